Source: an optimization exercise on an open RTL-to-GDS flow (aim: small area and a short achievable clock period). Production flows keep margins and buffers that such runs may drop.
At most, simulation tests tie the RTL to the original design; equivalence was not proved.
The runs stand in the order in which they began. Some may have run side by side, so a run need not build on the results above it, and the first need not be the original design.
Not every run is shown, and edits may drop behaviour that the tests do not exercise.
For runs 2 to 5, 9 and 11, only the layout was checked, not whether the RTL still works.
Power and IR drop assume default switching activity.

--- design/flow/config.mk ---
export PLATFORM = sky130hd
export DESIGN_NAME = decode
export DESIGN_NICKNAME = decode
export VERILOG_FILES = /design/flow/design.v
export SDC_FILE = /design/flow/constraint.sdc
export NUM_CORES = 4
export LEC_CHECK = 0
export CAP_MARGIN = 20
export CORE_MARGIN = 2
export CORE_UTILIZATION = 40
export PLACE_DENSITY = 0.6
export SLEW_MARGIN = 20
--- design/flow/constraint.sdc ---
create_clock -name core_clock -period 6.0 [get_ports {clk}]
set_input_delay 1.2000 -clock core_clock [delete_from_list [all_inputs] [get_ports {clk}]]
set_output_delay 1.2000 -clock core_clock [all_outputs]
set_load 0.01 [all_outputs]
--- design/flow/design.v ---
module decode(
	clk		,
	rst_n		,
	data_in	,
	data_out	
	);
	input clk;
	input rst_n;
	input [1:0] data_in;	 
	output reg data_out;
	wire [1:0] dis_00,dis_01,dis_10,dis_11;
	wire [31:0] add_1,add_2,add_3,add_4,add_5,add_6,add_7,add_8;
	reg [9:0]	path_s0,path_s1,path_s2,path_s3;   
	reg [31:0]	dis_s0,dis_s1,dis_s2,dis_s3;
	reg [19:0]count_clear;
	assign dis_00=data_in[1]+data_in[0];
	assign dis_01=data_in[1]+(data_in[0]^1'b1);
	assign dis_10=(data_in[1]^1'b1)+data_in[0];
	assign dis_11=(data_in[1]^1'b1)+(data_in[0]^1'b1);
	always @(posedge clk or negedge rst_n)
		if (rst_n==1'b0)
			count_clear<=20'b0;
		else if (count_clear>=20'd50000)
			count_clear<=20'b0;
		else
			count_clear<=count_clear+1'b1;
	assign add_1=dis_00+dis_s0;  
	assign add_2=dis_11+dis_s2;
	always @(posedge clk or negedge rst_n)
	begin
		if (rst_n==1'b0) 
			begin
				path_s0=10'b0;
				dis_s0=32'b0;
			end
		else if (count_clear==20'd50000)
			begin
				path_s0=10'b0;
				dis_s0=32'b0;
			end
		else if (add_1<=add_2)
			begin
				path_s0<={path_s0[8:0],1'b0};
				dis_s0<=add_1;
			end
		else 
			begin
				path_s0<={path_s2[8:0],1'b0};
				dis_s0<=add_2;
			end
	end
	assign add_3=dis_11+dis_s0;
	assign add_4=dis_00+dis_s2;
	always @(posedge clk or negedge rst_n)
	begin
		if (rst_n==1'b0) 
			begin
				path_s1=10'b0;
				dis_s1=32'b0;
			end
		else if (count_clear==20'd50000)
			begin
				path_s1=10'b0;
				dis_s1=32'b0;
			end
		else if (add_3<=add_4)
			begin
				path_s1<={path_s0[8:0],1'b1};
				dis_s1<=add_3;
			end
		else 
			begin
				path_s1<={path_s2[8:0],1'b1};
				dis_s1<=add_4;
			end
	end
	assign add_5=dis_01+dis_s1;
	assign add_6=dis_10+dis_s3;
	always @(posedge clk or negedge rst_n)
	begin
		if (rst_n==1'b0)
			begin
				path_s2=10'b0;
				dis_s2=32'b0;
			end
		else if (count_clear==20'd50000)
			begin
				path_s2=10'b0;
				dis_s2=32'b0;
			end
		else if (add_5<=add_6)
			begin
				path_s2<={path_s1[8:0],1'b0};
				dis_s2<=add_5;
			end
		else 
			begin
				path_s2<={path_s3[8:0],1'b0};
				dis_s2<=add_6;
			end
	end
	assign add_7=dis_10+dis_s1;
	assign add_8=dis_01+dis_s3;
	always @(posedge clk or negedge rst_n)
	begin
		if (rst_n==1'b0)
			begin
				path_s3=10'b0;
				dis_s3=32'b0;
			end
		else if (count_clear==20'd50000)
			begin
				path_s3=10'b0;
				dis_s3=32'b0;
			end
		else if (add_7<add_8)
			begin
				path_s3<={path_s1[8:0],1'b1};
				dis_s3<=add_7;
			end
		else 
			begin
				path_s3<={path_s3[8:0],1'b1};
				dis_s3<=add_8;
			end
	end
	always @(*)
	begin
		if ((dis_s0<=dis_s1)&&(dis_s0<=dis_s2)&&(dis_s0<=dis_s3))
			data_out<=path_s0[9];
		else if ((dis_s1<=dis_s0)&&(dis_s1<=dis_s2)&&(dis_s1<=dis_s3))
			data_out<=path_s1[9];
		else if ((dis_s2<=dis_s0)&&(dis_s2<=dis_s1)&&(dis_s2<=dis_s3))
			data_out<=path_s2[9];
		else  data_out<=path_s3[9];
	end
endmodule
--- design/flow/run.sh ---
#!/bin/bash
# synth_recipe.tcl (not shown) runs the flow's synth.tcl, then flattens the netlist and writes it again
# the make line also repeats each setting of config.mk as NAME=value (left out here)
make -C /OpenROAD-flow-scripts/flow DESIGN_CONFIG=/design/flow/config.mk WORK_HOME=/design/flow/orfs CLKGATE_MAP_FILE= SYNTH_SCRIPT=/design/flow/synth_recipe.tcl finish
==> results by group, run 1 <==
Status
  • Status: complete, no violations

Timing
  • Hold_ws: 0.464 ns
  • Fin crit period: 5.75 ns
  • Max Slew Vio Count: 0
  • # setup viols final: 0
  • Max Freq: 174 MHz
  • Fin crit share: 0.958
  • Final setup skew: 0.0203 ns
  • Worst Max-Slew Pin Slew: 1.08 ns
  • Final Hold Viols: 0
  • Slew HR: 0.275

GRT
  • Remaining global-route overflow: 0
  • Initial antenna violation count: 0
  • First-pass GRT wire length: 105 mm
  • Total track usage: 0.272
  • Largest net degree at the start of global routing: 97
  • Vias in the first global route: 18.0k

Cells and area
  • Layout cells sized above 1: 0.109
  • Final #Nets: 2770
  • Non-Filler Instances: 3056
  • Diode count: 0
  • Area delta synth->final: 14.7%

Place
  • Placed Instances: 3023
  • Port bufs: 4
  • Routability cong.: 0.960
  • DPL Wire Length: 54.0 mm

Yosys
  • Area leader, netlist: dfrtp_1
  • Yosys Warn Count: 1
  • Avg Cell Area, Syn: 8.46 sq um
  • Number of flops mapped to enable cells by yosys: 0
  • Mapped Area: 19400 sq um
  • Ys async rst share: 1.00
  • Netlist cell types: 73
  • Most numerous cell in the Yosys netlist: ha_1
  • Post-synth top cells: ha_1, xnor2_1, nand2_1
  • Ys flop type: dfrtp_1
  • Post-synth top area share: 0.235
  • Yosys reg bits: 182
  • Sequential-to-total area share from yosys stat: 0.235
  • Area contributors post-synth: dfrtp_1, ha_1, xnor2_1, a211oi_1, nand2_1
  • Syn Inst Count: 2293

CTS
  • Clk root buf: clkbuf_16
  • Clk latency of the worst-skew pair: 0.52 ns
  • TritonCTS clock tree: built
  • Cts bufs inserted: 17
  • H-tree Lvls: 4
  • CTS clk-pin slew, worst paths: 0.08 ns
  • Hold Buf Count CTS: 0
  • Clock sinks: 182
  • Clk buf depth: 2

Route
  • Vias: 18.1k
  • Initial DRC Count: 1648
  • Post-route ant nets: 0
  • Final Routed Wirelength: 66.3 mm
  • WL/cell: 21.7 um
  • Drt drc: 0
  • TritonRoute pass-1 iters: 7
  • Vias per cell: 5.92

Floorplanning
  • Core Area: 47800 sq um
  • DIE HEIGHT: 224 um
  • I/O Pins: 5
  • Cell Rows: 80
  • Die Width: 224 um
  • Starting Density: 0.405
  • Full die area: 50300 sq um

Job
  • Max Cap Viol: 0

Critical path
  • Critical path type: input port to flip-flop
  • Worst Path Required: 6.41 ns
  • Worst Path Max Fanout: 27
  • Startpoint type of the worst setup path: input port
  • Worst Path Arrival: 6.16 ns
  • CP Capture Type: flip-flop

Hold path
  • Hold WC Path Type: flip-flop to flip-flop
==> per-layer routing <==
layer	routed length, um	global-route usage	up-vias	share of wire
li1	-	-	8710	-
met1	29800	0.364	8705	0.45
met2	30400	0.442	560	0.46
met3	4150	0.0492	103	0.062
met4	1980	0.0927	0	0.030
met5	0	0	-	0
==> through the flow <==
stage | TNS (ns) | cell area [sq um] | setup slack (ns) | utilization
after detailed placement | -9.92 | 21600 | -0.379 | 0.450
after global placement | -5.06 | 21600 | -0.266 | 0.450
after floorplan | 0 | 19400 | 0.472 | -
final | 0 | 22300 | 0.253 | 0.465
after CTS | 0 | 22200 | 0.145 | 0.464
after global routing | -0.103 | 22300 | -0.0475 | 0.465
==> what timing repair did <==
action,in CTS,in global routing
resized for setup,0,9
buffers inserted,0,1
endpoints found under the setup margin,0,38
==> registers in the layout (all words and copies together) (netlist names) <==
signal / count
dis_s0: 32
dis_s2: 32
count_clear: 20
path_s0: 8
dis_s3: 32
path_s1: 8
path_s3: 10
path_s2: 8
dis_s1: 32
==> logic make-up after synthesis <==
group,count (synthesis),share of synthesized area
simple gates,836,0.219
compound gates,431,0.150
fa+ha+maj,338,0.218
xor+xnor,259,0.118
buf+inv,211,0.0426
flops,182,0.235
mux,35,0.0181
other cells,1,0.000193
==> worst max-delay path: stages <==
cell	delay, ns
clkdlybuf4s50_1	0.48
inv_1	0.06
ha_1	0.34
inv_1	0.11
ha_1	0.20
buf_4	0.14
ha_1	0.13
a21oi_1	0.12
nor3_1	0.66
nand3_1	0.24
xnor2_2	0.20
ha_1	0.31
nand4_1	0.22
nor4_2	0.36
buf_4	0.20
nand3_2	0.14
nand2_1	0.13
o21a_1	0.20
nand2_1	0.11
buf_12	0.19
buf_12	0.15
a211oi_1	0.25
==> worst paths after layout <==
| path | start | endpoint | slack, ns | cells past startpoint |
|---|---|---|---|---|
| max in group asynchronous | rst_n | dis_s2[13] | 3.90 | 2 |
| setup reg to reg | dis_s1[20] | dis_s2[6] | 0.89 | 17 |
| min in group asynchronous | rst_n | path_s0[3] | 0.74 | 1 |
| hold / removal | path_s3[0] | path_s3[1] | 0.46 | 1 |
| setup / recovery | data_in[0] | dis_s2[6] | 0.25 | 22 |
| hold reg to reg | path_s3[0] | path_s3[1] | 0.46 | 1 |
==> cell type report <==
class | count | area (sq um)
Tap cell | 615 | 769
Sequential cell | 182 | 4550
Multi-Input combinational cell | 1903 | 14100
Fill cell | 4735 | 25600
Inverter | 124 | 465
Timing Repair Buffer | 200 | 1720
Clock inverter | 15 | 228
Clock buffer | 17 | 425
==> cell usage in the layout (no fill, tap or decap), types with 4 or more instances in the layout <==
cell type / count
ha_1: 338
xnor2_1: 212
nand2_1: 203
dfrtp_1: 182
buf_4: 179
nor2_1: 137
nor3_1: 135
a21oi_1: 124
inv_1: 121
a211oi_1: 118
nand4_1: 102
nand3_1: 86
a21o_1: 58
nor4_1: 55
o21ai_0: 47
xor2_1: 45
mux2i_1: 35
nor2b_1: 19
and4_1: 18
clkbuf_16: 17
buf_12: 16
or3_1: 14
and3_1: 14
o211ai_1: 13
a221oi_1: 10
and2_1: 9
a31oi_1: 9
o21a_1: 8
nand2b_1: 8
clkinv_8: 7
or4_1: 5
nor3b_1: 5
a211oi_2: 5
a221o_1: 5
inv_12: 4
conb_1: 4
Power of run 1 is not shown: the default activity estimate is doubtful for this run.
==> run 2, diff against run 1 <==
==> design/flow/design.v (replaced) <==
module decode(
	clk,
	rst_n,
	data_in,
	data_out
	);
	input clk;
	input rst_n;
	input [1:0] data_in;	 
	output reg data_out;
	reg [4:0] m;
	reg [6:0] p0, p1, p2, p3;
	reg [15:0] lf;
	reg old;	 
	wire clr = (lf == 16'h1a00);
	wire [15:0] lf_nx = {lf[14:0], lf[15]^lf[13]^lf[12]^lf[10]^clr};
	reg [4:0] mn;
	reg [3:0] dec;
	reg [1:0] sel;
	always @(*) begin
		case ({m, data_in})
			7'b00000_00: begin mn = 5'd1; dec = 4'b1010; sel = 2'd0; end
			7'b00000_01: begin mn = 5'd2; dec = 4'b1000; sel = 2'd1; end
			7'b00000_10: begin mn = 5'd2; dec = 4'b0100; sel = 2'd3; end
			7'b00000_11: begin mn = 5'd1; dec = 4'b1001; sel = 2'd2; end
			7'b00001_00: begin mn = 5'd3; dec = 4'b0010; sel = 2'd0; end
			7'b00001_01: begin mn = 5'd4; dec = 4'b1000; sel = 2'd1; end
			7'b00001_10: begin mn = 5'd5; dec = 4'b0100; sel = 2'd1; end
			7'b00001_11: begin mn = 5'd6; dec = 4'b0001; sel = 2'd0; end
			7'b00010_00: begin mn = 5'd6; dec = 4'b1110; sel = 2'd2; end
			7'b00010_01: begin mn = 5'd5; dec = 4'b1011; sel = 2'd3; end
			7'b00010_10: begin mn = 5'd4; dec = 4'b0111; sel = 2'd3; end
			7'b00010_11: begin mn = 5'd3; dec = 4'b1101; sel = 2'd2; end
			7'b00011_00: begin mn = 5'd7; dec = 4'b1010; sel = 2'd0; end
			7'b00011_01: begin mn = 5'd0; dec = 4'b1000; sel = 2'd0; end
			7'b00011_10: begin mn = 5'd0; dec = 4'b0100; sel = 2'd0; end
			7'b00011_11: begin mn = 5'd8; dec = 4'b1001; sel = 2'd0; end
			7'b00100_00: begin mn = 5'd8; dec = 4'b1010; sel = 2'd2; end
			7'b00100_01: begin mn = 5'd0; dec = 4'b1011; sel = 2'd2; end
			7'b00100_10: begin mn = 5'd0; dec = 4'b0111; sel = 2'd2; end
			7'b00100_11: begin mn = 5'd7; dec = 4'b1001; sel = 2'd2; end
			7'b00101_00: begin mn = 5'd0; dec = 4'b1110; sel = 2'd0; end
			7'b00101_01: begin mn = 5'd9; dec = 4'b1000; sel = 2'd3; end
			7'b00101_10: begin mn = 5'd10; dec = 4'b0100; sel = 2'd3; end
			7'b00101_11: begin mn = 5'd0; dec = 4'b1101; sel = 2'd2; end
			7'b00110_00: begin mn = 5'd0; dec = 4'b0010; sel = 2'd0; end
			7'b00110_01: begin mn = 5'd10; dec = 4'b1000; sel = 2'd1; end
			7'b00110_10: begin mn = 5'd9; dec = 4'b0100; sel = 2'd1; end
			7'b00110_11: begin mn = 5'd0; dec = 4'b0001; sel = 2'd2; end
			7'b00111_00: begin mn = 5'd11; dec = 4'b0000; sel = 2'd0; end
			7'b00111_01: begin mn = 5'd12; dec = 4'b1000; sel = 2'd0; end
			7'b00111_10: begin mn = 5'd13; dec = 4'b0100; sel = 2'd0; end
			7'b00111_11: begin mn = 5'd14; dec = 4'b0000; sel = 2'd0; end
			7'b01000_00: begin mn = 5'd15; dec = 4'b0010; sel = 2'd0; end
			7'b01000_01: begin mn = 5'd16; dec = 4'b1000; sel = 2'd1; end
			7'b01000_10: begin mn = 5'd17; dec = 4'b0000; sel = 2'd1; end
			7'b01000_11: begin mn = 5'd18; dec = 4'b0001; sel = 2'd0; end
			7'b01001_00: begin mn = 5'd18; dec = 4'b1110; sel = 2'd2; end
			7'b01001_01: begin mn = 5'd17; dec = 4'b1011; sel = 2'd3; end
			7'b01001_10: begin mn = 5'd16; dec = 4'b1111; sel = 2'd3; end
			7'b01001_11: begin mn = 5'd15; dec = 4'b1101; sel = 2'd2; end
			7'b01010_00: begin mn = 5'd14; dec = 4'b1110; sel = 2'd2; end
			7'b01010_01: begin mn = 5'd13; dec = 4'b1011; sel = 2'd2; end
			7'b01010_10: begin mn = 5'd12; dec = 4'b0111; sel = 2'd2; end
			7'b01010_11: begin mn = 5'd11; dec = 4'b1101; sel = 2'd2; end
			7'b01011_00: begin mn = 5'd19; dec = 4'b1000; sel = 2'd0; end
			7'b01011_01: begin mn = 5'd1; dec = 4'b1000; sel = 2'd0; end
			7'b01011_10: begin mn = 5'd1; dec = 4'b0100; sel = 2'd0; end
			7'b01011_11: begin mn = 5'd20; dec = 4'b1000; sel = 2'd0; end
			7'b01100_00: begin mn = 5'd1; dec = 4'b0010; sel = 2'd0; end
			7'b01100_01: begin mn = 5'd4; dec = 4'b1000; sel = 2'd1; end
			7'b01100_10: begin mn = 5'd5; dec = 4'b0100; sel = 2'd1; end
			7'b01100_11: begin mn = 5'd1; dec = 4'b0001; sel = 2'd2; end
			7'b01101_00: begin mn = 5'd3; dec = 4'b1010; sel = 2'd0; end
			7'b01101_01: begin mn = 5'd2; dec = 4'b1000; sel = 2'd1; end
			7'b01101_10: begin mn = 5'd2; dec = 4'b0100; sel = 2'd3; end
			7'b01101_11: begin mn = 5'd6; dec = 4'b1001; sel = 2'd0; end
			7'b01110_00: begin mn = 5'd2; dec = 4'b0010; sel = 2'd1; end
			7'b01110_01: begin mn = 5'd21; dec = 4'b1000; sel = 2'd1; end
			7'b01110_10: begin mn = 5'd22; dec = 4'b0000; sel = 2'd1; end
			7'b01110_11: begin mn = 5'd2; dec = 4'b0001; sel = 2'd1; end
			7'b01111_00: begin mn = 5'd1; dec = 4'b1110; sel = 2'd0; end
			7'b01111_01: begin mn = 5'd5; dec = 4'b1000; sel = 2'd3; end
			7'b01111_10: begin mn = 5'd4; dec = 4'b0100; sel = 2'd3; end
			7'b01111_11: begin mn = 5'd1; dec = 4'b1101; sel = 2'd2; end
			7'b10000_00: begin mn = 5'd20; dec = 4'b1010; sel = 2'd2; end
			7'b10000_01: begin mn = 5'd1; dec = 4'b1011; sel = 2'd2; end
			7'b10000_10: begin mn = 5'd1; dec = 4'b0111; sel = 2'd2; end
			7'b10000_11: begin mn = 5'd19; dec = 4'b1001; sel = 2'd2; end
			7'b10001_00: begin mn = 5'd2; dec = 4'b1110; sel = 2'd3; end
			7'b10001_01: begin mn = 5'd22; dec = 4'b1000; sel = 2'd3; end
			7'b10001_10: begin mn = 5'd21; dec = 4'b1100; sel = 2'd3; end
			7'b10001_11: begin mn = 5'd2; dec = 4'b1101; sel = 2'd3; end
			7'b10010_00: begin mn = 5'd6; dec = 4'b1010; sel = 2'd2; end
			7'b10010_01: begin mn = 5'd2; dec = 4'b1011; sel = 2'd1; end
			7'b10010_10: begin mn = 5'd2; dec = 4'b0111; sel = 2'd3; end
			7'b10010_11: begin mn = 5'd3; dec = 4'b1001; sel = 2'd2; end
			7'b10011_00: begin mn = 5'd19; dec = 4'b0000; sel = 2'd0; end
			7'b10011_01: begin mn = 5'd23; dec = 4'b1000; sel = 2'd0; end
			7'b10011_10: begin mn = 5'd24; dec = 4'b0100; sel = 2'd0; end
			7'b10011_11: begin mn = 5'd20; dec = 4'b0000; sel = 2'd0; end
			7'b10100_00: begin mn = 5'd25; dec = 4'b0010; sel = 2'd1; end
			7'b10100_01: begin mn = 5'd21; dec = 4'b0000; sel = 2'd1; end
			7'b10100_10: begin mn = 5'd22; dec = 4'b0000; sel = 2'd1; end
			7'b10100_11: begin mn = 5'd26; dec = 4'b0001; sel = 2'd1; end
			7'b10101_00: begin mn = 5'd20; dec = 4'b1111; sel = 2'd2; end
			7'b10101_01: begin mn = 5'd24; dec = 4'b1011; sel = 2'd2; end
			7'b10101_10: begin mn = 5'd23; dec = 4'b0111; sel = 2'd2; end
			7'b10101_11: begin mn = 5'd19; dec = 4'b1111; sel = 2'd2; end
			7'b10110_00: begin mn = 5'd26; dec = 4'b1110; sel = 2'd3; end
			7'b10110_01: begin mn = 5'd22; dec = 4'b1111; sel = 2'd3; end
			7'b10110_10: begin mn = 5'd21; dec = 4'b1111; sel = 2'd3; end
			7'b10110_11: begin mn = 5'd25; dec = 4'b1101; sel = 2'd3; end
			7'b10111_00: begin mn = 5'd3; dec = 4'b0010; sel = 2'd0; end
			7'b10111_01: begin mn = 5'd27; dec = 4'b1000; sel = 2'd1; end
			7'b10111_10: begin mn = 5'd28; dec = 4'b0000; sel = 2'd1; end
			7'b10111_11: begin mn = 5'd6; dec = 4'b0001; sel = 2'd0; end
			7'b11000_00: begin mn = 5'd29; dec = 4'b0000; sel = 2'd0; end
			7'b11000_01: begin mn = 5'd4; dec = 4'b1000; sel = 2'd1; end
			7'b11000_10: begin mn = 5'd5; dec = 4'b0100; sel = 2'd1; end
			7'b11000_11: begin mn = 5'd30; dec = 4'b0000; sel = 2'd0; end
			7'b11001_00: begin mn = 5'd6; dec = 4'b1110; sel = 2'd2; end
			7'b11001_01: begin mn = 5'd28; dec = 4'b1011; sel = 2'd3; end
			7'b11001_10: begin mn = 5'd27; dec = 4'b1111; sel = 2'd3; end
			7'b11001_11: begin mn = 5'd3; dec = 4'b1101; sel = 2'd2; end
			7'b11010_00: begin mn = 5'd30; dec = 4'b1110; sel = 2'd2; end
			7'b11010_01: begin mn = 5'd5; dec = 4'b1011; sel = 2'd3; end
			7'b11010_10: begin mn = 5'd4; dec = 4'b0111; sel = 2'd3; end
			7'b11010_11: begin mn = 5'd29; dec = 4'b1101; sel = 2'd2; end
			7'b11011_00: begin mn = 5'd8; dec = 4'b0010; sel = 2'd2; end
			7'b11011_01: begin mn = 5'd12; dec = 4'b1011; sel = 2'd2; end
			7'b11011_10: begin mn = 5'd13; dec = 4'b0111; sel = 2'd2; end
			7'b11011_11: begin mn = 5'd7; dec = 4'b0001; sel = 2'd2; end
			7'b11100_00: begin mn = 5'd15; dec = 4'b1110; sel = 2'd0; end
			7'b11100_01: begin mn = 5'd9; dec = 4'b1000; sel = 2'd3; end
			7'b11100_10: begin mn = 5'd10; dec = 4'b0100; sel = 2'd3; end
			7'b11100_11: begin mn = 5'd18; dec = 4'b1101; sel = 2'd0; end
			7'b11101_00: begin mn = 5'd7; dec = 4'b1110; sel = 2'd0; end
			7'b11101_01: begin mn = 5'd13; dec = 4'b1000; sel = 2'd0; end
			7'b11101_10: begin mn = 5'd12; dec = 4'b0100; sel = 2'd0; end
			7'b11101_11: begin mn = 5'd8; dec = 4'b1101; sel = 2'd0; end
			7'b11110_00: begin mn = 5'd18; dec = 4'b0010; sel = 2'd2; end
			7'b11110_01: begin mn = 5'd10; dec = 4'b1011; sel = 2'd1; end
			7'b11110_10: begin mn = 5'd9; dec = 4'b0111; sel = 2'd1; end
			7'b11110_11: begin mn = 5'd15; dec = 4'b0001; sel = 2'd2; end
			default: begin mn = 5'd0; dec = 4'b0000; sel = 2'd0; end
		endcase
	end
	reg pick;
	always @(*)
		case (sel)
			2'd0: pick = p0[6];
			2'd1: pick = p1[6];
			2'd2: pick = p2[6];
			default: pick = p3[6];
		endcase
	always @(posedge clk or negedge rst_n)
		if (!rst_n) begin
			lf <= 16'h3400;
			old <= 1'b0;
			m <= 5'd0;
			data_out <= 1'b0;
		end else begin
			lf <= lf_nx;
			old <= ~clr & (old | lf[7]);
			m <= clr ? 5'd0 : mn;
			data_out <= ~clr & old & pick;
		end
	always @(posedge clk) begin
		p0 <= {dec[0] ? p2[5:0] : p0[5:0], dec[0]};
		p1 <= {dec[1] ? p2[5:0] : p0[5:0], dec[1]};
		p2 <= {dec[2] ? p3[5:0] : p1[5:0], dec[2]};
		p3 <= {dec[3] ? p3[5:0] : p1[5:0], dec[3]};
	end
endmodule
==> results by group, run 2 <==
Cells and area
  • Diode count: 0 (unchanged)
  • Max reg flops: 16
  • Layout cells sized above 1: 0.166 (was 0.109)
  • Sequential cell area: 1140 sq um (was 4550 sq um)
  • Final #Nets: 377 (was 2770)
  • Final Cell Area: 3540 sq um (was 22300 sq um)
  • Area delta synth->final: 3.43% (was 14.7%)
  • Non-Filler Instances: 467 (was 3056)
  • Most common cell after layout, fill and taps aside: nor2_1 (was ha_1)
  • Share of the core filled with cells: 0.429 (was 0.465)
  • Largest Register: lf
  • Filler cells: 818 (was 4735)
  • Area of the multi-input gates: 2060 sq um (was 14100 sq um)
  • Commonest cells after routing, fill and taps aside: nor2_1, nand2_1, dfxtp_1, a21oi_1, mux2_2 (was ha_1, xnor2_1, nand2_1, dfrtp_1, buf_4)

GRT
  • Vias in the first global route: 2513 (was 18.0k)
  • Largest net degree at the start of global routing: 60 (was 97)
  • Met2 Track Usage GR: 0.273 (was 0.442)
  • Remaining global-route overflow: 0 (unchanged)
  • Grt peak-use layer: met2 (unchanged)
  • First-pass GRT wire length: 12.9 mm (was 105 mm)
  • Met1 Track Usage GR: 0.256 (was 0.364)
  • Initial antenna violation count: 0 (unchanged)
  • Met3 Use GR: 0.0194 (was 0.0492)
  • Total track usage: 0.176 (was 0.272)

Timing
  • Worst Max-Slew Pin Slew: 0.826 ns (was 1.08 ns)
  • Max Freq: 251 MHz (was 174 MHz)
  • Fin crit share: 0.665 (was 0.958)
  • RSZ-0062 raised after global routing: false
  • Fin crit period: 3.99 ns (was 5.75 ns)
  • Slew HR: 0.449 (was 0.275)
  • Max Slew Vio Count: 0 (unchanged)
  • Final TNS setup: 0 ns (unchanged)
  • Final setup skew: 0.00315 ns (was 0.0203 ns)
  • Final Hold Viols: 0 (unchanged)
  • # setup viols final: 0 (unchanged)

CTS
  • H-tree Lvls: 2 (was 4)
  • Post-CTS setup buffers: 0 (unchanged)
  • Clk latency of the worst-skew pair: 0.29 ns (was 0.52 ns)
  • Clk root buf: clkbuf_8 (was clkbuf_16)
  • CTS clk-pin slew, worst paths: 0.09 ns (was 0.08 ns)
  • Clock sinks: 51 (was 182)
  • Clk buf depth: 2 (unchanged)
  • Post-CTS sizing: 0 (unchanged)
  • Hold Buf Count CTS: 0 (unchanged)
  • Cts bufs inserted: 5 (was 17)
  • TritonCTS clock tree: built (unchanged)

Route
  • Post-route ant nets: 0 (unchanged)
  • TritonRoute pass-1 iters: 5 (was 7)
  • Vias per cell: 5.95 (was 5.92)
  • Final Routed Wirelength: 7.79 mm (was 66.3 mm)
  • WL/cell: 16.7 um (was 21.7 um)
  • Vias: 2780 (was 18.1k)
  • Drt drc: 0 (unchanged)
  • Initial DRC Count: 206 (was 1648)

Critical path
  • Startpoint type of the worst setup path: input port (unchanged)
  • R2R Path Start: m[0] (was dis_s1[20])
  • Critical R2R Capture: data_out (was dis_s2[6])
  • CP Capture Type: flip-flop (unchanged)
  • Worst Path Arrival: 4.18 ns (was 6.16 ns)
  • Worst Path Max Fanout: 15 (was 27)
  • Worst Reg2Reg Path Length in Cells: 9 (was 17)
  • R2R Setup Slk: 3.06 ns (was 0.89 ns)
  • Worst Path Required: 6.19 ns (was 6.41 ns)
  • Critical path type: input port to flip-flop (unchanged)

Floorplanning
  • I/O Pins: 5 (unchanged)
  • Die Width: 96.5 um (was 224 um)
  • DIE HEIGHT: 96.5 um (was 224 um)
  • Cell Rows: 33 (was 80)
  • Starting Density: 0.415 (was 0.405)
  • Core Area: 8260 sq um (was 47800 sq um)
  • Full die area: 9320 sq um (was 50300 sq um)

Hold path
  • Hold WC Path Type: flip-flop to flip-flop (unchanged)
  • Hold EP: lf[4] (was path_s3[1])
  • Hold Path Stages: 0 (was 1)
  • Hold Crit Start: lf[3] (was path_s3[0])

Yosys
  • Post-synth top area share: 0.164 (was 0.235)
  • Ys async rst share: 0.451 (was 1.00)
  • Syn Inst Count: 380 (was 2293)
  • Yosys Warn Count: 1 (unchanged)
  • Number of flops mapped to enable cells by yosys: 0 (unchanged)
  • Sequential-to-total area share from yosys stat: 0.333 (was 0.235)
  • Avg Cell Area, Syn: 9.02 sq um (was 8.46 sq um)
  • Most numerous cell in the Yosys netlist: nor2_1 (was ha_1)
  • Mapped Area: 3430 sq um (was 19400 sq um)
  • Post-synth top cells: nor2_1, nand2_1, dfxtp_1 (was ha_1, xnor2_1, nand2_1)
  • Yosys reg bits: 51 (was 182)
  • Netlist cell types: 73 (unchanged)
  • Area contributors post-synth: dfxtp_1, dfrtp_1, mux2_2, ha_1, a21oi_1 (was dfrtp_1, ha_1, xnor2_1, a211oi_1, nand2_1)
  • Area leader, netlist: dfxtp_1 (was dfrtp_1)
  • Ys flop type: dfxtp_1 (was dfrtp_1)

Place
  • Port bufs: 4 (unchanged)
  • Placed Area: 3430 sq um (was 21600 sq um)
  • DPL Wire Length: 5.26 mm (was 54.0 mm)
  • Placed Instances: 459 (was 3023)
  • Routability cong.: 0.902 (was 0.960)

Status
  • Status: complete, no violations (unchanged)

Power
  • P per Cell Area: 569 nW/um^2
  • Leakage Power: 1.40 nW
  • Peak supply drop: 0.000269 V

Job
  • Max Cap Viol: 0 (unchanged)
[run 2: cell types whose count changed after synthesis, moves of 113 or more]
| cell | delta |
|---|---|
| nand2_1 | -174 |
| xnor2_1 | -208 |
| dfrtp_1 | -162 |
| inv_1 | -113 |
| nor3_1 | -126 |
| ha_1 | -326 |
[run 2: metrics by stage]
stage	power, mW	setup WS (ns)	hold slack (ns)
floorplan	1.59	2.85	0.346
finish	2.02	2.01	0.376
detailed placement	1.77	1.72	0.357
global placement	1.76	1.90	0.355
CTS	2.02	2.02	0.379
global route	2.18	1.72	0.387
[run 2: how the worst max path moves through the flow]
stage / startpoint / endpoint / slack [ns] / cells after the start
finish: data_in[1] / p3[2] / 2.01 / 8
global route: data_in[1] / p3[4] / 1.72 / 8
CTS: data_in[1] / p3[2] / 2.02 / 8
detailed placement: data_in[1] / p3[2] / 1.72 / 8
global placement: data_in[1] / p3[4] / 1.90 / 8
floorplan: data_in[1] / data_out / 2.85 / 10
[run 2: power breakdown]
group / switching, mW / internal [mW] / leakage [nW]
clock: 0.104 / 0.135 / 0.0612
sequential: 0.112 / 0.466 / 0.538
combinational: 0.670 / 0.531 / 0.797
total: 0.886 / 1.13 / 1.40
[run 2: critical path: stages]
cell	delay [ns]
clkdlybuf4s50_1	0.67
inv_1	0.32
ha_1	0.57
a21oi_1	0.13
a2111oi_0	0.43
o21ai_1	0.17
a21oi_4	0.30
mux2_2	0.38
[run 2: final cells by class]
| type | instances | share of cell area |
|---|---|---|
| timing repair buffer | 8 | 0.0184 |
| multi-input combinational | 286 | 0.580 |
| inverter | 9 | 0.00953 |
| sequential | 51 | 0.322 |
| clock inverter | 2 | 0.00989 |
| clock buffer | 6 | 0.0233 |
| tap | 105 | 0.0371 |
[run 2: kinds of logic (layout without fill, tap and decap cells)]
group / after synthesis / after routing / share of synthesized area
buffers and inverters: 43 / 25 / 0.0672
and+or+nand+nor: 114 / 114 / 0.168
adders and majority gates: 13 / 13 / 0.0467
DFF: 51 / 51 / 0.333
AOI/OAI and AO/OA: 115 / 115 / 0.247
xor gates and xnor gates: 9 / 9 / 0.0230
muxes: 35 / 35 / 0.115
[run 2: routing by layer]
layer | routed length [um] | vias up
met5 | 0 | -
met4 | 66 | 0
met3 | 362 | 8
met2 | 3560 | 79
met1 | 3800 | 1342
li1 | - | 1351
==> run 3, diff against run 2 <==
--- a/design/flow/config.mk
+++ b/design/flow/config.mk
@@ -5,8 +5,10 @@
 export SDC_FILE = /design/flow/constraint.sdc
 export NUM_CORES = 4
 export LEC_CHECK = 0
+export ABC_CLOCK_PERIOD_IN_PS = 2000
 export CAP_MARGIN = 20
 export CORE_MARGIN = 2
 export CORE_UTILIZATION = 40
 export PLACE_DENSITY = 0.6
+export SETUP_SLACK_MARGIN = 3.5
 export SLEW_MARGIN = 20
==> results by group, run 3 <==
Status
  • Status: complete, no violations (unchanged)

Place
  • DPL Wire Length: 5.25 mm (was 5.26 mm)
  • Placed Instances: 460 (was 459)
  • Routability cong.: 0.818 (was 0.902)
  • Port bufs: 4 (unchanged)

Critical path
  • CP Capture Type: flip-flop (unchanged)
  • Worst stage delay on the critical path: 0.32 ns (was 0.67 ns)
  • Buf/Inv on CP: 3 (was 2)
  • Sequence of cells on the critical path: buf_16, clkinv_8, buf_6, ha_4, or2_4, a221o_1, a32oi_1, o21ai_1, nor2_1, a311oi_2 (was clkdlybuf4s50_1, inv_1, ha_1, a21oi_1, a2111oi_0, o21ai_1, a21oi_4, mux2_2)
  • Worst Path Required: 6.15 ns (was 6.19 ns)
  • Startpoint type of the worst setup path: input port (unchanged)
  • Critical path type: input port to flip-flop (unchanged)
  • Critical path's top delay family: compound AO/OA/AOI/OAI gates (unchanged)
  • Worst Path Max Fanout: 7 (was 15)
  • CP max-delay cell: a221o_1 (was clkdlybuf4s50_1)
  • Worst Path Arrival: 2.83 ns (was 4.18 ns)

Yosys
  • Yosys reg bits: 51 (unchanged)
  • Number of flops mapped to enable cells by yosys: 0 (unchanged)
  • Avg Cell Area, Syn: 9.02 sq um (unchanged)
  • Area leader, netlist: dfxtp_1 (unchanged)
  • Post-synth top area share: 0.164 (unchanged)
  • Netlist cell types: 73 (unchanged)
  • Mapped Area: 3430 sq um (unchanged)
  • Syn Inst Count: 380 (unchanged)
  • Yosys Warn Count: 1 (unchanged)
  • Ys flop type: dfxtp_1 (unchanged)
  • Ys async rst share: 0.451 (unchanged)
  • Area contributors post-synth: dfxtp_1, dfrtp_1, mux2_2, ha_1, a21oi_1 (unchanged)
  • Post-synth top cells: nor2_1, nand2_1, dfxtp_1 (unchanged)
  • Most numerous cell in the Yosys netlist: nor2_1 (unchanged)
  • Sequential-to-total area share from yosys stat: 0.333 (unchanged)

Timing
  • Final setup skew: 0.00776 ns (was 0.00315 ns)
  • Worst Max-Slew Pin Slew: 0.579 ns (was 0.826 ns)
  • Fin crit share: 0.446 (was 0.665)
  • Final TNS setup: 0 ns (unchanged)
  • RSZ-0062 raised after global routing: true (was false)
  • Max Slew Vio Count: 0 (unchanged)
  • Slew HR: 0.611 (was 0.449)
  • Fin crit period: 2.68 ns (was 3.99 ns)
  • # setup viols final: 0 (unchanged)
  • Final Hold Viols: 0 (unchanged)
  • Max Freq: 373 MHz (was 251 MHz)

Floorplanning
  • Core Area: 8260 sq um (unchanged)
  • Cell Rows: 33 (unchanged)
  • I/O Pins: 5 (unchanged)
  • DIE HEIGHT: 96.5 um (unchanged)
  • Die Width: 96.5 um (unchanged)
  • Starting Density: 0.415 (unchanged)
  • Full die area: 9320 sq um (unchanged)

Route
  • Initial DRC Count: 263 (was 206)
  • Final Routed Wirelength: 8.97 mm (was 7.79 mm)
  • Vias: 3041 (was 2780)
  • WL/cell: 18.1 um (was 16.7 um)
  • Drt drc: 0 (unchanged)
  • TritonRoute pass-1 iters: 5 (unchanged)
  • Vias per cell: 6.12 (was 5.95)
  • Post-route ant nets: 0 (unchanged)

CTS
  • TritonCTS clock tree: built (unchanged)
  • Cts bufs inserted: 5 (unchanged)
  • Hold Buf Count CTS: 0 (unchanged)
  • Clk root buf: clkbuf_8 (unchanged)
  • CTS clk-pin slew, worst paths: 0.09 ns (about the same)
  • Clock sinks: 51 (unchanged)
  • Clk buf depth: 2 (unchanged)
  • H-tree Lvls: 2 (unchanged)
  • Clk latency of the worst-skew pair: 0.30 ns (was 0.29 ns)

GRT
  • Largest net degree at the start of global routing: 60 (unchanged)
  • Vias in the first global route: 2722 (was 2513)
  • Met3 Use GR: 0.0349 (was 0.0194)
  • Remaining global-route overflow: 0 (unchanged)
  • Total track usage: 0.198 (was 0.176)
  • Met1 Track Usage GR: 0.278 (was 0.256)
  • First-pass GRT wire length: 14.1 mm (was 12.9 mm)
  • Initial antenna violation count: 0 (unchanged)
  • Met2 Track Usage GR: 0.310 (was 0.273)
  • Grt peak-use layer: met2 (unchanged)

Cells and area
  • Sequential cell area: 1140 sq um (about the same)
  • Max reg flops: 16 (unchanged)
  • Largest Register: lf (unchanged)
  • Final #Nets: 407 (was 377)
  • Most common cell after layout, fill and taps aside: nor2_1 (unchanged)
  • Area of the multi-input gates: 2230 sq um (was 2060 sq um)
  • Commonest cells after routing, fill and taps aside: nor2_1, nand2_1, dfxtp_1, a21oi_1, buf_4 (was nor2_1, nand2_1, dfxtp_1, a21oi_1, mux2_2)
  • Layout cells sized above 1: 0.306 (was 0.166)
  • Area delta synth->final: 17.4% (was 3.43%)
  • Filler cells: 788 (was 818)
  • Diode count: 0 (unchanged)
  • Non-Filler Instances: 497 (was 467)

Hold path
  • Hold WC Path Type: flip-flop to flip-flop (unchanged)

Power
  • P per Cell Area: 548 nW/um^2 (was 569 nW/um^2)
  • Leakage Power: 1.61 nW (was 1.40 nW)
  • Peak supply drop: 0.000293 V (was 0.000269 V)

Job
  • Max Cap Viol: 0 (unchanged)
[run 3: cell counts after synthesis]
Identical to the previous run, type by type.
[run 3: logic make-up after synthesis]
logic type	count (synthesis)	synth area share
compound gates	115	0.247
xor+xnor	9	0.0230
fa+ha+maj	13	0.0467
buf+inv	43	0.0672
flops	51	0.333
mux	35	0.115
simple gates	114	0.168
[run 3: cell type report]
cell class / count / area share
inverters: 9 / 0.0131
well taps: 105 / 0.0327
clock inverters: 1 / 0.00156
repair buffers: 38 / 0.0896
flip-flops and latches: 51 / 0.284
multi-input cells: 286 / 0.555
clock buffers: 7 / 0.0240
[run 3: power breakdown]
group | switching [mW] | internal [mW] | total [mW] | leakage, nW
Sequential | 0.0706 | 0.468 | 0.539 | 0.536
Combinational | 0.790 | 0.661 | 1.45 | 1.01
Clock | 0.109 | 0.105 | 0.215 | 0.0548
Total | 0.969 | 1.24 | 2.20 | 1.61
[run 3: through the flow]
stage | instance area (sq um) | power [mW] | hold slack, ns | utilization | setup slack, ns
2_1_floorplan | 3530 | 1.63 | 0.346 | - | 3.08
3_3_place_gp | 3490 | 1.80 | 0.351 | 0.422 | 1.97
3_5_place_dp | 3490 | 1.82 | 0.352 | 0.422 | 1.90
4_1_cts | 3850 | 2.13 | 0.376 | 0.466 | 3.33
5_1_grt | 4020 | 2.36 | 0.387 | 0.487 | 3.28
6_report | 4020 | 2.20 | 0.375 | 0.487 | 3.32
[run 3: path summary, 6_finish.rpt]
check | start | endpoint | slack, ns | depth (start not counted)
min in group asynchronous | rst_n | lf[3] | 0.85 | 1
worst max register to register | m[1] | p2[3] | 3.52 | 7
worst min register to register | lf[4] | lf[5] | 0.38 | 0
worst min-delay path | lf[4] | lf[5] | 0.38 | 0
max in group asynchronous | rst_n | m[1] | 4.78 | 1
worst max-delay path | data_in[1] | m[3] | 3.32 | 10
[run 3: what timing repair did]
action,CTS,global route
setup endpoints to repair,34,31
pin swaps,16,21
buffers inserted,18,11
gates resized for setup,39,28
[run 3: routing by layer]
metal / routed length [um] / up-vias
met5: 0 / -
met4: 223 / 0
met3: 633 / 20
met2: 4160 / 130
met1: 3950 / 1478
li1: - / 1413
==> run 4, diff against run 3 <==
--- a/design/flow/config.mk
+++ b/design/flow/config.mk
@@ -10,5 +10,5 @@
 export CORE_MARGIN = 2
 export CORE_UTILIZATION = 40
 export PLACE_DENSITY = 0.6
-export SETUP_SLACK_MARGIN = 3.5
+export SETUP_SLACK_MARGIN = 4.0
 export SLEW_MARGIN = 20
==> results by group, run 4 <==
Status
  • Status: complete, no violations (unchanged)

Hold path
  • Hold Crit Start: lf[4] (unchanged)
  • Hold EP: lf[5] (unchanged)
  • Hold Path Stages: 0 (unchanged)
  • Hold WC Path Type: flip-flop to flip-flop (unchanged)

Timing
  • Max Freq: 373 MHz (about the same)
  • Hold_ws: 0.378 ns (was 0.375 ns)
  • Worst Max-Slew Pin Slew: 0.562 ns (was 0.579 ns)
  • # setup viols final: 0 (unchanged)
  • RSZ-0062 raised after global routing: true (unchanged)
  • Max Slew Vio Count: 0 (unchanged)
  • Slew HR: 0.626 (was 0.611)
  • Fin crit period: 2.68 ns (about the same)
  • Final Hold Viols: 0 (unchanged)
  • Fin crit share: 0.447 (was 0.446)
  • Final TNS setup: 0 ns (unchanged)
  • Final setup skew: 0.0112 ns (was 0.00776 ns)

CTS
  • Clock sinks: 51 (unchanged)
  • TritonCTS clock tree: built (unchanged)
  • Cts bufs inserted: 5 (unchanged)
  • Hold Buf Count CTS: 0 (unchanged)
  • CTS clk-pin slew, worst paths: 0.10 ns (was 0.09 ns)
  • Clk buf depth: 2 (unchanged)
  • Clk latency of the worst-skew pair: 0.31 ns (was 0.30 ns)
  • Clk root buf: clkbuf_8 (unchanged)
  • H-tree Lvls: 2 (unchanged)

Critical path
  • CP Capture Type: flip-flop (unchanged)
  • Worst Reg2Reg Path Length in Cells: 10 (was 7)
  • Startpoint type of the worst setup path: input port (unchanged)
  • Critical R2R Capture: data_out (was p2[3])
  • Worst Path Required: 6.20 ns (was 6.15 ns)
  • Worst Path Arrival: 2.88 ns (was 2.83 ns)
  • R2R Setup Slk: 3.41 ns (was 3.52 ns)
  • R2R Path Start: m[0] (was m[1])
  • Worst Path Max Fanout: 6 (was 7)
  • Critical path type: input port to flip-flop (unchanged)

Cells and area
  • Commonest cells after routing, fill and taps aside: buf_4, nor2_1, dfxtp_1, nand2_1, a21oi_1 (was nor2_1, nand2_1, dfxtp_1, a21oi_1, buf_4)
  • Filler cells: 742 (was 788)
  • Max reg flops: 16 (unchanged)
  • Layout cells sized above 1: 0.389 (was 0.306)
  • Most common cell after layout, fill and taps aside: buf_4 (was nor2_1)
  • Final #Nets: 429 (was 407)
  • Area delta synth->final: 29.0% (was 17.4%)
  • Largest Register: lf (unchanged)
  • Diode count: 0 (unchanged)

Yosys
  • Ys flop type: dfxtp_1 (unchanged)
  • Syn Inst Count: 380 (unchanged)
  • Most numerous cell in the Yosys netlist: nor2_1 (unchanged)
  • Ys async rst share: 0.451 (unchanged)
  • Mapped Area: 3430 sq um (unchanged)
  • Avg Cell Area, Syn: 9.02 sq um (unchanged)
  • Netlist cell types: 73 (unchanged)
  • Area contributors post-synth: dfxtp_1, dfrtp_1, mux2_2, ha_1, a21oi_1 (unchanged)
  • Post-synth top area share: 0.164 (unchanged)
  • Area leader, netlist: dfxtp_1 (unchanged)
  • Post-synth top cells: nor2_1, nand2_1, dfxtp_1 (unchanged)
  • Yosys Warn Count: 1 (unchanged)
  • Number of flops mapped to enable cells by yosys: 0 (unchanged)
  • Sequential-to-total area share from yosys stat: 0.333 (unchanged)
  • Yosys reg bits: 51 (unchanged)

Floorplanning
  • I/O Pins: 5 (unchanged)
  • Full die area: 9320 sq um (unchanged)
  • Core Area: 8260 sq um (unchanged)
  • Cell Rows: 33 (unchanged)
  • Starting Density: 0.415 (unchanged)
  • DIE HEIGHT: 96.5 um (unchanged)
  • Die Width: 96.5 um (unchanged)

GRT
  • Largest net degree at the start of global routing: 64 (was 60)
  • Total track usage: 0.206 (was 0.198)
  • Vias in the first global route: 2851 (was 2722)
  • Remaining global-route overflow: 0 (unchanged)
  • First-pass GRT wire length: 14.6 mm (was 14.1 mm)
  • Initial antenna violation count: 0 (unchanged)

Route
  • Vias: 3137 (was 3041)
  • Drt drc: 0 (unchanged)
  • Final Routed Wirelength: 9.59 mm (was 8.97 mm)
  • WL/cell: 18.5 um (was 18.1 um)
  • Post-route ant nets: 0 (unchanged)
  • TritonRoute pass-1 iters: 5 (unchanged)
  • Initial DRC Count: 330 (was 263)
  • Vias per cell: 6.04 (was 6.12)

Job
  • Max Cap Viol: 0 (unchanged)

Place
  • Port bufs: 4 (unchanged)
  • DPL Wire Length: 5.26 mm (was 5.25 mm)
  • Routability cong.: 0.819 (was 0.818)

Power
  • Peak supply drop: 0.000300 V (was 0.000293 V)
  • Leakage Power: 1.78 nW (was 1.61 nW)
  • P per Cell Area: 548 nW/um^2 (about the same)
==> run 4: cell counts after synthesis <==
No cell type changed its count.
==> run 4: final cells by class <==
class / count / area [sq um] / share of cell area
repair buffers: 60 / 601 / 0.136
clock inverters: 2 / 15.0 / 0.00340
multi-input cells: 286 / 2390 / 0.542
clock buffers: 6 / 72.6 / 0.0164
flip-flops and latches: 51 / 1150 / 0.259
inverters: 9 / 58.8 / 0.0133
well taps: 105 / 131 / 0.0297
==> run 4: power by group <==
| part | internal, mW | switching, mW | leakage, nW |
|---|---|---|---|
| clock | 0.0843 | 0.113 | 0.0461 |
| sequential | 0.471 | 0.0564 | 0.535 |
| combinational | 0.806 | 0.891 | 1.20 |
==> run 4: worst max-delay path by stage <==
stage | to | start | depth (start not counted)
final | data_out | data_in[1] | 11
after global routing | data_out | data_in[1] | 11
after CTS | p3[2] | data_in[1] | 9
after detailed placement | p3[5] | data_in[0] | 8
after global placement | p3[6] | data_in[0] | 8
after floorplan | p3[1] | data_in[1] | 9
==> run 4: routing by layer <==
layer,vias up,track usage,part of all wire
met2,153,0.321,0.46
met5,-,0,0
met3,25,0.0295,0.063
met1,1512,0.292,0.45
met4,0,0.0681,0.025
li1,1447,-,-
==> run 4: kinds of logic (layout without fill, tap and decap cells) <==
group | Yosys count | in the layout | share of synthesized area
AOI/OAI and AO/OA | 115 | 115 | 0.247
xor gates and xnor gates | 9 | 9 | 0.0230
adders and majority gates | 13 | 13 | 0.0467
buffers and inverters | 43 | 77 | 0.0672
DFF | 51 | 51 | 0.333
muxes | 35 | 35 | 0.115
and+or+nand+nor | 114 | 114 | 0.168
==> run 4: repair_timing <==
item	CTS	global route
hold endpoints to repair	0	0
setup endpoints to repair	56	37
buffers inserted	35	15
pin swaps	17	33
cloned	1	0
gates resized for setup	71	48
==> run 4: stage by stage <==
stage                     cell area [sq um]  total power, mW  instances  utilization  setup WS (ns)
after floorplan                        3530             1.63        380            -           3.08
after CTS                              4120             2.22        504        0.499           3.32
after global routing                   4420             2.58        519        0.535           3.33
after global placement                 3490             1.81        460        0.423           2.05
final                                  4420             2.42        519        0.535           3.32
after detailed placement               3490             1.82        460        0.423           1.99
==> run 4: critical path: stages <==
cell	delay [ns]
buf_12	0.10
clkinv_8	0.05
buf_6	0.12
ha_4	0.26
buf_6	0.12
xnor2_2	0.13
nor4_2	0.07
nor3_2	0.28
o311ai_2	0.18
o311ai_1	0.30
a21oi_1	0.06
==> run 5, diff against run 4 <==
==> design/flow/design.v (replaced) <==
module decode(
	clk,
	rst_n,
	data_in,
	data_out
	);
	input clk;
	input rst_n;
	input [1:0] data_in;	 
	output reg data_out;
	reg [4:0] m;
	reg [6:0] p0, p1, p2, p3;
	reg [15:0] lf;
	reg old;	 
	wire clr = (lf == 16'h1a00);
	wire [15:0] lf_nx = {lf[14:0], lf[15]^lf[13]^lf[12]^lf[10]^clr};
	wire [10:0] t0, t1, t2, t3;
	decode_step #(2'd0) u0 (.m(m), .t(t0));
	decode_step #(2'd1) u1 (.m(m), .t(t1));
	decode_step #(2'd2) u2 (.m(m), .t(t2));
	decode_step #(2'd3) u3 (.m(m), .t(t3));
	reg [10:0] t;
	always @(*)
		case (data_in)
			2'd0: t = t0;
			2'd1: t = t1;
			2'd2: t = t2;
			default: t = t3;
		endcase
	wire [4:0] mn = t[10:6];
	wire [3:0] dec = t[5:2];
	wire [1:0] sel = t[1:0];
	reg pick;
	always @(*)
		case (sel)
			2'd0: pick = p0[6];
			2'd1: pick = p1[6];
			2'd2: pick = p2[6];
			default: pick = p3[6];
		endcase
	always @(posedge clk or negedge rst_n)
		if (!rst_n) begin
			lf <= 16'h3400;
			old <= 1'b0;
			m <= 5'd0;
			data_out <= 1'b0;
		end else begin
			lf <= lf_nx;
			old <= ~clr & (old | lf[7]);
			m <= clr ? 5'd0 : mn;
			data_out <= ~clr & old & pick;
		end
	always @(posedge clk) begin
		p0 <= {dec[0] ? p2[5:0] : p0[5:0], dec[0]};
		p1 <= {dec[1] ? p2[5:0] : p0[5:0], dec[1]};
		p2 <= {dec[2] ? p3[5:0] : p1[5:0], dec[2]};
		p3 <= {dec[3] ? p3[5:0] : p1[5:0], dec[3]};
	end
endmodule
module decode_step #(parameter [1:0] D = 2'd0) (
	input [4:0] m,
	output reg [10:0] t
	);
	always @(*) begin
		t = {5'd0, 4'b0000, 2'd0};
		case (D)
			2'd0:
				case (m)
					5'd0: t = {5'd6, 4'b1010, 2'd0};
					5'd6: t = {5'd2, 4'b0010, 2'd0};
					5'd16: t = {5'd22, 4'b1110, 2'd2};
					5'd2: t = {5'd18, 4'b1010, 2'd0};
					5'd1: t = {5'd30, 4'b1010, 2'd2};
					5'd17: t = {5'd0, 4'b1110, 2'd0};
					5'd22: t = {5'd0, 4'b0010, 2'd0};
					5'd18: t = {5'd10, 4'b0000, 2'd0};
					5'd30: t = {5'd31, 4'b0010, 2'd0};
					5'd24: t = {5'd15, 4'b1110, 2'd2};
					5'd27: t = {5'd11, 4'b1110, 2'd2};
					5'd10: t = {5'd26, 4'b1000, 2'd0};
					5'd4: t = {5'd6, 4'b0010, 2'd0};
					5'd7: t = {5'd2, 4'b1010, 2'd0};
					5'd11: t = {5'd16, 4'b0010, 2'd1};
					5'd31: t = {5'd6, 4'b1110, 2'd0};
					5'd29: t = {5'd23, 4'b1010, 2'd2};
					5'd19: t = {5'd16, 4'b1110, 2'd3};
					5'd15: t = {5'd22, 4'b1010, 2'd2};
					5'd26: t = {5'd26, 4'b0000, 2'd0};
					5'd23: t = {5'd12, 4'b0010, 2'd1};
					5'd25: t = {5'd23, 4'b1111, 2'd2};
					5'd9: t = {5'd13, 4'b1110, 2'd3};
					5'd20: t = {5'd2, 4'b0010, 2'd0};
					5'd21: t = {5'd8, 4'b0000, 2'd0};
					5'd12: t = {5'd22, 4'b1110, 2'd2};
					5'd13: t = {5'd5, 4'b1110, 2'd2};
					5'd14: t = {5'd30, 4'b0010, 2'd2};
					5'd28: t = {5'd31, 4'b1110, 2'd0};
					5'd8: t = {5'd18, 4'b1110, 2'd0};
					5'd5: t = {5'd15, 4'b0010, 2'd2};
					default: ;
				endcase
			2'd1:
				case (m)
					5'd0: t = {5'd16, 4'b1000, 2'd1};
					5'd6: t = {5'd1, 4'b1000, 2'd1};
					5'd16: t = {5'd17, 4'b1011, 2'd3};
					5'd2: t = {5'd0, 4'b1000, 2'd0};
					5'd1: t = {5'd0, 4'b1011, 2'd2};
					5'd17: t = {5'd24, 4'b1000, 2'd3};
					5'd22: t = {5'd27, 4'b1000, 2'd1};
					5'd18: t = {5'd4, 4'b1000, 2'd0};
					5'd30: t = {5'd29, 4'b1000, 2'd1};
					5'd24: t = {5'd19, 4'b1011, 2'd3};
					5'd27: t = {5'd7, 4'b1011, 2'd2};
					5'd10: t = {5'd6, 4'b1000, 2'd0};
					5'd4: t = {5'd1, 4'b1000, 2'd1};
					5'd7: t = {5'd16, 4'b1000, 2'd1};
					5'd11: t = {5'd25, 4'b1000, 2'd1};
					5'd31: t = {5'd17, 4'b1000, 2'd3};
					5'd29: t = {5'd6, 4'b1011, 2'd2};
					5'd19: t = {5'd9, 4'b1000, 2'd3};
					5'd15: t = {5'd16, 4'b1011, 2'd1};
					5'd26: t = {5'd20, 4'b1000, 2'd0};
					5'd23: t = {5'd25, 4'b0000, 2'd1};
					5'd25: t = {5'd21, 4'b1011, 2'd2};
					5'd9: t = {5'd9, 4'b1111, 2'd3};
					5'd20: t = {5'd14, 4'b1000, 2'd1};
					5'd21: t = {5'd1, 4'b1000, 2'd1};
					5'd12: t = {5'd28, 4'b1011, 2'd3};
					5'd13: t = {5'd17, 4'b1011, 2'd3};
					5'd14: t = {5'd4, 4'b1011, 2'd2};
					5'd28: t = {5'd24, 4'b1000, 2'd3};
					5'd8: t = {5'd7, 4'b1000, 2'd0};
					5'd5: t = {5'd27, 4'b1011, 2'd1};
					default: ;
				endcase
			2'd2:
				case (m)
					5'd0: t = {5'd16, 4'b0100, 2'd3};
					5'd6: t = {5'd17, 4'b0100, 2'd1};
					5'd16: t = {5'd1, 4'b0111, 2'd3};
					5'd2: t = {5'd0, 4'b0100, 2'd0};
					5'd1: t = {5'd0, 4'b0111, 2'd2};
					5'd17: t = {5'd27, 4'b0100, 2'd3};
					5'd22: t = {5'd24, 4'b0100, 2'd1};
					5'd18: t = {5'd7, 4'b0100, 2'd0};
					5'd30: t = {5'd19, 4'b0000, 2'd1};
					5'd24: t = {5'd29, 4'b1111, 2'd3};
					5'd27: t = {5'd4, 4'b0111, 2'd2};
					5'd10: t = {5'd6, 4'b0100, 2'd0};
					5'd4: t = {5'd17, 4'b0100, 2'd1};
					5'd7: t = {5'd16, 4'b0100, 2'd3};
					5'd11: t = {5'd9, 4'b0000, 2'd1};
					5'd31: t = {5'd1, 4'b0100, 2'd3};
					5'd29: t = {5'd6, 4'b0111, 2'd2};
					5'd19: t = {5'd25, 4'b1100, 2'd3};
					5'd15: t = {5'd16, 4'b0111, 2'd3};
					5'd26: t = {5'd21, 4'b0100, 2'd0};
					5'd23: t = {5'd9, 4'b0000, 2'd1};
					5'd25: t = {5'd20, 4'b0111, 2'd2};
					5'd9: t = {5'd25, 4'b1111, 2'd3};
					5'd20: t = {5'd28, 4'b0000, 2'd1};
					5'd21: t = {5'd17, 4'b0100, 2'd1};
					5'd12: t = {5'd14, 4'b1111, 2'd3};
					5'd13: t = {5'd1, 4'b0111, 2'd3};
					5'd14: t = {5'd7, 4'b0111, 2'd2};
					5'd28: t = {5'd27, 4'b0100, 2'd3};
					5'd8: t = {5'd4, 4'b0100, 2'd0};
					5'd5: t = {5'd24, 4'b0111, 2'd1};
					default: ;
				endcase
			2'd3:
				case (m)
					5'd0: t = {5'd6, 4'b1001, 2'd2};
					5'd6: t = {5'd22, 4'b0001, 2'd0};
					5'd16: t = {5'd2, 4'b1101, 2'd2};
					5'd2: t = {5'd30, 4'b1001, 2'd0};
					5'd1: t = {5'd18, 4'b1001, 2'd2};
					5'd17: t = {5'd0, 4'b1101, 2'd2};
					5'd22: t = {5'd0, 4'b0001, 2'd2};
					5'd18: t = {5'd11, 4'b0000, 2'd0};
					5'd30: t = {5'd15, 4'b0001, 2'd0};
					5'd24: t = {5'd31, 4'b1101, 2'd2};
					5'd27: t = {5'd10, 4'b1101, 2'd2};
					5'd10: t = {5'd23, 4'b1000, 2'd0};
					5'd4: t = {5'd6, 4'b0001, 2'd2};
					5'd7: t = {5'd22, 4'b1001, 2'd0};
					5'd11: t = {5'd16, 4'b0001, 2'd1};
					5'd31: t = {5'd6, 4'b1101, 2'd2};
					5'd29: t = {5'd26, 4'b1001, 2'd2};
					5'd19: t = {5'd16, 4'b1101, 2'd3};
					5'd15: t = {5'd2, 4'b1001, 2'd2};
					5'd26: t = {5'd23, 4'b0000, 2'd0};
					5'd23: t = {5'd13, 4'b0001, 2'd1};
					5'd25: t = {5'd26, 4'b1111, 2'd2};
					5'd9: t = {5'd12, 4'b1101, 2'd3};
					5'd20: t = {5'd22, 4'b0001, 2'd0};
					5'd21: t = {5'd5, 4'b0000, 2'd0};
					5'd12: t = {5'd2, 4'b1101, 2'd2};
					5'd13: t = {5'd8, 4'b1101, 2'd2};
					5'd14: t = {5'd18, 4'b0001, 2'd2};
					5'd28: t = {5'd15, 4'b1101, 2'd0};
					5'd8: t = {5'd30, 4'b1101, 2'd0};
					5'd5: t = {5'd31, 4'b0001, 2'd2};
					default: ;
				endcase
		endcase
	end
endmodule
--- a/design/flow/config.mk
+++ b/design/flow/config.mk
@@ -10,5 +10,6 @@
 export CORE_MARGIN = 2
 export CORE_UTILIZATION = 40
 export PLACE_DENSITY = 0.6
-export SETUP_SLACK_MARGIN = 4.0
+export SETUP_SLACK_MARGIN = 3.5
 export SLEW_MARGIN = 20
+export SYNTH_HIERARCHICAL = 1
==> results by group, run 5 <==
Status
  • Status: complete, no violations (unchanged)

Yosys
  • Ys flop type: dfxtp_1 (unchanged)
  • Post-Synth Simple-Gate Area: 0.137 (was 0.168)
  • Mux share of post-synthesis cell area: 0.206 (was 0.115)
  • Yosys reg bits: 51 (unchanged)
  • Yosys Warn Count: 11 (was 1)
  • Post-synthesis xor/xnor area fraction: 0.0192 (was 0.0230)
  • Most numerous cell in the Yosys netlist: ha_1 (was nor2_1)
  • Post-synth top cells: ha_1, dfxtp_1, mux2_4 (was nor2_1, nand2_1, dfxtp_1)
  • Post-synthesis adder-cell area fraction: 0.0969 (was 0.0467)
  • Ys async rst share: 0.451 (unchanged)
  • Avg Cell Area, Syn: 10.2 sq um (was 9.02 sq um)
  • Syn Inst Count: 403 (was 380)
  • Sequential-to-total area share from yosys stat: 0.277 (was 0.333)
  • Area leader, netlist: dfxtp_1 (unchanged)
  • Largest family of logic cells by synthesized area: multiplexers (was compound AO/OA/AOI/OAI gates)
  • Post-synth top area share: 0.136 (was 0.164)
  • Mapped Area: 4110 sq um (was 3430 sq um)
  • Number of flops mapped to enable cells by yosys: 0 (unchanged)
  • Area contributors post-synth: dfxtp_1, dfrtp_1, mux2_4, ha_1, mux4_1 (was dfxtp_1, dfrtp_1, mux2_2, ha_1, a21oi_1)
  • Netlist cell types: 71 (was 73)
  • Complex-gate fraction of the synthesized area: 0.178 (was 0.247)

Timing
  • Final TNS setup: 0 ns (unchanged)
  • Final Hold Viols: 0 (unchanged)
  • Worst Max-Slew Pin Slew: 0.937 ns (was 0.562 ns)
  • RSZ-0062 raised after global routing: true (unchanged)
  • Final setup skew: 0.00982 ns (was 0.0112 ns)
  • Max Freq: 387 MHz (was 373 MHz)
  • Fin crit share: 0.431 (was 0.447)
  • Fin crit period: 2.58 ns (was 2.68 ns)
  • Max Slew Vio Count: 0 (unchanged)
  • # setup viols final: 0 (unchanged)
  • Slew HR: 0.373 (was 0.626)

Critical path
  • CP max-delay cell: mux4_2 (was o311ai_1)
  • Worst Reg2Reg Path Length in Cells: 6 (was 10)
  • Critical path type: flip-flop to flip-flop (was input port to flip-flop)
  • Worst Path Required: 6.18 ns (was 6.20 ns)
  • Buf/Inv on CP: 1 (was 4)
  • Sequence of cells on the critical path: buf_6, ha_4, maj3_2, a221o_1, mux4_2, mux2_4 (was buf_12, clkinv_8, buf_6, ha_4, buf_6, xnor2_2, nor4_2, nor3_2, o311ai_2, o311ai_1, a21oi_1)
  • CP Capture Type: flip-flop (unchanged)
  • Worst Path Arrival: 2.76 ns (was 2.88 ns)
  • Worst Path Max Fanout: 7 (was 6)
  • Critical path's top delay family: multiplexers (was compound AO/OA/AOI/OAI gates)
  • Worst stage delay on the critical path: 0.60 ns (was 0.30 ns)
  • Crit. path cell count: 6 (was 11)
  • Startpoint type of the worst setup path: flip-flop (was input port)

Hold path
  • Hold Path Stages: 0 (unchanged)
  • Hold WC Path Type: flip-flop to flip-flop (unchanged)

Floorplanning
  • DIE HEIGHT: 105 um (was 96.5 um)
  • Cell Rows: 36 (was 33)
  • Die Width: 105 um (was 96.5 um)
  • Full die area: 11100 sq um (was 9320 sq um)
  • Core Area: 9860 sq um (was 8260 sq um)
  • I/O Pins: 5 (unchanged)
  • Starting Density: 0.416 (was 0.415)

Cells and area
  • Final #Nets: 443 (was 429)
  • Most common cell after layout, fill and taps aside: dfxtp_1 (was buf_4)
  • Area delta synth->final: 14.3% (was 29.0%)
  • Commonest cells after routing, fill and taps aside: dfxtp_1, mux2_4, nand2_1, nor2_1 (was buf_4, nor2_1, dfxtp_1, nand2_1, a21oi_1)
  • Sequential cell area: 1160 sq um (was 1150 sq um)
  • Layout cells sized above 1: 0.312 (was 0.389)
  • Largest Register: lf (unchanged)
  • Area of the multi-input gates: 2810 sq um (was 2390 sq um)
  • Diode count: 0 (unchanged)
  • Filler cells: 899 (was 742)
  • Non-Filler Instances: 543 (was 519)
  • Max reg flops: 16 (unchanged)

Route
  • Vias per cell: 5.94 (was 6.04)
  • Final Routed Wirelength: 10.2 mm (was 9.59 mm)
  • Post-route ant nets: 0 (unchanged)
  • Vias: 3223 (was 3137)
  • Initial DRC Count: 366 (was 330)
  • Drt drc: 0 (unchanged)
  • WL/cell: 18.8 um (was 18.5 um)
  • TritonRoute pass-1 iters: 7 (was 5)

GRT
  • Largest net degree at the start of global routing: 55 (was 64)
  • First-pass GRT wire length: 16.5 mm (was 14.6 mm)
  • Remaining global-route overflow: 0 (unchanged)
  • Initial antenna violation count: 0 (unchanged)
  • Total track usage: 0.186 (was 0.206)
  • Vias in the first global route: 3000 (was 2851)

CTS
  • TritonCTS clock tree: built (unchanged)
  • Hold Buf Count CTS: 0 (unchanged)
  • Clk latency of the worst-skew pair: 0.29 ns (was 0.31 ns)
  • Clock sinks: 51 (unchanged)
  • CTS clk-pin slew, worst paths: 0.08 ns (was 0.10 ns)
  • H-tree Lvls: 2 (unchanged)
  • Clk buf depth: 2 (unchanged)
  • Clk root buf: clkbuf_8 (unchanged)
  • Cts bufs inserted: 5 (unchanged)

Place
  • Routability cong.: 0.871 (was 0.819)
  • Placed Instances: 510 (was 460)
  • DPL Wire Length: 5.99 mm (was 5.26 mm)
  • Port bufs: 4 (unchanged)

Job
  • Max Cap Viol: 0 (unchanged)
-- run 5: cell count changes after synthesis, sizes merged, moves of 12 or more --
cell / before / now
nor2: 33 / 21
a21oi: 29 / 15
ha: 12 / 30
inv: 8 / 22
mux4: 1 / 13
-- run 5: layout make-up --
class,count,share of cell area
Multi-Input combinational cell,297,0.598
Sequential cell,51,0.247
Timing Repair Buffer,32,0.0733
Tap cell,133,0.0354
Inverter,22,0.0210
Clock buffer,6,0.0176
Clock inverter,2,0.00746
-- run 5: cells by family after synthesis --
family	after synthesis
AO/OA/AOI/OAI	101
XOR/XNOR	9
adder cells (fa/ha/maj)	32
buffers and inverters	55
flip-flops	51
multiplexers	52
AND/OR/NAND/NOR	103
-- run 5: stage by stage --
stage,utilization,setup slack [ns],hold WS [ns],cell area (sq um)
global placement,0.417,2.72,0.358,4110
floorplan,-,3.46,0.347,4150
CTS,0.465,3.43,0.382,4590
global route,0.476,3.38,0.389,4700
detailed placement,0.417,2.70,0.354,4110
finish,0.476,3.42,0.378,4700
-- run 5: final timing paths --
kind / slack [ns] / start / endpoint
max reg2reg: 3.42 / m[0] / p1[3]
max in group asynchronous: 3.90 / rst_n / m[2]
min in group asynchronous: 1.43 / rst_n / m[3]
min: 0.38 / lf[11] / lf[12]
min reg2reg: 0.38 / lf[11] / lf[12]
max: 3.42 / m[0] / p1[3]
-- run 5: repair_timing --
action                                  CTS  global route
pin swaps                                 2             5
endpoints found under the setup margin   34            29
hold endpoints to repair                  0             0
setup buffers                            24             1
cloned                                    0             0
resized for setup                        43            17
-- run 5: layer usage --
layer,track usage,part of all wire,vias to the layer above,wire (um)
met5,0,0,-,0
li1,-,-,1490,-
met4,0.0667,0.032,0,323
met2,0.287,0.46,119,4740
met1,0.263,0.45,1585,4590
met3,0.0278,0.057,29,582
-- run 5: worst register-to-register path, delay by kind of cell (launching register included) --
| kind | cells | cell delay (ns) |
|---|---|---|
| compound gates | 1 | 0.33 |
| fa+ha+maj | 2 | 0.45 |
| buf+inv | 1 | 0.18 |
| flops | 1 | 0.58 |
| mux | 2 | 0.94 |
Power of run 5 is not shown: the default activity estimate is doubtful for this run.
==> run 6, diff against run 5 <==
==> design/flow/design.v (replaced) <==
module decode(
	clk,
	rst_n,
	data_in,
	data_out
	);
	input clk;
	input rst_n;
	input [1:0] data_in;	 
	output reg data_out;
	reg [4:0] m;
	reg [6:0] p0, p1, p2, p3;
	reg [15:0] lf;
	reg old;	 
	wire clr = (lf == 16'h1a00);
	wire [15:0] lf_nx = {lf[14:0], lf[15]^lf[13]^lf[12]^lf[10]^clr};
	reg [4:0] mn;
	reg [3:0] dec;
	reg [1:0] sel;
	always @(*) begin
		case ({m, data_in})
			7'b00000_00: begin mn = 5'd6; dec = 4'b1010; sel = 2'd0; end
			7'b00000_01: begin mn = 5'd16; dec = 4'b1000; sel = 2'd1; end
			7'b00000_10: begin mn = 5'd16; dec = 4'b0100; sel = 2'd3; end
			7'b00000_11: begin mn = 5'd6; dec = 4'b1001; sel = 2'd2; end
			7'b00110_00: begin mn = 5'd2; dec = 4'b0010; sel = 2'd0; end
			7'b00110_01: begin mn = 5'd1; dec = 4'b1000; sel = 2'd1; end
			7'b00110_10: begin mn = 5'd17; dec = 4'b0100; sel = 2'd1; end
			7'b00110_11: begin mn = 5'd22; dec = 4'b0001; sel = 2'd0; end
			7'b10000_00: begin mn = 5'd22; dec = 4'b1110; sel = 2'd2; end
			7'b10000_01: begin mn = 5'd17; dec = 4'b1011; sel = 2'd3; end
			7'b10000_10: begin mn = 5'd1; dec = 4'b0111; sel = 2'd3; end
			7'b10000_11: begin mn = 5'd2; dec = 4'b1101; sel = 2'd2; end
			7'b00010_00: begin mn = 5'd18; dec = 4'b1010; sel = 2'd0; end
			7'b00010_01: begin mn = 5'd0; dec = 4'b1000; sel = 2'd0; end
			7'b00010_10: begin mn = 5'd0; dec = 4'b0100; sel = 2'd0; end
			7'b00010_11: begin mn = 5'd30; dec = 4'b1001; sel = 2'd0; end
			7'b00001_00: begin mn = 5'd30; dec = 4'b1010; sel = 2'd2; end
			7'b00001_01: begin mn = 5'd0; dec = 4'b1011; sel = 2'd2; end
			7'b00001_10: begin mn = 5'd0; dec = 4'b0111; sel = 2'd2; end
			7'b00001_11: begin mn = 5'd18; dec = 4'b1001; sel = 2'd2; end
			7'b10001_00: begin mn = 5'd0; dec = 4'b1110; sel = 2'd0; end
			7'b10001_01: begin mn = 5'd24; dec = 4'b1000; sel = 2'd3; end
			7'b10001_10: begin mn = 5'd27; dec = 4'b0100; sel = 2'd3; end
			7'b10001_11: begin mn = 5'd0; dec = 4'b1101; sel = 2'd2; end
			7'b10110_00: begin mn = 5'd0; dec = 4'b0010; sel = 2'd0; end
			7'b10110_01: begin mn = 5'd27; dec = 4'b1000; sel = 2'd1; end
			7'b10110_10: begin mn = 5'd24; dec = 4'b0100; sel = 2'd1; end
			7'b10110_11: begin mn = 5'd0; dec = 4'b0001; sel = 2'd2; end
			7'b10010_00: begin mn = 5'd10; dec = 4'b0000; sel = 2'd0; end
			7'b10010_01: begin mn = 5'd4; dec = 4'b1000; sel = 2'd0; end
			7'b10010_10: begin mn = 5'd7; dec = 4'b0100; sel = 2'd0; end
			7'b10010_11: begin mn = 5'd11; dec = 4'b0000; sel = 2'd0; end
			7'b11110_00: begin mn = 5'd31; dec = 4'b0010; sel = 2'd0; end
			7'b11110_01: begin mn = 5'd29; dec = 4'b1000; sel = 2'd1; end
			7'b11110_10: begin mn = 5'd19; dec = 4'b0000; sel = 2'd1; end
			7'b11110_11: begin mn = 5'd15; dec = 4'b0001; sel = 2'd0; end
			7'b11000_00: begin mn = 5'd15; dec = 4'b1110; sel = 2'd2; end
			7'b11000_01: begin mn = 5'd19; dec = 4'b1011; sel = 2'd3; end
			7'b11000_10: begin mn = 5'd29; dec = 4'b1111; sel = 2'd3; end
			7'b11000_11: begin mn = 5'd31; dec = 4'b1101; sel = 2'd2; end
			7'b11011_00: begin mn = 5'd11; dec = 4'b1110; sel = 2'd2; end
			7'b11011_01: begin mn = 5'd7; dec = 4'b1011; sel = 2'd2; end
			7'b11011_10: begin mn = 5'd4; dec = 4'b0111; sel = 2'd2; end
			7'b11011_11: begin mn = 5'd10; dec = 4'b1101; sel = 2'd2; end
			7'b01010_00: begin mn = 5'd26; dec = 4'b1000; sel = 2'd0; end
			7'b01010_01: begin mn = 5'd6; dec = 4'b1000; sel = 2'd0; end
			7'b01010_10: begin mn = 5'd6; dec = 4'b0100; sel = 2'd0; end
			7'b01010_11: begin mn = 5'd23; dec = 4'b1000; sel = 2'd0; end
			7'b00100_00: begin mn = 5'd6; dec = 4'b0010; sel = 2'd0; end
			7'b00100_01: begin mn = 5'd1; dec = 4'b1000; sel = 2'd1; end
			7'b00100_10: begin mn = 5'd17; dec = 4'b0100; sel = 2'd1; end
			7'b00100_11: begin mn = 5'd6; dec = 4'b0001; sel = 2'd2; end
			7'b00111_00: begin mn = 5'd2; dec = 4'b1010; sel = 2'd0; end
			7'b00111_01: begin mn = 5'd16; dec = 4'b1000; sel = 2'd1; end
			7'b00111_10: begin mn = 5'd16; dec = 4'b0100; sel = 2'd3; end
			7'b00111_11: begin mn = 5'd22; dec = 4'b1001; sel = 2'd0; end
			7'b01011_00: begin mn = 5'd16; dec = 4'b0010; sel = 2'd1; end
			7'b01011_01: begin mn = 5'd25; dec = 4'b1000; sel = 2'd1; end
			7'b01011_10: begin mn = 5'd9; dec = 4'b0000; sel = 2'd1; end
			7'b01011_11: begin mn = 5'd16; dec = 4'b0001; sel = 2'd1; end
			7'b11111_00: begin mn = 5'd6; dec = 4'b1110; sel = 2'd0; end
			7'b11111_01: begin mn = 5'd17; dec = 4'b1000; sel = 2'd3; end
			7'b11111_10: begin mn = 5'd1; dec = 4'b0100; sel = 2'd3; end
			7'b11111_11: begin mn = 5'd6; dec = 4'b1101; sel = 2'd2; end
			7'b11101_00: begin mn = 5'd23; dec = 4'b1010; sel = 2'd2; end
			7'b11101_01: begin mn = 5'd6; dec = 4'b1011; sel = 2'd2; end
			7'b11101_10: begin mn = 5'd6; dec = 4'b0111; sel = 2'd2; end
			7'b11101_11: begin mn = 5'd26; dec = 4'b1001; sel = 2'd2; end
			7'b10011_00: begin mn = 5'd16; dec = 4'b1110; sel = 2'd3; end
			7'b10011_01: begin mn = 5'd9; dec = 4'b1000; sel = 2'd3; end
			7'b10011_10: begin mn = 5'd25; dec = 4'b1100; sel = 2'd3; end
			7'b10011_11: begin mn = 5'd16; dec = 4'b1101; sel = 2'd3; end
			7'b01111_00: begin mn = 5'd22; dec = 4'b1010; sel = 2'd2; end
			7'b01111_01: begin mn = 5'd16; dec = 4'b1011; sel = 2'd1; end
			7'b01111_10: begin mn = 5'd16; dec = 4'b0111; sel = 2'd3; end
			7'b01111_11: begin mn = 5'd2; dec = 4'b1001; sel = 2'd2; end
			7'b11010_00: begin mn = 5'd26; dec = 4'b0000; sel = 2'd0; end
			7'b11010_01: begin mn = 5'd20; dec = 4'b1000; sel = 2'd0; end
			7'b11010_10: begin mn = 5'd21; dec = 4'b0100; sel = 2'd0; end
			7'b11010_11: begin mn = 5'd23; dec = 4'b0000; sel = 2'd0; end
			7'b10111_00: begin mn = 5'd12; dec = 4'b0010; sel = 2'd1; end
			7'b10111_01: begin mn = 5'd25; dec = 4'b0000; sel = 2'd1; end
			7'b10111_10: begin mn = 5'd9; dec = 4'b0000; sel = 2'd1; end
			7'b10111_11: begin mn = 5'd13; dec = 4'b0001; sel = 2'd1; end
			7'b11001_00: begin mn = 5'd23; dec = 4'b1111; sel = 2'd2; end
			7'b11001_01: begin mn = 5'd21; dec = 4'b1011; sel = 2'd2; end
			7'b11001_10: begin mn = 5'd20; dec = 4'b0111; sel = 2'd2; end
			7'b11001_11: begin mn = 5'd26; dec = 4'b1111; sel = 2'd2; end
			7'b01001_00: begin mn = 5'd13; dec = 4'b1110; sel = 2'd3; end
			7'b01001_01: begin mn = 5'd9; dec = 4'b1111; sel = 2'd3; end
			7'b01001_10: begin mn = 5'd25; dec = 4'b1111; sel = 2'd3; end
			7'b01001_11: begin mn = 5'd12; dec = 4'b1101; sel = 2'd3; end
			7'b10100_00: begin mn = 5'd2; dec = 4'b0010; sel = 2'd0; end
			7'b10100_01: begin mn = 5'd14; dec = 4'b1000; sel = 2'd1; end
			7'b10100_10: begin mn = 5'd28; dec = 4'b0000; sel = 2'd1; end
			7'b10100_11: begin mn = 5'd22; dec = 4'b0001; sel = 2'd0; end
			7'b10101_00: begin mn = 5'd8; dec = 4'b0000; sel = 2'd0; end
			7'b10101_01: begin mn = 5'd1; dec = 4'b1000; sel = 2'd1; end
			7'b10101_10: begin mn = 5'd17; dec = 4'b0100; sel = 2'd1; end
			7'b10101_11: begin mn = 5'd5; dec = 4'b0000; sel = 2'd0; end
			7'b01100_00: begin mn = 5'd22; dec = 4'b1110; sel = 2'd2; end
			7'b01100_01: begin mn = 5'd28; dec = 4'b1011; sel = 2'd3; end
			7'b01100_10: begin mn = 5'd14; dec = 4'b1111; sel = 2'd3; end
			7'b01100_11: begin mn = 5'd2; dec = 4'b1101; sel = 2'd2; end
			7'b01101_00: begin mn = 5'd5; dec = 4'b1110; sel = 2'd2; end
			7'b01101_01: begin mn = 5'd17; dec = 4'b1011; sel = 2'd3; end
			7'b01101_10: begin mn = 5'd1; dec = 4'b0111; sel = 2'd3; end
			7'b01101_11: begin mn = 5'd8; dec = 4'b1101; sel = 2'd2; end
			7'b01110_00: begin mn = 5'd30; dec = 4'b0010; sel = 2'd2; end
			7'b01110_01: begin mn = 5'd4; dec = 4'b1011; sel = 2'd2; end
			7'b01110_10: begin mn = 5'd7; dec = 4'b0111; sel = 2'd2; end
			7'b01110_11: begin mn = 5'd18; dec = 4'b0001; sel = 2'd2; end
			7'b11100_00: begin mn = 5'd31; dec = 4'b1110; sel = 2'd0; end
			7'b11100_01: begin mn = 5'd24; dec = 4'b1000; sel = 2'd3; end
			7'b11100_10: begin mn = 5'd27; dec = 4'b0100; sel = 2'd3; end
			7'b11100_11: begin mn = 5'd15; dec = 4'b1101; sel = 2'd0; end
			7'b01000_00: begin mn = 5'd18; dec = 4'b1110; sel = 2'd0; end
			7'b01000_01: begin mn = 5'd7; dec = 4'b1000; sel = 2'd0; end
			7'b01000_10: begin mn = 5'd4; dec = 4'b0100; sel = 2'd0; end
			7'b01000_11: begin mn = 5'd30; dec = 4'b1101; sel = 2'd0; end
			7'b00101_00: begin mn = 5'd15; dec = 4'b0010; sel = 2'd2; end
			7'b00101_01: begin mn = 5'd27; dec = 4'b1011; sel = 2'd1; end
			7'b00101_10: begin mn = 5'd24; dec = 4'b0111; sel = 2'd1; end
			7'b00101_11: begin mn = 5'd31; dec = 4'b0001; sel = 2'd2; end
			default: begin mn = 5'd0; dec = 4'b0000; sel = 2'd0; end
		endcase
	end
	reg pick;
	always @(*)
		case (sel)
			2'd0: pick = p0[6];
			2'd1: pick = p1[6];
			2'd2: pick = p2[6];
			default: pick = p3[6];
		endcase
	always @(posedge clk or negedge rst_n)
		if (!rst_n) begin
			lf <= 16'h3400;
			old <= 1'b0;
			m <= 5'd0;
			data_out <= 1'b0;
		end else begin
			lf <= lf_nx;
			old <= ~clr & (old | lf[7]);
			m <= clr ? 5'd0 : mn;
			data_out <= ~clr & old & pick;
		end
	always @(posedge clk) begin
		p0 <= {dec[0] ? p2[5:0] : p0[5:0], dec[0]};
		p1 <= {dec[1] ? p2[5:0] : p0[5:0], dec[1]};
		p2 <= {dec[2] ? p3[5:0] : p1[5:0], dec[2]};
		p3 <= {dec[3] ? p3[5:0] : p1[5:0], dec[3]};
	end
endmodule
--- a/design/flow/config.mk
+++ b/design/flow/config.mk
@@ -12,4 +12,3 @@
 export PLACE_DENSITY = 0.6
 export SETUP_SLACK_MARGIN = 3.5
 export SLEW_MARGIN = 20
-export SYNTH_HIERARCHICAL = 1
==> results by group, run 6 <==
Status
  • Status: complete, no violations (unchanged)

Yosys
  • Sequential-to-total area share from yosys stat: 0.360 (was 0.277)
  • Area leader, netlist: dfxtp_1 (unchanged)
  • Yosys Warn Count: 1 (was 11)
  • Post-synth top area share: 0.177 (was 0.136)
  • Post-synth top cells: nor2_1, dfxtp_1, o21ai_0 (was ha_1, dfxtp_1, mux2_4)
  • Syn Inst Count: 351 (was 403)
  • Mapped Area: 3160 sq um (was 4110 sq um)
  • Number of flops mapped to enable cells by yosys: 0 (unchanged)
  • Area contributors post-synth: dfxtp_1, dfrtp_1, mux2_2, o21ai_0, ha_1 (was dfxtp_1, dfrtp_1, mux2_4, ha_1, mux4_1)
  • Yosys reg bits: 51 (unchanged)
  • Ys async rst share: 0.451 (unchanged)
  • Avg Cell Area, Syn: 9.02 sq um (was 10.2 sq um)
  • Ys flop type: dfxtp_1 (unchanged)
  • Netlist cell types: 65 (was 71)
  • Most numerous cell in the Yosys netlist: nor2_1 (was ha_1)

Place
  • Port bufs: 4 (unchanged)
  • Routability cong.: 0.865 (was 0.871)
  • Pre-CTS setup slack: 1.85 ns (was 2.70 ns)
  • DPL Wire Length: 5.08 mm (was 5.99 mm)

Floorplanning
  • DIE HEIGHT: 92.9 um (was 105 um)
  • I/O Pins: 5 (unchanged)
  • Starting Density: 0.412 (was 0.416)
  • Core Area: 7690 sq um (was 9860 sq um)
  • Cell Rows: 32 (was 36)
  • Die Width: 92.9 um (was 105 um)
  • Full die area: 8640 sq um (was 11100 sq um)

Route
  • Drt drc: 0 (unchanged)
  • Initial DRC Count: 384 (was 366)
  • Final Routed Wirelength: 8.76 mm (was 10.2 mm)
  • Post-route ant nets: 0 (unchanged)
  • Vias per cell: 6.11 (was 5.94)
  • TritonRoute pass-1 iters: 7 (unchanged)
  • WL/cell: 18.3 um (was 18.8 um)
  • Vias: 2921 (was 3223)

Timing
  • # setup viols final: 0 (unchanged)
  • Max Freq: 360 MHz (was 387 MHz)
  • Fin crit share: 0.463 (was 0.431)
  • Final setup skew: 0.0122 ns (was 0.00982 ns)
  • Slew HR: 0.589 (was 0.373)
  • Final TNS setup: 0 ns (unchanged)
  • RSZ-0062 raised after global routing: true (unchanged)
  • Final Hold Viols: 0 (unchanged)
  • Fin crit period: 2.78 ns (was 2.58 ns)
  • Worst Max-Slew Pin Slew: 0.617 ns (was 0.937 ns)
  • Max Slew Vio Count: 0 (unchanged)
  • Setup ws final: 3.22 ns (was 3.42 ns)

GRT
  • Vias in the first global route: 2751 (was 3000)
  • Largest net degree at the start of global routing: 53 (was 55)
  • Remaining global-route overflow: 0 (unchanged)
  • Initial antenna violation count: 0 (unchanged)
  • First-pass GRT wire length: 13.9 mm (was 16.5 mm)
  • Total track usage: 0.203 (was 0.186)

Job
  • Max Cap Viol: 0 (unchanged)

Cells and area
  • Commonest cells after routing, fill and taps aside: buf_4, nor2_1, dfxtp_1, o21ai_0 (was dfxtp_1, mux2_4, nand2_1, nor2_1)
  • Largest Register: lf (unchanged)
  • Final #Nets: 389 (was 443)
  • Max reg flops: 16 (unchanged)
  • Area delta synth->final: 28.2% (was 14.3%)
  • Most common cell after layout, fill and taps aside: buf_4 (was dfxtp_1)
  • Layout cells sized above 1: 0.362 (was 0.312)
  • Diode count: 0 (unchanged)

CTS
  • Cts bufs inserted: 5 (unchanged)
  • CTS clk-pin slew, worst paths: 0.09 ns (was 0.08 ns)
  • Clk root buf: clkbuf_8 (unchanged)
  • Clock sinks: 51 (unchanged)
  • Clk latency of the worst-skew pair: 0.31 ns (was 0.29 ns)
  • H-tree Lvls: 2 (unchanged)
  • TritonCTS clock tree: built (unchanged)
  • Clk buf depth: 2 (unchanged)

Hold path
  • Hold WC Path Type: flip-flop to flip-flop (unchanged)
  • Hold Crit Start: lf[9] (was lf[11])
  • Hold Path Stages: 0 (unchanged)
  • Hold EP: lf[10] (was lf[12])

Critical path
  • CP Capture Type: flip-flop (unchanged)
  • Worst Path Arrival: 2.98 ns (was 2.76 ns)
  • Startpoint type of the worst setup path: input port (was flip-flop)
  • Critical R2R Capture: data_out (was p1[3])
  • Worst Path Required: 6.20 ns (was 6.18 ns)
  • Worst Path Max Fanout: 6 (was 7)
  • Critical path type: input port to flip-flop (was flip-flop to flip-flop)
  • R2R Setup Slk: 3.32 ns (was 3.42 ns)
  • R2R Path Start: m[0] (unchanged)
  • Worst Reg2Reg Path Length in Cells: 8 (was 6)
run 6: cell count changes after synthesis, sizes merged, moves of 5 or more:
cell and delta:
o21ai +10, inv -9, nor2 +12, buf -15, nor2b -12, a21oi +7
mux4 -9, mux2 -5, clkbuf +13, ha -20
run 6: layer usage:
metal  global-route usage  vias up  routed length [um]
met5                    0        -                   0
met1                0.271     1401                3810
met4               0.0711        0                 233
met3               0.0407       34                 628
met2                0.327      146                4090
li1                     -     1340                   -
run 6: kinds of logic after synthesis:
group,synth area share
AOI/OAI and AO/OA,0.247
and+or+nand+nor,0.151
DFF,0.360
buffers and inverters,0.0581
muxes,0.136
adders and majority gates,0.0395
xor gates and xnor gates,0.00831
run 6: layout make-up:
type,count,area (sq um)
inverters,13,60.1
flip-flops and latches,51,1140
clock buffers,6,93.8
multi-input cells,256,2140
clock inverters,2,13.8
repair buffers,48,472
fillers,673,3630
well taps,102,128
run 6: worst max-delay path, cell delays in order:
cell        delay (ns)
buf_12            0.09
clkinvlp_4        0.14
ha_4              0.30
nand2b_4          0.15
a21oi_2           0.15
o21ai_2           0.08
o221ai_2          0.21
mux4_2            0.52
nor2b_4           0.13
run 6: how the worst max path moves through the flow:
stage,startpoint,end,cells past startpoint
after CTS,data_in[0],data_out,9
final,data_in[1],data_out,9
after global placement,data_in[1],data_out,9
after global routing,data_in[1],data_out,9
after floorplan,data_in[1],data_out,8
after detailed placement,data_in[1],data_out,9
run 6: repair_timing:
item | CTS | global route
hold buffers | 0 | 0
gates resized for setup | 48 | 34
pin swaps | 13 | 23
setup buffers | 26 | 14
setup endpoints to repair | 34 | 33
endpoints found under the hold margin | 0 | 0
run 6: per-stage QoR:
stage               cells  cell area [sq um]  hold slack (ns)  utilization
global route          478               4060            0.383        0.528
finish                478               4060            0.377        0.528
CTS                   464               3810            0.378        0.495
global placement      430               3330            0.354        0.433
floorplan             351               3310            0.347            -
detailed placement    430               3330            0.354        0.433
Power of run 6 is not shown: the default activity estimate is doubtful for this run.
==> run 7, diff against run 6 <==
==> design/flow/config.mk (replaced) <==
export PLATFORM = sky130hd
export DESIGN_NAME = decode
export DESIGN_NICKNAME = decode
export VERILOG_FILES = /design/flow/design.v
export SDC_FILE = /design/flow/constraint.sdc
export NUM_CORES = 4
export LEC_CHECK = 0
export ABC_CLOCK_PERIOD_IN_PS = 1500
export CAP_MARGIN = 20
export CORE_MARGIN = 2
export CORE_UTILIZATION = 65
export PLACE_DENSITY = 0.75
export SETUP_SLACK_MARGIN = 3.5
export SLEW_MARGIN = 20
==> results by group, run 7 <==
Status
  • Status: complete, no violations (unchanged)

Cells and area
  • Area delta synth->final: 20.3% (was 28.2%)
  • Filler cells: 292 (was 673)
  • Commonest cells after routing, fill and taps aside: nor2_1, dfxtp_1, buf_4 (was buf_4, nor2_1, dfxtp_1, o21ai_0)
  • Max reg flops: 16 (unchanged)
  • Diode count: 0 (unchanged)
  • Sequential cell area: 1140 sq um (about the same)
  • Largest Register: lf (unchanged)
  • Final #Nets: 379 (was 389)
  • Area of the multi-input gates: 2090 sq um (was 2140 sq um)
  • Most common cell after layout, fill and taps aside: nor2_1 (was buf_4)
  • Layout cells sized above 1: 0.322 (was 0.362)

Place
  • Pre-CTS setup slack: 1.76 ns (was 1.85 ns)
  • Port bufs: 4 (unchanged)
  • Routability cong.: 0.877 (was 0.865)
  • DPL Wire Length: 4.75 mm (was 5.08 mm)

CTS
  • Clk buf depth: 2 (unchanged)
  • Clk root buf: clkbuf_8 (unchanged)
  • CTS clk-pin slew, worst paths: 0.10 ns (was 0.09 ns)
  • Hold Buf Count CTS: 0 (unchanged)
  • Clk latency of the worst-skew pair: 0.31 ns (about the same)
  • Cts bufs inserted: 5 (unchanged)
  • Clock sinks: 51 (unchanged)
  • H-tree Lvls: 2 (unchanged)
  • TritonCTS clock tree: built (unchanged)

Yosys
  • Avg Cell Area, Syn: 9.02 sq um (unchanged)
  • Sequential-to-total area share from yosys stat: 0.360 (unchanged)
  • Number of flops mapped to enable cells by yosys: 0 (unchanged)
  • Post-synth top area share: 0.177 (unchanged)
  • Netlist cell types: 65 (unchanged)
  • Most numerous cell in the Yosys netlist: nor2_1 (unchanged)
  • Ys async rst share: 0.451 (unchanged)
  • Post-synth top cells: nor2_1, dfxtp_1, o21ai_0 (unchanged)
  • Area leader, netlist: dfxtp_1 (unchanged)
  • Mapped Area: 3160 sq um (unchanged)
  • Yosys reg bits: 51 (unchanged)
  • Ys flop type: dfxtp_1 (unchanged)
  • Yosys Warn Count: 1 (unchanged)
  • Area contributors post-synth: dfxtp_1, dfrtp_1, mux2_2, o21ai_0, ha_1 (unchanged)
  • Syn Inst Count: 351 (unchanged)

Route
  • Vias: 2923 (was 2921)
  • Drt drc: 0 (unchanged)
  • Vias per cell: 6.75 (was 6.11)
  • Initial DRC Count: 438 (was 384)
  • WL/cell: 19.5 um (was 18.3 um)
  • Final Routed Wirelength: 8.45 mm (was 8.76 mm)
  • TritonRoute pass-1 iters: 9 (was 7)
  • Post-route ant nets: 0 (unchanged)

Critical path
  • CP Capture Type: flip-flop (unchanged)
  • Worst Reg2Reg Path Length in Cells: 10 (was 8)
  • Critical R2R Capture: data_out (unchanged)
  • Worst stage delay on the critical path: 0.49 ns (was 0.52 ns)
  • CP Capture Point: m[0] (was data_out)
  • Startpoint type of the worst setup path: input port (unchanged)
  • CP max-delay cell: mux4_2 (unchanged)
  • R2R Path Start: m[0] (unchanged)
  • Worst Path Arrival: 2.96 ns (was 2.98 ns)
  • Worst Path Max Fanout: 6 (unchanged)
  • Sequence of cells on the critical path: buf_12, clkinvlp_4, ha_4, buf_6, nor2b_4, or3_1, o31ai_1, mux4_2, o21ai_2, nor2_1 (was buf_12, clkinvlp_4, ha_4, nand2b_4, a21oi_2, o21ai_2, o221ai_2, mux4_2, nor2b_4)
  • CP Launch Point: data_in[1] (unchanged)
  • Worst Path Required: 6.20 ns (about the same)
  • R2R Setup Slk: 3.40 ns (was 3.32 ns)
  • Critical path type: input port to flip-flop (unchanged)

Timing
  • Final Hold Viols: 0 (unchanged)
  • RSZ-0062 raised after global routing: true (unchanged)
  • Fin crit share: 0.460 (was 0.463)
  • Final setup skew: 0.00368 ns (was 0.0122 ns)
  • Worst Max-Slew Pin Slew: 0.603 ns (was 0.617 ns)
  • Fin crit period: 2.76 ns (was 2.78 ns)
  • Final TNS setup: 0 ns (unchanged)
  • Max Freq: 362 MHz (was 360 MHz)
  • Setup ws final: 3.24 ns (was 3.22 ns)
  • # setup viols final: 0 (unchanged)
  • Slew HR: 0.598 (was 0.589)
  • Max Slew Vio Count: 0 (unchanged)

Hold path
  • Hold WC Path Type: flip-flop to flip-flop (unchanged)

GRT
  • First-pass GRT wire length: 13.9 mm (about the same)
  • Total track usage: 0.336 (was 0.203)
  • Largest net degree at the start of global routing: 58 (was 53)
  • Vias in the first global route: 2835 (was 2751)
  • Remaining global-route overflow: 0 (unchanged)
  • Initial antenna violation count: 0 (unchanged)

Floorplanning
  • DIE HEIGHT: 73.8 um (was 92.9 um)
  • Die Width: 73.8 um (was 92.9 um)
  • Full die area: 5440 sq um (was 8640 sq um)
  • Core Area: 4720 sq um (was 7690 sq um)
  • Starting Density: 0.670 (was 0.412)
  • Cell Rows: 25 (was 32)
  • I/O Pins: 5 (unchanged)

Job
  • Max Cap Viol: 0 (unchanged)
[run 7: how the worst min path moves through the flow]
stage	depth (start not counted)	startpoint	end	slack [ns]
after floorplan	0	lf[11]	lf[12]	0.35
after global placement	0	lf[11]	lf[12]	0.36
after detailed placement	0	lf[11]	lf[12]	0.36
after CTS	0	lf[11]	lf[12]	0.38
after global routing	0	lf[9]	lf[10]	0.39
final	0	lf[11]	lf[12]	0.38
[run 7: per-layer routing]
metal  vias up  part of all wire  global-route usage
li1       1315                 -                   -
met1      1346              0.41               0.440
met2       201              0.45               0.518
met3        61             0.089              0.0549
met4         0             0.059               0.204
met5         -                 0                   0
[run 7: area by class of cell]
| class | instances | area share |
|---|---|---|
| clock buffer | 5 | 0.0181 |
| multi-input combinational | 256 | 0.550 |
| inverter | 13 | 0.0158 |
| sequential | 51 | 0.300 |
| tap | 67 | 0.0220 |
| timing repair buffer | 38 | 0.0868 |
| clock inverter | 3 | 0.00723 |
[run 7: per-stage QoR]
step	cells	hold WS, ns	util	cell area [sq um]
floorplan	351	0.347	-	3310
global placement	395	0.357	0.696	3290
detailed placement	395	0.360	0.696	3290
CTS	432	0.383	0.802	3790
global route	433	0.391	0.806	3810
finish	433	0.382	0.806	3810
[run 7: cell families (layout without fill, tap and decap cells)]
logic type	after synthesis	after routing	share of synthesized area
AO/OA/AOI/OAI	112	112	0.247
AND/OR/NAND/NOR	96	96	0.151
flip-flops	51	51	0.360
buffers and inverters	44	59	0.0581
multiplexers	35	35	0.136
adder cells (fa/ha/maj)	10	10	0.0395
XOR/XNOR	3	3	0.00831
[run 7: worst max-delay path: cells and delay by family]
family | cells | cell delay (ns)
muxes | 1 | 0.49
and+or+nand+nor | 3 | 0.36
buffers and inverters | 3 | 0.38
adders and majority gates | 1 | 0.31
AOI/OAI and AO/OA | 2 | 0.23
[run 7: timing repair]
item / CTS / global route
pin swaps: 24 / 9
buffers inserted: 29 / 1
resized for setup: 56 / 4
endpoints found under the setup margin: 34 / 32
Power of run 7 is not shown: the default activity estimate is doubtful for this run.
==> run 8, diff against run 7 <==
==> design/flow/config.mk (replaced) <==
export PLATFORM = sky130hd
export DESIGN_NAME = decode
export DESIGN_NICKNAME = decode
export VERILOG_FILES = /design/flow/design.v
export SDC_FILE = /design/flow/constraint.sdc
export NUM_CORES = 4
export LEC_CHECK = 0
export ABC_CLOCK_PERIOD_IN_PS = 2500
export CAP_MARGIN = 20
export CORE_MARGIN = 2
export CORE_UTILIZATION = 65
export PLACE_DENSITY = 0.75
export SETUP_SLACK_MARGIN = 3.2
export SLEW_MARGIN = 20
==> results by group, run 8 <==
Status
  • Status: complete, no violations (unchanged)

Route
  • TritonRoute pass-1 iters: 6 (was 9)
  • Vias per cell: 6.66 (was 6.75)
  • Vias: 2825 (was 2923)
  • Drt drc: 0 (unchanged)
  • Final Routed Wirelength: 8.21 mm (was 8.45 mm)
  • WL/cell: 19.4 um (was 19.5 um)
  • Initial DRC Count: 376 (was 438)
  • Post-route ant nets: 0 (unchanged)

CTS
  • H-tree Lvls: 2 (unchanged)
  • TritonCTS clock tree: built (unchanged)
  • Clock sinks: 51 (unchanged)
  • Hold Buf Count CTS: 0 (unchanged)
  • Clk buf depth: 2 (unchanged)
  • Cts bufs inserted: 5 (unchanged)
  • Clk latency of the worst-skew pair: 0.30 ns (was 0.31 ns)
  • CTS clk-pin slew, worst paths: 0.10 ns (about the same)
  • Clk root buf: clkbuf_8 (unchanged)

Cells and area
  • Non-Filler Instances: 424 (was 433)
  • Final #Nets: 370 (was 379)
  • Commonest cells after routing, fill and taps aside: nor2_1, dfxtp_1, o21ai_0, buf_4, a21oi_1 (was nor2_1, dfxtp_1, buf_4)
  • Filler cells: 335 (was 292)
  • Largest Register: lf (unchanged)
  • Diode count: 0 (unchanged)
  • Sequential cell area: 1140 sq um (unchanged)
  • Layout cells sized above 1: 0.258 (was 0.322)
  • Area of the multi-input gates: 1990 sq um (was 2090 sq um)
  • Final Cell Area: 3630 sq um (was 3810 sq um)
  • Max reg flops: 16 (unchanged)
  • Area delta synth->final: 14.7% (was 20.3%)
  • Most common cell after layout, fill and taps aside: nor2_1 (unchanged)

Yosys
  • Number of flops mapped to enable cells by yosys: 0 (unchanged)
  • Post-synth top cells: nor2_1, dfxtp_1, o21ai_0 (unchanged)
  • Yosys Warn Count: 1 (unchanged)
  • Syn Inst Count: 351 (unchanged)
  • Area leader, netlist: dfxtp_1 (unchanged)
  • Ys async rst share: 0.451 (unchanged)
  • Mapped Area: 3160 sq um (unchanged)
  • Post-synth top area share: 0.177 (unchanged)
  • Area contributors post-synth: dfxtp_1, dfrtp_1, mux2_2, o21ai_0, ha_1 (unchanged)
  • Avg Cell Area, Syn: 9.02 sq um (unchanged)
  • Sequential-to-total area share from yosys stat: 0.360 (unchanged)
  • Yosys reg bits: 51 (unchanged)
  • Ys flop type: dfxtp_1 (unchanged)
  • Most numerous cell in the Yosys netlist: nor2_1 (unchanged)
  • Netlist cell types: 65 (unchanged)

Timing
  • Final Hold Viols: 0 (unchanged)
  • Fin crit share: 0.473 (was 0.460)
  • # setup viols final: 0 (unchanged)
  • Max Freq: 353 MHz (was 362 MHz)
  • Max Slew Vio Count: 0 (unchanged)
  • Slew HR: 0.601 (was 0.598)
  • Worst Max-Slew Pin Slew: 0.598 ns (was 0.603 ns)
  • Final setup skew: 0.0113 ns (was 0.00368 ns)
  • Hold_ws: 0.379 ns (was 0.382 ns)
  • RSZ-0062 raised after global routing: true (unchanged)
  • Fin crit period: 2.84 ns (was 2.76 ns)
  • Final TNS setup: 0 ns (unchanged)

Critical path
  • Critical path type: input port to flip-flop (unchanged)
  • Startpoint type of the worst setup path: input port (unchanged)
  • CP Capture Type: flip-flop (unchanged)
  • Worst Reg2Reg Path Length in Cells: 10 (unchanged)
  • Worst Path Max Fanout: 6 (unchanged)
  • Worst Path Arrival: 3.03 ns (was 2.96 ns)
  • Worst Path Required: 6.20 ns (about the same)

Place
  • Port bufs: 4 (unchanged)
  • Routability cong.: 0.957 (was 0.877)
  • Placed Area: 3250 sq um (was 3290 sq um)
  • DPL Wire Length: 4.88 mm (was 4.75 mm)
  • Placed Instances: 396 (was 395)

Floorplanning
  • Die Width: 73.8 um (unchanged)
  • I/O Pins: 5 (unchanged)
  • DIE HEIGHT: 73.8 um (unchanged)
  • Cell Rows: 25 (unchanged)
  • Full die area: 5440 sq um (unchanged)
  • Starting Density: 0.670 (unchanged)
  • Core Area: 4720 sq um (unchanged)

Hold path
  • Hold Path Stages: 0 (unchanged)
  • Hold WC Path Type: flip-flop to flip-flop (unchanged)

GRT
  • Total track usage: 0.310 (was 0.336)
  • Largest net degree at the start of global routing: 58 (unchanged)
  • Remaining global-route overflow: 0 (unchanged)
  • Initial antenna violation count: 0 (unchanged)
  • Vias in the first global route: 2594 (was 2835)
  • First-pass GRT wire length: 13.0 mm (was 13.9 mm)

Job
  • Max Cap Viol: 0 (unchanged)
[run 8: cell counts after synthesis]
Identical to the previous run, type by type.
[run 8: final timing paths]
| check | startpoint | end | slack (ns) |
|---|---|---|---|
| min in group asynchronous | rst_n | m[2] | 0.86 |
| max in group asynchronous | rst_n | lf[12] | 4.78 |
| worst max-delay path | data_in[0] | data_out | 3.16 |
| worst min register to register | lf[9] | lf[10] | 0.38 |
| worst min-delay path | lf[9] | lf[10] | 0.38 |
| worst max register to register | m[0] | data_out | 3.33 |
[run 8: routing by layer]
layer / part of all wire / routed length (um) / track usage / vias to the layer above
li1: - / - / - / 1298
met2: 0.47 / 3880 / 0.491 / 165
met3: 0.076 / 625 / 0.0466 / 39
met5: 0 / 0 / 0 / -
met4: 0.041 / 336 / 0.141 / 0
met1: 0.41 / 3370 / 0.418 / 1323
[run 8: cell type report]
class,count,area share
well taps,67,0.0231
flip-flops and latches,51,0.314
inverters,13,0.0165
repair buffers,29,0.0744
clock inverters,2,0.00448
clock buffers,6,0.0200
multi-input cells,256,0.547
[run 8: critical path, stage by stage]
cell	delay [ns]
buf_12	0.09
clkinvlp_4	0.15
ha_4	0.21
and3b_1	0.17
or3_1	0.35
a21oi_2	0.15
o221ai_2	0.12
mux4_2	0.45
nor2b_4	0.14
[run 8: through the flow]
stage | util | worst slack (ns)
2_1_floorplan | - | 3.12
3_3_place_gp | 0.689 | 1.93
3_5_place_dp | 0.689 | 1.82
4_1_cts | 0.735 | 3.18
5_1_grt | 0.769 | 3.14
6_report | 0.769 | 3.16
[run 8: cells by family after synthesis]
kind of cell,Yosys count,share of synthesized area
AO/OA/AOI/OAI,112,0.247
adder cells (fa/ha/maj),10,0.0395
multiplexers,35,0.136
flip-flops,51,0.360
XOR/XNOR,3,0.00831
buffers and inverters,44,0.0581
AND/OR/NAND/NOR,96,0.151
[run 8: timing repair]
action	CTS	global route
pin swaps	4	7
endpoints found under the hold margin	0	0
cloned	0	1
setup endpoints to repair	34	27
buffers inserted	9	10
resized for setup	24	15
Power of run 8 is not shown: the default activity estimate is doubtful for this run.
==> run 9, diff against run 8 <==
==> design/flow/design.v (replaced) <==
module decode(
	clk,
	rst_n,
	data_in,
	data_out
	);
	input clk;
	input rst_n;
	input [1:0] data_in;	 
	output reg data_out;
	reg [4:0] m;
	reg [3:0] dec;
	reg [5:0] p0, p1, p2, p3;
	reg [15:0] lf;
	reg old;	 
	wire clr = (lf == 16'h1a00);
	wire [15:0] lf_nx = {lf[14:0], lf[15]^lf[13]^lf[12]^lf[10]^clr};
	wire [6:0] q0 = {dec[0] ? p2 : p0, dec[0]};
	wire [6:0] q1 = {dec[1] ? p2 : p0, dec[1]};
	wire [6:0] q2 = {dec[2] ? p3 : p1, dec[2]};
	wire [6:0] q3 = {dec[3] ? p3 : p1, dec[3]};
	reg [4:0] mn;
	reg [3:0] dn;
	always @(*) begin
		case ({m, data_in})
			7'b00000_00: begin mn = 5'd6; dn = 4'b1010; end
			7'b00000_01: begin mn = 5'd7; dn = 4'b1000; end
			7'b00000_10: begin mn = 5'd7; dn = 4'b0100; end
			7'b00000_11: begin mn = 5'd6; dn = 4'b1001; end
			7'b00110_00: begin mn = 5'd3; dn = 4'b0010; end
			7'b00110_01: begin mn = 5'd9; dn = 4'b1000; end
			7'b00110_10: begin mn = 5'd11; dn = 4'b0100; end
			7'b00110_11: begin mn = 5'd5; dn = 4'b0001; end
			7'b00111_00: begin mn = 5'd5; dn = 4'b1110; end
			7'b00111_01: begin mn = 5'd11; dn = 4'b1011; end
			7'b00111_10: begin mn = 5'd9; dn = 4'b0111; end
			7'b00111_11: begin mn = 5'd3; dn = 4'b1101; end
			7'b00011_00: begin mn = 5'd24; dn = 4'b1010; end
			7'b00011_01: begin mn = 5'd0; dn = 4'b1000; end
			7'b00011_10: begin mn = 5'd0; dn = 4'b0100; end
			7'b00011_11: begin mn = 5'd16; dn = 4'b1001; end
			7'b01001_00: begin mn = 5'd16; dn = 4'b1010; end
			7'b01001_01: begin mn = 5'd0; dn = 4'b1011; end
			7'b01001_10: begin mn = 5'd0; dn = 4'b0111; end
			7'b01001_11: begin mn = 5'd24; dn = 4'b1001; end
			7'b01011_00: begin mn = 5'd0; dn = 4'b1110; end
			7'b01011_01: begin mn = 5'd17; dn = 4'b1000; end
			7'b01011_10: begin mn = 5'd25; dn = 4'b0100; end
			7'b01011_11: begin mn = 5'd0; dn = 4'b1101; end
			7'b00101_00: begin mn = 5'd0; dn = 4'b0010; end
			7'b00101_01: begin mn = 5'd25; dn = 4'b1000; end
			7'b00101_10: begin mn = 5'd17; dn = 4'b0100; end
			7'b00101_11: begin mn = 5'd0; dn = 4'b0001; end
			7'b11000_00: begin mn = 5'd28; dn = 4'b0000; end
			7'b11000_01: begin mn = 5'd4; dn = 4'b1000; end
			7'b11000_10: begin mn = 5'd8; dn = 4'b0100; end
			7'b11000_11: begin mn = 5'd20; dn = 4'b0000; end
			7'b10000_00: begin mn = 5'd12; dn = 4'b0010; end
			7'b10000_01: begin mn = 5'd27; dn = 4'b1000; end
			7'b10000_10: begin mn = 5'd21; dn = 4'b0000; end
			7'b10000_11: begin mn = 5'd30; dn = 4'b0001; end
			7'b10001_00: begin mn = 5'd30; dn = 4'b1110; end
			7'b10001_01: begin mn = 5'd21; dn = 4'b1011; end
			7'b10001_10: begin mn = 5'd27; dn = 4'b1111; end
			7'b10001_11: begin mn = 5'd12; dn = 4'b1101; end
			7'b11001_00: begin mn = 5'd20; dn = 4'b1110; end
			7'b11001_01: begin mn = 5'd8; dn = 4'b1011; end
			7'b11001_10: begin mn = 5'd4; dn = 4'b0111; end
			7'b11001_11: begin mn = 5'd28; dn = 4'b1101; end
			7'b11100_00: begin mn = 5'd2; dn = 4'b1000; end
			7'b11100_01: begin mn = 5'd6; dn = 4'b1000; end
			7'b11100_10: begin mn = 5'd6; dn = 4'b0100; end
			7'b11100_11: begin mn = 5'd14; dn = 4'b1000; end
			7'b00100_00: begin mn = 5'd6; dn = 4'b0010; end
			7'b00100_01: begin mn = 5'd9; dn = 4'b1000; end
			7'b00100_10: begin mn = 5'd11; dn = 4'b0100; end
			7'b00100_11: begin mn = 5'd6; dn = 4'b0001; end
			7'b01000_00: begin mn = 5'd3; dn = 4'b1010; end
			7'b01000_01: begin mn = 5'd7; dn = 4'b1000; end
			7'b01000_10: begin mn = 5'd7; dn = 4'b0100; end
			7'b01000_11: begin mn = 5'd5; dn = 4'b1001; end
			7'b10100_00: begin mn = 5'd7; dn = 4'b0010; end
			7'b10100_01: begin mn = 5'd31; dn = 4'b1000; end
			7'b10100_10: begin mn = 5'd15; dn = 4'b0000; end
			7'b10100_11: begin mn = 5'd7; dn = 4'b0001; end
			7'b01100_00: begin mn = 5'd6; dn = 4'b1110; end
			7'b01100_01: begin mn = 5'd11; dn = 4'b1000; end
			7'b01100_10: begin mn = 5'd9; dn = 4'b0100; end
			7'b01100_11: begin mn = 5'd6; dn = 4'b1101; end
			7'b11011_00: begin mn = 5'd14; dn = 4'b1010; end
			7'b11011_01: begin mn = 5'd6; dn = 4'b1011; end
			7'b11011_10: begin mn = 5'd6; dn = 4'b0111; end
			7'b11011_11: begin mn = 5'd2; dn = 4'b1001; end
			7'b10101_00: begin mn = 5'd7; dn = 4'b1110; end
			7'b10101_01: begin mn = 5'd15; dn = 4'b1000; end
			7'b10101_10: begin mn = 5'd31; dn = 4'b1100; end
			7'b10101_11: begin mn = 5'd7; dn = 4'b1101; end
			7'b11110_00: begin mn = 5'd5; dn = 4'b1010; end
			7'b11110_01: begin mn = 5'd7; dn = 4'b1011; end
			7'b11110_10: begin mn = 5'd7; dn = 4'b0111; end
			7'b11110_11: begin mn = 5'd3; dn = 4'b1001; end
			7'b00010_00: begin mn = 5'd2; dn = 4'b0000; end
			7'b00010_01: begin mn = 5'd10; dn = 4'b1000; end
			7'b00010_10: begin mn = 5'd26; dn = 4'b0100; end
			7'b00010_11: begin mn = 5'd14; dn = 4'b0000; end
			7'b01110_00: begin mn = 5'd1; dn = 4'b0010; end
			7'b01110_01: begin mn = 5'd31; dn = 4'b0000; end
			7'b01110_10: begin mn = 5'd15; dn = 4'b0000; end
			7'b01110_11: begin mn = 5'd13; dn = 4'b0001; end
			7'b11111_00: begin mn = 5'd14; dn = 4'b1111; end
			7'b11111_01: begin mn = 5'd26; dn = 4'b1011; end
			7'b11111_10: begin mn = 5'd10; dn = 4'b0111; end
			7'b11111_11: begin mn = 5'd2; dn = 4'b1111; end
			7'b01111_00: begin mn = 5'd13; dn = 4'b1110; end
			7'b01111_01: begin mn = 5'd15; dn = 4'b1111; end
			7'b01111_10: begin mn = 5'd31; dn = 4'b1111; end
			7'b01111_11: begin mn = 5'd1; dn = 4'b1101; end
			7'b01010_00: begin mn = 5'd3; dn = 4'b0010; end
			7'b01010_01: begin mn = 5'd19; dn = 4'b1000; end
			7'b01010_10: begin mn = 5'd23; dn = 4'b0000; end
			7'b01010_11: begin mn = 5'd5; dn = 4'b0001; end
			7'b11010_00: begin mn = 5'd29; dn = 4'b0000; end
			7'b11010_01: begin mn = 5'd9; dn = 4'b1000; end
			7'b11010_10: begin mn = 5'd11; dn = 4'b0100; end
			7'b11010_11: begin mn = 5'd22; dn = 4'b0000; end
			7'b00001_00: begin mn = 5'd5; dn = 4'b1110; end
			7'b00001_01: begin mn = 5'd23; dn = 4'b1011; end
			7'b00001_10: begin mn = 5'd19; dn = 4'b1111; end
			7'b00001_11: begin mn = 5'd3; dn = 4'b1101; end
			7'b01101_00: begin mn = 5'd22; dn = 4'b1110; end
			7'b01101_01: begin mn = 5'd11; dn = 4'b1011; end
			7'b01101_10: begin mn = 5'd9; dn = 4'b0111; end
			7'b01101_11: begin mn = 5'd29; dn = 4'b1101; end
			7'b10011_00: begin mn = 5'd16; dn = 4'b0010; end
			7'b10011_01: begin mn = 5'd4; dn = 4'b1011; end
			7'b10011_10: begin mn = 5'd8; dn = 4'b0111; end
			7'b10011_11: begin mn = 5'd24; dn = 4'b0001; end
			7'b10111_00: begin mn = 5'd12; dn = 4'b1110; end
			7'b10111_01: begin mn = 5'd17; dn = 4'b1000; end
			7'b10111_10: begin mn = 5'd25; dn = 4'b0100; end
			7'b10111_11: begin mn = 5'd30; dn = 4'b1101; end
			7'b11101_00: begin mn = 5'd24; dn = 4'b1110; end
			7'b11101_01: begin mn = 5'd8; dn = 4'b1000; end
			7'b11101_10: begin mn = 5'd4; dn = 4'b0100; end
			7'b11101_11: begin mn = 5'd16; dn = 4'b1101; end
			7'b10110_00: begin mn = 5'd30; dn = 4'b0010; end
			7'b10110_01: begin mn = 5'd25; dn = 4'b1011; end
			7'b10110_10: begin mn = 5'd17; dn = 4'b0111; end
			7'b10110_11: begin mn = 5'd12; dn = 4'b0001; end
			default: begin mn = 5'd0; dn = 4'b0000; end
		endcase
	end
	reg [7:0] sl;
	always @(*) begin
		case (m)
			5'd0: sl = {2'd2, 2'd3, 2'd1, 2'd0};
			5'd6: sl = {2'd0, 2'd1, 2'd1, 2'd0};
			5'd7: sl = {2'd2, 2'd3, 2'd3, 2'd2};
			5'd3: sl = {2'd0, 2'd0, 2'd0, 2'd0};
			5'd9: sl = {2'd2, 2'd2, 2'd2, 2'd2};
			5'd11: sl = {2'd2, 2'd3, 2'd3, 2'd0};
			5'd5: sl = {2'd2, 2'd1, 2'd1, 2'd0};
			5'd24: sl = {2'd0, 2'd0, 2'd0, 2'd0};
			5'd16: sl = {2'd0, 2'd1, 2'd1, 2'd0};
			5'd17: sl = {2'd2, 2'd3, 2'd3, 2'd2};
			5'd25: sl = {2'd2, 2'd2, 2'd2, 2'd2};
			5'd28: sl = {2'd0, 2'd0, 2'd0, 2'd0};
			5'd4: sl = {2'd2, 2'd1, 2'd1, 2'd0};
			5'd8: sl = {2'd0, 2'd3, 2'd1, 2'd0};
			5'd20: sl = {2'd1, 2'd1, 2'd1, 2'd1};
			5'd12: sl = {2'd2, 2'd3, 2'd3, 2'd0};
			5'd27: sl = {2'd2, 2'd2, 2'd2, 2'd2};
			5'd21: sl = {2'd3, 2'd3, 2'd3, 2'd3};
			5'd30: sl = {2'd2, 2'd3, 2'd1, 2'd2};
			5'd2: sl = {2'd0, 2'd0, 2'd0, 2'd0};
			5'd14: sl = {2'd1, 2'd1, 2'd1, 2'd1};
			5'd31: sl = {2'd2, 2'd2, 2'd2, 2'd2};
			5'd15: sl = {2'd3, 2'd3, 2'd3, 2'd3};
			5'd10: sl = {2'd0, 2'd1, 2'd1, 2'd0};
			5'd26: sl = {2'd0, 2'd1, 2'd1, 2'd0};
			5'd1: sl = {2'd2, 2'd3, 2'd3, 2'd2};
			5'd13: sl = {2'd2, 2'd3, 2'd3, 2'd2};
			5'd19: sl = {2'd2, 2'd2, 2'd2, 2'd2};
			5'd23: sl = {2'd0, 2'd3, 2'd3, 2'd0};
			5'd29: sl = {2'd0, 2'd0, 2'd0, 2'd0};
			5'd22: sl = {2'd2, 2'd1, 2'd1, 2'd2};
			default: sl = 8'd0;
		endcase
	end
	wire [3:0] b8 = {q3[6], q2[6], q1[6], q0[6]};
	wire [3:0] cand = {b8[sl[7:6]], b8[sl[5:4]], b8[sl[3:2]], b8[sl[1:0]]};
	always @(posedge clk or negedge rst_n)
		if (!rst_n) begin
			lf <= 16'h3400;
			old <= 1'b0;
			m <= 5'd0;
			data_out <= 1'b0;
		end else begin
			lf <= lf_nx;
			old <= ~clr & (old | lf[7]);
			m <= clr ? 5'd0 : mn;
			data_out <= ~clr & old & cand[data_in];
		end
	always @(posedge clk) begin
		dec <= dn;
		p0 <= q0[5:0];
		p1 <= q1[5:0];
		p2 <= q2[5:0];
		p3 <= q3[5:0];
	end
endmodule
--- a/design/flow/config.mk
+++ b/design/flow/config.mk
@@ -10,5 +10,5 @@
 export CORE_MARGIN = 2
 export CORE_UTILIZATION = 65
 export PLACE_DENSITY = 0.75
-export SETUP_SLACK_MARGIN = 3.2
+export SETUP_SLACK_MARGIN = 3.6
 export SLEW_MARGIN = 20
==> results by group, run 9 <==
Timing
  • Final Hold Viols: 0 (unchanged)
  • # setup viols final: 0 (unchanged)
  • Max Slew Vio Count: 0 (unchanged)
  • RSZ-0062 raised after global routing: true (unchanged)
  • Fin crit period: 2.50 ns (was 2.84 ns)
  • Final setup skew: 0.00585 ns (was 0.0113 ns)
  • Worst Max-Slew Pin Slew: 0.619 ns (was 0.598 ns)
  • Max Freq: 400 MHz (was 353 MHz)
  • Final TNS setup: 0 ns (unchanged)
  • Hold_ws: 0.375 ns (was 0.379 ns)
  • Slew HR: 0.587 (was 0.601)
  • Fin crit share: 0.417 (was 0.473)

GRT
  • Remaining global-route overflow: 0 (unchanged)
  • First-pass GRT wire length: 12.7 mm (was 13.0 mm)
  • Total track usage: 0.293 (was 0.310)
  • Largest net degree at the start of global routing: 56 (was 58)
  • Vias in the first global route: 2571 (was 2594)
  • Initial antenna violation count: 0 (unchanged)

CTS
  • Clk root buf: clkbuf_8 (unchanged)
  • TritonCTS clock tree: built (unchanged)
  • CTS clk-pin slew, worst paths: 0.09 ns (was 0.10 ns)
  • Clk buf depth: 2 (unchanged)
  • Clk latency of the worst-skew pair: 0.30 ns (about the same)
  • Cts bufs inserted: 5 (unchanged)
  • H-tree Lvls: 2 (unchanged)
  • Clock sinks: 51 (unchanged)
  • Hold Buf Count CTS: 0 (unchanged)

Critical path
  • CP max-delay cell: mux4_2 (unchanged)
  • Worst Path Max Fanout: 6 (unchanged)
  • Worst stage delay on the critical path: 0.49 ns (was 0.45 ns)
  • Buf/Inv on CP: 2 (unchanged)
  • Startpoint type of the worst setup path: input port (unchanged)
  • CP Capture Type: flip-flop (unchanged)
  • Critical path type: input port to flip-flop (unchanged)
  • Worst Path Required: 6.24 ns (was 6.20 ns)
  • Crit. path cell count: 9 (unchanged)
  • Sequence of cells on the critical path: buf_12, inv_8, ha_4, nor2b_4, or3b_4, a21oi_2, a21oi_1, mux4_2, nor2_1 (was buf_12, clkinvlp_4, ha_4, and3b_1, or3_1, a21oi_2, o221ai_2, mux4_2, nor2b_4)
  • Critical path's top delay family: simple AND/OR/NAND/NOR gates (unchanged)
  • Worst Reg2Reg Path Length in Cells: 10 (unchanged)
  • Worst Path Arrival: 2.74 ns (was 3.03 ns)

Yosys
  • Post-synthesis xor/xnor area fraction: 0.0131 (was 0.00830)
  • Largest family of logic cells by synthesized area: compound AO/OA/AOI/OAI gates (unchanged)
  • Sequential-to-total area share from yosys stat: 0.342 (was 0.360)
  • Syn Inst Count: 378 (was 351)
  • Area leader, netlist: dfxtp_1 (unchanged)
  • Complex-gate fraction of the synthesized area: 0.239 (was 0.247)
  • Post-Synth Simple-Gate Area: 0.172 (was 0.151)
  • Post-synth top cells: dfxtp_1, o21ai_0, nand2_1, nor2_1, a21oi_1 (was nor2_1, dfxtp_1, o21ai_0)
  • Ys flop type: dfxtp_1 (unchanged)
  • Yosys reg bits: 51 (unchanged)
  • Yosys Warn Count: 1 (unchanged)
  • Mux share of post-synthesis cell area: 0.112 (was 0.136)
  • Number of flops mapped to enable cells by yosys: 0 (unchanged)
  • Netlist cell types: 63 (was 65)
  • Avg Cell Area, Syn: 8.81 sq um (was 9.02 sq um)
  • Mapped Area: 3330 sq um (was 3160 sq um)
  • Post-synthesis adder-cell area fraction: 0.0481 (was 0.0395)
  • Ys async rst share: 0.451 (unchanged)
  • Area contributors post-synth: dfxtp_1, dfrtp_1, mux2_2, ha_1, o21ai_0 (was dfxtp_1, dfrtp_1, mux2_2, o21ai_0, ha_1)
  • Post-synth top area share: 0.168 (was 0.177)

Floorplanning
  • Cell Rows: 26 (was 25)
  • Full die area: 5710 sq um (was 5440 sq um)
  • I/O Pins: 5 (unchanged)
  • Core Area: 5010 sq um (was 4720 sq um)
  • Die Width: 75.6 um (was 73.8 um)
  • DIE HEIGHT: 75.6 um (was 73.8 um)
  • Starting Density: 0.665 (was 0.670)

Cells and area
  • Area delta synth->final: 12.4% (was 14.7%)
  • Diode count: 0 (unchanged)
  • Max reg flops: 16 (unchanged)
  • Filler cells: 388 (was 335)
  • Commonest cells after routing, fill and taps aside: dfxtp_1, o21ai_0, nor2_1, nand2_1, a21oi_1 (was nor2_1, dfxtp_1, o21ai_0, buf_4, a21oi_1)
  • Share of the core filled with cells: 0.747 (was 0.769)
  • Final #Nets: 387 (was 370)
  • Final Cell Area: 3740 sq um (was 3630 sq um)
  • Most common cell after layout, fill and taps aside: dfxtp_1 (was nor2_1)
  • Largest Register: lf (unchanged)
  • Layout cells sized above 1: 0.239 (was 0.258)

Route
  • Post-route ant nets: 0 (unchanged)
  • Drt drc: 0 (unchanged)
  • Vias per cell: 6.82 (was 6.66)
  • Initial DRC Count: 279 (was 376)
  • TritonRoute pass-1 iters: 5 (was 6)
  • WL/cell: 19.2 um (was 19.4 um)
  • Vias: 3013 (was 2825)
  • Final Routed Wirelength: 8.50 mm (was 8.21 mm)

Place
  • Routability cong.: 0.895 (was 0.957)
  • Port bufs: 4 (unchanged)
  • Placed Area: 3350 sq um (was 3250 sq um)
  • DPL Wire Length: 5.29 mm (was 4.88 mm)

Status
  • Status: complete, no violations (unchanged)

Hold path
  • Hold WC Path Type: flip-flop to flip-flop (unchanged)
  • Hold Path Stages: 0 (unchanged)

Job
  • Max Cap Viol: 0 (unchanged)
==> run 9: cell count changes in the layout (fill, tap and decap cells not counted), moves of 4 or more <==
cell | previous run | this run
a21oi_1 | 20 | 24
nor3_1 | 3 | 8
a311oi_1 | 0 | 6
mux2_2 | 15 | 22
o21ai_2 | 5 | 0
nand2b_1 | 7 | 12
nand2_1 | 19 | 26
o21ai_0 | 23 | 27
a221oi_1 | 1 | 5
buf_4 | 22 | 13
nor2_1 | 30 | 26
mux2_1 | 9 | 0
==> run 9: cells by family after synthesis <==
| kind of cell | count (synthesis) |
|---|---|
| fa+ha+maj | 13 |
| xor+xnor | 5 |
| buf+inv | 50 |
| simple gates | 109 |
| compound gates | 118 |
| flops | 51 |
| mux | 32 |
==> run 9: per-stage QoR <==
step / cells / setup WS, ns
after global placement: 420 / 2.34
after detailed placement: 420 / 2.27
after CTS: 435 / 3.48
after floorplan: 378 / 3.23
final: 442 / 3.50
after global routing: 442 / 3.48
==> run 9: worst paths after layout <==
path	from	end	slack [ns]
worst max-delay path	data_in[0]	m[1]	3.50
worst min-delay path	lf[9]	lf[10]	0.38
worst max register to register	m[0]	data_out	3.67
worst min register to register	lf[9]	lf[10]	0.38
max in group asynchronous	rst_n	lf[13]	4.80
min in group asynchronous	rst_n	m[1]	0.85
==> run 9: metal layers <==
metal  routed length (um)  track usage  up-vias
li1                     -            -     1385
met4                  369        0.142        0
met1                 3340        0.401     1398
met2                 3930        0.443      191
met5                    0            0        -
met3                  855       0.0582       39
==> run 9: worst register-to-register path: stages, from the launching register on <==
cell and delay [ns]:
dfrtp_2 0.44, buf_12 0.17, clkinvlp_4 0.12, buf_12 0.12, ha_2 0.17, inv_1 0.06, mux4_2 0.46, mux2i_1 0.18
mux2i_1 0.20, nor2_1 0.06, o22ai_2 0.24
==> run 9: final cells by class <==
type | instances | area, sq um | area share
clock inverters | 1 | 30.0 | 0.00802
well taps | 70 | 87.6 | 0.0234
clock buffers | 7 | 97.6 | 0.0261
inverters | 13 | 65.1 | 0.0174
repair buffers | 23 | 254 | 0.0678
multi-input cells | 277 | 2070 | 0.552
flip-flops and latches | 51 | 1140 | 0.305
==> run 9: what timing repair did <==
item / CTS / global route
resized for setup: 30 / 24
endpoints found under the hold margin: 0 / 0
setup endpoints to repair: 10 / 9
buffers inserted: 7 / 6
cloned: 0 / 1
pin swaps: 6 / 11
Power of run 9 is not shown: the default activity estimate is doubtful for this run.
==> run 10, diff against run 9 <==
==> design/flow/design.v (replaced) <==
module decode(
	clk,
	rst_n,
	data_in,
	data_out
	);
	input clk;
	input rst_n;
	input [1:0] data_in;	 
	output reg data_out;
	reg [4:0] m;
	reg [3:0] dec;
	reg [5:0] p0, p1, p2, p3;
	reg [15:0] lf;
	reg old;	 
	wire clr = (lf == 16'h1a00);
	wire [15:0] lf_nx = {lf[14:0], lf[15]^lf[13]^lf[12]^lf[10]^clr};
	wire [6:0] q0 = {dec[0] ? p2 : p0, dec[0]};
	wire [6:0] q1 = {dec[1] ? p2 : p0, dec[1]};
	wire [6:0] q2 = {dec[2] ? p3 : p1, dec[2]};
	wire [6:0] q3 = {dec[3] ? p3 : p1, dec[3]};
	reg [8:0] tn0, tn1, tn2, tn3;
	always @(*) begin
		case (m)
			5'd0: begin tn0 = {5'd6, 4'b1010}; tn1 = {5'd7, 4'b1000}; tn2 = {5'd7, 4'b0100}; tn3 = {5'd6, 4'b1001}; end
			5'd6: begin tn0 = {5'd3, 4'b0010}; tn1 = {5'd9, 4'b1000}; tn2 = {5'd11, 4'b0100}; tn3 = {5'd5, 4'b0001}; end
			5'd7: begin tn0 = {5'd5, 4'b1110}; tn1 = {5'd11, 4'b1011}; tn2 = {5'd9, 4'b0111}; tn3 = {5'd3, 4'b1101}; end
			5'd3: begin tn0 = {5'd24, 4'b1010}; tn1 = {5'd0, 4'b1000}; tn2 = {5'd0, 4'b0100}; tn3 = {5'd16, 4'b1001}; end
			5'd9: begin tn0 = {5'd16, 4'b1010}; tn1 = {5'd0, 4'b1011}; tn2 = {5'd0, 4'b0111}; tn3 = {5'd24, 4'b1001}; end
			5'd11: begin tn0 = {5'd0, 4'b1110}; tn1 = {5'd17, 4'b1000}; tn2 = {5'd25, 4'b0100}; tn3 = {5'd0, 4'b1101}; end
			5'd5: begin tn0 = {5'd0, 4'b0010}; tn1 = {5'd25, 4'b1000}; tn2 = {5'd17, 4'b0100}; tn3 = {5'd0, 4'b0001}; end
			5'd24: begin tn0 = {5'd28, 4'b0000}; tn1 = {5'd4, 4'b1000}; tn2 = {5'd8, 4'b0100}; tn3 = {5'd20, 4'b0000}; end
			5'd16: begin tn0 = {5'd12, 4'b0010}; tn1 = {5'd27, 4'b1000}; tn2 = {5'd21, 4'b0000}; tn3 = {5'd30, 4'b0001}; end
			5'd17: begin tn0 = {5'd30, 4'b1110}; tn1 = {5'd21, 4'b1011}; tn2 = {5'd27, 4'b1111}; tn3 = {5'd12, 4'b1101}; end
			5'd25: begin tn0 = {5'd20, 4'b1110}; tn1 = {5'd8, 4'b1011}; tn2 = {5'd4, 4'b0111}; tn3 = {5'd28, 4'b1101}; end
			5'd28: begin tn0 = {5'd2, 4'b1000}; tn1 = {5'd6, 4'b1000}; tn2 = {5'd6, 4'b0100}; tn3 = {5'd14, 4'b1000}; end
			5'd4: begin tn0 = {5'd6, 4'b0010}; tn1 = {5'd9, 4'b1000}; tn2 = {5'd11, 4'b0100}; tn3 = {5'd6, 4'b0001}; end
			5'd8: begin tn0 = {5'd3, 4'b1010}; tn1 = {5'd7, 4'b1000}; tn2 = {5'd7, 4'b0100}; tn3 = {5'd5, 4'b1001}; end
			5'd20: begin tn0 = {5'd7, 4'b0010}; tn1 = {5'd31, 4'b1000}; tn2 = {5'd15, 4'b0000}; tn3 = {5'd7, 4'b0001}; end
			5'd12: begin tn0 = {5'd6, 4'b1110}; tn1 = {5'd11, 4'b1000}; tn2 = {5'd9, 4'b0100}; tn3 = {5'd6, 4'b1101}; end
			5'd27: begin tn0 = {5'd14, 4'b1010}; tn1 = {5'd6, 4'b1011}; tn2 = {5'd6, 4'b0111}; tn3 = {5'd2, 4'b1001}; end
			5'd21: begin tn0 = {5'd7, 4'b1110}; tn1 = {5'd15, 4'b1000}; tn2 = {5'd31, 4'b1100}; tn3 = {5'd7, 4'b1101}; end
			5'd30: begin tn0 = {5'd5, 4'b1010}; tn1 = {5'd7, 4'b1011}; tn2 = {5'd7, 4'b0111}; tn3 = {5'd3, 4'b1001}; end
			5'd2: begin tn0 = {5'd2, 4'b0000}; tn1 = {5'd10, 4'b1000}; tn2 = {5'd26, 4'b0100}; tn3 = {5'd14, 4'b0000}; end
			5'd14: begin tn0 = {5'd1, 4'b0010}; tn1 = {5'd31, 4'b0000}; tn2 = {5'd15, 4'b0000}; tn3 = {5'd13, 4'b0001}; end
			5'd31: begin tn0 = {5'd14, 4'b1111}; tn1 = {5'd26, 4'b1011}; tn2 = {5'd10, 4'b0111}; tn3 = {5'd2, 4'b1111}; end
			5'd15: begin tn0 = {5'd13, 4'b1110}; tn1 = {5'd15, 4'b1111}; tn2 = {5'd31, 4'b1111}; tn3 = {5'd1, 4'b1101}; end
			5'd10: begin tn0 = {5'd3, 4'b0010}; tn1 = {5'd19, 4'b1000}; tn2 = {5'd23, 4'b0000}; tn3 = {5'd5, 4'b0001}; end
			5'd26: begin tn0 = {5'd29, 4'b0000}; tn1 = {5'd9, 4'b1000}; tn2 = {5'd11, 4'b0100}; tn3 = {5'd22, 4'b0000}; end
			5'd1: begin tn0 = {5'd5, 4'b1110}; tn1 = {5'd23, 4'b1011}; tn2 = {5'd19, 4'b1111}; tn3 = {5'd3, 4'b1101}; end
			5'd13: begin tn0 = {5'd22, 4'b1110}; tn1 = {5'd11, 4'b1011}; tn2 = {5'd9, 4'b0111}; tn3 = {5'd29, 4'b1101}; end
			5'd19: begin tn0 = {5'd16, 4'b0010}; tn1 = {5'd4, 4'b1011}; tn2 = {5'd8, 4'b0111}; tn3 = {5'd24, 4'b0001}; end
			5'd23: begin tn0 = {5'd12, 4'b1110}; tn1 = {5'd17, 4'b1000}; tn2 = {5'd25, 4'b0100}; tn3 = {5'd30, 4'b1101}; end
			5'd29: begin tn0 = {5'd24, 4'b1110}; tn1 = {5'd8, 4'b1000}; tn2 = {5'd4, 4'b0100}; tn3 = {5'd16, 4'b1101}; end
			5'd22: begin tn0 = {5'd30, 4'b0010}; tn1 = {5'd25, 4'b1011}; tn2 = {5'd17, 4'b0111}; tn3 = {5'd12, 4'b0001}; end
			default: begin tn0 = {5'd0, 4'b0000}; tn1 = tn0; tn2 = tn0; tn3 = tn0; end
		endcase
	end
	reg [8:0] tn;
	always @(*)
		case (data_in)
			2'd0: tn = tn0;
			2'd1: tn = tn1;
			2'd2: tn = tn2;
			default: tn = tn3;
		endcase
	wire [4:0] mn = tn[8:4];
	wire [3:0] dn = tn[3:0];
	reg [7:0] sl;
	always @(*) begin
		case (m)
			5'd0: sl = {2'd2, 2'd3, 2'd1, 2'd0};
			5'd6: sl = {2'd0, 2'd1, 2'd1, 2'd0};
			5'd7: sl = {2'd2, 2'd3, 2'd3, 2'd2};
			5'd3: sl = {2'd0, 2'd0, 2'd0, 2'd0};
			5'd9: sl = {2'd2, 2'd2, 2'd2, 2'd2};
			5'd11: sl = {2'd2, 2'd3, 2'd3, 2'd0};
			5'd5: sl = {2'd2, 2'd1, 2'd1, 2'd0};
			5'd24: sl = {2'd0, 2'd0, 2'd0, 2'd0};
			5'd16: sl = {2'd0, 2'd1, 2'd1, 2'd0};
			5'd17: sl = {2'd2, 2'd3, 2'd3, 2'd2};
			5'd25: sl = {2'd2, 2'd2, 2'd2, 2'd2};
			5'd28: sl = {2'd0, 2'd0, 2'd0, 2'd0};
			5'd4: sl = {2'd2, 2'd1, 2'd1, 2'd0};
			5'd8: sl = {2'd0, 2'd3, 2'd1, 2'd0};
			5'd20: sl = {2'd1, 2'd1, 2'd1, 2'd1};
			5'd12: sl = {2'd2, 2'd3, 2'd3, 2'd0};
			5'd27: sl = {2'd2, 2'd2, 2'd2, 2'd2};
			5'd21: sl = {2'd3, 2'd3, 2'd3, 2'd3};
			5'd30: sl = {2'd2, 2'd3, 2'd1, 2'd2};
			5'd2: sl = {2'd0, 2'd0, 2'd0, 2'd0};
			5'd14: sl = {2'd1, 2'd1, 2'd1, 2'd1};
			5'd31: sl = {2'd2, 2'd2, 2'd2, 2'd2};
			5'd15: sl = {2'd3, 2'd3, 2'd3, 2'd3};
			5'd10: sl = {2'd0, 2'd1, 2'd1, 2'd0};
			5'd26: sl = {2'd0, 2'd1, 2'd1, 2'd0};
			5'd1: sl = {2'd2, 2'd3, 2'd3, 2'd2};
			5'd13: sl = {2'd2, 2'd3, 2'd3, 2'd2};
			5'd19: sl = {2'd2, 2'd2, 2'd2, 2'd2};
			5'd23: sl = {2'd0, 2'd3, 2'd3, 2'd0};
			5'd29: sl = {2'd0, 2'd0, 2'd0, 2'd0};
			5'd22: sl = {2'd2, 2'd1, 2'd1, 2'd2};
			default: sl = 8'd0;
		endcase
	end
	wire [3:0] b8 = {q3[6], q2[6], q1[6], q0[6]};
	wire [3:0] cand = {b8[sl[7:6]], b8[sl[5:4]], b8[sl[3:2]], b8[sl[1:0]]};
	always @(posedge clk or negedge rst_n)
		if (!rst_n) begin
			lf <= 16'h3400;
			old <= 1'b0;
			m <= 5'd0;
			data_out <= 1'b0;
		end else begin
			lf <= lf_nx;
			old <= ~clr & (old | lf[7]);
			m <= clr ? 5'd0 : mn;
			data_out <= ~clr & old & cand[data_in];
		end
	always @(posedge clk) begin
		dec <= dn;
		p0 <= q0[5:0];
		p1 <= q1[5:0];
		p2 <= q2[5:0];
		p3 <= q3[5:0];
	end
endmodule
==> results by group, run 10 <==
Status
  • Status: complete, no violations (unchanged)

Floorplanning
  • I/O Pins: 5 (unchanged)
  • DIE HEIGHT: 75.5 um (was 75.6 um)
  • Die Width: 75.5 um (was 75.6 um)
  • Core Area: 5010 sq um (unchanged)
  • Starting Density: 0.663 (was 0.665)
  • Full die area: 5690 sq um (was 5710 sq um)
  • Cell Rows: 26 (unchanged)

Critical path
  • Sequence of cells on the critical path: inv_6, ha_4, or3b_4, a31oi_4, mux2i_1, mux2_4, a21oi_2, and4b_1 (was buf_12, inv_8, ha_4, nor2b_4, or3b_4, a21oi_2, a21oi_1, mux4_2, nor2_1)
  • Worst Path Arrival: 2.58 ns (was 2.74 ns)
  • Worst Reg2Reg Path Length in Cells: 8 (was 10)
  • Critical path type: flip-flop to flip-flop (was input port to flip-flop)
  • CP Capture Type: flip-flop (unchanged)
  • Worst Path Max Fanout: 5 (was 6)
  • Startpoint type of the worst setup path: flip-flop (was input port)
  • Worst Path Required: 6.20 ns (was 6.24 ns)
  • CP max-delay cell: dfrtp_4 (was mux4_2)
  • Worst stage delay on the critical path: 0.55 ns (was 0.49 ns)

Route
  • Post-route ant nets: 0 (unchanged)
  • TritonRoute pass-1 iters: 6 (was 5)
  • Vias: 3124 (was 3013)
  • WL/cell: 20.6 um (was 19.2 um)
  • Drt drc: 0 (unchanged)
  • Initial DRC Count: 457 (was 279)
  • Vias per cell: 6.93 (was 6.82)
  • Final Routed Wirelength: 9.28 mm (was 8.50 mm)

Timing
  • RSZ-0062 raised after global routing: true (unchanged)
  • Slew HR: 0.524 (was 0.587)
  • Final setup skew: 0.00870 ns (was 0.00585 ns)
  • Worst Max-Slew Pin Slew: 0.706 ns (was 0.619 ns)
  • Final Hold Viols: 0 (unchanged)
  • Max Freq: 420 MHz (was 400 MHz)
  • Fin crit period: 2.38 ns (was 2.50 ns)
  • Fin crit share: 0.397 (was 0.417)
  • Setup ws final: 3.62 ns (was 3.50 ns)
  • # setup viols final: 0 (unchanged)
  • Final TNS setup: 0 ns (unchanged)
  • Max Slew Vio Count: 0 (unchanged)

CTS
  • H-tree Lvls: 2 (unchanged)
  • Clk latency of the worst-skew pair: 0.30 ns (about the same)
  • TritonCTS clock tree: built (unchanged)
  • Clock sinks: 51 (unchanged)
  • CTS clk-pin slew, worst paths: 0.09 ns (about the same)
  • Hold Buf Count CTS: 0 (unchanged)
  • Clk buf depth: 2 (unchanged)
  • Clk root buf: clkbuf_8 (unchanged)
  • Cts bufs inserted: 5 (unchanged)

Place
  • Routability cong.: 0.972 (was 0.895)
  • Pre-CTS setup slack: 2.67 ns (was 2.27 ns)
  • Port bufs: 4 (unchanged)
  • DPL Wire Length: 5.74 mm (was 5.29 mm)

Cells and area
  • Sequential cell area: 1150 sq um (was 1140 sq um)
  • Commonest cells after routing, fill and taps aside: nand2_1, o21ai_0, dfxtp_1, a21oi_1, nor2_1 (was dfxtp_1, o21ai_0, nor2_1, nand2_1, a21oi_1)
  • Max reg flops: 16 (unchanged)
  • Layout cells sized above 1: 0.228 (was 0.239)
  • Area delta synth->final: 11.5% (was 12.4%)
  • Area of the multi-input gates: 2070 sq um (about the same)
  • Diode count: 0 (unchanged)
  • Most common cell after layout, fill and taps aside: nand2_1 (was dfxtp_1)
  • Filler cells: 396 (was 388)
  • Largest Register: lf (unchanged)
  • Final #Nets: 397 (was 387)

GRT
  • Initial antenna violation count: 0 (unchanged)
  • Largest net degree at the start of global routing: 67 (was 56)
  • Vias in the first global route: 2652 (was 2571)
  • Total track usage: 0.323 (was 0.293)
  • Remaining global-route overflow: 0 (unchanged)
  • First-pass GRT wire length: 13.6 mm (was 12.7 mm)

Yosys
  • Yosys Warn Count: 1 (unchanged)
  • Area contributors post-synth: dfxtp_1, dfrtp_1, mux2_2, ha_1, o21ai_0 (unchanged)
  • Post-synth top cells: nand2_1, o21ai_0, dfxtp_1 (was dfxtp_1, o21ai_0, nand2_1, nor2_1, a21oi_1)
  • Syn Inst Count: 379 (was 378)
  • Area leader, netlist: dfxtp_1 (unchanged)
  • Number of flops mapped to enable cells by yosys: 0 (unchanged)
  • Post-synth top area share: 0.169 (was 0.168)
  • Most numerous cell in the Yosys netlist: nand2_1
  • Netlist cell types: 64 (was 63)
  • Mapped Area: 3320 sq um (was 3330 sq um)
  • Ys async rst share: 0.451 (unchanged)
  • Yosys reg bits: 51 (unchanged)
  • Sequential-to-total area share from yosys stat: 0.343 (was 0.342)
  • Ys flop type: dfxtp_1 (unchanged)
  • Avg Cell Area, Syn: 8.76 sq um (was 8.81 sq um)

Job
  • Max Cap Viol: 0 (unchanged)

Hold path
  • Hold Path Stages: 0 (unchanged)
  • Hold WC Path Type: flip-flop to flip-flop (unchanged)
## run 10: timing repair
item,CTS,global route
gates cloned,1,0
setup endpoints to repair,10,5
pin swaps,1,3
endpoints found under the hold margin,0,0
buffers inserted,13,6
gates resized for setup,18,18
## run 10: final cells by class
cell class                 count  share of cell area
sequential                    51               0.310
multi-input combinational    285               0.559
clock inverter                 1             0.00203
inverter                      10              0.0149
timing repair buffer          26              0.0625
timing repair inverter         1             0.00135
clock buffer                   7              0.0264
tap                           70              0.0237
## run 10: layer usage
metal | GRT usage | wire, um | up-vias
met1 | 0.463 | 3830 | 1437
met4 | 0.0975 | 348 | 0
met3 | 0.0926 | 1010 | 60
met5 | 0 | 0 | -
met2 | 0.475 | 4090 | 226
li1 | - | - | 1401
## run 10: worst paths after layout
path | start | slack (ns) | end
max reg2reg | m[1] | 3.62 | data_out
min | lf[9] | 0.37 | lf[10]
max in group asynchronous | rst_n | 4.76 | m[1]
min reg2reg | lf[9] | 0.37 | lf[10]
min in group asynchronous | rst_n | 0.85 | lf[8]
max | m[1] | 3.62 | data_out
## run 10: worst max-delay path: cells and delay by family, from the launching register on
kind                       cells  cell delay [ns]
buffers and inverters          1             0.09
DFF                            1             0.55
adders and majority gates      1             0.13
and+or+nand+nor                2             0.58
muxes                          2             0.59
AOI/OAI and AO/OA              2             0.34
## run 10: through the flow
stage               instance area, sq um  instances  hold slack (ns)   util
finish                              3700        451            0.375  0.739
floorplan                           3350        379            0.326      -
global route                        3700        451            0.377  0.739
detailed placement                  3330        423            0.355  0.666
CTS                                 3610        445            0.377  0.720
global placement                    3330        423            0.351  0.666
## run 10: kinds of logic (layout without fill, tap and decap cells)
kind of cell | after synthesis | in the layout | share of synthesized area
muxes | 38 | 38 | 0.132
buffers and inverters | 43 | 45 | 0.0573
xor gates and xnor gates | 4 | 4 | 0.0106
adders and majority gates | 13 | 13 | 0.0490
DFF | 51 | 51 | 0.343
AOI/OAI and AO/OA | 118 | 118 | 0.238
and+or+nand+nor | 112 | 112 | 0.170
Power of run 10 is not shown: the default activity estimate is doubtful for this run.
==> run 11, diff against run 10 <==
==> design/flow/design.v (replaced) <==
module decode(
	clk,
	rst_n,
	data_in,
	data_out
	);
	input clk;
	input rst_n;
	input [1:0] data_in;	 
	output reg data_out;
	reg [4:0] m;
	reg [3:0] dec;
	reg [5:0] p0, p1, p2, p3;
	reg [15:0] lf;
	reg old;	 
	wire clr = (lf == 16'h1a00);
	wire [15:0] lf_nx = {lf[14:0], lf[15]^lf[13]^lf[12]^lf[10]^clr};
	wire [6:0] q0 = {dec[0] ? p2 : p0, dec[0]};
	wire [6:0] q1 = {dec[1] ? p2 : p0, dec[1]};
	wire [6:0] q2 = {dec[2] ? p3 : p1, dec[2]};
	wire [6:0] q3 = {dec[3] ? p3 : p1, dec[3]};
	wire [8:0] tn0, tn1, tn2, tn3;
	wire [7:0] sl;
	decode_step u_step (.m(m), .tn0(tn0), .tn1(tn1), .tn2(tn2), .tn3(tn3), .sl(sl));
	reg [8:0] tn;
	always @(*)
		case (data_in)
			2'd0: tn = tn0;
			2'd1: tn = tn1;
			2'd2: tn = tn2;
			default: tn = tn3;
		endcase
	wire [4:0] mn = tn[8:4];
	wire [3:0] dn = tn[3:0];
	wire [3:0] b8 = {q3[6], q2[6], q1[6], q0[6]};
	wire [3:0] cand = {b8[sl[7:6]], b8[sl[5:4]], b8[sl[3:2]], b8[sl[1:0]]};
	always @(posedge clk or negedge rst_n)
		if (!rst_n) begin
			lf <= 16'h3400;
			old <= 1'b0;
			m <= 5'd0;
			data_out <= 1'b0;
		end else begin
			lf <= lf_nx;
			old <= ~clr & (old | lf[7]);
			m <= clr ? 5'd0 : mn;
			data_out <= ~clr & old & cand[data_in];
		end
	always @(posedge clk) begin
		dec <= dn;
		p0 <= q0[5:0];
		p1 <= q1[5:0];
		p2 <= q2[5:0];
		p3 <= q3[5:0];
	end
endmodule
module decode_step (
	input [4:0] m,
	output reg [8:0] tn0,
	output reg [8:0] tn1,
	output reg [8:0] tn2,
	output reg [8:0] tn3,
	output reg [7:0] sl
	);
	always @(*) begin
		case (m)
			5'd0: begin tn0 = {5'd6, 4'b1010}; tn1 = {5'd7, 4'b1000}; tn2 = {5'd7, 4'b0100}; tn3 = {5'd6, 4'b1001}; sl = {2'd2, 2'd3, 2'd1, 2'd0}; end
			5'd6: begin tn0 = {5'd3, 4'b0010}; tn1 = {5'd9, 4'b1000}; tn2 = {5'd11, 4'b0100}; tn3 = {5'd5, 4'b0001}; sl = {2'd0, 2'd1, 2'd1, 2'd0}; end
			5'd7: begin tn0 = {5'd5, 4'b1110}; tn1 = {5'd11, 4'b1011}; tn2 = {5'd9, 4'b0111}; tn3 = {5'd3, 4'b1101}; sl = {2'd2, 2'd3, 2'd3, 2'd2}; end
			5'd3: begin tn0 = {5'd24, 4'b1010}; tn1 = {5'd0, 4'b1000}; tn2 = {5'd0, 4'b0100}; tn3 = {5'd16, 4'b1001}; sl = {2'd0, 2'd0, 2'd0, 2'd0}; end
			5'd9: begin tn0 = {5'd16, 4'b1010}; tn1 = {5'd0, 4'b1011}; tn2 = {5'd0, 4'b0111}; tn3 = {5'd24, 4'b1001}; sl = {2'd2, 2'd2, 2'd2, 2'd2}; end
			5'd11: begin tn0 = {5'd0, 4'b1110}; tn1 = {5'd17, 4'b1000}; tn2 = {5'd25, 4'b0100}; tn3 = {5'd0, 4'b1101}; sl = {2'd2, 2'd3, 2'd3, 2'd0}; end
			5'd5: begin tn0 = {5'd0, 4'b0010}; tn1 = {5'd25, 4'b1000}; tn2 = {5'd17, 4'b0100}; tn3 = {5'd0, 4'b0001}; sl = {2'd2, 2'd1, 2'd1, 2'd0}; end
			5'd24: begin tn0 = {5'd28, 4'b0000}; tn1 = {5'd4, 4'b1000}; tn2 = {5'd8, 4'b0100}; tn3 = {5'd20, 4'b0000}; sl = {2'd0, 2'd0, 2'd0, 2'd0}; end
			5'd16: begin tn0 = {5'd12, 4'b0010}; tn1 = {5'd27, 4'b1000}; tn2 = {5'd21, 4'b0000}; tn3 = {5'd30, 4'b0001}; sl = {2'd0, 2'd1, 2'd1, 2'd0}; end
			5'd17: begin tn0 = {5'd30, 4'b1110}; tn1 = {5'd21, 4'b1011}; tn2 = {5'd27, 4'b1111}; tn3 = {5'd12, 4'b1101}; sl = {2'd2, 2'd3, 2'd3, 2'd2}; end
			5'd25: begin tn0 = {5'd20, 4'b1110}; tn1 = {5'd8, 4'b1011}; tn2 = {5'd4, 4'b0111}; tn3 = {5'd28, 4'b1101}; sl = {2'd2, 2'd2, 2'd2, 2'd2}; end
			5'd28: begin tn0 = {5'd2, 4'b1000}; tn1 = {5'd6, 4'b1000}; tn2 = {5'd6, 4'b0100}; tn3 = {5'd14, 4'b1000}; sl = {2'd0, 2'd0, 2'd0, 2'd0}; end
			5'd4: begin tn0 = {5'd6, 4'b0010}; tn1 = {5'd9, 4'b1000}; tn2 = {5'd11, 4'b0100}; tn3 = {5'd6, 4'b0001}; sl = {2'd2, 2'd1, 2'd1, 2'd0}; end
			5'd8: begin tn0 = {5'd3, 4'b1010}; tn1 = {5'd7, 4'b1000}; tn2 = {5'd7, 4'b0100}; tn3 = {5'd5, 4'b1001}; sl = {2'd0, 2'd3, 2'd1, 2'd0}; end
			5'd20: begin tn0 = {5'd7, 4'b0010}; tn1 = {5'd31, 4'b1000}; tn2 = {5'd15, 4'b0000}; tn3 = {5'd7, 4'b0001}; sl = {2'd1, 2'd1, 2'd1, 2'd1}; end
			5'd12: begin tn0 = {5'd6, 4'b1110}; tn1 = {5'd11, 4'b1000}; tn2 = {5'd9, 4'b0100}; tn3 = {5'd6, 4'b1101}; sl = {2'd2, 2'd3, 2'd3, 2'd0}; end
			5'd27: begin tn0 = {5'd14, 4'b1010}; tn1 = {5'd6, 4'b1011}; tn2 = {5'd6, 4'b0111}; tn3 = {5'd2, 4'b1001}; sl = {2'd2, 2'd2, 2'd2, 2'd2}; end
			5'd21: begin tn0 = {5'd7, 4'b1110}; tn1 = {5'd15, 4'b1000}; tn2 = {5'd31, 4'b1100}; tn3 = {5'd7, 4'b1101}; sl = {2'd3, 2'd3, 2'd3, 2'd3}; end
			5'd30: begin tn0 = {5'd5, 4'b1010}; tn1 = {5'd7, 4'b1011}; tn2 = {5'd7, 4'b0111}; tn3 = {5'd3, 4'b1001}; sl = {2'd2, 2'd3, 2'd1, 2'd2}; end
			5'd2: begin tn0 = {5'd2, 4'b0000}; tn1 = {5'd10, 4'b1000}; tn2 = {5'd26, 4'b0100}; tn3 = {5'd14, 4'b0000}; sl = {2'd0, 2'd0, 2'd0, 2'd0}; end
			5'd14: begin tn0 = {5'd1, 4'b0010}; tn1 = {5'd31, 4'b0000}; tn2 = {5'd15, 4'b0000}; tn3 = {5'd13, 4'b0001}; sl = {2'd1, 2'd1, 2'd1, 2'd1}; end
			5'd31: begin tn0 = {5'd14, 4'b1111}; tn1 = {5'd26, 4'b1011}; tn2 = {5'd10, 4'b0111}; tn3 = {5'd2, 4'b1111}; sl = {2'd2, 2'd2, 2'd2, 2'd2}; end
			5'd15: begin tn0 = {5'd13, 4'b1110}; tn1 = {5'd15, 4'b1111}; tn2 = {5'd31, 4'b1111}; tn3 = {5'd1, 4'b1101}; sl = {2'd3, 2'd3, 2'd3, 2'd3}; end
			5'd10: begin tn0 = {5'd3, 4'b0010}; tn1 = {5'd19, 4'b1000}; tn2 = {5'd23, 4'b0000}; tn3 = {5'd5, 4'b0001}; sl = {2'd0, 2'd1, 2'd1, 2'd0}; end
			5'd26: begin tn0 = {5'd29, 4'b0000}; tn1 = {5'd9, 4'b1000}; tn2 = {5'd11, 4'b0100}; tn3 = {5'd22, 4'b0000}; sl = {2'd0, 2'd1, 2'd1, 2'd0}; end
			5'd1: begin tn0 = {5'd5, 4'b1110}; tn1 = {5'd23, 4'b1011}; tn2 = {5'd19, 4'b1111}; tn3 = {5'd3, 4'b1101}; sl = {2'd2, 2'd3, 2'd3, 2'd2}; end
			5'd13: begin tn0 = {5'd22, 4'b1110}; tn1 = {5'd11, 4'b1011}; tn2 = {5'd9, 4'b0111}; tn3 = {5'd29, 4'b1101}; sl = {2'd2, 2'd3, 2'd3, 2'd2}; end
			5'd19: begin tn0 = {5'd16, 4'b0010}; tn1 = {5'd4, 4'b1011}; tn2 = {5'd8, 4'b0111}; tn3 = {5'd24, 4'b0001}; sl = {2'd2, 2'd2, 2'd2, 2'd2}; end
			5'd23: begin tn0 = {5'd12, 4'b1110}; tn1 = {5'd17, 4'b1000}; tn2 = {5'd25, 4'b0100}; tn3 = {5'd30, 4'b1101}; sl = {2'd0, 2'd3, 2'd3, 2'd0}; end
			5'd29: begin tn0 = {5'd24, 4'b1110}; tn1 = {5'd8, 4'b1000}; tn2 = {5'd4, 4'b0100}; tn3 = {5'd16, 4'b1101}; sl = {2'd0, 2'd0, 2'd0, 2'd0}; end
			5'd22: begin tn0 = {5'd30, 4'b0010}; tn1 = {5'd25, 4'b1011}; tn2 = {5'd17, 4'b0111}; tn3 = {5'd12, 4'b0001}; sl = {2'd2, 2'd1, 2'd1, 2'd2}; end
			default: begin tn0 = {5'd0, 4'b0000}; tn1 = tn0; tn2 = tn0; tn3 = tn0; sl = 8'd0; end
		endcase
	end
endmodule
--- a/design/flow/config.mk
+++ b/design/flow/config.mk
@@ -12,3 +12,4 @@
 export PLACE_DENSITY = 0.75
 export SETUP_SLACK_MARGIN = 3.6
 export SLEW_MARGIN = 20
+export SYNTH_HIERARCHICAL = 1
==> results by group, run 11 <==
Status
  • Status: complete, no violations (unchanged)

Cells and area
  • Final #Nets: 346 (was 397)
  • Final Cell Area: 3740 sq um (was 3700 sq um)
  • Commonest cells after routing, fill and taps aside: dfxtp_1, mux2_2, mux4_2, nand2_1, buf_4 (was nand2_1, o21ai_0, dfxtp_1, a21oi_1, nor2_1)
  • Sequential cell area: 1150 sq um (about the same)
  • Diode count: 0 (unchanged)
  • Layout cells sized above 1: 0.339 (was 0.228)
  • Area delta synth->final: 7.51% (was 11.5%)
  • Area of the multi-input gates: 2120 sq um (was 2070 sq um)
  • Max reg flops: 16 (unchanged)
  • Largest Register: lf (unchanged)
  • Most common cell after layout, fill and taps aside: dfxtp_1 (was nand2_1)
  • Filler cells: 394 (was 396)
  • Non-Filler Instances: 400 (was 451)

Floorplanning
  • Core Area: 5140 sq um (was 5010 sq um)
  • Cell Rows: 26 (unchanged)
  • I/O Pins: 5 (unchanged)
  • Full die area: 5960 sq um (was 5690 sq um)
  • Die Width: 77.2 um (was 75.5 um)
  • Starting Density: 0.678 (was 0.663)
  • DIE HEIGHT: 77.2 um (was 75.5 um)

Critical path
  • CP Capture Type: flip-flop (unchanged)
  • Worst Path Max Fanout: 7 (was 5)
  • Startpoint type of the worst setup path: flip-flop (unchanged)
  • R2R Path Start: m[1] (unchanged)
  • Critical path type: flip-flop to flip-flop (unchanged)
  • CP Launch Point: m[1] (unchanged)
  • Worst Path Required: 6.18 ns (was 6.20 ns)
  • Worst Path Arrival: 2.71 ns (was 2.58 ns)
  • Worst Reg2Reg Path Length in Cells: 8 (unchanged)

Yosys
  • Yosys reg bits: 51 (unchanged)
  • Number of flops mapped to enable cells by yosys: 0 (unchanged)
  • Post-synth top cells: dfxtp_1, mux2_2, dfrtp_1 (was nand2_1, o21ai_0, dfxtp_1)
  • Sequential-to-total area share from yosys stat: 0.327 (was 0.343)
  • Syn Inst Count: 331 (was 379)
  • Area contributors post-synth: dfxtp_1, dfrtp_1, mux4_2, mux2_2, ha_1 (was dfxtp_1, dfrtp_1, mux2_2, ha_1, o21ai_0)
  • Mapped Area: 3480 sq um (was 3320 sq um)
  • Post-synth top area share: 0.161 (was 0.169)
  • Most numerous cell in the Yosys netlist: dfxtp_1 (was nand2_1)
  • Area leader, netlist: dfxtp_1 (unchanged)
  • Yosys Warn Count: 8 (was 1)
  • Ys async rst share: 0.451 (unchanged)
  • Ys flop type: dfxtp_1 (unchanged)
  • Netlist cell types: 66 (was 64)
  • Avg Cell Area, Syn: 10.5 sq um (was 8.76 sq um)

Job
  • Max Cap Viol: 0 (unchanged)

Route
  • Met1 wire length: 3.27 mm (was 3.83 mm)
  • Initial DRC Count: 206 (was 457)
  • Vias: 2674 (was 3124)
  • Top layer in use: met4 (unchanged)
  • TritonRoute pass-1 iters: 5 (was 6)
  • Vias per cell: 6.69 (was 6.93)
  • Drt drc: 0 (unchanged)
  • Final Routed Wirelength: 8.25 mm (was 9.28 mm)
  • WL/cell: 20.6 um (about the same)
  • Metal2 WL: 3.79 mm (was 4.09 mm)
  • Post-route ant nets: 0 (unchanged)
  • Metal3 WL: 774 um (was 1.01 mm)

CTS
  • Clock sinks: 51 (unchanged)
  • Clk latency of the worst-skew pair: 0.30 ns (about the same)
  • Clk root buf: clkbuf_8 (unchanged)
  • Hold Buf Count CTS: 0 (unchanged)
  • TritonCTS clock tree: built (unchanged)
  • Cts bufs inserted: 5 (unchanged)
  • H-tree Lvls: 2 (unchanged)
  • Clk buf depth: 2 (unchanged)
  • CTS clk-pin slew, worst paths: 0.09 ns (about the same)

GRT
  • Vias in the first global route: 2512 (was 2652)
  • First-pass GRT wire length: 13.4 mm (was 13.6 mm)
  • Remaining global-route overflow: 0 (unchanged)
  • Total track usage: 0.290 (was 0.323)
  • Largest net degree at the start of global routing: 39 (was 67)
  • Initial antenna violation count: 0 (unchanged)

Hold path
  • Hold Path Stages: 0 (unchanged)
  • Hold WC Path Type: flip-flop to flip-flop (unchanged)
  • Hold Crit Start: lf[9] (unchanged)

Timing
  • Fin crit period: 2.52 ns (was 2.38 ns)
  • Worst Max-Slew Pin Slew: 0.600 ns (was 0.706 ns)
  • Setup ws final: 3.48 ns (was 3.62 ns)
  • Final Hold Viols: 0 (unchanged)
  • Fin crit share: 0.421 (was 0.397)
  • RSZ-0062 raised after global routing: true (unchanged)
  • Max Slew Vio Count: 0 (unchanged)
  • Final TNS setup: 0 ns (unchanged)
  • Final setup skew: 0.00772 ns (was 0.00870 ns)
  • Max Freq: 396 MHz (was 420 MHz)
  • # setup viols final: 0 (unchanged)
  • Slew HR: 0.599 (was 0.524)

Place
  • DPL Wire Length: 5.14 mm (was 5.74 mm)
  • Placed Area: 3360 sq um (was 3330 sq um)
  • Routability cong.: 0.951 (was 0.972)
  • Port bufs: 4 (unchanged)
  • Placed Instances: 371 (was 423)
  • Pre-CTS setup slack: 2.97 ns (was 2.67 ns)
run 11: cell count changes after synthesis, sizes merged, moves of 5 or more:
cell,change
o21ai,-18
mux4,+17
nand2,-16
buf,+14
a21oi,-10
clkbuf,-10
a211oi,-9
nand3,-7
nor2,-6
nor2b,+5
o22ai,-5
run 11: worst max-delay path, stage by stage, from the launching register on:
cell	delay (ns)
dfrtp_4	0.49
clkinvlp_4	0.22
buf_6	0.18
ha_4	0.20
nor2_4	0.18
a21oi_2	0.07
mux4_2	0.47
mux4_2	0.46
nor2b_1	0.14
run 11: worst paths after layout:
path                               end  slack (ns)
worst max-delay path              m[1]        3.48
worst min-delay path            lf[10]        0.38
worst max register to register    m[1]        3.48
worst min register to register  lf[10]        0.38
max in group asynchronous         m[1]        4.79
min in group asynchronous        lf[9]        0.85
run 11: logic make-up (layout without fill, tap and decap cells):
| group | Yosys count | in the layout | synth area share |
|---|---|---|---|
| buffers and inverters | 48 | 47 | 0.0902 |
| XOR/XNOR | 4 | 4 | 0.0101 |
| multiplexers | 58 | 58 | 0.243 |
| adder cells (fa/ha/maj) | 13 | 13 | 0.0467 |
| flip-flops | 51 | 51 | 0.327 |
| AO/OA/AOI/OAI | 74 | 74 | 0.148 |
| AND/OR/NAND/NOR | 83 | 83 | 0.134 |
run 11: layer usage:
metal / vias to the layer above / track usage
li1: 1206 / -
met1: 1256 / 0.387
met2: 170 / 0.450
met3: 42 / 0.0588
met4: 0 / 0.148
met5: - / 0
run 11: cell type report:
class                      instances  area share
timing repair buffer              27      0.0621
sequential                        51       0.308
tap                               70      0.0234
inverter                          11      0.0137
clock buffer                       7      0.0231
clock inverter                     1     0.00134
timing repair inverter             1     0.00134
multi-input combinational        232       0.567
run 11: through the flow:
step | util | hold slack (ns)
global route | 0.729 | 0.388
CTS | 0.707 | 0.378
detailed placement | 0.654 | 0.366
finish | 0.729 | 0.375
floorplan | - | 0.347
global placement | 0.654 | 0.356
run 11: modules after synthesis (local to each module, per instance):
module	flops+latches	cells inside	cell area, sq um
decode	51	129	1980
decode_step	0	202	1510
run 11: what timing repair did:
item,4_1_cts,5_1_grt
gates cloned,1,0
gates resized for setup,21,17
pin swaps,0,5
endpoints found under the setup margin,10,6
setup buffers,14,6
Power of run 11 is not shown: the default activity estimate is doubtful for this run.
==> run 12, diff against run 11 <==
==> design/flow/design.v: back to that of run 10 <==
--- a/design/flow/config.mk
+++ b/design/flow/config.mk
@@ -10,6 +10,5 @@
 export CORE_MARGIN = 2
 export CORE_UTILIZATION = 65
 export PLACE_DENSITY = 0.75
-export SETUP_SLACK_MARGIN = 3.6
+export SETUP_SLACK_MARGIN = 4.0
 export SLEW_MARGIN = 20
-export SYNTH_HIERARCHICAL = 1
==> results by group, run 12 <==
Status
  • Status: complete, no violations (unchanged)

Route
  • Post-route ant nets: 0 (unchanged)
  • WL/cell: 21.6 um (was 20.6 um)
  • Vias: 3201 (was 2674)
  • Initial DRC Count: 588 (was 206)
  • Drt drc: 0 (unchanged)
  • Final Routed Wirelength: 10.0 mm (was 8.25 mm)
  • Vias per cell: 6.93 (was 6.69)
  • TritonRoute pass-1 iters: 5 (unchanged)

Cells and area
  • Area delta synth->final: 18.9% (was 7.51%)
  • Final #Nets: 408 (was 346)
  • Layout cells sized above 1: 0.309 (was 0.339)
  • Non-Filler Instances: 462 (was 400)
  • Max reg flops: 16 (unchanged)
  • Filler cells: 355 (was 394)
  • Largest Register: lf (unchanged)
  • Commonest cells after routing, fill and taps aside: nand2_1, buf_4, dfxtp_1, o21ai_0, a21oi_1 (was dfxtp_1, mux2_2, mux4_2, nand2_1, buf_4)
  • Diode count: 0 (unchanged)
  • Most common cell after layout, fill and taps aside: nand2_1 (was dfxtp_1)

Timing
  • Final setup skew: 0.00959 ns (was 0.00772 ns)
  • Fin crit period: 2.34 ns (was 2.52 ns)
  • # setup viols final: 0 (unchanged)
  • RSZ-0062 raised after global routing: true (unchanged)
  • Slew HR: 0.627 (was 0.599)
  • Final Hold Viols: 0 (unchanged)
  • Max Slew Vio Count: 0 (unchanged)
  • Fin crit share: 0.389 (was 0.421)
  • Max Freq: 428 MHz (was 396 MHz)
  • Final TNS setup: 0 ns (unchanged)
  • Worst Max-Slew Pin Slew: 0.556 ns (was 0.600 ns)

GRT
  • Remaining global-route overflow: 0 (unchanged)
  • First-pass GRT wire length: 15.0 mm (was 13.4 mm)
  • Largest net degree at the start of global routing: 66 (was 39)
  • Total track usage: 0.361 (was 0.290)
  • Initial antenna violation count: 0 (unchanged)
  • Vias in the first global route: 2886 (was 2512)

Yosys
  • Mapped Area: 3320 sq um (was 3480 sq um)
  • Post-synth top area share: 0.169 (was 0.161)
  • Ys async rst share: 0.451 (unchanged)
  • Largest family of logic cells by synthesized area: compound AO/OA/AOI/OAI gates (was multiplexers)
  • Most numerous cell in the Yosys netlist: nand2_1 (was dfxtp_1)
  • Yosys Warn Count: 1 (was 8)
  • Sequential-to-total area share from yosys stat: 0.343 (was 0.327)
  • Number of flops mapped to enable cells by yosys: 0 (unchanged)
  • Avg Cell Area, Syn: 8.76 sq um (was 10.5 sq um)
  • Post-synthesis xor/xnor area fraction: 0.0106 (was 0.0101)
  • Netlist cell types: 64 (was 66)
  • Syn Inst Count: 379 (was 331)
  • Yosys reg bits: 51 (unchanged)
  • Post-Synth Simple-Gate Area: 0.170 (was 0.134)
  • Mux share of post-synthesis cell area: 0.132 (was 0.243)
  • Post-synth top cells: nand2_1, o21ai_0, dfxtp_1 (was dfxtp_1, mux2_2, dfrtp_1)
  • Area leader, netlist: dfxtp_1 (unchanged)
  • Post-synthesis adder-cell area fraction: 0.0490 (was 0.0467)
  • Ys flop type: dfxtp_1 (unchanged)
  • Area contributors post-synth: dfxtp_1, dfrtp_1, mux2_2, ha_1, o21ai_0 (was dfxtp_1, dfrtp_1, mux4_2, mux2_2, ha_1)
  • Complex-gate fraction of the synthesized area: 0.238 (was 0.148)

Critical path
  • Buf/Inv on CP: 1 (was 2)
  • R2R Path Start: m[1] (unchanged)
  • CP Capture Type: flip-flop (unchanged)
  • Worst Path Arrival: 2.55 ns (was 2.71 ns)
  • Worst stage delay on the critical path: 0.54 ns (was 0.49 ns)
  • Worst Path Max Fanout: 4 (was 7)
  • Critical path type: flip-flop to flip-flop (unchanged)
  • Startpoint type of the worst setup path: flip-flop (unchanged)
  • CP max-delay cell: dfrtp_4 (unchanged)
  • CP Launch Point: m[1] (unchanged)
  • Worst Path Required: 6.21 ns (was 6.18 ns)
  • Critical path's top delay family: multiplexers (unchanged)
  • Sequence of cells on the critical path: inv_8, ha_4, or3b_4, a31oi_4, mux2i_2, mux2_4, a21oi_2, and4b_1 (was clkinvlp_4, buf_6, ha_4, nor2_4, a21oi_2, mux4_2, mux4_2, nor2b_1)

Place
  • Port bufs: 4 (unchanged)
  • Routability cong.: 1.00 (was 0.951)
  • DPL Wire Length: 5.83 mm (was 5.14 mm)
  • Placed Instances: 423 (was 371)

Floorplanning
  • Die Width: 75.5 um (was 77.2 um)
  • Starting Density: 0.663 (was 0.678)
  • Full die area: 5690 sq um (was 5960 sq um)
  • I/O Pins: 5 (unchanged)
  • Cell Rows: 26 (unchanged)
  • DIE HEIGHT: 75.5 um (was 77.2 um)
  • Core Area: 5010 sq um (was 5140 sq um)

Job
  • Max Cap Viol: 0 (unchanged)

CTS
  • Hold Buf Count CTS: 0 (unchanged)
  • Clock sinks: 51 (unchanged)
  • H-tree Lvls: 2 (unchanged)
  • CTS clk-pin slew, worst paths: 0.10 ns (was 0.09 ns)
  • Clk buf depth: 2 (unchanged)
  • Clk root buf: clkbuf_8 (unchanged)
  • Clk latency of the worst-skew pair: 0.32 ns (was 0.30 ns)
  • TritonCTS clock tree: built (unchanged)
  • Cts bufs inserted: 5 (unchanged)

Hold path
  • Hold Crit Start: lf[9] (unchanged)
  • Hold WC Path Type: flip-flop to flip-flop (unchanged)
## run 12: changes by cell type in the layout (fill, tap and decap cells not counted), sizes merged, moves of 5 or more
cell    delta
o21ai     +18
mux4      -17
nand2     +16
buf       +12
a21oi     +10
a211oi     +9
nand3      +7
nor2       +6
nor2b      -5
o22ai      +5
## run 12: cell families (layout without fill, tap and decap cells)
kind of cell | after synthesis | after routing
buf+inv | 43 | 56
fa+ha+maj | 13 | 13
mux | 38 | 38
xor+xnor | 4 | 4
simple gates | 112 | 112
compound gates | 118 | 118
flops | 51 | 51
## run 12: layout make-up
class,count,area [sq um],share of cell area
inverters,10,83.8,0.0212
well taps,70,87.6,0.0222
flip-flops and latches,51,1150,0.291
clock inverters,2,16.3,0.00412
repair buffers,37,304,0.0770
multi-input cells,285,2220,0.562
clock buffers,6,82.6,0.0209
repair inverters,1,5.00,0.00127
## run 12: what timing repair did
| item | in CTS | in global routing |
|---|---|---|
| pin swaps | 5 | 10 |
| resized for setup | 45 | 29 |
| buffers inserted | 20 | 10 |
| endpoints found under the setup margin | 31 | 11 |
| gates cloned | 1 | 0 |
## run 12: metal layers
| layer | up-vias | share of wire | track usage |
|---|---|---|---|
| li1 | 1420 | - | - |
| met3 | 42 | 0.11 | 0.0886 |
| met1 | 1509 | 0.41 | 0.514 |
| met2 | 230 | 0.45 | 0.537 |
| met4 | 0 | 0.034 | 0.129 |
| met5 | - | 0 | 0 |
## run 12: path summary, 6_finish.rpt
| path | endpoint | slack [ns] | cells after the start |
|---|---|---|---|
| max | data_out | 3.66 | 8 |
| min | lf[10] | 0.39 | 0 |
| max reg2reg | data_out | 3.66 | 8 |
| min reg2reg | lf[10] | 0.39 | 0 |
| max in group asynchronous | m[0] | 4.74 | 1 |
| min in group asynchronous | data_out | 0.85 | 1 |
## run 12: stage by stage
stage	util	worst slack [ns]	area [sq um]	hold slack, ns
after global routing	0.788	3.62	3950	0.394
after floorplan	-	3.66	3450	0.326
after CTS	0.752	3.63	3770	0.385
after detailed placement	0.679	2.66	3400	0.364
after global placement	0.679	2.68	3400	0.349
final	0.788	3.66	3950	0.385
Power of run 12 is not shown: the default activity estimate is doubtful for this run.
==> run 13, diff against run 12 <==
--- a/design/flow/config.mk
+++ b/design/flow/config.mk
@@ -10,5 +10,5 @@
 export CORE_MARGIN = 2
 export CORE_UTILIZATION = 65
 export PLACE_DENSITY = 0.75
-export SETUP_SLACK_MARGIN = 4.0
+export SETUP_SLACK_MARGIN = 4.3
 export SLEW_MARGIN = 20
==> results by group, run 13 <==
Status
  • Status: complete, no violations (unchanged)

Floorplanning
  • Core Area: 5010 sq um (unchanged)
  • DIE HEIGHT: 75.5 um (unchanged)
  • Full die area: 5690 sq um (unchanged)
  • Die Width: 75.5 um (unchanged)
  • Starting Density: 0.663 (unchanged)
  • Cell Rows: 26 (unchanged)
  • I/O Pins: 5 (unchanged)

Yosys
  • Number of flops mapped to enable cells by yosys: 0 (unchanged)
  • Avg Cell Area, Syn: 8.76 sq um (unchanged)
  • Ys async rst share: 0.451 (unchanged)
  • Area contributors post-synth: dfxtp_1, dfrtp_1, mux2_2, ha_1, o21ai_0 (unchanged)
  • Yosys Warn Count: 1 (unchanged)
  • Sequential-to-total area share from yosys stat: 0.343 (unchanged)
  • Syn Inst Count: 379 (unchanged)
  • Post-synth top cells: nand2_1, o21ai_0, dfxtp_1 (unchanged)
  • Most numerous cell in the Yosys netlist: nand2_1 (unchanged)
  • Ys flop type: dfxtp_1 (unchanged)
  • Netlist cell types: 64 (unchanged)
  • Mapped Area: 3320 sq um (unchanged)
  • Yosys reg bits: 51 (unchanged)
  • Post-synth top area share: 0.169 (unchanged)
  • Area leader, netlist: dfxtp_1 (unchanged)

Cells and area
  • Diode count: 0 (unchanged)
  • Area delta synth->final: 25.9% (was 18.9%)
  • Final #Nets: 418 (was 408)
  • Sequential cell area: 1150 sq um (about the same)
  • Most common cell after layout, fill and taps aside: nand2_1 (unchanged)
  • Layout cells sized above 1: 0.358 (was 0.309)
  • Max reg flops: 16 (unchanged)
  • Largest Register: lf (unchanged)
  • Filler cells: 295 (was 355)
  • Commonest cells after routing, fill and taps aside: nand2_1, buf_4, dfxtp_1, o21ai_0 (was nand2_1, buf_4, dfxtp_1, o21ai_0, a21oi_1)
  • Area of the multi-input gates: 2270 sq um (was 2220 sq um)

Timing
  • # setup viols final: 0 (unchanged)
  • Setup ws final: 3.66 ns (about the same)
  • Fin crit share: 0.391 (was 0.389)
  • Slew HR: 0.616 (was 0.627)
  • Max Freq: 427 MHz (was 428 MHz)
  • Final TNS setup: 0 ns (unchanged)
  • Final Hold Viols: 0 (unchanged)
  • RSZ-0062 raised after global routing: true (unchanged)
  • Fin crit period: 2.34 ns (about the same)
  • Worst Max-Slew Pin Slew: 0.576 ns (was 0.556 ns)
  • Max Slew Vio Count: 0 (unchanged)
  • Final setup skew: 0.00461 ns (was 0.00959 ns)

Hold path
  • Hold WC Path Type: flip-flop to flip-flop (unchanged)
  • Hold Path Stages: 0 (unchanged)

Place
  • DPL Wire Length: 5.64 mm (was 5.83 mm)
  • Pre-CTS setup slack: 2.60 ns (was 2.66 ns)
  • Routability cong.: 1.03 (was 1.00)
  • Port bufs: 4 (unchanged)

Route
  • Vias per cell: 7.11 (was 6.93)
  • Drt drc: 0 (unchanged)
  • TritonRoute pass-1 iters: 7 (was 5)
  • Final Routed Wirelength: 10.7 mm (was 10.0 mm)
  • Vias: 3354 (was 3201)
  • Initial DRC Count: 632 (was 588)
  • Post-route ant nets: 0 (unchanged)
  • WL/cell: 22.7 um (was 21.6 um)

Critical path
  • Critical path's top delay family: compound AO/OA/AOI/OAI gates (was multiplexers)
  • Worst Path Max Fanout: 5 (was 4)
  • CP max-delay cell: dfrtp_4 (unchanged)
  • CP Capture Type: flip-flop (unchanged)
  • Critical path type: flip-flop to flip-flop (unchanged)
  • Worst Path Arrival: 2.59 ns (was 2.55 ns)
  • Worst Path Required: 6.25 ns (was 6.21 ns)
  • Buf/Inv on CP: 3 (was 1)
  • Worst Reg2Reg Path Length in Cells: 10 (was 8)
  • Worst stage delay on the critical path: 0.47 ns (was 0.54 ns)
  • Crit. path cell count: 10 (was 8)
  • Sequence of cells on the critical path: clkinvlp_4, buf_6, ha_4, buf_4, nor2b_1, o21ai_0, a221oi_1, a31oi_1, a21oi_1, o31a_1 (was inv_8, ha_4, or3b_4, a31oi_4, mux2i_2, mux2_4, a21oi_2, and4b_1)
  • Startpoint type of the worst setup path: flip-flop (unchanged)

GRT
  • First-pass GRT wire length: 15.0 mm (about the same)
  • Remaining global-route overflow: 0 (unchanged)
  • Total track usage: 0.353 (was 0.361)
  • Largest net degree at the start of global routing: 53 (was 66)
  • Vias in the first global route: 2982 (was 2886)
  • Initial antenna violation count: 0 (unchanged)

Job
  • Max Cap Viol: 0 (unchanged)

CTS
  • CTS clk-pin slew, worst paths: 0.09 ns (was 0.10 ns)
  • Cts bufs inserted: 5 (unchanged)
  • Clk latency of the worst-skew pair: 0.30 ns (was 0.32 ns)
  • Hold Buf Count CTS: 0 (unchanged)
  • Clock sinks: 51 (unchanged)
  • TritonCTS clock tree: built (unchanged)
  • Clk buf depth: 2 (unchanged)
  • Clk root buf: clkbuf_8 (unchanged)
  • H-tree Lvls: 2 (unchanged)
[run 13: logic make-up (layout without fill, tap and decap cells)]
| family | count (synthesis) | count (layout) | synth area share |
|---|---|---|---|
| compound gates | 118 | 118 | 0.238 |
| simple gates | 112 | 112 | 0.170 |
| flops | 51 | 51 | 0.343 |
| buf+inv | 43 | 66 | 0.0573 |
| mux | 38 | 38 | 0.132 |
| fa+ha+maj | 13 | 13 | 0.0490 |
| xor+xnor | 4 | 4 | 0.0106 |
[run 13: worst paths after layout]
check	from	endpoint	slack, ns
hold reg to reg	lf[11]	lf[12]	0.38
min in group asynchronous	rst_n	lf[5]	0.97
setup reg to reg	m[0]	m[2]	3.66
max in group asynchronous	rst_n	m[1]	4.59
setup / recovery	m[0]	m[2]	3.66
hold / removal	lf[11]	lf[12]	0.38
[run 13: cell type report]
class / count / share of cell area
sequential: 51 / 0.275
clock inverter: 3 / 0.0105
clock buffer: 5 / 0.0165
multi-input combinational: 285 / 0.544
inverter: 10 / 0.0192
timing repair buffer: 48 / 0.114
tap: 70 / 0.0210
[run 13: layer usage]
layer,vias to the layer above,GRT usage,routed length (um)
li1,1443,-,-
met1,1556,0.478,4190
met2,281,0.526,4610
met3,74,0.107,1380
met4,0,0.152,554
met5,-,0,0
[run 13: timing repair]
action,CTS,global route
setup buffers,21,17
gates cloned,1,1
resized for setup,60,32
pin swaps,5,13
setup endpoints to repair,35,11
[run 13: metrics by stage]
step                hold slack (ns)  std cells  utilization  instance area (sq um)
floorplan                     0.326        379            -                   3510
global placement              0.350        424        0.687                   3440
detailed placement            0.356        424        0.687                   3440
CTS                           0.376        454        0.777                   3890
global route                  0.385        472        0.834                   4180
finish                        0.376        472        0.834                   4180
Power of run 13 is not shown: the default activity estimate is doubtful for this run.
==> run 14, diff against run 13 <==
==> design/flow/flow/run.sh (new file) <==
#!/bin/bash
# Layout flow: the standard flow, except that synthesis leaves half and
# full adders to abc as plain logic (no ADDER_MAP_FILE) instead of
# extracting them into adder cells.
set -euo pipefail
bash standard.sh ADDER_MAP_FILE= finish > make_finish.log 2>&1
==> design/flow/standard.sh (new file) <==
#!/bin/bash
# synth_recipe.tcl (not shown) runs the flow's synth.tcl, then flattens the netlist and writes it again
# the make line also repeats each setting of config.mk as NAME=value (left out here)
make -C /OpenROAD-flow-scripts/flow DESIGN_CONFIG=/design/flow/config.mk WORK_HOME=/design/flow/orfs CLKGATE_MAP_FILE= SYNTH_SCRIPT=/design/flow/synth_recipe.tcl "${@:-finish}"
--- a/design/flow/config.mk
+++ b/design/flow/config.mk
@@ -10,5 +10,5 @@
 export CORE_MARGIN = 2
 export CORE_UTILIZATION = 65
 export PLACE_DENSITY = 0.75
-export SETUP_SLACK_MARGIN = 4.3
+export SETUP_SLACK_MARGIN = 3.6
 export SLEW_MARGIN = 20
removed: design/flow/run.sh
==> results by group, run 14 <==
Critical path
  • Worst Path Required: 6.22 ns (was 6.25 ns)
  • Worst Path Max Fanout: 44 (was 5)
  • Buf/Inv on CP: 1 (was 3)
  • CP Capture Type: flip-flop (unchanged)
  • Critical path's top delay family: compound AO/OA/AOI/OAI gates (unchanged)
  • R2R Path Start: m[2] (was m[0])
  • Startpoint type of the worst setup path: flip-flop (unchanged)
  • Critical R2R Capture: data_out (was m[2])
  • R2R Setup Slk: 3.68 ns (was 3.66 ns)
  • Worst Path Arrival: 2.54 ns (was 2.59 ns)
  • Worst Reg2Reg Path Length in Cells: 7 (was 10)
  • Sequence of cells on the critical path: buf_6, a21oi_1, o21a_1, a211oi_1, mux2i_1, o211ai_1, nor4_1 (was clkinvlp_4, buf_6, ha_4, buf_4, nor2b_1, o21ai_0, a221oi_1, a31oi_1, a21oi_1, o31a_1)
  • Crit. path cell count: 7 (was 10)
  • CP max-delay cell: dfrtp_2 (was dfrtp_4)
  • Worst stage delay on the critical path: 0.49 ns (was 0.47 ns)
  • Critical path type: flip-flop to flip-flop (unchanged)

Yosys
  • Number of flops mapped to enable cells by yosys: 0 (unchanged)
  • Ys async rst share: 0.451 (unchanged)
  • Yosys Warn Count: 1 (unchanged)
  • Post-synth top cells: nand2_1, a21oi_1, o21ai_0 (was nand2_1, o21ai_0, dfxtp_1)
  • Yosys reg bits: 51 (unchanged)
  • Area contributors post-synth: dfxtp_1, dfrtp_1, mux2_2, a21oi_1, o21ai_0 (was dfxtp_1, dfrtp_1, mux2_2, ha_1, o21ai_0)
  • Netlist cell types: 63 (was 64)
  • Post-synth top area share: 0.185 (was 0.169)
  • Most numerous cell in the Yosys netlist: nand2_1 (unchanged)
  • Ys flop type: dfxtp_1 (unchanged)
  • Syn Inst Count: 353 (was 379)
  • Avg Cell Area, Syn: 8.58 sq um (was 8.76 sq um)
  • Sequential-to-total area share from yosys stat: 0.376 (was 0.343)
  • Mapped Area: 3030 sq um (was 3320 sq um)
  • Area leader, netlist: dfxtp_1 (unchanged)

Floorplanning
  • Core Area: 4410 sq um (was 5010 sq um)
  • Starting Density: 0.686 (was 0.663)
  • Cell Rows: 24 (was 26)
  • Die Width: 72.3 um (was 75.5 um)
  • DIE HEIGHT: 72.3 um (was 75.5 um)
  • Full die area: 5220 sq um (was 5690 sq um)
  • I/O Pins: 5 (unchanged)

Route
  • TritonRoute pass-1 iters: 5 (was 7)
  • Initial DRC Count: 528 (was 632)
  • WL/cell: 19.1 um (was 22.7 um)
  • Vias per cell: 6.99 (was 7.11)
  • Drt drc: 0 (unchanged)
  • Final Routed Wirelength: 7.51 mm (was 10.7 mm)
  • Post-route ant nets: 0 (unchanged)
  • Vias: 2747 (was 3354)

Hold path
  • Hold WC Path Type: flip-flop to flip-flop (unchanged)
  • Hold EP: lf[12] (unchanged)
  • Hold Path Stages: 0 (unchanged)
  • Hold Crit Start: lf[11] (unchanged)

CTS
  • Clock sinks: 51 (unchanged)
  • Clk latency of the worst-skew pair: 0.31 ns (was 0.30 ns)
  • Clk root buf: clkbuf_8 (unchanged)
  • H-tree Lvls: 2 (unchanged)
  • Cts bufs inserted: 5 (unchanged)
  • TritonCTS clock tree: built (unchanged)
  • CTS clk-pin slew, worst paths: 0.10 ns (was 0.09 ns)
  • Clk buf depth: 2 (unchanged)

GRT
  • Vias in the first global route: 2439 (was 2982)
  • Met2 Track Usage GR: 0.439 (was 0.526)
  • Remaining global-route overflow: 0 (unchanged)
  • Total track usage: 0.306 (was 0.353)
  • Grt peak-use layer: met1 (was met2)
  • Largest net degree at the start of global routing: 48 (was 53)
  • Initial antenna violation count: 0 (unchanged)
  • Met1 Track Usage GR: 0.466 (was 0.478)
  • Met3 Use GR: 0.0694 (was 0.107)
  • First-pass GRT wire length: 12.5 mm (was 15.0 mm)

Place
  • DPL Wire Length: 4.96 mm (was 5.64 mm)
  • Routability cong.: 0.968 (was 1.03)
  • Port bufs: 4 (unchanged)

Timing
  • Final TNS setup: 0 ns (unchanged)
  • Worst Max-Slew Pin Slew: 0.516 ns (was 0.576 ns)
  • Fin crit period: 2.32 ns (was 2.34 ns)
  • Max Freq: 431 MHz (was 427 MHz)
  • Final setup skew: 0.00720 ns (was 0.00461 ns)
  • Max Slew Vio Count: 0 (unchanged)
  • # setup viols final: 0 (unchanged)
  • Slew HR: 0.656 (was 0.616)
  • Final Hold Viols: 0 (unchanged)
  • RSZ-0062 raised after global routing: true (unchanged)
  • Fin crit share: 0.387 (was 0.391)

Cells and area
  • Max reg flops: 16 (unchanged)
  • Area delta synth->final: 4.42% (was 25.9%)
  • Diode count: 0 (unchanged)
  • Most common cell after layout, fill and taps aside: nand2_1 (unchanged)
  • Commonest cells after routing, fill and taps aside: nand2_1, a21oi_1, o21ai_0, dfxtp_1, nor2_1 (was nand2_1, buf_4, dfxtp_1, o21ai_0)
  • Layout cells sized above 1: 0.147 (was 0.358)
  • Largest Register: lf (unchanged)
  • Final #Nets: 344 (was 418)

Status
  • Status: complete, no violations (unchanged)

Job
  • Max Cap Viol: 0 (unchanged)
-- run 14: worst max path at each step --
stage               start        to  slack, ns
4_1_cts              m[2]  data_out       3.60
2_1_floorplan  data_in[0]    dec[2]       3.79
6_report             m[2]  data_out       3.68
3_3_place_gp   data_in[0]      m[4]       2.95
5_1_grt              m[2]  data_out       3.50
3_5_place_dp   data_in[0]      m[4]       2.96
-- run 14: logic make-up (layout without fill, tap and decap cells) --
kind of cell / count (synthesis) / after routing / share of synthesized area
mux: 23 / 23 / 0.0843
compound gates: 128 / 128 / 0.274
simple gates: 109 / 109 / 0.189
xor+xnor: 4 / 4 / 0.0116
flops: 51 / 51 / 0.376
buf+inv: 38 / 26 / 0.0649
-- run 14: repair_timing --
| action | in CTS | in global routing |
|---|---|---|
| resized for setup | 10 | 6 |
| cloned | 1 | 0 |
| setup buffers | 1 | 0 |
| endpoints found under the setup margin | 9 | 5 |
| hold buffers | 0 | 0 |
-- run 14: routing by layer --
layer / vias to the layer above / part of all wire
li1: 1286 / -
met5: - / 0
met1: 1264 / 0.45
met2: 174 / 0.42
met4: 0 / 0.021
met3: 23 / 0.11
-- run 14: stage by stage --
stage          hold WS, ns  setup slack, ns  utilization  cells  instance area, sq um
2_1_floorplan        0.329             3.79            -    353                  3030
3_3_place_gp         0.357             2.95        0.681    383                  3000
3_5_place_dp         0.362             2.96        0.681    383                  3000
4_1_cts              0.385             3.60        0.715    393                  3160
5_1_grt              0.389             3.50        0.716    393                  3160
6_report             0.383             3.68        0.716    393                  3160
-- run 14: worst reg2reg max path: stages (launching register included) --
cell and delay [ns]:
dfrtp_2 0.49, buf_6 0.31, a21oi_1 0.26, o21a_1 0.23
a211oi_1 0.30, mux2i_1 0.26, o211ai_1 0.10, nor4_1 0.28
-- run 14: area by class of cell --
cell class	count	area [sq um]
well taps	52	65.1
repair buffers	12	136
multi-input cells	264	1700
inverters	6	26.3
clock buffers	5	68.8
fillers	351	1250
clock inverters	3	22.5
flip-flops and latches	51	1140
Power of run 14 is not shown: the default activity estimate is doubtful for this run.
==> run 15, diff against run 14 <==
--- a/design/flow/config.mk
+++ b/design/flow/config.mk
@@ -5,6 +5,7 @@
 export SDC_FILE = /design/flow/constraint.sdc
 export NUM_CORES = 4
 export LEC_CHECK = 0
+export ABC_AREA = 1
 export ABC_CLOCK_PERIOD_IN_PS = 2500
 export CAP_MARGIN = 20
 export CORE_MARGIN = 2
==> results by group, run 15 <==
Cells and area
  • Commonest cells after routing, fill and taps aside: nand2_1, nand3_1, nor2_1, o21ai_0, inv_1 (was nand2_1, a21oi_1, o21ai_0, dfxtp_1, nor2_1)
  • Diode count: 0 (unchanged)
  • Filler cells: 365 (was 351)
  • Largest Register: lf (unchanged)
  • Area delta synth->final: 3.68% (was 4.42%)
  • Final #Nets: 422 (was 344)
  • Max reg flops: 16 (unchanged)
  • Layout cells sized above 1: 0.0644 (was 0.147)
  • Most common cell after layout, fill and taps aside: nand2_1 (unchanged)

Route
  • Post-route ant nets: 0 (unchanged)
  • Initial DRC Count: 307 (was 528)
  • Drt drc: 0 (unchanged)
  • Vias: 2874 (was 2747)
  • Vias per cell: 6.10 (was 6.99)
  • TritonRoute pass-1 iters: 6 (was 5)
  • Final Routed Wirelength: 7.53 mm (was 7.51 mm)
  • WL/cell: 16.0 um (was 19.1 um)

GRT
  • Total track usage: 0.321 (was 0.306)
  • First-pass GRT wire length: 12.4 mm (was 12.5 mm)
  • Largest net degree at the start of global routing: 32 (was 48)
  • Initial antenna violation count: 0 (unchanged)
  • Remaining global-route overflow: 0 (unchanged)
  • Vias in the first global route: 2617 (was 2439)

CTS
  • Clk root buf: clkbuf_8 (unchanged)
  • Hold Buf Count CTS: 0 (unchanged)
  • Clock sinks: 51 (unchanged)
  • TritonCTS clock tree: built (unchanged)
  • Clk buf depth: 2 (unchanged)
  • Cts bufs inserted: 5 (unchanged)
  • CTS clk-pin slew, worst paths: 0.08 ns (was 0.10 ns)
  • Clk latency of the worst-skew pair: 0.30 ns (was 0.31 ns)
  • H-tree Lvls: 2 (unchanged)

Timing
  • Final setup skew: 0.00478 ns (was 0.00720 ns)
  • Slew HR: 0.387 (was 0.656)
  • Worst Max-Slew Pin Slew: 0.916 ns (was 0.516 ns)
  • Fin crit share: 0.394 (was 0.387)
  • Final Hold Viols: 0 (unchanged)
  • Final TNS setup: 0 ns (unchanged)
  • RSZ-0062 raised after global routing: false (was true)
  • Max Slew Vio Count: 0 (unchanged)
  • Fin crit period: 2.37 ns (was 2.32 ns)
  • Max Freq: 423 MHz (was 431 MHz)
  • # setup viols final: 0 (unchanged)

Critical path
  • Worst Path Required: 6.22 ns (about the same)
  • Critical path's top delay family: simple AND/OR/NAND/NOR gates (was compound AO/OA/AOI/OAI gates)
  • CP max-delay cell: clkdlybuf4s50_1 (was dfrtp_2)
  • Startpoint type of the worst setup path: input port (was flip-flop)
  • Worst stage delay on the critical path: 0.56 ns (was 0.49 ns)
  • Worst Path Max Fanout: 5 (was 44)
  • CP Capture Type: flip-flop (unchanged)
  • Sequence of cells on the critical path: clkdlybuf4s50_1, nand2_1, nor2_1, nand3_1, nand3_1, nor2_1, a21oi_1 (was buf_6, a21oi_1, o21a_1, a211oi_1, mux2i_1, o211ai_1, nor4_1)
  • Critical path type: input port to flip-flop (was flip-flop to flip-flop)
  • Worst Path Arrival: 2.58 ns (was 2.54 ns)
  • Buf/Inv on CP: 1 (unchanged)

Yosys
  • Most numerous cell in the Yosys netlist: nand2_1 (unchanged)
  • Sequential-to-total area share from yosys stat: 0.399 (was 0.376)
  • Syn Inst Count: 423 (was 353)
  • Area leader, netlist: dfxtp_1 (unchanged)
  • Mapped Area: 2850 sq um (was 3030 sq um)
  • Ys async rst share: 0.451 (unchanged)
  • Area contributors post-synth: dfxtp_1, dfrtp_1, nand2_1, nand3_1, o21ai_0 (was dfxtp_1, dfrtp_1, mux2_2, a21oi_1, o21ai_0)
  • Yosys reg bits: 51 (unchanged)
  • Avg Cell Area, Syn: 6.75 sq um (was 8.58 sq um)
  • Number of flops mapped to enable cells by yosys: 0 (unchanged)
  • Yosys Warn Count: 1 (unchanged)
  • Ys flop type: dfxtp_1 (unchanged)
  • Netlist cell types: 34 (was 63)
  • Post-synth top area share: 0.196 (was 0.185)
  • Post-synth top cells: nand2_1, nand3_1, nor2_1 (was nand2_1, a21oi_1, o21ai_0)

Place
  • Port bufs: 4 (unchanged)
  • Routability cong.: 1.07 (was 0.968)
  • DPL Wire Length: 5.47 mm (was 4.96 mm)

Floorplanning
  • Core Area: 4290 sq um (was 4410 sq um)
  • I/O Pins: 5 (unchanged)
  • Cell Rows: 24 (unchanged)
  • Starting Density: 0.665 (was 0.686)
  • Full die area: 4940 sq um (was 5220 sq um)
  • Die Width: 70.3 um (was 72.3 um)
  • DIE HEIGHT: 70.3 um (was 72.3 um)

Hold path
  • Hold WC Path Type: flip-flop to flip-flop (unchanged)

Job
  • Max Cap Viol: 0 (unchanged)

Status
  • Status: complete, no violations (unchanged)
run 15: metrics by stage:
step / hold WS (ns) / instance area, sq um / worst slack [ns] / utilization / instances
after floorplan: 0.354 / 2850 / 4.01 / - / 423
after global placement: 0.360 / 2830 / 3.35 / 0.659 / 463
after detailed placement: 0.362 / 2830 / 3.22 / 0.659 / 463
after CTS: 0.387 / 2950 / 3.63 / 0.687 / 471
after global routing: 0.397 / 2960 / 3.60 / 0.689 / 471
final: 0.381 / 2960 / 3.63 / 0.689 / 471
run 15: area by class of cell:
type | count | area, sq um | share of cell area
multi-input cells | 315 | 1430 | 0.485
flip-flops and latches | 51 | 1140 | 0.385
inverters | 40 | 153 | 0.0516
clock buffers | 6 | 82.6 | 0.0279
repair buffers | 5 | 50.0 | 0.0169
well taps | 52 | 65.1 | 0.0220
clock inverters | 2 | 35.0 | 0.0118
run 15: layer usage:
layer,vias to the layer above,GRT usage,routed length [um]
li1,1370,-,-
met1,1234,0.417,3030
met2,210,0.517,3390
met3,60,0.0404,655
met4,0,0.175,451
met5,-,0,0
run 15: repair_timing:
item,CTS,global route
pin swaps,0,0
setup endpoints to repair,3,5
resized for setup,2,3
setup buffers,0,0
run 15: worst paths after layout:
kind	end	start	slack (ns)	cells after the start
min in group asynchronous	lf[1]	rst_n	1.41	1
max	m[4]	data_in[0]	3.63	7
max reg2reg	data_out	m[4]	3.67	10
max in group asynchronous	lf[15]	rst_n	4.03	1
min reg2reg	lf[1]	lf[0]	0.38	0
min	lf[1]	lf[0]	0.38	0
run 15: cell families after synthesis:
kind of cell / Yosys count / share of synthesized area
AND/OR/NAND/NOR: 236 / 0.346
flip-flops: 51 / 0.399
XOR/XNOR: 3 / 0.00921
AO/OA/AOI/OAI: 76 / 0.145
buffers and inverters: 57 / 0.100
Power of run 15 is not shown: the default activity estimate is doubtful for this run.
==> run 16, diff against run 15 <==
==> design/flow/config.mk (replaced) <==
export PLATFORM = sky130hd
export DESIGN_NAME = decode
export DESIGN_NICKNAME = decode
export VERILOG_FILES = /design/flow/design.v
export SDC_FILE = /design/flow/constraint.sdc
export NUM_CORES = 4
export LEC_CHECK = 0
export ABC_CLOCK_PERIOD_IN_PS = 1500
export CAP_MARGIN = 20
export CORE_MARGIN = 2
export CORE_UTILIZATION = 65
export PLACE_DENSITY = 0.75
export SETUP_SLACK_MARGIN = 3.9
export SLEW_MARGIN = 20
==> results by group, run 16 <==
Critical path
  • CP max-delay cell: buf_4 (was clkdlybuf4s50_1)
  • Worst Path Required: 6.21 ns (was 6.22 ns)
  • Sequence of cells on the critical path: buf_4, nand2b_2, o22ai_1, a211oi_1, mux2i_1, nor3_1, nor4_1 (was clkdlybuf4s50_1, nand2_1, nor2_1, nand3_1, nand3_1, nor2_1, a21oi_1)
  • Crit. path cell count: 7 (unchanged)
  • Critical path's top delay family: simple AND/OR/NAND/NOR gates (unchanged)
  • Worst Path Arrival: 2.31 ns (was 2.58 ns)
  • CP Launch Point: m[3] (was data_in[0])
  • Critical path type: flip-flop to flip-flop (was input port to flip-flop)
  • Worst Reg2Reg Path Length in Cells: 7 (was 10)
  • Worst stage delay on the critical path: 0.34 ns (was 0.56 ns)
  • R2R Path Start: m[3] (was m[4])
  • Worst Path Max Fanout: 36 (was 5)
  • Buf/Inv on CP: 1 (unchanged)
  • CP Capture Type: flip-flop (unchanged)
  • Startpoint type of the worst setup path: flip-flop (was input port)

Yosys
  • Yosys reg bits: 51 (unchanged)
  • Area contributors post-synth: dfxtp_1, dfrtp_1, mux2_2, a21oi_1, o21ai_0 (was dfxtp_1, dfrtp_1, nand2_1, nand3_1, o21ai_0)
  • Post-synth top area share: 0.185 (was 0.196)
  • Ys async rst share: 0.451 (unchanged)
  • Yosys Warn Count: 1 (unchanged)
  • Most numerous cell in the Yosys netlist: nand2_1 (unchanged)
  • Mapped Area: 3030 sq um (was 2850 sq um)
  • Sequential-to-total area share from yosys stat: 0.376 (was 0.399)
  • Avg Cell Area, Syn: 8.58 sq um (was 6.75 sq um)
  • Ys flop type: dfxtp_1 (unchanged)
  • Netlist cell types: 63 (was 34)
  • Number of flops mapped to enable cells by yosys: 0 (unchanged)
  • Syn Inst Count: 353 (was 423)
  • Area leader, netlist: dfxtp_1 (unchanged)
  • Post-synth top cells: nand2_1, a21oi_1, o21ai_0 (was nand2_1, nand3_1, nor2_1)

Cells and area
  • Most common cell after layout, fill and taps aside: nand2_1 (unchanged)
  • Layout cells sized above 1: 0.207 (was 0.0644)
  • Commonest cells after routing, fill and taps aside: nand2_1, a21oi_1, dfxtp_1, o21ai_0 (was nand2_1, nand3_1, nor2_1, o21ai_0, inv_1)
  • Diode count: 0 (unchanged)
  • Area delta synth->final: 11.4% (was 3.68%)
  • Largest Register: lf (unchanged)
  • Max reg flops: 16 (unchanged)
  • Final #Nets: 356 (was 422)

Timing
  • Final TNS setup: 0 ns (unchanged)
  • Worst Max-Slew Pin Slew: 0.528 ns (was 0.916 ns)
  • Final setup skew: 0.00889 ns (was 0.00478 ns)
  • Fin crit period: 2.10 ns (was 2.37 ns)
  • Final Hold Viols: 0 (unchanged)
  • Fin crit share: 0.351 (was 0.394)
  • RSZ-0062 raised after global routing: true (was false)
  • Slew HR: 0.648 (was 0.387)
  • Max Freq: 475 MHz (was 423 MHz)
  • Max Slew Vio Count: 0 (unchanged)
  • # setup viols final: 0 (unchanged)

Route
  • Drt drc: 0 (unchanged)
  • Initial DRC Count: 440 (was 307)
  • Final Routed Wirelength: 8.02 mm (was 7.53 mm)
  • WL/cell: 19.8 um (was 16.0 um)
  • Vias: 2838 (was 2874)
  • Vias per cell: 7.01 (was 6.10)
  • TritonRoute pass-1 iters: 6 (unchanged)
  • Post-route ant nets: 0 (unchanged)

GRT
  • First-pass GRT wire length: 13.3 mm (was 12.4 mm)
  • Total track usage: 0.326 (was 0.321)
  • Remaining global-route overflow: 0 (unchanged)
  • Largest net degree at the start of global routing: 54 (was 32)
  • Vias in the first global route: 2702 (was 2617)
  • Initial antenna violation count: 0 (unchanged)

Hold path
  • Hold Path Stages: 0 (unchanged)
  • Hold Crit Start: lf[11] (was lf[0])
  • Hold WC Path Type: flip-flop to flip-flop (unchanged)

Floorplanning
  • Full die area: 5220 sq um (was 4940 sq um)
  • Die Width: 72.3 um (was 70.3 um)
  • Starting Density: 0.686 (was 0.665)
  • I/O Pins: 5 (unchanged)
  • DIE HEIGHT: 72.3 um (was 70.3 um)
  • Cell Rows: 24 (unchanged)
  • Core Area: 4410 sq um (was 4290 sq um)

CTS
  • Clk root buf: clkbuf_8 (unchanged)
  • Hold Buf Count CTS: 0 (unchanged)
  • Clk latency of the worst-skew pair: 0.31 ns (was 0.30 ns)
  • Cts bufs inserted: 5 (unchanged)
  • TritonCTS clock tree: built (unchanged)
  • Clock sinks: 51 (unchanged)
  • Clk buf depth: 2 (unchanged)
  • H-tree Lvls: 2 (unchanged)
  • CTS clk-pin slew, worst paths: 0.09 ns (was 0.08 ns)

Place
  • DPL Wire Length: 5.01 mm (was 5.47 mm)
  • Routability cong.: 0.947 (was 1.07)
  • Port bufs: 4 (unchanged)

Status
  • Status: complete, no violations (unchanged)

Job
  • Max Cap Viol: 0 (unchanged)
## run 16: worst paths after layout
path | to | slack, ns
max in group asynchronous | m[4] | 4.76
min in group asynchronous | m[3] | 0.86
max reg2reg | data_out | 3.90
min reg2reg | lf[12] | 0.38
min | lf[12] | 0.38
max | data_out | 3.90
## run 16: layout make-up
cell class,instances,area [sq um]
clock buffers,5,68.8
clock inverters,3,42.5
fillers,312,1040
inverters,6,30.0
multi-input cells,264,1760
flip-flops and latches,51,1140
well taps,52,65.1
repair buffers,24,269
## run 16: kinds of logic after synthesis
group	count (synthesis)	synth area share
DFF	51	0.376
xor gates and xnor gates	4	0.0116
muxes	23	0.0843
AOI/OAI and AO/OA	128	0.274
and+or+nand+nor	109	0.189
buffers and inverters	38	0.0649
## run 16: what timing repair did
action	CTS	global route
cloned	2	0
buffers inserted	7	5
pin swaps	4	2
resized for setup	36	12
endpoints found under the setup margin	31	7
## run 16: layer usage
metal,vias to the layer above,share of wire,GRT usage
met3,27,0.11,0.110
met5,-,0,0
met2,196,0.43,0.479
met4,0,0.026,0.113
met1,1299,0.43,0.449
li1,1316,-,-
## run 16: metrics by stage
step / hold WS [ns] / cells / worst slack [ns] / util / instance area [sq um]
floorplan: 0.329 / 353 / 3.91 / - / 3030
global placement: 0.359 / 383 / 3.02 / 0.681 / 3000
detailed placement: 0.357 / 383 / 2.98 / 0.681 / 3000
CTS: 0.379 / 400 / 3.89 / 0.745 / 3290
global route: 0.397 / 405 / 3.82 / 0.764 / 3370
finish: 0.379 / 405 / 3.90 / 0.764 / 3370
Power of run 16 is not shown: the default activity estimate is doubtful for this run.
==> run 17, diff against run 16 <==
==> design/flow/design.v (replaced) <==
module decode(
	clk,
	rst_n,
	data_in,
	data_out
	);
	input clk;
	input rst_n;
	input [1:0] data_in;	 
	output reg data_out;
	reg [4:0] m;
	reg [3:0] dec;
	reg [5:0] p0, p1, p2, p3;
	reg [15:0] lf;
	reg old;	 
	wire clr = (lf == 16'h1a00);
	wire [15:0] lf_nx = {lf[14:0], lf[15]^lf[13]^lf[12]^lf[10]^clr};
	wire [6:0] q0 = {dec[0] ? p2 : p0, dec[0]};
	wire [6:0] q1 = {dec[1] ? p2 : p0, dec[1]};
	wire [6:0] q2 = {dec[2] ? p3 : p1, dec[2]};
	wire [6:0] q3 = {dec[3] ? p3 : p1, dec[3]};
	reg [8:0] tn0, tn1, tn2, tn3;
	always @(*) begin
		case (m)
			5'd0: begin tn0 = {5'd4, 4'b1010}; tn1 = {5'd7, 4'b1000}; tn2 = {5'd7, 4'b0100}; tn3 = {5'd4, 4'b1001}; end
			5'd4: begin tn0 = {5'd8, 4'b0010}; tn1 = {5'd9, 4'b1000}; tn2 = {5'd11, 4'b0100}; tn3 = {5'd28, 4'b0001}; end
			5'd7: begin tn0 = {5'd28, 4'b1110}; tn1 = {5'd11, 4'b1011}; tn2 = {5'd9, 4'b0111}; tn3 = {5'd8, 4'b1101}; end
			5'd8: begin tn0 = {5'd24, 4'b1010}; tn1 = {5'd0, 4'b1000}; tn2 = {5'd0, 4'b0100}; tn3 = {5'd16, 4'b1001}; end
			5'd9: begin tn0 = {5'd16, 4'b1010}; tn1 = {5'd0, 4'b1011}; tn2 = {5'd0, 4'b0111}; tn3 = {5'd24, 4'b1001}; end
			5'd11: begin tn0 = {5'd0, 4'b1110}; tn1 = {5'd3, 4'b1000}; tn2 = {5'd19, 4'b0100}; tn3 = {5'd0, 4'b1101}; end
			5'd28: begin tn0 = {5'd0, 4'b0010}; tn1 = {5'd19, 4'b1000}; tn2 = {5'd3, 4'b0100}; tn3 = {5'd0, 4'b0001}; end
			5'd24: begin tn0 = {5'd13, 4'b0000}; tn1 = {5'd6, 4'b1000}; tn2 = {5'd12, 4'b0100}; tn3 = {5'd20, 4'b0000}; end
			5'd16: begin tn0 = {5'd5, 4'b0010}; tn1 = {5'd21, 4'b1000}; tn2 = {5'd29, 4'b0000}; tn3 = {5'd2, 4'b0001}; end
			5'd3: begin tn0 = {5'd2, 4'b1110}; tn1 = {5'd29, 4'b1011}; tn2 = {5'd21, 4'b1111}; tn3 = {5'd5, 4'b1101}; end
			5'd19: begin tn0 = {5'd20, 4'b1110}; tn1 = {5'd12, 4'b1011}; tn2 = {5'd6, 4'b0111}; tn3 = {5'd13, 4'b1101}; end
			5'd13: begin tn0 = {5'd30, 4'b1000}; tn1 = {5'd4, 4'b1000}; tn2 = {5'd4, 4'b0100}; tn3 = {5'd14, 4'b1000}; end
			5'd6: begin tn0 = {5'd4, 4'b0010}; tn1 = {5'd9, 4'b1000}; tn2 = {5'd11, 4'b0100}; tn3 = {5'd4, 4'b0001}; end
			5'd12: begin tn0 = {5'd8, 4'b1010}; tn1 = {5'd7, 4'b1000}; tn2 = {5'd7, 4'b0100}; tn3 = {5'd28, 4'b1001}; end
			5'd20: begin tn0 = {5'd7, 4'b0010}; tn1 = {5'd31, 4'b1000}; tn2 = {5'd15, 4'b0000}; tn3 = {5'd7, 4'b0001}; end
			5'd5: begin tn0 = {5'd4, 4'b1110}; tn1 = {5'd11, 4'b1000}; tn2 = {5'd9, 4'b0100}; tn3 = {5'd4, 4'b1101}; end
			5'd21: begin tn0 = {5'd14, 4'b1010}; tn1 = {5'd4, 4'b1011}; tn2 = {5'd4, 4'b0111}; tn3 = {5'd30, 4'b1001}; end
			5'd29: begin tn0 = {5'd7, 4'b1110}; tn1 = {5'd15, 4'b1000}; tn2 = {5'd31, 4'b1100}; tn3 = {5'd7, 4'b1101}; end
			5'd2: begin tn0 = {5'd28, 4'b1010}; tn1 = {5'd7, 4'b1011}; tn2 = {5'd7, 4'b0111}; tn3 = {5'd8, 4'b1001}; end
			5'd30: begin tn0 = {5'd30, 4'b0000}; tn1 = {5'd10, 4'b1000}; tn2 = {5'd26, 4'b0100}; tn3 = {5'd14, 4'b0000}; end
			5'd14: begin tn0 = {5'd1, 4'b0010}; tn1 = {5'd31, 4'b0000}; tn2 = {5'd15, 4'b0000}; tn3 = {5'd23, 4'b0001}; end
			5'd31: begin tn0 = {5'd14, 4'b1111}; tn1 = {5'd26, 4'b1011}; tn2 = {5'd10, 4'b0111}; tn3 = {5'd30, 4'b1111}; end
			5'd15: begin tn0 = {5'd23, 4'b1110}; tn1 = {5'd15, 4'b1111}; tn2 = {5'd31, 4'b1111}; tn3 = {5'd1, 4'b1101}; end
			5'd10: begin tn0 = {5'd8, 4'b0010}; tn1 = {5'd27, 4'b1000}; tn2 = {5'd17, 4'b0000}; tn3 = {5'd28, 4'b0001}; end
			5'd26: begin tn0 = {5'd18, 4'b0000}; tn1 = {5'd9, 4'b1000}; tn2 = {5'd11, 4'b0100}; tn3 = {5'd22, 4'b0000}; end
			5'd1: begin tn0 = {5'd28, 4'b1110}; tn1 = {5'd17, 4'b1011}; tn2 = {5'd27, 4'b1111}; tn3 = {5'd8, 4'b1101}; end
			5'd23: begin tn0 = {5'd22, 4'b1110}; tn1 = {5'd11, 4'b1011}; tn2 = {5'd9, 4'b0111}; tn3 = {5'd18, 4'b1101}; end
			5'd27: begin tn0 = {5'd16, 4'b0010}; tn1 = {5'd6, 4'b1011}; tn2 = {5'd12, 4'b0111}; tn3 = {5'd24, 4'b0001}; end
			5'd17: begin tn0 = {5'd5, 4'b1110}; tn1 = {5'd3, 4'b1000}; tn2 = {5'd19, 4'b0100}; tn3 = {5'd2, 4'b1101}; end
			5'd18: begin tn0 = {5'd24, 4'b1110}; tn1 = {5'd12, 4'b1000}; tn2 = {5'd6, 4'b0100}; tn3 = {5'd16, 4'b1101}; end
			5'd22: begin tn0 = {5'd2, 4'b0010}; tn1 = {5'd19, 4'b1011}; tn2 = {5'd3, 4'b0111}; tn3 = {5'd5, 4'b0001}; end
			default: begin tn0 = {5'd0, 4'b0000}; tn1 = tn0; tn2 = tn0; tn3 = tn0; end
		endcase
	end
	reg [8:0] tn;
	always @(*)
		case (data_in)
			2'd0: tn = tn0;
			2'd1: tn = tn1;
			2'd2: tn = tn2;
			default: tn = tn3;
		endcase
	wire [4:0] mn = tn[8:4];
	wire [3:0] dn = tn[3:0];
	reg [7:0] sl;
	always @(*) begin
		case (m)
			5'd0: sl = {2'd2, 2'd3, 2'd1, 2'd0};
			5'd4: sl = {2'd0, 2'd1, 2'd1, 2'd0};
			5'd7: sl = {2'd2, 2'd3, 2'd3, 2'd2};
			5'd8: sl = {2'd0, 2'd0, 2'd0, 2'd0};
			5'd9: sl = {2'd2, 2'd2, 2'd2, 2'd2};
			5'd11: sl = {2'd2, 2'd3, 2'd3, 2'd0};
			5'd28: sl = {2'd2, 2'd1, 2'd1, 2'd0};
			5'd24: sl = {2'd0, 2'd0, 2'd0, 2'd0};
			5'd16: sl = {2'd0, 2'd1, 2'd1, 2'd0};
			5'd3: sl = {2'd2, 2'd3, 2'd3, 2'd2};
			5'd19: sl = {2'd2, 2'd2, 2'd2, 2'd2};
			5'd13: sl = {2'd0, 2'd0, 2'd0, 2'd0};
			5'd6: sl = {2'd2, 2'd1, 2'd1, 2'd0};
			5'd12: sl = {2'd0, 2'd3, 2'd1, 2'd0};
			5'd20: sl = {2'd1, 2'd1, 2'd1, 2'd1};
			5'd5: sl = {2'd2, 2'd3, 2'd3, 2'd0};
			5'd21: sl = {2'd2, 2'd2, 2'd2, 2'd2};
			5'd29: sl = {2'd3, 2'd3, 2'd3, 2'd3};
			5'd2: sl = {2'd2, 2'd3, 2'd1, 2'd2};
			5'd30: sl = {2'd0, 2'd0, 2'd0, 2'd0};
			5'd14: sl = {2'd1, 2'd1, 2'd1, 2'd1};
			5'd31: sl = {2'd2, 2'd2, 2'd2, 2'd2};
			5'd15: sl = {2'd3, 2'd3, 2'd3, 2'd3};
			5'd10: sl = {2'd0, 2'd1, 2'd1, 2'd0};
			5'd26: sl = {2'd0, 2'd1, 2'd1, 2'd0};
			5'd1: sl = {2'd2, 2'd3, 2'd3, 2'd2};
			5'd23: sl = {2'd2, 2'd3, 2'd3, 2'd2};
			5'd27: sl = {2'd2, 2'd2, 2'd2, 2'd2};
			5'd17: sl = {2'd0, 2'd3, 2'd3, 2'd0};
			5'd18: sl = {2'd0, 2'd0, 2'd0, 2'd0};
			5'd22: sl = {2'd2, 2'd1, 2'd1, 2'd2};
			default: sl = 8'd0;
		endcase
	end
	wire [3:0] b8 = {q3[6], q2[6], q1[6], q0[6]};
	wire [3:0] cand = {b8[sl[7:6]], b8[sl[5:4]], b8[sl[3:2]], b8[sl[1:0]]};
	always @(posedge clk or negedge rst_n)
		if (!rst_n) begin
			lf <= 16'h3400;
			old <= 1'b0;
			m <= 5'd0;
			data_out <= 1'b0;
		end else begin
			lf <= lf_nx;
			old <= ~clr & (old | lf[7]);
			m <= clr ? 5'd0 : mn;
			data_out <= ~clr & old & cand[data_in];
		end
	always @(posedge clk) begin
		dec <= dn;
		p0 <= q0[5:0];
		p1 <= q1[5:0];
		p2 <= q2[5:0];
		p3 <= q3[5:0];
	end
endmodule
==> design/flow/config.mk (replaced) <==
export PLATFORM = sky130hd
export DESIGN_NAME = decode
export DESIGN_NICKNAME = decode
export VERILOG_FILES = /design/flow/design.v
export SDC_FILE = /design/flow/constraint.sdc
export NUM_CORES = 4
export LEC_CHECK = 0
export ABC_AREA = 1
export ABC_CLOCK_PERIOD_IN_PS = 2500
export CAP_MARGIN = 20
export CORE_MARGIN = 2
export CORE_UTILIZATION = 65
export PLACE_DENSITY = 0.75
export SETUP_SLACK_MARGIN = 3.6
export SLEW_MARGIN = 20
==> results by group, run 17 <==
Yosys
  • Post-synth top area share: 0.203 (was 0.185)
  • Mapped Area: 2770 sq um (was 3030 sq um)
  • Area contributors post-synth: dfxtp_1, dfrtp_1, nand2_1, o21ai_0, nor2_1 (was dfxtp_1, dfrtp_1, mux2_2, a21oi_1, o21ai_0)
  • Avg Cell Area, Syn: 6.84 sq um (was 8.58 sq um)
  • Post-synth top cells: nand2_1, o21ai_0, nor2_1 (was nand2_1, a21oi_1, o21ai_0)
  • Most numerous cell in the Yosys netlist: nand2_1 (unchanged)
  • Netlist cell types: 34 (was 63)
  • Yosys reg bits: 51 (unchanged)
  • Yosys Warn Count: 1 (unchanged)
  • Ys flop type: dfxtp_1 (unchanged)
  • Syn Inst Count: 404 (was 353)
  • Ys async rst share: 0.451 (unchanged)
  • Sequential-to-total area share from yosys stat: 0.412 (was 0.376)
  • Area leader, netlist: dfxtp_1 (unchanged)
  • Number of flops mapped to enable cells by yosys: 0 (unchanged)

Place
  • Port bufs: 4 (unchanged)
  • DPL Wire Length: 5.36 mm (was 5.01 mm)
  • Routability cong.: 1.01 (was 0.947)
  • Pre-CTS setup slack: 3.20 ns (was 2.98 ns)

Critical path
  • Critical path type: input port to flip-flop (was flip-flop to flip-flop)
  • Worst Path Required: 6.18 ns (was 6.21 ns)
  • Worst stage delay on the critical path: 0.54 ns (was 0.34 ns)
  • Critical R2R Capture: m[3] (was data_out)
  • Worst Path Arrival: 2.54 ns (was 2.31 ns)
  • Worst Reg2Reg Path Length in Cells: 8 (was 7)
  • CP Capture Point: m[2] (was data_out)
  • Startpoint type of the worst setup path: input port (was flip-flop)
  • R2R Path Start: m[2] (was m[3])
  • R2R Setup Slk: 3.83 ns (was 3.90 ns)
  • Sequence of cells on the critical path: clkdlybuf4s50_1, nor2_2, nor2_2, nand3_1, nand3_1, nand2_1, nor2_1 (was buf_4, nand2b_2, o22ai_1, a211oi_1, mux2i_1, nor3_1, nor4_1)
  • Worst Path Max Fanout: 8 (was 36)
  • CP max-delay cell: clkdlybuf4s50_1 (was buf_4)
  • CP Launch Point: data_in[1] (was m[3])
  • CP Capture Type: flip-flop (unchanged)

Route
  • Post-route ant nets: 0 (unchanged)
  • Vias per cell: 6.19 (was 7.01)
  • WL/cell: 16.7 um (was 19.8 um)
  • Initial DRC Count: 494 (was 440)
  • Final Routed Wirelength: 7.53 mm (was 8.02 mm)
  • Vias: 2797 (was 2838)
  • TritonRoute pass-1 iters: 7 (was 6)
  • Drt drc: 0 (unchanged)

Hold path
  • Hold WC Path Type: flip-flop to flip-flop (unchanged)

Floorplanning
  • Core Area: 4060 sq um (was 4410 sq um)
  • Full die area: 4790 sq um (was 5220 sq um)
  • Cell Rows: 23 (was 24)
  • Starting Density: 0.681 (was 0.686)
  • Die Width: 69.2 um (was 72.3 um)
  • DIE HEIGHT: 69.2 um (was 72.3 um)
  • I/O Pins: 5 (unchanged)

Cells and area
  • Diode count: 0 (unchanged)
  • Largest Register: lf (unchanged)
  • Max reg flops: 16 (unchanged)
  • Final #Nets: 405 (was 356)
  • Filler cells: 314 (was 312)
  • Layout cells sized above 1: 0.0821 (was 0.207)
  • Most common cell after layout, fill and taps aside: nand2_1 (unchanged)
  • Area delta synth->final: 5.48% (was 11.4%)
  • Commonest cells after routing, fill and taps aside: nand2_1, o21ai_0, nor2_1, inv_1, nand3_1 (was nand2_1, a21oi_1, dfxtp_1, o21ai_0)

GRT
  • Met2 Track Usage GR: 0.507 (was 0.479)
  • Total track usage: 0.326 (about the same)
  • Largest net degree at the start of global routing: 30 (was 54)
  • Met1 Track Usage GR: 0.414 (was 0.449)
  • Grt peak-use layer: met2 (unchanged)
  • Met3 Use GR: 0.131 (was 0.110)
  • Initial antenna violation count: 0 (unchanged)
  • Remaining global-route overflow: 0 (unchanged)
  • First-pass GRT wire length: 12.4 mm (was 13.3 mm)
  • Vias in the first global route: 2706 (was 2702)

Timing
  • Fin crit period: 2.36 ns (was 2.10 ns)
  • RSZ-0062 raised after global routing: true (unchanged)
  • Max Freq: 423 MHz (was 475 MHz)
  • # setup viols final: 0 (unchanged)
  • Final setup skew: 0.00780 ns (was 0.00889 ns)
  • Setup ws final: 3.64 ns (was 3.90 ns)
  • Final Hold Viols: 0 (unchanged)
  • Final TNS setup: 0 ns (unchanged)
  • Worst Max-Slew Pin Slew: 0.606 ns (was 0.528 ns)
  • Max Slew Vio Count: 0 (unchanged)
  • Fin crit share: 0.394 (was 0.351)
  • Slew HR: 0.596 (was 0.648)

CTS
  • Clk buf depth: 2 (unchanged)
  • Hold Buf Count CTS: 0 (unchanged)
  • Clk latency of the worst-skew pair: 0.31 ns (about the same)
  • Clock sinks: 51 (unchanged)
  • Clk root buf: clkbuf_8 (unchanged)
  • H-tree Lvls: 2 (unchanged)
  • CTS clk-pin slew, worst paths: 0.09 ns (about the same)
  • TritonCTS clock tree: built (unchanged)
  • Post-CTS setup buffers: 0 (was 7)
  • Cts bufs inserted: 5 (unchanged)

Job
  • Max Cap Viol: 0 (unchanged)

Status
  • Status: complete, no violations (unchanged)
## run 17: cell types whose count changed after synthesis, sizes merged, moves of 20 or more
| cell | previous run | this run |
|---|---|---|
| mux2 | 20 | 0 |
| o21ai | 31 | 55 |
| nor2 | 21 | 49 |
| inv | 5 | 42 |
| nand2 | 32 | 108 |
| nand3 | 5 | 30 |
## run 17: worst min path at each step
stage	cells past startpoint	slack, ns	endpoint	start
after floorplan	0	0.35	lf[9]	lf[8]
final	0	0.38	lf[4]	lf[3]
after global placement	0	0.36	lf[15]	lf[14]
after detailed placement	0	0.37	lf[5]	lf[4]
after CTS	0	0.38	lf[4]	lf[3]
after global routing	0	0.39	lf[13]	lf[12]
## run 17: metrics by stage
stage / cells / util / instance area, sq um / hold WS [ns]
floorplan: 404 / - / 2770 / 0.354
CTS: 452 / 0.716 / 2900 / 0.382
finish: 452 / 0.719 / 2920 / 0.381
detailed placement: 444 / 0.690 / 2800 / 0.367
global route: 452 / 0.719 / 2920 / 0.388
global placement: 444 / 0.690 / 2800 / 0.357
## run 17: final cells by class
type | count | area, sq um | area share
Clock buffer | 6 | 82.6 | 0.0283
Clock inverter | 2 | 16.3 | 0.00558
Timing Repair Buffer | 6 | 52.6 | 0.0180
Multi-Input combinational cell | 294 | 1400 | 0.479
Sequential cell | 51 | 1140 | 0.391
Tap cell | 50 | 62.6 | 0.0215
Inverter | 43 | 165 | 0.0566
## run 17: what timing repair did
action,4_1_cts,5_1_grt
setup endpoints to repair,5,11
gates resized for setup,2,8
pin swaps,0,0
## run 17: cell families after synthesis
logic type / share of synthesized area
DFF: 0.412
buffers and inverters: 0.0882
and+or+nand+nor: 0.306
AOI/OAI and AO/OA: 0.184
xor gates and xnor gates: 0.00950
## run 17: metal layers
metal,part of all wire,routed length [um]
met1,0.41,3060
met2,0.45,3380
met3,0.12,910
met4,0.023,176
met5,0,0
## run 17: critical path: cells and delay by family
kind | cells | cell delay (ns)
buffers and inverters | 1 | 0.54
and+or+nand+nor | 6 | 0.81
Power of run 17 is not shown: the default activity estimate is doubtful for this run.

## separate check: timing with driven ports
In the flow no input, the clock included, has a driving cell. The finished layouts below were timed again as built, in two steps.
Step 1 (the two cells are an assumption about what drives the block):
set clk [get_ports {clk}]
set_driving_cell -lib_cell sky130_fd_sc_hd__clkbuf_16 $clk
set_driving_cell -lib_cell sky130_fd_sc_hd__buf_2 [delete_from_list [all_inputs] $clk]
Step 2 times the ports against the registers' clock, not the clock port: input delays grow and output delays shrink by t, the midpoint of the rising clock arrivals with the driver on.
a / b / c = ideal ports / drivers / drivers and shift; a / b = the first two.
| run | t, ns | setup slack, ns | cell pins on the clock port's net |
|---|---|---|---|
| run 1 | 0.565 | 0.253 / 0.227 / -0.288 | 1 |
| run 2 | 0.315 | 2.009 / 2.010 / 1.695 | 1 |
| run 3 | 0.322 | 3.321 / 3.262 / 2.940 | 1 |
| run 4 | 0.328 | 3.316 / 3.251 / 2.924 | 1 |
| run 5 | 0.316 | 3.415 / 3.415 / 3.130 | 1 |
| run 6 | 0.331 | 3.221 / 3.180 / 2.850 | 1 |
| run 7 | 0.334 | 3.237 / 3.194 / 2.861 | 1 |
| run 8 | 0.317 | 3.164 / 3.095 / 2.779 | 1 |
| run 9 | 0.325 | 3.501 / 3.462 / 3.137 | 1 |
| run 10 | 0.326 | 3.620 / 3.596 / 3.461 | 1 |
| run 11 | 0.320 | 3.475 / 3.475 / 3.475 | 1 |
| run 12 | 0.340 | 3.664 / 3.664 / 3.611 | 1 |
| run 13 | 0.327 | 3.656 / 3.656 / 3.581 | 1 |
| run 14 | 0.330 | 3.677 / 3.677 / 3.381 | 1 |
| run 15 | 0.324 | 3.635 / 3.626 / 3.309 | 1 |
| run 16 | 0.330 | 3.896 / 3.889 / 3.559 | 1 |
| run 17 | 0.338 | 3.636 / 3.651 / 3.313 | 1 |
With both steps, setup timing fails in run 1, where it was met with ideal ports. The setup slack of run 1, which loses most, moves by -0.026 ns with the drivers and by -0.541 ns with both steps.
